This is an optimization exercise on Yosys and OpenROAD, whose aim is small area, a short achievable clock period and few clock cycles per item, not a production implementation.
RTL that was checked went through simulation tests only; none was proved equivalent to the original.
The runs stand in the order in which they began. Some may have run side by side, so a run need not build on the results above it, and the first need not be the original design.
The series may have gaps, and a smaller design here may also do less where the tests do not look.
Function not checked in runs 2 and 3: the RTL went through the layout flow alone.
Power is estimated from default activity; no workload was simulated.

==> flow/design.v <==
module CNN(
    input                           clk,
    input                           rst_n,
    input                           in_valid,
    input      signed   [15:0]      in_data,
    input                           opt,
    output reg                      out_valid, 
    output reg signed   [15:0]      out_data	
);
reg signed [15:0] ifmap_Buffer[0:5][0:5];   
reg signed [15:0] kernel_Buffer[0:8];  
reg [5:0] count;
reg [2:0] state, next_state;
reg signed [15:0] conv_layer[0:15];
reg signed [15:0] relu_layer[0:15];
reg opt_reg;
genvar i;
parameter IDLE = 'd0;
parameter READ = 'd1;
parameter CAL  = 'd2;
parameter OUT  = 'd3;
always @(posedge clk or negedge rst_n) begin
    if(!rst_n)begin
        state <= IDLE;
    end
    else begin
        state <= next_state;
    end 
end
always @(*) begin
    case(state)
        IDLE:begin
            if(in_valid)begin
                next_state <= READ;
            end
            else begin
                next_state <= IDLE;
            end
        end
        READ:begin
            if(count == 'd44)begin
                next_state <= CAL;
            end
            else begin
                next_state <= READ;
            end
        end
        CAL:begin
            if(count == 'd16)begin
                next_state <= OUT;
            end
            else begin
                next_state <= CAL;
            end
        end
        OUT:begin
            if(count == 'd3)begin
                next_state <= IDLE;
            end
            else begin
                next_state <= OUT;
            end
        end
        default : next_state <= IDLE;
    endcase
end
always @(posedge clk) begin
    if(in_valid && count == 0)begin
        opt_reg <= opt;
    end
end
always@(posedge clk) begin
	if(in_valid && (count < 36 && count >= 0))begin
        ifmap_Buffer[count/6][count%6] <= in_data;
    end
end
always@(posedge clk) begin
    if(in_valid && (count < 45 && count >= 36))begin
        kernel_Buffer[count - 'd36] <= in_data;
    end
end
always@(posedge clk or negedge rst_n) begin
	if(!rst_n) begin
		count <= 'd0;
	end
    else if(count == 'd44 && state == READ) begin
		count <= 'd0;
	end 
	else if(in_valid) begin
		count <= count + 'd1;
	end 
	else if(count == 'd16 && state == CAL) begin
		count <= 'd0;
	end
    else if(count == 'd3 && state == OUT) begin
		count <= 'd0;
	end  
    else if(state == CAL || state == OUT) begin
		count <= count + 'd1;
	end                  
	else begin
		count <= count;
	end 
end
wire [2:0] row = count[4:2];
wire [2:0] col = count[1:0];
always@(posedge clk) begin
    if(count < 16 && state == CAL)begin
        conv_layer[count] <= ifmap_Buffer[row  ][col  ] * kernel_Buffer[0] +
                             ifmap_Buffer[row  ][col+1] * kernel_Buffer[1] +
                             ifmap_Buffer[row  ][col+2] * kernel_Buffer[2] +
                             ifmap_Buffer[row+1][col  ] * kernel_Buffer[3] +
                             ifmap_Buffer[row+1][col+1] * kernel_Buffer[4] +
                             ifmap_Buffer[row+1][col+2] * kernel_Buffer[5] +
                             ifmap_Buffer[row+2][col  ] * kernel_Buffer[6] +
                             ifmap_Buffer[row+2][col+1] * kernel_Buffer[7] +
                             ifmap_Buffer[row+2][col+2] * kernel_Buffer[8] ;
    end
end
generate
for(i = 0; i < 16; i = i + 1)begin
    always @(posedge clk) begin
        if(!opt_reg)begin
            if(conv_layer[i][15])begin
                relu_layer[i] <= 0;
            end
            else begin
                relu_layer[i] <= conv_layer[i];      
            end
        end
        else begin
            relu_layer[i] <= conv_layer[i];
        end
    end
end
endgenerate
wire signed [15:0] maxpool_l1 [0:7];
wire signed [15:0] maxpool_l2 [0:3];
assign maxpool_l1[0] = (relu_layer[0]  > relu_layer[1])  ? relu_layer[0]  : relu_layer[1];
assign maxpool_l1[1] = (relu_layer[2]  > relu_layer[3])  ? relu_layer[2]  : relu_layer[3];
assign maxpool_l1[2] = (relu_layer[4]  > relu_layer[5])  ? relu_layer[4]  : relu_layer[5];
assign maxpool_l1[3] = (relu_layer[6]  > relu_layer[7])  ? relu_layer[6]  : relu_layer[7];
assign maxpool_l1[4] = (relu_layer[8]  > relu_layer[9])  ? relu_layer[8]  : relu_layer[9];
assign maxpool_l1[5] = (relu_layer[10] > relu_layer[11]) ? relu_layer[10] : relu_layer[11];
assign maxpool_l1[6] = (relu_layer[12] > relu_layer[13]) ? relu_layer[12] : relu_layer[13];
assign maxpool_l1[7] = (relu_layer[14] > relu_layer[15]) ? relu_layer[14] : relu_layer[15];
assign maxpool_l2[0] = (maxpool_l1[0] > maxpool_l1[2]) ? maxpool_l1[0] : maxpool_l1[2];
assign maxpool_l2[1] = (maxpool_l1[1] > maxpool_l1[3]) ? maxpool_l1[1] : maxpool_l1[3];
assign maxpool_l2[2] = (maxpool_l1[4] > maxpool_l1[6]) ? maxpool_l1[4] : maxpool_l1[6];
assign maxpool_l2[3] = (maxpool_l1[5] > maxpool_l1[7]) ? maxpool_l1[5] : maxpool_l1[7];
always@(posedge clk or negedge rst_n) begin
    if(!rst_n)begin
        out_valid <= 0;
    end
    else if(state == OUT)begin
        out_valid <= 1;
    end
    else begin
        out_valid <= 0;
    end
end
always@(posedge clk or negedge rst_n) begin
    if(!rst_n)begin
        out_data <= 0;
    end
    else if(state == OUT)begin
        out_data <= maxpool_l2[count];
    end
    else begin
        out_data <= 0;
    end
end
endmodule
==> flow/run.sh <==
#!/bin/bash
# synth_recipe.tcl (not shown) runs the flow's synth.tcl, then flattens the netlist and writes it again
# the make line also repeats each setting of config.mk as NAME=value (left out here)
make -C /OpenROAD-flow-scripts/flow DESIGN_CONFIG=/design/flow/config.mk WORK_HOME=/design/flow/orfs CLKGATE_MAP_FILE= SYNTH_SCRIPT=/design/flow/synth_recipe.tcl finish
==> flow/config.mk <==
export PLATFORM = sky130hd
export DESIGN_NAME = CNN
export DESIGN_NICKNAME = CNN
export VERILOG_FILES = /design/flow/design.v
export SDC_FILE = /design/flow/constraint.sdc
export NUM_CORES = 4
export LEC_CHECK = 0
export CAP_MARGIN = 20
export CORE_MARGIN = 2
export CORE_UTILIZATION = 40
export SLEW_MARGIN = 20
==> flow/constraint.sdc <==
create_clock -name core_clock -period 18.0 [get_ports {clk}]
set_input_delay 3.6000 -clock core_clock [delete_from_list [all_inputs] [get_ports {clk}]]
set_output_delay 3.6000 -clock core_clock [all_outputs]
set_load 0.01 [all_outputs]
==> results of run 1 <==
-- logic make-up (layout without fill, tap and decap cells) --
group           Yosys count  after routing
flops                  1258           1258
buf+inv                1670           1766
mux                    1178           1178
other cells               0              8
simple gates           2097           2097
fa+ha+maj              1586           1586
compound gates          621            621
xor+xnor                352            352
-- area by class of cell --
class	instances	area, um2
Antenna cell	8	20.0
Clock buffer	189	4090
Clock inverter	79	830
Fill cell	24600	152000
Inverter	1232	4620
Multi-Input combinational cell	5834	67300
Sequential cell	1258	35100
Tap cell	3570	4470
Timing Repair Buffer	266	2140
-- critical path: cells and delay by family, from the launching register on --
kind            cells  cell delay, ns
flops               1            0.88
simple gates        2            0.33
xor+xnor            5            1.40
buf+inv             9            1.94
compound gates     11            3.53
mux                 1            0.57
fa+ha+maj          15            6.97
-- per-layer routing --
metal  track usage  vias to the layer above  part of all wire
met3        0.0683                      938              0.11
li1              -                    30400                 -
met5             0                        -           0.00013
met4         0.146                        8             0.069
met1         0.343                    37800              0.38
met2         0.415                     4143              0.45
-- per-stage QoR --
step,hold slack [ns],worst slack (ns),instances
2_1_floorplan,0.420,3.67,8762
3_3_place_gp,0.422,2.42,12200
3_5_place_dp,0.424,2.27,12200
4_1_cts,0.344,2.15,12400
5_1_grt,0.377,1.25,12400
6_report,0.357,1.99,12400
-- synth_stat cells, types with 18 or more instances --
cell      number
inv_1       1230
edfxtp_1     977
fa_1         918
nand2_1      880
mux4_2       768
and2_1       677
ha_1         668
mux2i_1      271
xnor2_1      266
dfxtp_1      256
clkbuf_1     247
nor2b_1      130
mux2_2       129
nor2_1       127
o21ai_0      123
a21oi_1      107
buf_2         77
o21a_1        73
nand2b_1      69
nand4_1       60
xor2_1        60
and3_1        47
nand3_1       47
a211oi_1      44
a31oi_1       41
buf_4         36
buf_6         35
a21o_1        34
o211ai_1      33
buf_1         30
o22ai_1       29
dfrtp_1       25
a221oi_1      20
or2_2         19
o221ai_1      18
-- worst max-delay path by stage --
stage | startpoint | to | slack (ns) | cells after the start
floorplan | count[0] | conv_layer[0][15] | 3.67 | 52
global placement | count[2] | conv_layer[4][15] | 2.42 | 43
detailed placement | count[2] | conv_layer[4][15] | 2.27 | 43
CTS | count[2] | conv_layer[14][15] | 2.15 | 43
global route | count[2] | conv_layer[14][15] | 1.25 | 43
finish | count[2] | conv_layer[14][15] | 1.99 | 43
==> impl_metrics.csv, run 1 <==
group,metric,value,unit
sta,report.final.slew_viol_count,0,
synthesis,synthArstFlopShare,0.0199,
floorplan,fp.coreArea,270000,um2
synthesis,yosysUniqueCellTypes,89,
synthesis,synthXorXnorAreaFrac,0.0312,
worst_hold_path,hp-start,"conv_layer[14][3]",
final_layout,area_delta_synth_final,9.30,%
floorplan,dieArea,275000,um2
detailed_routing,drc,0,
sta,fin_skew,0.0954,ns
synthesis,synth_mux_area_frac,0.199,
synthesis,yosysSeqAreaShare,0.324,
synthesis,avgSynthCellArea,12.4,um2
worst_hold_path,whs_endpoint,"relu_layer[14][3]",
floorplan,row_count,191,
worst_setup_path,critical_path.max_stage_delay,1.00,ns
floorplan,io_pins,37,
placement,io_buffers,36,
sta,rsz0062_at_grt,"no",
worst_setup_path,cpMostUsedCell,"fa_1",
synthesis,synth_top_cell_area_share,0.271,
final_layout,final_cell_mix,"1230 x inv_1, 977 x edfxtp_1, 913 x fa_1",
worst_setup_path,path_class,"flip-flop to flip-flop",
cts,htreeDepth,4,
worst_hold_path,hold_class,"flip-flop to flip-flop",
detailed_routing,vias_per_cell,5.89,
synthesis,synth_top_family_by_area,"adder cells",
cts,cts-buffers-inserted,155,
synthesis,synth_compound_area_frac,0.0382,
placement,gp_congestion,0.975,
grt,grt_pass1_wl,533000,um
grt,grt_antenna_before_repair,24,
worst_setup_path,r2r_cells,43,
synthesis,ys_ff_latch,1258,
final_layout,reg_top3,"ifmap_Buffer (576), conv_layer (256), relu_layer (256)",
grt,grt_max_degree,134,
cts,root_buffer,"clkbuf_16",
synthesis,syn_area,108000,um2
final_layout,final_area,119000,um2
worst_setup_path,endpoint_kind,"flip-flop",
grt,track_usage,0.268,
cts,cts_setup_buffers,0,
sta,setup_viol,0,
final_layout,post-route-util,0.438,
sta,fmax,62.5,MHz
detailed_routing,routed_wl,370000,um
cts,clock_latency,0.87,ns
floorplan,die_w,525,um
synthesis,synth_fa_ha_area_frac,0.247,
worst_setup_path,r2r_start,"count[2]",
detailed_routing,wl_per_cell,29.7,um
final_layout,mostFrequentLayoutCell,"inv_1",
detailed_routing,firstDrtPassIters,7,
cts,clk_pin_slew_worst_paths,0.07,ns
detailed_routing,ant_nets,0,
worst_setup_path,startpoint_type,"flip-flop",
floorplan,initial_core_util,0.401,
synthesis,synth-edff-count,977,
synthesis,ys_warn_count,2,
detailed_routing,num_vias,73300,
final_layout,largest_register,"ifmap_Buffer",
sta,hold_viol,0,
synthesis,synth-main-ff-cell,"edfxtp_1",
worst_setup_path,arrival,16.59,ns
sta,worstMarginPinSlew,1.24,ns
synthesis,synth_area_leader_cell,"edfxtp_1",
cts,cts_tree,"yes",
final_layout,drive_above_1_share,0.172,
placement,placed_area,114000,um2
worst_hold_path,hold_depth,1,
cts,numClockSinks,1258,
floorplan,die_y,525,um
detailed_routing,drtIter0Drc,8342,
run_status,outcome,"complete, no violations",
worst_setup_path,r2r_end,"conv_layer[14][15]",
worst_setup_path,r2r_slack,1.99,ns
synthesis,synth_fp_nets,10400,
synthesis,synthTopCellsByArea,"edfxtp_1 27%, fa_1 17%, mux4_2 16%",
grt,grt_pass1_vias,74700,
grt,overflow,0,
sta,finalSetupTns,0,ns
placement,hpwl,277000,um
worst_setup_path,cpMaxStageDelayCell,"a211oi_1",
final_layout,largest_reg_flops,576,
worst_setup_path,path_max_fanout,18,
cts,hold_buffers,0,
final_layout,layout.nets,10400,
sta,relSlewSlack,0.171,
cts,clockBufferDepth,4,
sta,finalCriticalPeriod,16.01,ns
synthesis,syn_inst,8762,
job,cap_violations,0,
synthesis,yosys.area_share.simple,0.0974,
worst_setup_path,required,18.58,ns
sta,period_share,0.889,
cts,post_cts_resized,0,
Testbench counts, summed over its fixed seeds: cycles 64,320, items 960.
Power of run 1 is left out: the tool's default activity adds up to more than one toggle a clock period on the data nets, which glitch-free logic cannot reach.
## Run 2: large edit since run 1, in outline
flow/design.v: 173 -> 4144 lines; modules unchanged: 0
  CNN: edited, 173 -> 4144 lines, shown in part
==> module CNN, changes in run 2, first 62 of 4308 lines <==
@@ -1,173 +1,4144 @@
 module CNN(
-    input                           clk,
-    input                           rst_n,
-    input                           in_valid,
-    input      signed   [15:0]      in_data,
-    input                           opt,
-    output reg                      out_valid, 
-    output reg signed   [15:0]      out_data	
+    input                       clk,
+    input                       rst_n,
+    input                       in_valid,
+    input      signed [15:0]    in_data,
+    input                       opt,
+    output reg                  out_valid,
+    output reg signed [15:0]    out_data
 );
-reg signed [15:0] ifmap_Buffer[0:5][0:5];   
-reg signed [15:0] kernel_Buffer[0:8];  
-reg [5:0] count;
-reg [2:0] state, next_state;
-reg signed [15:0] conv_layer[0:15];
-reg signed [15:0] relu_layer[0:15];
-reg opt_reg;
-genvar i;
-parameter IDLE = 'd0;
-parameter READ = 'd1;
-parameter CAL  = 'd2;
-parameter OUT  = 'd3;
+reg [15:0] ring [0:35];
+reg [15:0] kr   [0:8];
+reg [6:0]  cnt;              
+reg        opt_r;
+reg [15:0] sa0, sa1, sb0, sb1;
+reg signed [15:0] m1, m2, m3;
+integer i;
 always @(posedge clk or negedge rst_n) begin
-    if(!rst_n)begin
-        state <= IDLE;
-    end
-    else begin
-        state <= next_state;
-    end 
+    if (!rst_n)
+        cnt <= 7'd0;
+    else if (cnt == 7'd68)
+        cnt <= 7'd0;
+    else if (cnt != 7'd0 || in_valid)
+        cnt <= cnt + 7'd1;
 end
+always @(posedge clk or negedge rst_n) begin
+    if (!rst_n)
+        out_valid <= 1'b0;
+    else
+        out_valid <= (cnt >= 7'd64) && (cnt <= 7'd67);
+end
+always @(posedge clk) begin
+    if (cnt == 7'd0)
+        opt_r <= opt;
+end
+always @(posedge clk) begin
+    ring[0] <= (cnt < 7'd36) ? in_data : ring[35];
--- a/flow/config.mk
+++ b/flow/config.mk
@@ -5,6 +5,7 @@
 export SDC_FILE = /design/flow/constraint.sdc
 export NUM_CORES = 4
 export LEC_CHECK = 0
+export ABC_CLOCK_PERIOD_IN_PS = 4500
 export CAP_MARGIN = 20
 export CORE_MARGIN = 2
 export CORE_UTILIZATION = 40
==> run 2 against run 1 <==
Synthesized cell count decreased by 28%. Core utilization decreased by 0.46 points. Critical endpoint is now sa1[15]. Clock skew fell by 0.021 ns. Global-route usage fell by 1.3 points. Worst setup slack improved by 9.1 ns. First-iteration DRC count fell by 28%. Via count is 38% lower. Sequential cell count shrank 401. Highest routed layer unchanged. Critical path depth shrank 19. Sequential share of layout area grew 0.95 points. Area after synthesis fell by 46%.
==> impl_metrics.csv, run 2 <==
group,metric,value,unit
sta,finalSetupTns,0,ns
detailed_routing,vias_per_cell,5.74,
worst_setup_path,required,18.67,ns
worst_hold_path,hold_class,"flip-flop to flip-flop",
power,internal_power,0.00514,W
sta,worstMarginPinSlew,1.15,ns
floorplan,die_y,387,um
cts,hold_buffers,0,
floorplan,initial_core_util,0.403,
floorplan,fp.coreArea,146000,um2
cts,root_buffer,"clkbuf_16",
cts,cts_tree,"yes",
power,combPwrFrac,0.471,
sta,fin_ws,11.10,ns
detailed_routing,ant_nets,0,
grt,track_usage,0.254,
power,peakVddDrop,0.180,mV
placement,pre_cts_ws,10.98,ns
cts,clk_pin_slew_worst_paths,0.07,ns
worst_setup_path,endpoint_kind,"flip-flop",
worst_setup_path,path_max_fanout,26,
cts,post_cts_resized,0,
worst_setup_path,r2r_start,"kr[1][3]",
worst_setup_path,r2r_end,"sa1[15]",
cts,clockBufferDepth,3,
placement,gp_congestion,0.997,
final_layout,post-route-util,0.434,
grt,grt_max_degree,73,
synthesis,synth_common_cells,"641 x nand2_1, 640 x dfxtp_1, 547 x fa_1",
final_layout,area_delta_synth_final,7.78,%
sta,finalCriticalPeriod,6.90,ns
synthesis,ys_ff_latch,857,
floorplan,row_count,140,
power,switching_share,0.385,
final_layout,layout.nets,6603,
sta,hold_viol,0,
final_layout,largest_reg_flops,576,
detailed_routing,firstDrtPassIters,6,
grt,grt_pass1_vias,41600,
worst_setup_path,startpoint_type,"flip-flop",
cts,cts-buffers-inserted,94,
sta,holdWs,0.318,ns
detailed_routing,drtIter0Drc,6018,
final_layout,mostFrequentLayoutCell,"nand2_1",
cts,cts_setup_buffers,0,
power,p_seq_frac,0.292,
cts,numClockSinks,857,
floorplan,die_w,387,um
final_layout,final_cell_mix,"641 x nand2_1, 634 x dfxtp_1, 547 x fa_1",
sta,fin_skew,0.0742,ns
sta,fmax,145,MHz
final_layout,largest_register,"ring",
run_status,outcome,"complete, no violations",
sta,period_share,0.383,
synthesis,synth-main-ff-cell,"dfxtp_1",
worst_setup_path,crit_end,"sa1[15]",
detailed_routing,drc,0,
detailed_routing,num_vias,45700,
detailed_routing,routed_wl,194000,um
power,pwr-share-clk,0.237,
synthesis,synth_top_cell_area_share,0.219,
synthesis,avgSynthCellArea,9.26,um2
placement,hpwl,143000,um
sta,report.final.slew_viol_count,0,
synthesis,yosysUniqueCellTypes,79,
power,p_sw,0.00322,W
synthesis,syn_inst,6326,
sta,rsz0062_at_grt,"no",
cts,htreeDepth,3,
final_layout,drive_above_1_share,0.0612,
worst_setup_path,r2r_slack,11.10,ns
synthesis,synthArstFlopShare,0.00933,
synthesis,synthTopCellsByArea,"dfxtp_1 22%, fa_1 19%, edfxtp_1 11%",
power,power_density,132,nW/um2
sta,setup_viol,0,
grt,overflow,0,
worst_setup_path,path_class,"flip-flop to flip-flop",
worst_setup_path,arrival,7.58,ns
synthesis,synth_area_leader_cell,"dfxtp_1",
power,p_leak,24.7,nW
cts,clock_latency,0.73,ns
synthesis,synth_fp_nets,6965,
floorplan,dieArea,150000,um2
floorplan,io_pins,37,
job,cap_violations,0,
final_layout,reg_top3,"ring (576), kr (144)",
placement,io_buffers,36,
sta,relSlewSlack,0.232,
grt,grt_pass1_wl,284000,um
synthesis,yosysSeqAreaShare,0.329,
detailed_routing,wl_per_cell,24.4,um
synthesis,syn_area,58600,um2
worst_setup_path,crit_start,"kr[1][3]",
synthesis,synth-edff-count,209,
synthesis,yosysMostFrequentCell,"nand2_1",
worst_setup_path,r2r_cells,24,
grt,grt_antenna_before_repair,14,
synthesis,ys_warn_count,3,
[run 2: metrics by stage]
| stage | std cells | cell area [um2] | power, W |
|---|---|---|---|
| finish | 7964 | 63200 | 0.00836 |
| CTS | 7960 | 63100 | 0.00838 |
| global placement | 7784 | 59900 | 0.00633 |
| floorplan | 6326 | 58600 | 0.00505 |
| global route | 7961 | 63100 | 0.00892 |
| detailed placement | 7784 | 59900 | 0.00639 |
[run 2: worst min-delay path by stage]
stage / from / slack (ns) / endpoint / depth (start not counted)
floorplan: ring[9][0] / 0.31 / ring[10][0] / 0
global placement: ring[28][2] / 0.31 / ring[29][2] / 0
detailed placement: ring[9][14] / 0.31 / ring[10][14] / 0
CTS: ring[33][3] / 0.32 / ring[34][3] / 0
global route: ring[9][14] / 0.32 / ring[10][14] / 0
finish: ring[13][14] / 0.32 / ring[14][14] / 0
[run 2: routing by layer]
metal,global-route usage,vias up,share of wire
met5,0,-,0.00015
met3,0.0401,406,0.091
met4,0.122,4,0.055
met2,0.395,2337,0.45
met1,0.347,22200,0.41
li1,-,20700,-
[run 2: logic make-up (layout without fill, tap and decap cells)]
logic type	count (synthesis)	in the layout	synth area share
simple gates	1430	1430	0.114
compound gates	1611	1611	0.174
xor+xnor	429	429	0.0654
other cells	0	3	0
flops	857	857	0.329
fa+ha+maj	745	745	0.224
buf+inv	1149	867	0.0750
mux	105	105	0.0190
[run 2: area by class of cell]
cell class | count | area (um2)
Antenna cell | 3 | 7.51
Clock inverter | 55 | 601
Inverter | 538 | 2020
Tap cell | 1917 | 2400
Multi-Input combinational cell | 4320 | 35000
Timing Repair Buffer | 153 | 1210
Clock buffer | 121 | 2660
Fill cell | 13900 | 82400
Sequential cell | 857 | 19300
[run 2: critical path, stage by stage, from the launching register on]
cell	delay, ns
edfxtp_1	0.98
nor2b_1	0.60
nand2_1	0.10
o21ai_0	0.11
a21oi_1	0.15
fa_1	0.61
inv_1	0.07
fa_1	0.44
fa_1	0.55
inv_1	0.05
fa_1	0.52
inv_1	0.06
fa_1	0.53
inv_1	0.05
fa_1	0.41
inv_1	0.10
fa_1	0.21
xnor2_1	0.15
xnor2_1	0.16
xnor2_1	0.16
xnor2_1	0.15
xnor2_1	0.10
xnor2_1	0.27
xnor2_2	0.15
xnor2_1	0.13
[run 2: power groups by stage]
stage,clock [W],combinational [W],sequential (W)
final,0.00198,0.00393,0.00244
after global routing,0.00210,0.00436,0.00246
after CTS,0.00202,0.00391,0.00244
after detailed placement,0,0.00390,0.00249
after global placement,0,0.00385,0.00248
after floorplan,0,0.00260,0.00244
--- run 3: outline of the changes from run 2 ---
flow/design.v: 4144 -> 5282 lines; modules unchanged: 0
  CNN: edited, 4144 -> 5282 lines, shown in part
==> module CNN, changes in run 3, first 79 of 9296 lines <==
@@ -8,12 +8,19 @@
     output reg signed [15:0]    out_data
 );
 reg [15:0] ring [0:35];
-reg [15:0] kr   [0:8];
 reg [6:0]  cnt;              
 reg        opt_r;
-reg [15:0] sa0, sa1, sb0, sb1;
 reg signed [15:0] m1, m2, m3;
 integer i;
+reg [7:0]  k_one [0:8];
+reg [7:0]  k_two [0:8];
+reg [7:0]  k_neg [0:8];
+reg [15:0] cs0_0, cs0_1;
+reg [1:0] cs0_x;
+reg [15:0] cs1_0, cs1_1;
+reg [1:0] cs1_x;
+reg [15:0] cs2_0, cs2_1;
+reg [1:0] cs2_x;
 always @(posedge clk or negedge rst_n) begin
     if (!rst_n)
         cnt <= 7'd0;
@@ -37,4078 +44,5209 @@
     for (i = 1; i < 36; i = i + 1)
         ring[i] <= ring[i-1];
 end
+wire [16:0] kx = {in_data, 1'b0};
+reg  [7:0]  e_one, e_two, e_neg;
+always @(*) begin
+    for (i = 0; i < 8; i = i + 1) begin
+        e_one[i] = kx[2*i+1] ^ kx[2*i];
+        e_two[i] = (kx[2*i+2] & ~kx[2*i+1] & ~kx[2*i]) | (~kx[2*i+2] & kx[2*i+1] & kx[2*i]);
+        e_neg[i] = kx[2*i+2] & ~(kx[2*i+1] & kx[2*i]);
+    end
+end
 always @(posedge clk) begin
     for (i = 0; i < 9; i = i + 1)
-        if (cnt == 7'd36 + i)
-            kr[i] <= in_data;
+        if (cnt == 7'd36 + i) begin
+            k_one[i] <= e_one;
+            k_two[i] <= e_two;
+            k_neg[i] <= e_neg;
+        end
 end
-wire a0_one0;
-wire a0_two0;
-wire a0_pp0_0;
-wire a0_pp0_1;
-wire a0_pp0_2;
-wire a0_pp0_3;
-wire a0_pp0_4;
-wire a0_pp0_5;
-wire a0_pp0_6;
-wire a0_pp0_7;
-wire a0_pp0_8;
-wire a0_pp0_9;
-wire a0_pp0_10;
-wire a0_pp0_11;
-wire a0_pp0_12;
-wire a0_pp0_13;
-wire a0_pp0_14;
-wire a0_pp0_15;
-wire a0_one1;
-wire a0_two1;
-wire a0_pp1_0;
-wire a0_pp1_1;
-wire a0_pp1_2;
-wire a0_pp1_3;
-wire a0_pp1_4;
-wire a0_pp1_5;
-wire a0_pp1_6;
-wire a0_pp1_7;
-wire a0_pp1_8;
-wire a0_pp1_9;
-wire a0_pp1_10;
-wire a0_pp1_11;
-wire a0_pp1_12;
-wire a0_pp1_13;
==> run 3 against run 2 <==
Clock power rose by 5%. Worst setup slack improved by 1.5 ns. Sequential power rose by 19%. Still clean. Sequential share of layout area rose by 6.9 points. Hold slack got worse by 0.025 ns. Global-route usage fell by 2.9 points. Core utilization rose by 0.48 points. First-iteration DRC count fell by 30%. Non-clock buffer count fell by 56. Largest cell class unchanged. Sequential cell count rose by 110. Power rose by 11%. Final area fell by 6.1%.
==> impl_metrics.csv, run 3 <==
group,metric,value,unit
run_status,outcome,"complete, no violations",
power,p_sw,0.00364,W
grt,use_met1,0.315,
synthesis,synth_fp_nets,5445,
sta,rsz0062_at_grt,"no",
synthesis,synth-main-ff-cell,"dfxtp_1",
power,p_leak,24.7,nW
grt,grtUsageMet2,0.353,
power,pwr-share-clk,0.222,
synthesis,avgSynthCellArea,11.4,um2
power,switching_share,0.391,
synthesis,yosysMostFrequentCell,"dfxtp_1",
cts,clockBufferDepth,3,
sta,worstMarginPinSlew,1.24,ns
synthesis,synth_common_cells,"678 x dfxtp_1, 617 x inv_1, 543 x fa_1",
power,peakVddDrop,0.226,mV
grt,grt_pass1_wl,231000,um
grt,busiest_layer,"met2",
sta,fin_skew,0.0657,ns
detailed_routing,ant_nets,0,
grt,grt_pass1_vias,34900,
sta,finalSetupTns,0,ns
worst_setup_path,crit_buf_inv,4,
worst_hold_path,hold_depth,0,
synthesis,yosysUniqueCellTypes,66,
sta,report.final.slew_viol_count,0,
synthesis,yosysSeqAreaShare,0.409,
cts,clock_latency,0.72,ns
worst_setup_path,crit_family,"compound AO/OA/AOI/OAI gates",
power,p_seq_frac,0.313,
synthesis,synth-edff-count,281,
placement,gp_congestion,0.926,
grt,use_met3,0.0355,
final_layout,mostFrequentLayoutCell,"dfxtp_1",
worst_setup_path,arrival,5.88,ns
sta,relSlewSlack,0.175,
worst_setup_path,r2r_start,"cnt[2]",
worst_setup_path,startpoint_type,"flip-flop",
detailed_routing,drtIter0Drc,4225,
synthesis,syn_inst,4781,
cts,hold_buffers,0,
worst_setup_path,required,18.46,ns
floorplan,io_pins,37,
power,finalPower,0.00932,W
cts,post_cts_resized,0,
synthesis,ys_warn_count,5,
final_layout,largest_reg_flops,576,
cts,root_buffer,"clkbuf_16",
cts,cts_tree,"yes",
grt,overflow,0,
worst_setup_path,r2r_end,"m3[9]",
cts,htreeDepth,3,
worst_setup_path,r2r_slack,12.58,ns
floorplan,row_count,135,
power,power_density,157,nW/um2
sta,finalCriticalPeriod,5.42,ns
synthesis,synth_area_leader_cell,"dfxtp_1",
worst_setup_path,crit_chain,"or3_1 -> nor3_1 -> nor2_4 -> inv_1 -> buf_4 -> a22o_1 -> o21a_1 -> inv_1 -> ha_1 -> a21oi_1 -> a21boi_0 -> o21a_1 -> o21a_1 -> o31ai_1 -> buf_4 -> and3_1 -> nor2_1",
detailed_routing,drc,0,
final_layout,final_cell_mix,"677 x dfxtp_1, 617 x inv_1, 543 x fa_1",
detailed_routing,wl_per_cell,24.3,um
worst_setup_path,path_max_fanout,18,
detailed_routing,num_vias,36200,
cts,numClockSinks,967,
worst_setup_path,critical_path.max_stage_delay,0.79,ns
cts,clk_pin_slew_worst_paths,0.06,ns
placement,hpwl,119000,um
grt,track_usage,0.225,
grt,grt_antenna_before_repair,3,
synthesis,syn_area,54300,um2
sta,setup_viol,0,
floorplan,die_w,373,um
sta,fin_ws,12.58,ns
floorplan,initial_core_util,0.402,
worst_hold_path,hold_class,"flip-flop to flip-flop",
power,internal_power,0.00568,W
cts,cts_setup_buffers,0,
detailed_routing,firstDrtPassIters,8,
floorplan,fp.coreArea,135000,um2
job,cap_violations,0,
floorplan,dieArea,139000,um2
final_layout,layout.nets,5245,
synthesis,synth_top_cell_area_share,0.250,
worst_hold_path,hp-start,"ring[25][6]",
final_layout,largest_register,"ring",
synthesis,ys_ff_latch,967,
detailed_routing,vias_per_cell,5.62,
worst_hold_path,whs_endpoint,"ring[26][6]",
worst_setup_path,endpoint_kind,"flip-flop",
sta,hold_viol,0,
worst_setup_path,cpMaxStageDelayCell,"o31ai_1",
sta,period_share,0.301,
sta,fmax,184,MHz
power,combPwrFrac,0.465,
detailed_routing,routed_wl,157000,um
worst_setup_path,r2r_cells,17,
worst_setup_path,path_class,"flip-flop to flip-flop",
cts,cts-buffers-inserted,96,
sta,holdWs,0.293,ns
final_layout,drive_above_1_share,0.0738,
floorplan,die_y,373,um
placement,io_buffers,36,
placement,pre_cts_ws,12.35,ns
final_layout,area_delta_synth_final,9.08,%
synthesis,synthTopCellsByArea,"dfxtp_1 25%, fa_1 20%, edfxtp_1 16%",
worst_setup_path,cpMostUsedCell,"o21a_1",
synthesis,synthArstFlopShare,0.00827,
grt,grt_max_degree,38,
## run 3: cell families after synthesis
| kind of cell | share of synthesized area |
|---|---|
| compound gates | 0.159 |
| xor+xnor | 0.0903 |
| mux | 0.00352 |
| fa+ha+maj | 0.223 |
| simple gates | 0.0436 |
| flops | 0.409 |
| buf+inv | 0.0711 |
## run 3: cell type report
cell class,instances,area (um2)
fill,12500,75900
multi-input combinational,2794,28300
sequential,967,22200
clock buffer,127,2800
inverter,625,2350
tap,1781,2230
timing repair buffer,97,837
clock inverter,51,528
antenna,1,2.50
## run 3: through the flow
step | utilization | cells | cell area, um2
6_report | 0.439 | 6443 | 59300
2_1_floorplan | - | 4781 | 54300
3_5_place_dp | 0.414 | 6261 | 55900
5_1_grt | 0.439 | 6442 | 59300
3_3_place_gp | 0.414 | 6261 | 55900
4_1_cts | 0.438 | 6439 | 59200
## run 3: worst max path at each step
stage | startpoint | endpoint | depth (start not counted)
global placement | in_data[3] | k_neg[0][2] | 3
CTS | out_data[14] | out_data[14] | 1
detailed placement | in_data[3] | k_neg[2][2] | 3
floorplan | k_neg[4][0] | cs1_1[13] | 13
global route | cnt[0] | m2[9] | 19
finish | cnt[2] | m3[9] | 17
## run 3: power by group through the flow
stage               logic [W]  registers [W]  clock network, W
global placement      0.00424        0.00296                 0
CTS                   0.00434        0.00291           0.00212
floorplan             0.00288        0.00287                 0
global route          0.00483        0.00293           0.00220
detailed placement    0.00433        0.00296                 0
finish                0.00434        0.00291           0.00207
## run 3: metal layers
layer | share of wire | wire (um) | vias up
met4 | 0.039 | 6110 | 0
met1 | 0.42 | 66100 | 18300
met3 | 0.080 | 12600 | 278
li1 | - | - | 16000
met5 | 0 | 0 | -
met2 | 0.46 | 71900 | 1680
==> run 4, diff against run 3 <==
--- a/flow/design.v
+++ b/flow/design.v
@@ -5242,20 +5242,24 @@
     cs2_1 <= {r2_c1260, r2_s1259, r2_s1257, r2_s1255, r2_s1253, r2_s1251, r2_s1249, r2_s1247, r2_s1245, r2_s1243, r2_s1241, r2_s1239, r2_s1237, r2_s1235, r2_s1233, r2_s1143};
     cs2_x <= {r2_c1200, r2_c1230};
 end
-wire signed [15:0] conv = cs2_0 + cs2_1 + {^cs2_x, 15'd0};
+wire        px = ^cs2_x;
+wire [17:0] t1 = {2'b0, cs2_0} + {2'b0, cs2_1} + (px ? 18'h10000 : 18'h08000);
+wire signed [15:0] conv = t1[15:0] ^ 16'h8000;
 reg  [1:0] blk;
-reg        upd, first, last;
-always @(*) begin
-    blk = 2'd0; upd = 1'b0;
-    case (cnt)
-        7'd46, 7'd47, 7'd52, 7'd53: begin blk = 2'd0; upd = 1'b1; end
-        7'd48, 7'd49, 7'd54, 7'd55: begin blk = 2'd1; upd = 1'b1; end
-        7'd58, 7'd59, 7'd64, 7'd65: begin blk = 2'd2; upd = 1'b1; end
-        7'd60, 7'd61, 7'd66, 7'd67: begin blk = 2'd3; upd = 1'b1; end
+reg        upd, first, last, ld1, ld2;
+always @(posedge clk) begin
+    blk <= 2'd0; upd <= 1'b0;
+    case (cnt + 7'd1)
+        7'd46, 7'd47, 7'd52, 7'd53: begin blk <= 2'd0; upd <= 1'b1; end
+        7'd48, 7'd49, 7'd54, 7'd55: begin blk <= 2'd1; upd <= 1'b1; end
+        7'd58, 7'd59, 7'd64, 7'd65: begin blk <= 2'd2; upd <= 1'b1; end
+        7'd60, 7'd61, 7'd66, 7'd67: begin blk <= 2'd3; upd <= 1'b1; end
         default: ;
     endcase
-    first = (cnt == 7'd46) || (cnt == 7'd48) || (cnt == 7'd58) || (cnt == 7'd60);
-    last  = (cnt == 7'd67);
+    first <= (cnt == 7'd45) || (cnt == 7'd47) || (cnt == 7'd57) || (cnt == 7'd59);
+    last  <= (cnt == 7'd66);
+    ld1   <= (cnt == 7'd64);
+    ld2   <= (cnt == 7'd65);
 end
 reg signed [15:0] mb;
 always @(*) begin
@@ -5267,16 +5271,19 @@
     endcase
 end
 wire signed [15:0] acur = first ? {opt_r, 15'd0} : mb;
-wire signed [15:0] mx   = (conv > acur) ? conv : acur;
+wire [17:0] t2 = {2'b0, cs2_0} + {2'b0, cs2_1} + (px ? 18'h10000 : 18'h08000)
+               + {2'b0, ~(acur ^ 16'h8000)};
+wire               gt   = t1[16] ^ t2[16];
+wire signed [15:0] mx   = gt ? conv : acur;
 always @(posedge clk) begin
     if (upd && blk == 2'd1) m1 <= mx;
     if (upd && blk == 2'd2) m2 <= mx;
     if (upd && blk == 2'd3) m3 <= mx;
     if ((upd && blk == 2'd0) || last)
         out_data <= mx;
-    else if (cnt == 7'd65)
+    else if (ld1)
         out_data <= m1;
-    else if (cnt == 7'd66)
+    else if (ld2)
         out_data <= m2;
 end
 endmodule
==> run 4 against run 3 <==
Still clean on timing, DRC and antenna. Count of clock-buffer cells in the layout rose by 4. Final cell count down 3.0%. Routed wire length shrank 0.86%. First-iteration DRC count down 16%. Global-route usage increased by 0.095 points. Maximum frequency increased by 2.5%. Synthesized cell count shrank 4.9%. Core utilization grew 0.33 points. Register-to-register slack gained 0.23 ns. Worst setup slack gained 0.13 ns. Via count fell by 5.5%. Critical path depth shrank 16.
==> impl_metrics.csv, run 4 <==
group,metric,value,unit
grt,track_usage,0.226,
sta,setup_viol,0,
final_layout,area_delta_synth_final,9.77,%
floorplan,fp.coreArea,133000,um2
cts,cts-buffers-inserted,99,
placement,placed_area,55400,um2
sta,period_share,0.294,
detailed_routing,ant_nets,0,
final_layout,drive_above_1_share,0.0759,
final_layout,largest_register,"ring",
final_layout,final_cell_mix,"685 x dfxtp_1, 615 x inv_1, 544 x fa_1",
synthesis,synth_area_leader_cell,"dfxtp_1",
final_layout,mostFrequentLayoutCell,"dfxtp_1",
grt,use_met1,0.319,
sta,fin_skew,0.0883,ns
cts,numClockSinks,974,
detailed_routing,wl_per_cell,24.9,um
worst_setup_path,path_class,"flip-flop to primary output",
sta,report.final.slew_viol_count,0,
synthesis,synth_fp_nets,5211,
cts,cts_tree,"yes",
worst_setup_path,crit_buf_inv,1,
grt,grt_pass1_wl,227000,um
cts,htreeDepth,3,
worst_hold_path,hold_class,"flip-flop to flip-flop",
worst_setup_path,required,14.40,ns
sta,finalSetupTns,0,ns
floorplan,io_pins,37,
run_status,outcome,"complete, no violations",
worst_setup_path,r2r_cells,13,
synthesis,syn_area,53700,um2
grt,overflow,0,
synthesis,yosysUniqueCellTypes,63,
detailed_routing,num_vias,34200,
synthesis,ys_ff_latch,974,
placement,hpwl,118000,um
synthesis,synth_top_cell_area_share,0.255,
worst_setup_path,endpoint_kind,"primary output",
placement,io_buffers,36,
cts,cts_setup_buffers,0,
synthesis,synthArstFlopShare,0.00821,
final_layout,largest_reg_flops,576,
synthesis,synth-main-ff-cell,"dfxtp_1",
cts,clockBufferDepth,3,
cts,post_cts_resized,0,
floorplan,dieArea,137000,um2
sta,rsz0062_at_grt,"no",
synthesis,ys_warn_count,5,
sta,fmax,189,MHz
grt,grtUsageMet2,0.352,
synthesis,avgSynthCellArea,11.8,um2
final_layout,layout.nets,5061,
sta,relSlewSlack,0.259,
final_layout,fillCellCount,12400,
grt,busiest_layer,"met2",
cts,root_buffer,"clkbuf_16",
detailed_routing,firstDrtPassIters,6,
worst_hold_path,hold_depth,0,
worst_setup_path,cpMaxStageDelayCell,"clkdlybuf4s50_1",
detailed_routing,drc,0,
placement,gp_congestion,0.947,
synthesis,syn_inst,4545,
synthesis,synth-edff-count,281,
floorplan,die_y,370,um
detailed_routing,routed_wl,155000,um
cts,clock_latency,0.74,ns
worst_setup_path,crit_chain,"clkdlybuf4s50_1",
worst_setup_path,r2r_slack,12.81,ns
sta,finalCriticalPeriod,5.29,ns
synthesis,synth_common_cells,"685 x dfxtp_1, 615 x inv_1, 544 x fa_1",
floorplan,row_count,134,
sta,worstMarginPinSlew,1.10,ns
grt,use_met3,0.0418,
floorplan,die_w,370,um
floorplan,initial_core_util,0.403,
detailed_routing,drtIter0Drc,3541,
synthesis,yosysSeqAreaShare,0.416,
cts,hold_buffers,0,
worst_setup_path,critical_path.max_stage_delay,0.56,ns
synthesis,synthTopCellsByArea,"dfxtp_1 26%, fa_1 20%, edfxtp_1 16%",
worst_setup_path,arrival,1.69,ns
worst_setup_path,crit_family,"buffers and inverters",
worst_setup_path,r2r_end,"cs1_1[14]",
worst_setup_path,path_max_fanout,2,
detailed_routing,vias_per_cell,5.47,
job,cap_violations,0,
worst_setup_path,r2r_start,"k_neg[3][1]",
grt,grt_max_degree,34,
worst_hold_path,hp-start,"ring[3][2]",
worst_setup_path,startpoint_type,"flip-flop",
worst_hold_path,whs_endpoint,"ring[4][2]",
grt,grt_antenna_before_repair,7,
cts,clk_pin_slew_worst_paths,0.07,ns
grt,grt_pass1_vias,33500,
sta,hold_viol,0,
final_layout,final_area,59000,um2
synthesis,yosysMostFrequentCell,"dfxtp_1",
-- run 4: cell type report --
cell class	count	area, um2	share of cell area
well taps	1768	2210	0.0375
flip-flops and latches	974	22400	0.379
clock buffers	131	2760	0.0468
multi-input cells	2607	27800	0.471
repair buffers	88	771	0.0131
diodes	2	5.00	0.0000849
clock inverters	54	748	0.0127
inverters	625	2350	0.0398
-- run 4: worst max-delay path by stage --
stage	from	end	depth (start not counted)
global placement	in_data[5]	k_two[6][3]	3
CTS	out_data[15]	out_data[15]	1
finish	out_data[15]	out_data[15]	1
global route	k_neg[3][1]	cs1_1[14]	13
floorplan	k_neg[3][1]	cs1_1[14]	15
detailed placement	in_data[5]	k_two[6][3]	3
-- run 4: logic make-up (layout without fill, tap and decap cells) --
family,count (synthesis),in the layout,share of synthesized area
AND/OR/NAND/NOR,369,369,0.0315
adder cells (fa/ha/maj),646,646,0.226
flip-flops,974,974,0.416
AO/OA/AOI/OAI,916,916,0.139
buffers and inverters,964,898,0.0682
multiplexers,56,56,0.0153
XOR/XNOR,620,620,0.104
other,0,2,0
-- run 4: metal layers --
layer  vias to the layer above  part of all wire
li1                      15100                 -
met1                     17400              0.43
met2                      1508              0.45
met3                       254             0.081
met4                        10             0.034
met5                         -           0.00041
-- run 4: through the flow --
stage	hold slack, ns	std cells	setup slack [ns]	utilization
floorplan	0.310	4545	12.96	-
global placement	0.310	6060	12.35	0.415
detailed placement	0.312	6061	12.30	0.415
CTS	0.282	6246	12.65	0.442
global route	0.292	6247	12.64	0.442
finish	0.275	6249	12.71	0.442
Testbench counts for the RTL of run 4, summed over its fixed seeds: cycles 66,240, items 960.
Power of run 4 is left out: the tool's default activity adds up to more than one toggle a clock period on the data nets, which glitch-free logic cannot reach.
==> run 5, diff against run 4 <==
--- a/flow/config.mk
+++ b/flow/config.mk
@@ -8,5 +8,6 @@
 export ABC_CLOCK_PERIOD_IN_PS = 4500
 export CAP_MARGIN = 20
 export CORE_MARGIN = 2
-export CORE_UTILIZATION = 40
+export CORE_UTILIZATION = 60
+export PLACE_DENSITY = 0.7
 export SLEW_MARGIN = 20
==> run 5 against run 4 <==
Final area down 1.9%. Final cell count shrank 10%. Synthesized cell count is the same. Area after synthesis unchanged. Routed wire length down 2.9%. Critical path depth increased by 11. Sequential cell count unchanged. Critical endpoint is now cs2_1[13].
==> impl_metrics.csv, run 5 <==
group,metric,value,unit
run_status,outcome,"complete, no violations",
floorplan,initial_core_util,0.607,
cts,numClockSinks,974,
synthesis,ys_warn_count,5,
floorplan,io_pins,37,
sta,relSlewSlack,0.245,
job,cap_violations,0,
synthesis,synthTopCellsByArea,"dfxtp_1 26%, fa_1 20%, edfxtp_1 16%",
floorplan,dieArea,91900,um2
grt,track_usage,0.332,
cts,clock_latency,0.71,ns
synthesis,synth_common_cells,"685 x dfxtp_1, 615 x inv_1, 544 x fa_1",
placement,placed_area,54600,um2
floorplan,die_y,303,um
worst_hold_path,hold_class,"flip-flop to flip-flop",
grt,use_met3,0.0710,
placement,pre_cts_ws,12.32,ns
grt,use_met1,0.472,
final_layout,drive_above_1_share,0.0724,
final_layout,fillCellCount,6705,
synthesis,avgSynthCellArea,11.8,um2
cts,root_buffer,"clkbuf_16",
placement,io_buffers,36,
grt,overflow,0,
final_layout,multiInputGateArea,27800,um2
detailed_routing,firstDrtPassIters,6,
synthesis,synth_top_cell_area_share,0.255,
worst_setup_path,arrival,5.78,ns
synthesis,synthArstFlopShare,0.00821,
worst_setup_path,r2r_cells,12,
cts,htreeDepth,3,
cts,cts-buffers-inserted,93,
placement,gp_congestion,0.997,
grt,grtUsageMet2,0.502,
cts,hold_buffers,0,
sta,worstMarginPinSlew,1.12,ns
final_layout,final_cell_mix,"684 x dfxtp_1, 615 x inv_1, 544 x fa_1",
final_layout,largest_register,"ring",
grt,busiest_layer,"met2",
grt,grt_pass1_wl,220000,um
sta,setup_viol,0,
sta,fin_ws,12.74,ns
synthesis,synth-edff-count,281,
detailed_routing,ant_nets,0,
floorplan,die_w,303,um
synthesis,yosysSeqAreaShare,0.416,
sta,finalCriticalPeriod,5.26,ns
final_layout,mostFrequentLayoutCell,"dfxtp_1",
detailed_routing,num_vias,34600,
synthesis,yosysMostFrequentCell,"dfxtp_1",
sta,period_share,0.292,
sta,fin_skew,0.0787,ns
detailed_routing,drtIter0Drc,4178,
cts,cts_setup_buffers,0,
final_layout,largest_reg_flops,576,
synthesis,ys_ff_latch,974,
sta,report.final.slew_viol_count,0,
synthesis,synth_area_leader_cell,"dfxtp_1",
grt,grt_antenna_before_repair,6,
synthesis,syn_inst,4545,
cts,clk_pin_slew_worst_paths,0.06,ns
cts,cts_tree,"yes",
worst_setup_path,path_class,"flip-flop to flip-flop",
cts,clockBufferDepth,3,
final_layout,final_area,57800,um2
placement,hpwl,114000,um
detailed_routing,routed_wl,151000,um
synthesis,syn_area,53700,um2
grt,grt_max_degree,34,
detailed_routing,vias_per_cell,6.14,
synthesis,synth_fp_nets,5211,
floorplan,fp.coreArea,88500,um2
sta,fmax,190,MHz
final_layout,layout.nets,5049,
sta,hold_viol,0,
final_layout,seqCellArea,22400,um2
final_layout,stdcell_count,5625,
sta,finalSetupTns,0,ns
synthesis,yosysUniqueCellTypes,63,
worst_setup_path,required,18.52,ns
final_layout,area_delta_synth_final,7.66,%
synthesis,synth-main-ff-cell,"dfxtp_1",
worst_setup_path,startpoint_type,"flip-flop",
worst_setup_path,endpoint_kind,"flip-flop",
detailed_routing,drc,0,
worst_setup_path,path_max_fanout,18,
floorplan,row_count,109,
placement,dp.cells,5452,
grt,grt_pass1_vias,33600,
worst_hold_path,hold_depth,0,
sta,rsz0062_at_grt,"no",
cts,post_cts_resized,0,
detailed_routing,wl_per_cell,26.8,um
run 5: cell count changes in the layout (fill, tap and decap cells not counted), moves of 2 or more:
| cell | before | now |
|---|---|---|
| clkinvlp_4 | 9 | 7 |
| inv_6 | 12 | 4 |
| buf_4 | 51 | 46 |
| clkbuf_1 | 17 | 10 |
| bufinv_16 | 10 | 4 |
| clkbuf_16 | 100 | 95 |
| clkinv_2 | 9 | 14 |
| clkinv_1 | 11 | 15 |
| clkbuf_8 | 14 | 19 |
run 5: cells by family (layout without fill, tap and decap cells):
| kind of cell | count (synthesis) | after routing | synth area share |
|---|---|---|---|
| adder cells (fa/ha/maj) | 646 | 646 | 0.226 |
| buffers and inverters | 964 | 878 | 0.0682 |
| flip-flops | 974 | 974 | 0.416 |
| AND/OR/NAND/NOR | 369 | 369 | 0.0315 |
| AO/OA/AOI/OAI | 916 | 916 | 0.139 |
| multiplexers | 56 | 56 | 0.0153 |
| other | 0 | 1 | 0 |
| XOR/XNOR | 620 | 620 | 0.104 |
run 5: area by class of cell:
class	instances	share of cell area
antenna	1	0.0000433
clock buffer	124	0.0463
clock inverter	47	0.00896
inverter	625	0.0406
multi-input combinational	2607	0.480
sequential	974	0.386
tap	1165	0.0252
timing repair buffer	82	0.0122
run 5: per-layer routing:
metal  vias to the layer above  part of all wire
met3                       292              0.10
met2                      1805              0.45
met1                     17400              0.41
li1                      15000                 -
met4                         8             0.042
met5                         -           0.00030
run 5: final timing paths:
path	start	endpoint	slack [ns]
max	k_one[7][0]	cs2_1[13]	12.74
min	ring[29][12]	ring[30][12]	0.31
max reg2reg	k_one[7][0]	cs2_1[13]	12.74
min reg2reg	ring[29][12]	ring[30][12]	0.31
max in group asynchronous	rst_n	cnt[5]	14.49
min in group asynchronous	rst_n	cnt[3]	3.21
run 5: through the flow:
stage / hold slack, ns / utilization
after detailed placement: 0.312 / 0.617
after CTS: 0.303 / 0.653
after global routing: 0.299 / 0.653
after floorplan: 0.310 / -
final: 0.308 / 0.653
after global placement: 0.309 / 0.617
run 5: worst max-delay path: stages (launching register included):
cell	delay, ns
edfxtp_1	0.86
inv_1	0.49
o221a_2	0.41
nor2_1	0.16
ha_1	0.29
fa_1	0.52
fa_1	0.52
inv_1	0.06
fa_1	0.49
fa_1	0.39
fa_1	0.49
inv_1	0.05
fa_1	0.42
Power of run 5 is left out for the same reason.
==> run 6, diff against run 5 <==
==> flow/flow/run.sh (new file) <==
#!/bin/bash
set -euo pipefail
export SETUP_SLACK_MARGIN=13.5
bash standard.sh > standard.log 2>&1
==> flow/standard.sh (new file) <==
#!/bin/bash
# synth_recipe.tcl (not shown) runs the flow's synth.tcl, then flattens the netlist and writes it again
# the make line also repeats each setting of config.mk as NAME=value (left out here)
make -C /OpenROAD-flow-scripts/flow DESIGN_CONFIG=/design/flow/config.mk WORK_HOME=/design/flow/orfs CLKGATE_MAP_FILE= SYNTH_SCRIPT=/design/flow/synth_recipe.tcl "${@:-finish}"
--- a/flow/config.mk
+++ b/flow/config.mk
@@ -8,6 +8,5 @@
 export ABC_CLOCK_PERIOD_IN_PS = 4500
 export CAP_MARGIN = 20
 export CORE_MARGIN = 2
-export CORE_UTILIZATION = 60
-export PLACE_DENSITY = 0.7
+export CORE_UTILIZATION = 40
 export SLEW_MARGIN = 20
removed: flow/run.sh
==> run 6 against run 5 <==
Still clean. Register-to-register slack gained 0.69 ns. Clock skew increased by 0.0068 ns. Critical path depth is 11 lower. Via count increased by 2.2%. Maximum frequency increased by 7.5%. Global-route usage decreased by 10 points. First-iteration DRC count down 5.0%. Hold slack gained 0.010 ns. Critical endpoint is now out_data[15]. Largest cell class unchanged.
==> impl_metrics.csv, run 6 <==
group,metric,value,unit
floorplan,dieArea,137000,um2
cts,root_buffer,"clkbuf_16",
worst_setup_path,path_class,"flip-flop to primary output",
sta,fmax,204,MHz
worst_hold_path,hold_depth,0,
floorplan,fp.coreArea,133000,um2
synthesis,syn_area,53700,um2
placement,hpwl,114000,um
worst_setup_path,critical_path.max_stage_delay,0.43,ns
worst_hold_path,whs_endpoint,"ring[18][10]",
final_layout,largest_reg_flops,576,
worst_setup_path,r2r_cells,14,
cts,cts-buffers-inserted,98,
floorplan,initial_core_util,0.403,
worst_hold_path,hp-start,"ring[17][10]",
worst_setup_path,path_max_fanout,2,
floorplan,die_y,370,um
synthesis,synth-main-ff-cell,"dfxtp_1",
worst_setup_path,required,14.40,ns
worst_setup_path,r2r_end,"cs1_1[13]",
sta,hold_viol,0,
placement,io_buffers,36,
detailed_routing,num_vias,35300,
sta,period_share,0.272,
cts,numClockSinks,974,
cts,clockBufferDepth,3,
grt,grt_pass1_wl,230000,um
final_layout,largest_register,"ring",
worst_hold_path,hold_class,"flip-flop to flip-flop",
worst_setup_path,cpMaxStageDelayCell,"edfxtp_1",
placement,gp_congestion,0.991,
synthesis,synth_common_cells,"685 x dfxtp_1, 615 x inv_1, 544 x fa_1",
worst_setup_path,r2r_start,"k_neg[3][1]",
detailed_routing,vias_per_cell,5.44,
worst_setup_path,startpoint_type,"flip-flop",
worst_setup_path,crit_chain,"buf_2",
detailed_routing,ant_nets,0,
final_layout,fillCellCount,12100,
detailed_routing,drc,0,
final_layout,multiInputGateArea,28500,um2
placement,placed_area,55400,um2
grt,grt_pass1_vias,34800,
synthesis,yosysSeqAreaShare,0.416,
sta,relSlewSlack,0.282,
sta,setup_viol,0,
run_status,outcome,"complete, no violations",
grt,overflow,0,
final_layout,post-route-util,0.463,
final_layout,seqCellArea,22500,um2
floorplan,io_pins,37,
final_layout,final_area,61700,um2
sta,worstMarginPinSlew,1.08,ns
worst_setup_path,r2r_slack,13.43,ns
sta,rsz0062_at_grt,"yes",
detailed_routing,routed_wl,157000,um
detailed_routing,firstDrtPassIters,6,
synthesis,synthTopCellsByArea,"dfxtp_1 26%, fa_1 20%, edfxtp_1 16%",
grt,grt_antenna_before_repair,10,
synthesis,yosysUniqueCellTypes,63,
final_layout,area_delta_synth_final,14.9,%
sta,finalSetupTns,0,ns
synthesis,ys_ff_latch,974,
synthesis,ys_warn_count,5,
synthesis,syn_inst,4545,
job,cap_violations,0,
synthesis,synthArstFlopShare,0.00821,
sta,finalCriticalPeriod,4.89,ns
synthesis,synth_fp_nets,5211,
sta,fin_skew,0.0854,ns
worst_setup_path,arrival,1.29,ns
sta,report.final.slew_viol_count,0,
cts,clock_latency,0.74,ns
cts,htreeDepth,3,
floorplan,row_count,134,
floorplan,die_w,370,um
grt,grt_max_degree,34,
detailed_routing,wl_per_cell,24.2,um
synthesis,synth_area_leader_cell,"dfxtp_1",
worst_setup_path,crit_family,"flip-flops",
final_layout,final_cell_mix,"627 x dfxtp_1, 573 x inv_1, 494 x fa_1",
cts,cts_tree,"yes",
grt,track_usage,0.228,
final_layout,layout.nets,5302,
final_layout,drive_above_1_share,0.175,
synthesis,avgSynthCellArea,11.8,um2
cts,hold_buffers,0,
detailed_routing,drtIter0Drc,3968,
synthesis,synth_top_cell_area_share,0.255,
worst_setup_path,endpoint_kind,"primary output",
cts,clk_pin_slew_worst_paths,0.06,ns
synthesis,yosysMostFrequentCell,"dfxtp_1",
final_layout,mostFrequentLayoutCell,"dfxtp_1",
worst_setup_path,crit_buf_inv,1,
synthesis,synth-edff-count,281,
[run 6: worst max path at each step]
stage,end,cells after the start,start,slack [ns]
after global routing,out_data[15],1,out_data[15],13.05
after floorplan,cs1_1[14],15,k_neg[3][1],13.46
after detailed placement,k_two[8][2],3,in_data[4],12.39
after CTS,out_data[15],1,out_data[15],13.04
after global placement,k_two[0][2],3,in_data[4],12.37
final,out_data[15],1,out_data[15],13.11
[run 6: final cells by class]
| type | instances | area share |
|---|---|---|
| flip-flops and latches | 974 | 0.364 |
| well taps | 1768 | 0.0358 |
| repair buffers | 328 | 0.0458 |
| inverters | 625 | 0.0390 |
| multi-input cells | 2609 | 0.461 |
| diodes | 4 | 0.000162 |
| clock buffers | 130 | 0.0440 |
| clock inverters | 48 | 0.0101 |
[run 6: kinds of logic (layout without fill, tap and decap cells)]
logic type | Yosys count | in the layout | synth area share
AO/OA/AOI/OAI | 916 | 918 | 0.139
XOR/XNOR | 620 | 620 | 0.104
adder cells (fa/ha/maj) | 646 | 646 | 0.226
buffers and inverters | 964 | 1131 | 0.0682
flip-flops | 974 | 974 | 0.416
multiplexers | 56 | 56 | 0.0153
other | 0 | 4 | 0
AND/OR/NAND/NOR | 369 | 369 | 0.0315
[run 6: routing by layer]
metal | vias to the layer above | wire [um] | GRT usage
li1 | 15500 | - | -
met1 | 17700 | 65600 | 0.316
met2 | 1708 | 70200 | 0.352
met3 | 336 | 13800 | 0.0414
met4 | 10 | 7230 | 0.0917
met5 | - | 61 | 0
[run 6: through the flow]
step / hold slack [ns] / instances / setup WS [ns]
CTS: 0.316 / 6400 / 13.04
floorplan: 0.310 / 4545 / 13.46
global route: 0.325 / 6483 / 13.05
finish: 0.318 / 6486 / 13.11
detailed placement: 0.312 / 6057 / 12.39
global placement: 0.310 / 6057 / 12.37
[run 6: repair_timing]
item / 4_1_cts / 5_1_grt
setup buffers: 163 / 82
pin swaps: 44 / 114
resized for setup: 202 / 170
setup endpoints to repair: 256 / 123
gates cloned: 2 / 0
Power of run 6 is left out for the same reason.
==> run 7, diff against run 6 <==
==> flow/run.sh (new file) <==
#!/bin/bash
# synth_recipe.tcl (not shown) runs the flow's synth.tcl, then flattens the netlist and writes it again
# the make line also repeats each setting of config.mk as NAME=value (left out here)
make -C /OpenROAD-flow-scripts/flow DESIGN_CONFIG=/design/flow/config.mk WORK_HOME=/design/flow/orfs CLKGATE_MAP_FILE= SYNTH_SCRIPT=/design/flow/synth_recipe.tcl finish
--- a/flow/config.mk
+++ b/flow/config.mk
@@ -9,4 +9,6 @@
 export CAP_MARGIN = 20
 export CORE_MARGIN = 2
 export CORE_UTILIZATION = 40
+export CTS_CLUSTER_DIAMETER = 150
+export CTS_CLUSTER_SIZE = 20
 export SLEW_MARGIN = 20
removed: flow/flow/run.sh
removed: flow/standard.sh
==> run 7 against run 6 <==
Clock skew down 0.029 ns. Critical path depth unchanged. Die area unchanged. Critical path type unchanged. Register-to-register slack worse by 0.59 ns. Highest routed layer unchanged. Sequential share of layout area up 2.8 points. Count of clock-buffer cells in the layout down 51.
==> impl_metrics.csv, run 7 <==
group,metric,value,unit
run_status,outcome,"complete, no violations",
worst_setup_path,required,14.40,ns
worst_setup_path,path_class,"flip-flop to primary output",
cts,numClockSinks,974,
final_layout,post-route-util,0.427,
worst_setup_path,crit_buf_inv,1,
placement,placed_area,55400,um2
sta,fmax,191,MHz
grt,grt_pass1_vias,33000,
cts,clk_pin_slew_worst_paths,0.09,ns
floorplan,die_w,370,um
synthesis,synth-edff-count,281,
worst_hold_path,hold_class,"flip-flop to flip-flop",
synthesis,synthTopCellsByArea,"dfxtp_1 26%, fa_1 20%, edfxtp_1 16%",
synthesis,synthArstFlopShare,0.00821,
final_layout,mostFrequentLayoutCell,"dfxtp_1",
synthesis,ys_ff_latch,974,
cts,hold_buffers,0,
detailed_routing,ant_nets,0,
sta,rsz0062_at_grt,"no",
synthesis,synth_compound_area_frac,0.139,
synthesis,avgSynthCellArea,11.8,um2
final_layout,final_cell_mix,"685 x dfxtp_1, 615 x inv_1, 544 x fa_1",
synthesis,ys_warn_count,5,
grt,overflow,0,
synthesis,yosysUniqueCellTypes,63,
sta,hold_viol,0,
detailed_routing,vias_per_cell,5.50,
final_layout,layout.nets,5016,
detailed_routing,routed_wl,154000,um
detailed_routing,drc,0,
worst_setup_path,endpoint_kind,"primary output",
worst_setup_path,crit_family,"buffers and inverters",
synthesis,synthXorXnorAreaFrac,0.104,
synthesis,yosysSeqAreaShare,0.416,
cts,cts_setup_buffers,0,
sta,setup_viol,0,
floorplan,dieArea,137000,um2
sta,report.final.slew_viol_count,0,
grt,grt_max_degree,34,
worst_setup_path,crit_chain,"clkdlybuf4s50_1",
synthesis,synth_top_cell_area_share,0.255,
worst_setup_path,critical_path.max_stage_delay,0.56,ns
floorplan,fp.coreArea,133000,um2
placement,hpwl,118000,um
job,cap_violations,0,
floorplan,io_pins,37,
cts,clock_latency,0.70,ns
placement,io_buffers,36,
detailed_routing,wl_per_cell,25.0,um
cts,cts_tree,"yes",
final_layout,final_area,57000,um2
synthesis,synth_top_family_by_area,"adder cells",
synthesis,synth_fp_nets,5211,
final_layout,largest_register,"ring",
grt,grt_antenna_before_repair,9,
sta,fin_skew,0.0562,ns
cts,root_buffer,"clkbuf_16",
synthesis,syn_inst,4545,
detailed_routing,firstDrtPassIters,6,
floorplan,initial_core_util,0.403,
sta,finalCriticalPeriod,5.22,ns
worst_setup_path,cpMaxStageDelayCell,"clkdlybuf4s50_1",
cts,htreeDepth,2,
detailed_routing,drtIter0Drc,3686,
worst_setup_path,path_max_fanout,2,
synthesis,synth-main-ff-cell,"dfxtp_1",
final_layout,drive_above_1_share,0.0532,
worst_setup_path,startpoint_type,"flip-flop",
final_layout,area_delta_synth_final,6.14,%
final_layout,largest_reg_flops,576,
placement,gp_congestion,0.947,
floorplan,row_count,134,
final_layout,fillCellCount,12600,
synthesis,synth_common_cells,"685 x dfxtp_1, 615 x inv_1, 544 x fa_1",
synthesis,syn_area,53700,um2
sta,finalSetupTns,0,ns
sta,worstMarginPinSlew,1.11,ns
synthesis,synth_area_leader_cell,"dfxtp_1",
synthesis,yosys.area_share.simple,0.0315,
grt,grt_pass1_wl,224000,um
detailed_routing,num_vias,33900,
grt,track_usage,0.223,
worst_setup_path,arrival,1.62,ns
cts,post_cts_resized,0,
synthesis,yosysMostFrequentCell,"dfxtp_1",
cts,cts-buffers-inserted,54,
sta,holdWs,0.307,ns
sta,relSlewSlack,0.255,
floorplan,die_y,370,um
cts,clockBufferDepth,3,
synthesis,synth_fa_ha_area_frac,0.226,
synthesis,synth_mux_area_frac,0.0153,
sta,period_share,0.290,
-- run 7: cell families (layout without fill, tap and decap cells) --
logic type | count (synthesis) | count (layout)
AND/OR/NAND/NOR | 369 | 369
buffers and inverters | 964 | 797
multiplexers | 56 | 56
adder cells (fa/ha/maj) | 646 | 646
other | 0 | 5
flip-flops | 974 | 974
XOR/XNOR | 620 | 620
AO/OA/AOI/OAI | 916 | 916
-- run 7: per-stage QoR --
step | worst slack, ns | cells
2_1_floorplan | 12.96 | 4545
3_3_place_gp | 12.35 | 6060
3_5_place_dp | 12.30 | 6061
4_1_cts | 12.70 | 6145
5_1_grt | 12.68 | 6146
6_report | 12.78 | 6151
-- run 7: per-layer routing --
layer  up-vias  track usage  part of all wire
met1     17200        0.318              0.43
li1      14900            -                 -
met2      1542        0.349              0.45
met5         -            0           0.00049
met3       231       0.0362             0.081
met4        12       0.0698             0.034
-- run 7: worst paths after layout --
path	start	to	slack, ns	cells past startpoint
worst max-delay path	out_data[15]	out_data[15]	12.78	1
worst min-delay path	ring[19][15]	ring[20][15]	0.31	0
worst max register to register	k_neg[3][1]	cs1_1[14]	12.84	13
worst min register to register	ring[19][15]	ring[20][15]	0.31	0
max in group asynchronous	rst_n	cnt[5]	14.52	1
min in group asynchronous	rst_n	out_valid	3.22	1
-- run 7: cell type report --
| class | instances | area [um2] | area share |
|---|---|---|---|
| clock inverter | 5 | 100 | 0.00176 |
| clock buffer | 79 | 1450 | 0.0253 |
| timing repair buffer | 88 | 771 | 0.0135 |
| antenna | 5 | 12.5 | 0.000219 |
| inverter | 625 | 2350 | 0.0411 |
| multi-input combinational | 2607 | 27800 | 0.487 |
| tap | 1768 | 2210 | 0.0388 |
| sequential | 974 | 22400 | 0.392 |
Power of run 7 is left out for the same reason.
==> run 8, diff against run 7 <==
--- a/flow/config.mk
+++ b/flow/config.mk
@@ -9,6 +9,6 @@
 export CAP_MARGIN = 20
 export CORE_MARGIN = 2
 export CORE_UTILIZATION = 40
-export CTS_CLUSTER_DIAMETER = 150
-export CTS_CLUSTER_SIZE = 20
+export CTS_CLUSTER_DIAMETER = 120
+export CTS_CLUSTER_SIZE = 24
 export SLEW_MARGIN = 20
==> run 8 against run 7 <==
Clock skew increased by 0.0016 ns. Sequential cell count unchanged. Worst setup slack got worse by 0.038 ns. Highest routed layer unchanged. Via count about the same. Core utilization about the same.
==> impl_metrics.csv, run 8 <==
group,metric,value,unit
synthesis,yosysUniqueCellTypes,63,
synthesis,synth-edff-count,281,
sta,worstMarginPinSlew,1.15,ns
worst_setup_path,cpMaxStageDelayCell,"clkdlybuf4s50_1",
floorplan,row_count,134,
worst_setup_path,path_class,"flip-flop to primary output",
detailed_routing,wl_per_cell,25.0,um
synthesis,yosysSeqAreaShare,0.416,
synthesis,synthXorXnorAreaFrac,0.104,
cts,htreeDepth,2,
synthesis,synth_fp_nets,5211,
worst_setup_path,crit_family,"buffers and inverters",
final_layout,multiInputGateArea,27800,um2
synthesis,synth_mux_area_frac,0.0153,
sta,setup_viol,0,
final_layout,final_cell_mix,"685 x dfxtp_1, 616 x inv_1, 544 x fa_1",
worst_hold_path,hold_class,"flip-flop to flip-flop",
synthesis,synthTopCellsByArea,"dfxtp_1 26%, fa_1 20%, edfxtp_1 16%",
floorplan,die_w,370,um
worst_setup_path,startpoint_type,"flip-flop",
detailed_routing,drc,0,
final_layout,layout.nets,5011,
sta,finalSetupTns,0,ns
sta,fin_skew,0.0578,ns
cts,cts-buffers-inserted,49,
synthesis,synthArstFlopShare,0.00821,
grt,grt_pass1_wl,224000,um
synthesis,synth_area_leader_cell,"dfxtp_1",
synthesis,avgSynthCellArea,11.8,um2
grt,grt_pass1_vias,33000,
sta,report.final.slew_viol_count,0,
synthesis,ys_warn_count,5,
detailed_routing,routed_wl,154000,um
synthesis,synth_top_cell_area_share,0.255,
grt,track_usage,0.223,
cts,clock_latency,0.71,ns
synthesis,ys_ff_latch,974,
run_status,outcome,"complete, no violations",
detailed_routing,firstDrtPassIters,7,
synthesis,synth_common_cells,"685 x dfxtp_1, 615 x inv_1, 544 x fa_1",
detailed_routing,ant_nets,0,
floorplan,io_pins,37,
final_layout,largest_register,"ring",
cts,hold_buffers,0,
worst_setup_path,required,14.40,ns
job,cap_violations,0,
worst_setup_path,crit_buf_inv,1,
worst_setup_path,arrival,1.66,ns
floorplan,fp.coreArea,133000,um2
detailed_routing,vias_per_cell,5.51,
synthesis,synth-main-ff-cell,"dfxtp_1",
sta,fmax,190,MHz
synthesis,synth_compound_area_frac,0.139,
sta,relSlewSlack,0.229,
synthesis,syn_inst,4545,
final_layout,seqCellArea,22400,um2
detailed_routing,drtIter0Drc,3788,
synthesis,yosys.area_share.simple,0.0315,
sta,hold_viol,0,
cts,numClockSinks,974,
grt,overflow,0,
placement,gp_congestion,0.947,
floorplan,initial_core_util,0.403,
final_layout,mostFrequentLayoutCell,"dfxtp_1",
sta,finalCriticalPeriod,5.26,ns
final_layout,area_delta_synth_final,6.14,%
cts,clockBufferDepth,3,
floorplan,dieArea,137000,um2
cts,root_buffer,"clkbuf_16",
worst_setup_path,crit_chain,"clkdlybuf4s50_1",
final_layout,fillCellCount,12600,
synthesis,synth_fa_ha_area_frac,0.226,
sta,rsz0062_at_grt,"no",
synthesis,synth_top_family_by_area,"adder cells",
worst_setup_path,endpoint_kind,"primary output",
floorplan,die_y,370,um
worst_setup_path,critical_path.max_stage_delay,0.56,ns
cts,clk_pin_slew_worst_paths,0.10,ns
cts,cts_tree,"yes",
cts,post_cts_resized,0,
placement,io_buffers,36,
worst_setup_path,path_max_fanout,2,
final_layout,drive_above_1_share,0.0542,
placement,hpwl,118000,um
cts,cts_setup_buffers,0,
synthesis,yosysMostFrequentCell,"dfxtp_1",
grt,grt_antenna_before_repair,7,
detailed_routing,num_vias,33900,
sta,period_share,0.292,
final_layout,largest_reg_flops,576,
grt,grt_max_degree,34,
synthesis,syn_area,53700,um2
-- run 8: changes by cell type in the layout (fill, tap and decap cells not counted), sizes merged --
| cell | change |
|---|---|
| clkinv | -1 |
| diode | +1 |
| clkbuf | -13 |
| bufinv | +2 |
| inv | +6 |
| clkinvlp | +2 |
-- run 8: cells by family after synthesis --
kind of cell / count (synthesis)
mux: 56
simple gates: 369
buf+inv: 964
flops: 974
compound gates: 916
fa+ha+maj: 646
xor+xnor: 620
-- run 8: final timing paths --
| kind | depth (start not counted) | slack, ns | startpoint | to |
|---|---|---|---|---|
| setup / recovery | 1 | 12.74 | out_data[15] | out_data[15] |
| hold / removal | 0 | 0.29 | ring[19][11] | ring[20][11] |
| setup reg to reg | 13 | 12.81 | k_neg[3][1] | cs1_1[14] |
| hold reg to reg | 0 | 0.29 | ring[19][11] | ring[20][11] |
| max in group asynchronous | 1 | 14.54 | rst_n | cnt[5] |
| min in group asynchronous | 1 | 3.20 | rst_n | cnt[4] |
-- run 8: stage by stage --
stage | instance area, um2 | setup WS, ns | util | hold slack (ns) | std cells
2_1_floorplan | 53700 | 12.96 | - | 0.310 | 4545
3_3_place_gp | 55400 | 12.35 | 0.415 | 0.310 | 6060
3_5_place_dp | 55400 | 12.30 | 0.415 | 0.312 | 6061
4_1_cts | 57000 | 12.68 | 0.427 | 0.299 | 6141
5_1_grt | 57000 | 12.64 | 0.427 | 0.315 | 6142
6_report | 57000 | 12.74 | 0.427 | 0.289 | 6148
-- run 8: area by class of cell --
| type | count | share of cell area |
|---|---|---|
| multi-input cells | 2607 | 0.487 |
| flip-flops and latches | 974 | 0.392 |
| inverters | 625 | 0.0411 |
| well taps | 1768 | 0.0388 |
| clock buffers | 66 | 0.0230 |
| repair buffers | 88 | 0.0135 |
| clock inverters | 14 | 0.00410 |
| diodes | 6 | 0.000263 |
-- run 8: per-layer routing --
layer,track usage,vias up,routed length [um]
li1,-,14900,-
met1,0.319,17300,67000
met2,0.351,1501,69400
met3,0.0371,208,12600
met4,0.0607,10,4530
met5,0,-,64
Power of run 8 is left out for the same reason.
==> run 9, diff against run 8 <==
==> flow/flow/run.sh (new file) <==
#!/bin/bash
# The standard layout (standard.sh) with one change to synthesis: Yosys's
# synth runs with -noabc, so the generic ABC pass before full-adder
# extraction does not restructure the hand-written carry-save trees (the
# registers and all other passes are unchanged).  make's output is in
# standard.log; each tool's own log is under orfs/logs.
set -euo pipefail
export SYNTH_ARGS=-noabc
bash standard.sh > standard.log 2>&1
==> flow/standard.sh (new file) <==
#!/bin/bash
# synth_recipe.tcl (not shown) runs the flow's synth.tcl, then flattens the netlist and writes it again
# the make line also repeats each setting of config.mk as NAME=value (left out here)
make -C /OpenROAD-flow-scripts/flow DESIGN_CONFIG=/design/flow/config.mk WORK_HOME=/design/flow/orfs CLKGATE_MAP_FILE= SYNTH_SCRIPT=/design/flow/synth_recipe.tcl "${@:-finish}"
--- a/flow/config.mk
+++ b/flow/config.mk
@@ -9,6 +9,4 @@
 export CAP_MARGIN = 20
 export CORE_MARGIN = 2
 export CORE_UTILIZATION = 40
-export CTS_CLUSTER_DIAMETER = 120
-export CTS_CLUSTER_SIZE = 24
 export SLEW_MARGIN = 20
removed: flow/run.sh
==> run 9 against run 8 <==
Synthesized cell count fell by 17%. Non-clock buffer count fell by 11. Critical path depth did not move. Critical path type unchanged.
==> impl_metrics.csv, run 9 <==
group,metric,value,unit
floorplan,die_w,360,um
cts,post_cts_resized,0,
sta,hold_viol,0,
detailed_routing,routed_wl,143000,um
synthesis,ys_ff_latch,974,
final_layout,largest_reg_flops,576,
synthesis,synth_area_leader_cell,"dfxtp_1",
synthesis,ys_warn_count,5,
grt,overflow,0,
floorplan,die_y,360,um
worst_setup_path,required,14.40,ns
floorplan,dieArea,130000,um2
worst_setup_path,cpMaxStageDelayCell,"clkdlybuf4s50_1",
cts,clk_pin_slew_worst_paths,0.06,ns
synthesis,yosysMostFrequentCell,"dfxtp_1",
sta,holdWs,0.318,ns
placement,gp_congestion,0.914,
placement,hpwl,112000,um
synthesis,yosysUniqueCellTypes,58,
synthesis,synth_common_cells,"685 x dfxtp_1, 634 x xor2_1, 547 x a22o_1",
run_status,outcome,"complete, no violations",
sta,fmax,191,MHz
synthesis,synth-edff-count,281,
worst_hold_path,hold_class,"flip-flop to flip-flop",
sta,period_share,0.291,
sta,setup_viol,0,
sta,report.final.slew_viol_count,0,
synthesis,yosysSeqAreaShare,0.440,
cts,hold_buffers,0,
detailed_routing,drtIter0Drc,3237,
cts,root_buffer,"clkbuf_16",
detailed_routing,drc,0,
synthesis,syn_area,50800,um2
placement,io_buffers,36,
sta,fin_skew,0.0883,ns
worst_setup_path,path_class,"flip-flop to primary output",
final_layout,drive_above_1_share,0.0716,
floorplan,row_count,130,
grt,grt_pass1_vias,30200,
grt,track_usage,0.221,
detailed_routing,wl_per_cell,26.6,um
detailed_routing,num_vias,29700,
synthesis,synth_top_cell_area_share,0.270,
sta,finalCriticalPeriod,5.25,ns
cts,htreeDepth,3,
final_layout,largest_register,"ring",
synthesis,synth-main-ff-cell,"dfxtp_1",
final_layout,layout.nets,4314,
worst_setup_path,startpoint_type,"flip-flop",
worst_setup_path,critical_path.max_stage_delay,0.58,ns
floorplan,initial_core_util,0.404,
final_layout,final_area,55800,um2
cts,cts-buffers-inserted,99,
floorplan,fp.coreArea,126000,um2
sta,finalSetupTns,0,ns
worst_setup_path,crit_family,"buffers and inverters",
job,cap_violations,0,
placement,placed_area,52400,um2
synthesis,synthTopCellsByArea,"dfxtp_1 27%, fa_1 21%, edfxtp_1 17%",
worst_setup_path,arrival,1.65,ns
synthesis,avgSynthCellArea,13.5,um2
grt,grt_max_degree,33,
synthesis,synthArstFlopShare,0.00821,
final_layout,final_cell_mix,"685 x dfxtp_1, 634 x xor2_1, 547 x a22o_1",
sta,relSlewSlack,0.221,
detailed_routing,vias_per_cell,5.53,
floorplan,io_pins,37,
grt,grt_antenna_before_repair,5,
worst_setup_path,crit_chain,"clkdlybuf4s50_1",
worst_setup_path,path_max_fanout,2,
cts,cts_tree,"yes",
synthesis,synth_fp_nets,4438,
cts,cts_setup_buffers,0,
final_layout,area_delta_synth_final,9.86,%
worst_setup_path,crit_buf_inv,1,
cts,clockBufferDepth,3,
sta,rsz0062_at_grt,"no",
detailed_routing,firstDrtPassIters,5,
sta,worstMarginPinSlew,1.17,ns
worst_setup_path,endpoint_kind,"primary output",
detailed_routing,ant_nets,0,
cts,clock_latency,0.74,ns
final_layout,mostFrequentLayoutCell,"dfxtp_1",
cts,numClockSinks,974,
synthesis,syn_inst,3768,
grt,grt_pass1_wl,209000,um
==> run 9: worst paths after layout <==
check                      depth (start not counted)  slack [ns]            to         start
setup reg to reg                                  16       12.96   out_data[8]      cs2_0[1]
max in group asynchronous                          1       14.55        cnt[3]         rst_n
min in group asynchronous                          1        3.17        cnt[0]         rst_n
setup / recovery                                   1       12.75  out_data[13]  out_data[13]
hold / removal                                     0        0.32   ring[13][8]   ring[12][8]
hold reg to reg                                    0        0.32   ring[13][8]   ring[12][8]
==> run 9: kinds of logic (layout without fill, tap and decap cells) <==
group | count (synthesis) | in the layout | share of synthesized area
AND/OR/NAND/NOR | 202 | 202 | 0.0208
flip-flops | 974 | 974 | 0.440
multiplexers | 56 | 56 | 0.0128
XOR/XNOR | 766 | 766 | 0.133
buffers and inverters | 333 | 293 | 0.0255
other | 0 | 2 | 0
AO/OA/AOI/OAI | 787 | 787 | 0.128
adder cells (fa/ha/maj) | 650 | 650 | 0.240
==> run 9: layer usage <==
layer,part of all wire,global-route usage,up-vias
met5,0.00018,0,-
met4,0.038,0.0770,4
met3,0.066,0.0375,255
met2,0.48,0.370,1172
met1,0.42,0.289,15400
li1,-,-,12900
==> run 9: through the flow <==
| stage | setup slack (ns) | std cells | utilization |
|---|---|---|---|
| detailed placement | 12.44 | 5193 | 0.416 |
| CTS | 12.68 | 5378 | 0.444 |
| finish | 12.75 | 5380 | 0.444 |
| global placement | 12.49 | 5193 | 0.416 |
| floorplan | 13.37 | 3768 | - |
| global route | 12.65 | 5379 | 0.444 |
==> run 9: final cells by class <==
cell class              count  area (um2)
fillers                 11400       70100
multi-input cells        2461       27200
flip-flops and latches    974       22400
clock buffers             130        2730
well taps                1650        2060
clock inverters            55         714
repair buffers             77         668
inverters                  31         116
diodes                      2        5.00
Power of run 9 is left out for the same reason.
==> run 10, diff against run 9 <==
==> flow/flow/run.sh (replaced) <==
#!/bin/bash
set -euo pipefail
export SYNTH_ARGS=-noabc
export SETUP_SLACK_MARGIN=13.5
bash standard.sh > standard.log 2>&1
==> run 10 against run 9 <==
Core utilization up 0.96 points. Synthesized cell count did not move. Global-route usage up 0.067 points. Routed wire length increased by 0.60%. Area after synthesis unchanged. Count of clock-buffer cells in the layout up 6. Critical endpoint is now out_data[0]. Still clean on timing, DRC and antenna. First-iteration DRC count shrank 17%.
==> impl_metrics.csv, run 10 <==
group,metric,value,unit
worst_hold_path,hold_depth,0,
cts,clk_pin_slew_worst_paths,0.06,ns
worst_setup_path,required,14.40,ns
detailed_routing,num_vias,30200,
synthesis,yosysMostFrequentCell,"dfxtp_1",
worst_setup_path,r2r_end,"cs1_1[12]",
synthesis,syn_area,50800,um2
cts,htreeDepth,3,
final_layout,largest_register,"ring",
detailed_routing,drc,0,
final_layout,drive_above_1_share,0.120,
worst_setup_path,crit_buf_inv,1,
floorplan,fp.coreArea,126000,um2
worst_setup_path,path_class,"flip-flop to primary output",
final_layout,largest_reg_flops,576,
final_layout,area_delta_synth_final,12.2,%
synthesis,avgSynthCellArea,13.5,um2
floorplan,die_y,360,um
detailed_routing,routed_wl,144000,um
grt,grt_pass1_wl,210000,um
synthesis,synth_compound_area_frac,0.128,
grt,grt_pass1_vias,30700,
detailed_routing,wl_per_cell,26.2,um
floorplan,io_pins,37,
worst_setup_path,cpMaxStageDelayCell,"edfxtp_1",
synthesis,synth_area_leader_cell,"dfxtp_1",
sta,finalCriticalPeriod,4.88,ns
worst_setup_path,cp.depth,1,
worst_setup_path,arrival,1.28,ns
sta,setup_viol,0,
worst_setup_path,crit_chain,"buf_2",
sta,fin_skew,0.0982,ns
sta,fmax,205,MHz
detailed_routing,firstDrtPassIters,7,
final_layout,final_cell_mix,"655 x dfxtp_1, 633 x xor2_1, 547 x a22o_1",
sta,report.final.slew_viol_count,0,
grt,grt_antenna_before_repair,7,
worst_setup_path,crit_family,"flip-flops",
sta,rsz0062_at_grt,"yes",
synthesis,synth_top_family_by_area,"adder cells",
worst_setup_path,r2r_cells,9,
cts,root_buffer,"clkbuf_16",
synthesis,ys_ff_latch,974,
worst_hold_path,hold_class,"flip-flop to flip-flop",
placement,hpwl,112000,um
worst_setup_path,startpoint_type,"flip-flop",
sta,fin_ws,13.12,ns
synthesis,synth_mux_area_frac,0.0128,
placement,io_buffers,36,
final_layout,mostFrequentLayoutCell,"dfxtp_1",
sta,worstMarginPinSlew,1.01,ns
floorplan,die_w,360,um
worst_setup_path,r2r_slack,13.54,ns
final_layout,final_area,57100,um2
sta,relSlewSlack,0.323,
synthesis,synth-main-ff-cell,"dfxtp_1",
grt,overflow,0,
cts,numClockSinks,974,
synthesis,synthXorXnorAreaFrac,0.133,
sta,hold_viol,0,
sta,finalSetupTns,0,ns
detailed_routing,drtIter0Drc,2697,
synthesis,yosysUniqueCellTypes,58,
cts,cts-buffers-inserted,98,
worst_setup_path,critical_path.max_stage_delay,0.43,ns
synthesis,synth_common_cells,"685 x dfxtp_1, 634 x xor2_1, 547 x a22o_1",
placement,gp_congestion,0.948,
grt,grt_max_degree,33,
floorplan,row_count,130,
floorplan,initial_core_util,0.404,
worst_setup_path,endpoint_kind,"primary output",
synthesis,synthTopCellsByArea,"dfxtp_1 27%, fa_1 21%, edfxtp_1 17%",
synthesis,syn_inst,3768,
cts,cts_tree,"yes",
synthesis,synth_fp_nets,4438,
synthesis,yosys.area_share.simple,0.0208,
job,cap_violations,0,
synthesis,synth-edff-count,281,
worst_hold_path,hp-start,"ring[2][7]",
detailed_routing,ant_nets,0,
synthesis,synth_top_cell_area_share,0.270,
worst_setup_path,path_max_fanout,2,
worst_setup_path,r2r_start,"k_neg[4][1]",
synthesis,yosysSeqAreaShare,0.440,
sta,period_share,0.271,
run_status,outcome,"complete, no violations",
worst_setup_path,crit_start,"out_data[0]",
final_layout,layout.nets,4424,
synthesis,ys_warn_count,5,
worst_hold_path,whs_endpoint,"ring[3][7]",
synthesis,synth_fa_ha_area_frac,0.240,
floorplan,dieArea,130000,um2
placement,pre_cts_ws,12.67,ns
grt,track_usage,0.221,
detailed_routing,vias_per_cell,5.50,
final_layout,post-route-util,0.453,
cts,clock_latency,0.75,ns
cts,clockBufferDepth,3,
synthesis,synthArstFlopShare,0.00821,
placement,placed_area,52400,um2
-- run 10: cell counts after synthesis --
No cell type changed its count.
-- run 10: layer usage --
metal  wire length, um  GRT usage
met5                23          0
met4              5950     0.0861
met2             69700      0.371
met3              9400     0.0340
met1             59000      0.288
-- run 10: cell families (layout without fill, tap and decap cells) --
| family | after synthesis | in the layout |
|---|---|---|
| mux | 56 | 56 |
| fa+ha+maj | 650 | 650 |
| flops | 974 | 974 |
| simple gates | 202 | 202 |
| other cells | 0 | 5 |
| xor+xnor | 766 | 766 |
| compound gates | 787 | 787 |
| buf+inv | 333 | 403 |
-- run 10: worst max-delay path by stage --
stage,endpoint,slack (ns)
after floorplan,cs1_1[14],13.56
after global placement,k_neg[7][1],12.77
after detailed placement,k_neg[7][3],12.67
after CTS,out_data[0],13.07
after global routing,out_data[1],13.07
final,out_data[0],13.12
-- run 10: per-stage QoR --
step	std cells	hold slack, ns
global route	5488	0.298
floorplan	3768	0.310
global placement	5189	0.310
finish	5493	0.298
detailed placement	5189	0.312
CTS	5432	0.282
-- run 10: final cells by class --
cell class | count | area (um2)
antenna | 5 | 12.5
clock inverter | 48 | 587
sequential | 974 | 22400
timing repair buffer | 188 | 1690
clock buffer | 136 | 2820
tap | 1650 | 2060
inverter | 31 | 116
multi-input combinational | 2461 | 27400
fill | 11300 | 68800
-- run 10: repair_timing --
action,4_1_cts,5_1_grt
endpoints found under the setup margin,114,96
gates resized for setup,96,63
hold buffers,0,0
setup buffers,59,54
pin swaps,10,18
cloned,0,2
Power of run 10 is left out for the same reason.
==> run 11, diff against run 10 <==
--- a/flow/design.v
+++ b/flow/design.v
@@ -10,7 +10,7 @@
 reg [15:0] ring [0:35];
 reg [6:0]  cnt;              
 reg        opt_r;
-reg signed [15:0] m1, m2, m3;
+reg signed [15:0] m0, m1, m2, m3;
 integer i;
 reg [7:0]  k_one [0:8];
 reg [7:0]  k_two [0:8];
@@ -5246,7 +5246,7 @@
 wire [17:0] t1 = {2'b0, cs2_0} + {2'b0, cs2_1} + (px ? 18'h10000 : 18'h08000);
 wire signed [15:0] conv = t1[15:0] ^ 16'h8000;
 reg  [1:0] blk;
-reg        upd, first, last, ld1, ld2;
+reg        upd, first, last, ld0, ld1, ld2;
 always @(posedge clk) begin
     blk <= 2'd0; upd <= 1'b0;
     case (cnt + 7'd1)
@@ -5258,13 +5258,14 @@
     endcase
     first <= (cnt == 7'd45) || (cnt == 7'd47) || (cnt == 7'd57) || (cnt == 7'd59);
     last  <= (cnt == 7'd66);
+    ld0   <= (cnt == 7'd63);
     ld1   <= (cnt == 7'd64);
     ld2   <= (cnt == 7'd65);
 end
 reg signed [15:0] mb;
 always @(*) begin
     case (blk)
-        2'd0: mb = out_data;
+        2'd0: mb = m0;
         2'd1: mb = m1;
         2'd2: mb = m2;
         default: mb = m3;
@@ -5276,14 +5277,10 @@
 wire               gt   = t1[16] ^ t2[16];
 wire signed [15:0] mx   = gt ? conv : acur;
 always @(posedge clk) begin
+    if (upd && blk == 2'd0) m0 <= mx;
     if (upd && blk == 2'd1) m1 <= mx;
     if (upd && blk == 2'd2) m2 <= mx;
     if (upd && blk == 2'd3) m3 <= mx;
-    if ((upd && blk == 2'd0) || last)
-        out_data <= mx;
-    else if (ld1)
-        out_data <= m1;
-    else if (ld2)
-        out_data <= m2;
+    out_data <= ld0 ? m0 : ld1 ? m1 : ld2 ? m2 : mx;
 end
 endmodule
==> flow/run.sh (new file) <==
#!/bin/bash
# synth_recipe.tcl (not shown) runs the flow's synth.tcl, then flattens the netlist and writes it again
# the make line also repeats each setting of config.mk as NAME=value (left out here)
make -C /OpenROAD-flow-scripts/flow DESIGN_CONFIG=/design/flow/config.mk WORK_HOME=/design/flow/orfs CLKGATE_MAP_FILE= SYNTH_SCRIPT=/design/flow/synth_recipe.tcl finish
--- a/flow/config.mk
+++ b/flow/config.mk
@@ -9,4 +9,6 @@
 export CAP_MARGIN = 20
 export CORE_MARGIN = 2
 export CORE_UTILIZATION = 40
+export CTS_CLUSTER_DIAMETER = 150
+export CTS_CLUSTER_SIZE = 20
 export SLEW_MARGIN = 20
removed: flow/flow/run.sh
removed: flow/standard.sh
==> run 11 against run 10 <==
Hold slack gained 0.0019 ns. Die area grew 7.5%. Sequential cell count grew 16. Maximum frequency shrank 6.3%. Register-to-register slack lost 0.75 ns. Global-route usage shrank 0.27 points. Sequential share of layout area is essentially flat. Area after synthesis grew 7.6%. Routed wire length grew 7.3%. Final cell count grew 14%. Synthesized cell count grew 24%.
==> impl_metrics.csv, run 11 <==
group,metric,value,unit
cts,cts-buffers-inserted,55,
synthesis,syn_inst,4689,
grt,track_usage,0.219,
synthesis,syn_area,54700,um2
worst_setup_path,r2r_cells,17,
synthesis,synth-main-ff-cell,"dfxtp_1",
detailed_routing,num_vias,34800,
final_layout,area_delta_synth_final,5.67,%
worst_setup_path,startpoint_type,"flip-flop",
placement,io_buffers,36,
sta,setup_viol,0,
detailed_routing,vias_per_cell,5.54,
worst_setup_path,crit_end,"m1[13]",
worst_setup_path,r2r_slack,12.79,ns
sta,report.final.slew_viol_count,0,
detailed_routing,drc,0,
sta,finalSetupTns,0,ns
worst_setup_path,required,18.47,ns
sta,rsz0062_at_grt,"no",
cts,post_cts_resized,0,
final_layout,largest_reg_flops,576,
detailed_routing,ant_nets,0,
grt,grt_antenna_before_repair,8,
worst_setup_path,path_max_fanout,15,
detailed_routing,routed_wl,155000,um
synthesis,yosysSeqAreaShare,0.415,
cts,clk_pin_slew_worst_paths,0.08,ns
final_layout,mostFrequentLayoutCell,"dfxtp_1",
grt,overflow,0,
grt,grt_max_degree,34,
floorplan,die_y,374,um
floorplan,io_pins,37,
cts,root_buffer,"clkbuf_16",
cts,hold_buffers,0,
cts,htreeDepth,2,
worst_setup_path,arrival,5.68,ns
sta,fmax,192,MHz
worst_setup_path,endpoint_kind,"flip-flop",
floorplan,row_count,135,
final_layout,drive_above_1_share,0.0524,
synthesis,ys_ff_latch,990,
synthesis,yosysMostFrequentCell,"dfxtp_1",
floorplan,die_w,374,um
job,cap_violations,0,
placement,gp_congestion,0.956,
final_layout,fillCellCount,12600,
synthesis,synthTopCellsByArea,"dfxtp_1 26%, fa_1 20%, edfxtp_1 15%",
synthesis,synth_fp_nets,5355,
worst_setup_path,crit_start,"cs2_0[1]",
synthesis,synth_area_leader_cell,"dfxtp_1",
floorplan,initial_core_util,0.403,
synthesis,synth_common_cells,"701 x dfxtp_1, 618 x inv_1, 544 x fa_1",
synthesis,synth-edff-count,281,
cts,cts_setup_buffers,0,
worst_setup_path,r2r_end,"m1[13]",
sta,fin_skew,0.0607,ns
cts,clock_latency,0.73,ns
synthesis,ys_warn_count,5,
final_layout,layout.nets,5124,
detailed_routing,firstDrtPassIters,6,
cts,cts_tree,"yes",
grt,grt_pass1_wl,227000,um
cts,clockBufferDepth,3,
sta,worstMarginPinSlew,1.11,ns
worst_setup_path,path_class,"flip-flop to flip-flop",
worst_setup_path,r2r_start,"cs2_0[1]",
synthesis,synth_top_cell_area_share,0.257,
final_layout,largest_register,"ring",
placement,hpwl,118000,um
run_status,outcome,"complete, no violations",
detailed_routing,wl_per_cell,24.6,um
grt,grt_pass1_vias,33700,
cts,numClockSinks,990,
sta,finalCriticalPeriod,5.21,ns
sta,holdWs,0.300,ns
detailed_routing,drtIter0Drc,3457,
floorplan,dieArea,140000,um2
final_layout,final_cell_mix,"700 x dfxtp_1, 618 x inv_1, 544 x fa_1",
sta,relSlewSlack,0.257,
synthesis,yosysUniqueCellTypes,69,
synthesis,synthArstFlopShare,0.00808,
worst_hold_path,hold_class,"flip-flop to flip-flop",
sta,period_share,0.289,
floorplan,fp.coreArea,136000,um2
sta,hold_viol,0,
synthesis,avgSynthCellArea,11.7,um2
[run 11: cell types whose count changed after synthesis, sizes merged, moves of 50 or more]
cell	before	now
inv	31	618
a22o	547	211
a22oi	66	250
xor2	634	472
nand2	40	186
nor2	42	125
a221o	0	77
o221a	0	76
o221ai	2	76
a221oi	19	90
o21ai	35	87
clkbuf	212	262
[run 11: cell type report]
type	instances	area, um2	area share
diodes	4	10.0	0.000173
clock buffers	81	1480	0.0257
clock inverters	4	98.8	0.00171
inverters	626	2350	0.0407
multi-input cells	2704	28200	0.489
flip-flops and latches	990	22700	0.392
well taps	1781	2230	0.0386
repair buffers	81	698	0.0121
[run 11: routing by layer]
layer	share of wire	global-route usage	vias to the layer above	routed length, um
li1	-	-	15400	-
met1	0.43	0.310	17700	66600
met2	0.45	0.342	1465	69800
met3	0.088	0.0413	212	13600
met4	0.029	0.0610	6	4510
met5	0.00027	0	-	41
[run 11: logic make-up (layout without fill, tap and decap cells)]
group,after synthesis,in the layout,share of synthesized area
and+or+nand+nor,443,443,0.0363
DFF,990,990,0.415
adders and majority gates,646,646,0.223
AOI/OAI and AO/OA,977,977,0.147
xor gates and xnor gates,596,596,0.0980
buffers and inverters,995,792,0.0696
other,0,4,0
muxes,42,42,0.0117
[run 11: worst max-delay path, stage by stage, from the launching register on]
cell and delay, ns:
dfxtp_1 0.31, ha_1 0.29, ha_1 0.22, fa_1 0.48, a21o_1 0.21, a221oi_2 0.35
nor3_1 0.12, a211oi_1 0.27, xor2_1 0.32, inv_1 0.08, ha_1 0.33, a211o_1 0.27
a31oi_1 0.16, o21bai_1 0.10, a21o_1 0.27, a211oi_4 0.80, nor2_1 0.16, a21oi_1 0.28
[run 11: worst min-delay path by stage]
stage                 startpoint            to  slack (ns)  cells after the start
detailed placement  ring[10][15]  ring[11][15]        0.31                      0
CTS                 ring[18][11]  ring[19][11]        0.32                      0
finish              ring[18][11]  ring[19][11]        0.30                      0
global placement     ring[21][6]   ring[22][6]        0.31                      0
global route         ring[26][0]   ring[27][0]        0.32                      0
floorplan             ring[9][0]   ring[10][0]        0.31                      0
[run 11: metrics by stage]
stage               cells  worst slack, ns  utilization  instance area [um2]
floorplan            4689            13.11            -                54700
global placement     6182            12.44        0.414                56200
finish               6271            12.79        0.426                57800
CTS                  6267            12.73        0.426                57800
global route         6267            12.37        0.426                57800
detailed placement   6182            12.38        0.414                56200
Testbench counts for the RTL of run 11, summed over its fixed seeds: cycles 66,240, items 960.
Power of run 11 is left out for the same reason.
==> run 12, diff against run 11 <==
==> flow/flow/run.sh (new file) <==
#!/bin/bash
set -euo pipefail
export SYNTH_ARGS=-noabc
export SETUP_SLACK_MARGIN=13.5
bash standard.sh > standard.log 2>&1
==> flow/standard.sh (new file) <==
#!/bin/bash
# synth_recipe.tcl (not shown) runs the flow's synth.tcl, then flattens the netlist and writes it again
# the make line also repeats each setting of config.mk as NAME=value (left out here)
make -C /OpenROAD-flow-scripts/flow DESIGN_CONFIG=/design/flow/config.mk WORK_HOME=/design/flow/orfs CLKGATE_MAP_FILE= SYNTH_SCRIPT=/design/flow/synth_recipe.tcl "${@:-finish}"
removed: flow/run.sh
==> run 12 against run 11 <==
Worst setup slack improved by 0.40 ns. Synthesized cell count fell by 19%. Maximum frequency rose by 8.4%. Still clean on timing, DRC and antenna. Final area fell by 3.7%. Area after synthesis fell by 6.3%. Clock skew rose by 0.015 ns. Die area fell by 6.2%. Non-clock buffer count rose by 115. Via count fell by 14%. Highest routed layer unchanged.
==> impl_metrics.csv, run 12 <==
group,metric,value,unit
synthesis,syn_area,51200,um2
sta,holdWs,0.300,ns
final_layout,drive_above_1_share,0.0926,
synthesis,synth-edff-count,281,
final_layout,final_cell_mix,"667 x dfxtp_1, 642 x xor2_1, 553 x a22o_1",
worst_setup_path,path_class,"flip-flop to primary output",
grt,track_usage,0.216,
detailed_routing,drtIter0Drc,2955,
final_layout,area_delta_synth_final,8.65,%
sta,report.final.slew_viol_count,0,
final_layout,multiInputGateArea,27400,um2
worst_setup_path,arrival,1.21,ns
detailed_routing,dr_wl_met2,67800,um
synthesis,ys_ff_latch,990,
sta,finalSetupTns,0,ns
synthesis,yosysUniqueCellTypes,60,
synthesis,synth_fa_ha_area_frac,0.239,
detailed_routing,vias_per_cell,5.48,
synthesis,yosys.area_share.simple,0.0220,
run_status,outcome,"complete, no violations",
sta,rsz0062_at_grt,"yes",
worst_setup_path,endpoint_kind,"primary output",
job,cap_violations,0,
worst_setup_path,cpMaxStageDelayCell,"dfrtp_1",
detailed_routing,drc,0,
cts,cts_tree,"yes",
synthesis,synth_compound_area_frac,0.131,
floorplan,die_w,362,um
detailed_routing,wl_per_cell,26.1,um
synthesis,synth_top_family_by_area,"adder cells",
grt,overflow,0,
synthesis,synthXorXnorAreaFrac,0.133,
synthesis,ys_warn_count,5,
cts,root_buffer,"clkbuf_16",
sta,setup_viol,0,
grt,grt_antenna_before_repair,11,
synthesis,yosysSeqAreaShare,0.443,
final_layout,largest_register,"ring",
final_layout,mostFrequentLayoutCell,"dfxtp_1",
worst_setup_path,crit_buf_inv,1,
synthesis,avgSynthCellArea,13.4,um2
detailed_routing,top_layer,"met5",
detailed_routing,num_vias,29900,
floorplan,fp.coreArea,127000,um2
worst_setup_path,r2r_start,"k_neg[6][4]",
final_layout,layout.nets,4434,
detailed_routing,met3WireLength,9140,um
detailed_routing,routed_wl,142000,um
worst_setup_path,required,14.40,ns
grt,grt_pass1_vias,30300,
detailed_routing,wl_met1,58800,um
synthesis,yosysMostFrequentCell,"dfxtp_1",
placement,io_buffers,36,
cts,numClockSinks,990,
placement,gp_congestion,0.924,
sta,hold_viol,0,
grt,grt_pass1_wl,207000,um
cts,cts-buffers-inserted,56,
sta,period_share,0.267,
worst_setup_path,crit_family,"flip-flops",
synthesis,syn_inst,3815,
synthesis,synth-main-ff-cell,"dfxtp_1",
floorplan,io_pins,37,
cts,htreeDepth,2,
floorplan,row_count,131,
final_layout,seqCellArea,22700,um2
synthesis,synth_area_leader_cell,"dfxtp_1",
detailed_routing,firstDrtPassIters,5,
cts,hold_buffers,0,
synthesis,synth_common_cells,"701 x dfxtp_1, 643 x xor2_1, 553 x a22o_1",
placement,hpwl,111000,um
grt,grt_max_degree,36,
floorplan,dieArea,131000,um2
final_layout,fillCellCount,11600,
synthesis,synth_fp_nets,4485,
cts,clockBufferDepth,3,
cts,clock_latency,0.71,ns
sta,fmax,208,MHz
worst_setup_path,crit_chain,"buf_2",
sta,worstMarginPinSlew,0.974,ns
synthesis,synthArstFlopShare,0.00808,
worst_setup_path,critical_path.max_stage_delay,0.37,ns
final_layout,largest_reg_flops,576,
worst_hold_path,hp-start,"ring[20][4]",
cts,clk_pin_slew_worst_paths,0.09,ns
worst_setup_path,path_max_fanout,1,
floorplan,initial_core_util,0.402,
worst_setup_path,startpoint_type,"flip-flop",
synthesis,synth_mux_area_frac,0.00635,
synthesis,synthTopCellsByArea,"dfxtp_1 27%, fa_1 21%, edfxtp_1 16%",
worst_setup_path,crit_start,"out_valid",
worst_hold_path,hold_class,"flip-flop to flip-flop",
sta,relSlewSlack,0.350,
sta,fin_skew,0.0761,ns
sta,finalCriticalPeriod,4.81,ns
floorplan,die_y,362,um
synthesis,synth_top_cell_area_share,0.274,
detailed_routing,ant_nets,0,
run 12: changes by cell type after synthesis, sizes merged, moves of 36 or more:
cell / before / now
a22o: 211 / 553
a22oi: 250 / 67
a221o: 77 / 4
clkbuf: 262 / 182
o221ai: 76 / 1
nor2: 125 / 51
nand2: 186 / 46
inv: 618 / 26
o221a: 76 / 0
xor2: 472 / 643
o21ai: 87 / 51
a221oi: 90 / 12
run 12: worst paths after layout:
path / to / slack, ns / depth (start not counted)
worst max-delay path: out_valid / 13.19 / 1
worst min-delay path: ring[21][4] / 0.30 / 0
worst max register to register: cs2_1[14] / 13.56 / 9
worst min register to register: ring[21][4] / 0.30 / 0
max in group asynchronous: cnt[0] / 14.54 / 1
min in group asynchronous: out_valid / 3.18 / 1
run 12: area by class of cell:
class,instances,share of cell area
Antenna cell,1,0.0000450
Timing Repair Buffer,196,0.0317
Tap cell,1662,0.0374
Sequential cell,990,0.408
Clock inverter,5,0.00155
Multi-Input combinational cell,2494,0.492
Clock buffer,81,0.0272
Inverter,26,0.00175
run 12: timing repair:
action | 4_1_cts | 5_1_grt
resized for setup | 106 | 56
setup buffers | 69 | 58
setup endpoints to repair | 203 | 166
pin swaps | 3 | 15
run 12: logic make-up after synthesis:
logic type / after synthesis
AO/OA/AOI/OAI: 822
XOR/XNOR: 775
adder cells (fa/ha/maj): 650
buffers and inverters: 331
flip-flops: 990
multiplexers: 28
AND/OR/NAND/NOR: 219
run 12: per-layer routing:
| metal | up-vias | GRT usage |
|---|---|---|
| met5 | - | 0 |
| met4 | 8 | 0.0888 |
| met3 | 258 | 0.0313 |
| met2 | 1118 | 0.360 |
| met1 | 15400 | 0.283 |
| li1 | 13200 | - |
run 12: metrics by stage:
step	setup WS, ns	cells	instance area, um2	util
3_5_place_dp	12.58	5241	52700	0.414
4_1_cts	13.15	5396	55000	0.432
3_3_place_gp	12.67	5241	52700	0.414
2_1_floorplan	13.56	3815	51200	-
5_1_grt	13.15	5455	55700	0.437
6_report	13.19	5455	55700	0.437
Power of run 12 is left out for the same reason.
==> run 13, diff against run 12 <==
--- a/flow/design.v
+++ b/flow/design.v
@@ -54,11 +54,16 @@
     end
 end
 always @(posedge clk) begin
-    for (i = 0; i < 9; i = i + 1)
-        if (cnt == 7'd36 + i) begin
-            k_one[i] <= e_one;
-            k_two[i] <= e_two;
-            k_neg[i] <= e_neg;
+    if (cnt >= 7'd36 && cnt <= 7'd44) begin
+        k_one[8] <= e_one;
+        k_two[8] <= e_two;
+        k_neg[8] <= e_neg;
+    end
+    for (i = 0; i < 8; i = i + 1)
+        if (cnt == 7'd37 + i) begin
+            k_one[i] <= k_one[8];
+            k_two[i] <= k_two[8];
+            k_neg[i] <= k_neg[8];
         end
 end
 wire s0t0_xn0_0;
@@ -5245,42 +5250,34 @@
 wire        px = ^cs2_x;
 wire [17:0] t1 = {2'b0, cs2_0} + {2'b0, cs2_1} + (px ? 18'h10000 : 18'h08000);
 wire signed [15:0] conv = t1[15:0] ^ 16'h8000;
-reg  [1:0] blk;
-reg        upd, first, last, ld0, ld1, ld2;
+reg  [3:0] wr, wr_n;
+reg        first, last, ld0, ld1, ld2;
+always @(*) begin
+    wr_n[0] = (cnt == 7'd45) || (cnt == 7'd46) || (cnt == 7'd51) || (cnt == 7'd52);
+    wr_n[1] = (cnt == 7'd47) || (cnt == 7'd48) || (cnt == 7'd53) || (cnt == 7'd54);
+    wr_n[2] = (cnt == 7'd57) || (cnt == 7'd58) || (cnt == 7'd63) || (cnt == 7'd64);
+    wr_n[3] = (cnt == 7'd59) || (cnt == 7'd60) || (cnt == 7'd65) || (cnt == 7'd66);
+end
 always @(posedge clk) begin
-    blk <= 2'd0; upd <= 1'b0;
-    case (cnt + 7'd1)
-        7'd46, 7'd47, 7'd52, 7'd53: begin blk <= 2'd0; upd <= 1'b1; end
-        7'd48, 7'd49, 7'd54, 7'd55: begin blk <= 2'd1; upd <= 1'b1; end
-        7'd58, 7'd59, 7'd64, 7'd65: begin blk <= 2'd2; upd <= 1'b1; end
-        7'd60, 7'd61, 7'd66, 7'd67: begin blk <= 2'd3; upd <= 1'b1; end
-        default: ;
-    endcase
+    wr    <= wr_n;
     first <= (cnt == 7'd45) || (cnt == 7'd47) || (cnt == 7'd57) || (cnt == 7'd59);
     last  <= (cnt == 7'd66);
     ld0   <= (cnt == 7'd63);
     ld1   <= (cnt == 7'd64);
     ld2   <= (cnt == 7'd65);
 end
-reg signed [15:0] mb;
-always @(*) begin
-    case (blk)
-        2'd0: mb = m0;
-        2'd1: mb = m1;
-        2'd2: mb = m2;
-        default: mb = m3;
-    endcase
-end
+wire signed [15:0] mb = ({16{wr[0]}} & m0) | ({16{wr[1]}} & m1)
+                      | ({16{wr[2]}} & m2) | ({16{wr[3]}} & m3);
 wire signed [15:0] acur = first ? {opt_r, 15'd0} : mb;
 wire [17:0] t2 = {2'b0, cs2_0} + {2'b0, cs2_1} + (px ? 18'h10000 : 18'h08000)
                + {2'b0, ~(acur ^ 16'h8000)};
 wire               gt   = t1[16] ^ t2[16];
 wire signed [15:0] mx   = gt ? conv : acur;
 always @(posedge clk) begin
-    if (upd && blk == 2'd0) m0 <= mx;
-    if (upd && blk == 2'd1) m1 <= mx;
-    if (upd && blk == 2'd2) m2 <= mx;
-    if (upd && blk == 2'd3) m3 <= mx;
+    if (wr[0]) m0 <= mx;
+    if (wr[1]) m1 <= mx;
+    if (wr[2]) m2 <= mx;
+    if (wr[3]) m3 <= mx;
     out_data <= ld0 ? m0 : ld1 ? m1 : ld2 ? m2 : mx;
 end
 endmodule
==> run 13 against run 12 <==
Still clean on timing, DRC and antenna. Routed wire length increased by 0.43%. Die area is 0.45% lower. Clock skew is 0.016 ns higher. Global-route usage rose by 0.18 points. Area after synthesis down 0.46%. Critical path depth unchanged. Maximum frequency fell by 0.82%. Sequential cell count grew 1. Worst setup slack worse by 0.040 ns. Core utilization up 0.64 points.
==> impl_metrics.csv, run 13 <==
group,metric,value,unit
worst_setup_path,r2r_cells,16,
final_layout,mostFrequentLayoutCell,"dfxtp_1",
floorplan,dieArea,130000,um2
worst_setup_path,path_class,"flip-flop to primary output",
worst_setup_path,r2r_slack,13.57,ns
run_status,outcome,"complete, no violations",
floorplan,io_pins,37,
synthesis,yosysSeqAreaShare,0.445,
worst_setup_path,cp.depth,1,
synthesis,synthTopCellsByArea,"dfxtp_1 28%, fa_1 21%, edfxtp_1 17%",
sta,fin_skew,0.0926,ns
placement,io_buffers,36,
floorplan,die_y,361,um
grt,overflow,0,
cts,cts_tree,"yes",
final_layout,largest_reg_flops,576,
synthesis,ys_ff_latch,991,
detailed_routing,routed_wl,143000,um
sta,holdWs,0.265,ns
synthesis,avgSynthCellArea,13.6,um2
worst_setup_path,r2r_end,"out_data[15]",
worst_setup_path,crit_end,"out_valid",
final_layout,layout.nets,4417,
final_layout,final_cell_mix,"665 x dfxtp_1, 649 x xor2_1, 570 x a22o_1",
detailed_routing,firstDrtPassIters,5,
synthesis,syn_area,51000,um2
grt,grt_pass1_vias,30300,
worst_setup_path,startpoint_type,"flip-flop",
sta,report.final.slew_viol_count,0,
worst_setup_path,crit_start,"out_valid",
floorplan,initial_core_util,0.404,
worst_setup_path,crit_buf_inv,1,
detailed_routing,drtIter0Drc,2499,
synthesis,ys_warn_count,5,
worst_hold_path,hold_depth,0,
synthesis,yosysMostFrequentCell,"dfxtp_1",
grt,track_usage,0.218,
cts,root_buffer,"clkbuf_16",
worst_setup_path,critical_path.max_stage_delay,0.41,ns
synthesis,yosysUniqueCellTypes,69,
job,cap_violations,0,
final_layout,area_delta_synth_final,9.62,%
detailed_routing,ant_nets,0,
floorplan,row_count,130,
sta,fmax,206,MHz
cts,clock_latency,0.71,ns
worst_hold_path,hold_class,"flip-flop to flip-flop",
floorplan,fp.coreArea,126000,um2
synthesis,synth_common_cells,"702 x dfxtp_1, 650 x xor2_1, 570 x a22o_1",
worst_setup_path,path_max_fanout,1,
cts,cts-buffers-inserted,55,
grt,grt_antenna_before_repair,12,
detailed_routing,drc,0,
synthesis,synth_area_leader_cell,"dfxtp_1",
synthesis,synth-main-ff-cell,"dfxtp_1",
sta,rsz0062_at_grt,"yes",
placement,gp_congestion,0.936,
final_layout,drive_above_1_share,0.106,
sta,relSlewSlack,0.355,
placement,hpwl,107000,um
synthesis,syn_inst,3752,
grt,grt_pass1_wl,208000,um
detailed_routing,vias_per_cell,5.48,
sta,hold_viol,0,
worst_setup_path,cpMaxStageDelayCell,"dfrtp_1",
worst_setup_path,endpoint_kind,"primary output",
detailed_routing,wl_per_cell,26.3,um
sta,period_share,0.269,
detailed_routing,num_vias,29800,
worst_setup_path,crit_chain,"buf_2",
synthesis,synth-edff-count,281,
cts,htreeDepth,2,
cts,clk_pin_slew_worst_paths,0.09,ns
grt,grt_max_degree,33,
final_layout,largest_register,"ring",
worst_setup_path,crit_family,"flip-flops",
floorplan,die_w,361,um
worst_setup_path,required,14.40,ns
final_layout,fillCellCount,11400,
worst_setup_path,r2r_start,"cs2_0[2]",
cts,numClockSinks,991,
sta,setup_viol,0,
synthesis,synthArstFlopShare,0.00807,
cts,hold_buffers,0,
sta,finalSetupTns,0,ns
synthesis,synth_top_cell_area_share,0.276,
sta,finalCriticalPeriod,4.85,ns
sta,worstMarginPinSlew,0.967,ns
synthesis,synth_fp_nets,4418,
cts,clockBufferDepth,3,
worst_setup_path,arrival,1.25,ns
==> run 13: changes by cell type in the layout (fill, tap and decap cells not counted), moves of 9 or more <==
cell      previous run  this run
a222oi_1            16         0
a22o_1             553       570
a22oi_1             67        99
buf_4              138       182
mux2i_1              1        14
nor2_1              51        21
o21a_1              11         2
o21ai_0             42        19
==> run 13: cell type report <==
type,instances,area [um2],share of cell area
Timing Repair Buffer,239,2110,0.0377
Multi-Input combinational cell,2431,27300,0.488
Tap cell,1650,2060,0.0369
Antenna cell,3,7.51,0.000134
Clock inverter,4,61.3,0.00110
Sequential cell,991,22700,0.407
Clock buffer,86,1510,0.0271
Inverter,33,124,0.00222
==> run 13: layer usage <==
| layer | wire length (um) | GRT usage | share of wire |
|---|---|---|---|
| met4 | 5600 | 0.0753 | 0.039 |
| met2 | 69100 | 0.367 | 0.48 |
| met3 | 7500 | 0.0287 | 0.053 |
| met1 | 60500 | 0.289 | 0.42 |
| met5 | 47 | 0 | 0.00033 |
==> run 13: worst min-delay path by stage <==
stage	start	end
finish	ring[28][1]	ring[29][1]
floorplan	ring[9][0]	ring[10][0]
global route	ring[29][2]	ring[30][2]
detailed placement	ring[33][14]	ring[34][14]
CTS	ring[29][2]	ring[30][2]
global placement	ring[11][5]	ring[12][5]
==> run 13: metrics by stage <==
stage | setup slack (ns) | instances | util | cell area [um2]
final | 13.15 | 5437 | 0.443 | 55900
after global routing | 13.10 | 5434 | 0.443 | 55900
after CTS | 13.10 | 5348 | 0.436 | 54900
after detailed placement | 12.79 | 5192 | 0.418 | 52700
after global placement | 12.76 | 5192 | 0.418 | 52700
after floorplan | 13.55 | 3752 | - | 51000
==> run 13: logic make-up after synthesis <==
family          after synthesis  share of synthesized area
mux                          41                    0.00893
flops                       991                      0.445
xor+xnor                    783                      0.135
compound gates              804                      0.131
simple gates                157                     0.0161
buf+inv                     330                     0.0256
fa+ha+maj                   646                      0.239
==> run 13: repair_timing <==
item | 4_1_cts | 5_1_grt
gates resized for setup | 115 | 67
setup buffers | 66 | 85
pin swaps | 10 | 29
endpoints found under the setup margin | 126 | 113
gates cloned | 0 | 1
Testbench counts for the RTL of run 13, summed over its fixed seeds: cycles 66,240, items 960.
Power of run 13 is left out for the same reason.
==> run 14, diff against run 13 <==
--- a/flow/config.mk
+++ b/flow/config.mk
@@ -12,3 +12,4 @@
 export CTS_CLUSTER_DIAMETER = 150
 export CTS_CLUSTER_SIZE = 20
 export SLEW_MARGIN = 20
+export TNS_END_PERCENT = 20
==> run 14 against run 13 <==
Non-clock buffer count shrank 3. Final area decreased by 0.17%. Count of clock-buffer cells in the layout grew 1. Still clean on timing, DRC and antenna. Highest routed layer unchanged. Area after synthesis did not move. Largest cell class unchanged. Synthesized cell count stayed put.
==> impl_metrics.csv, run 14 <==
group,metric,value,unit
cts,clock_latency,0.73,ns
detailed_routing,drtIter0Drc,2433,
synthesis,yosysUniqueCellTypes,69,
floorplan,initial_core_util,0.404,
final_layout,mostFrequentLayoutCell,"dfxtp_1",
synthesis,syn_inst,3752,
grt,overflow,0,
grt,grt_pass1_wl,207000,um
worst_setup_path,required,14.40,ns
placement,placed_area,52600,um2
worst_setup_path,startpoint_type,"flip-flop",
detailed_routing,top_layer,"met5",
placement,hpwl,106000,um
sta,report.final.slew_viol_count,0,
sta,rsz0062_at_grt,"yes",
synthesis,synth-main-ff-cell,"dfxtp_1",
worst_setup_path,crit_buf_inv,1,
worst_setup_path,critical_path.max_stage_delay,0.42,ns
detailed_routing,ant_nets,0,
worst_setup_path,arrival,1.27,ns
grt,grt_antenna_before_repair,9,
floorplan,fp.coreArea,126000,um2
floorplan,die_y,361,um
sta,finalCriticalPeriod,4.87,ns
detailed_routing,routed_wl,141000,um
sta,fmax,205,MHz
synthesis,yosysSeqAreaShare,0.445,
synthesis,yosysMostFrequentCell,"dfxtp_1",
final_layout,final_area,55800,um2
cts,clockBufferDepth,3,
floorplan,dieArea,130000,um2
worst_setup_path,cpMaxStageDelayCell,"dfrtp_1",
worst_setup_path,crit_family,"flip-flops",
final_layout,largest_register,"ring",
synthesis,synth-edff-count,281,
synthesis,avgSynthCellArea,13.6,um2
job,cap_violations,0,
grt,grt_max_degree,33,
synthesis,syn_area,51000,um2
synthesis,synth_area_leader_cell,"dfxtp_1",
synthesis,synth_fp_nets,4418,
worst_setup_path,path_max_fanout,1,
sta,finalSetupTns,0,ns
detailed_routing,num_vias,29600,
detailed_routing,met3WireLength,8590,um
final_layout,fillCellCount,11400,
cts,cts-buffers-inserted,55,
cts,clk_pin_slew_worst_paths,0.09,ns
final_layout,area_delta_synth_final,9.43,%
sta,worstMarginPinSlew,0.959,ns
detailed_routing,wl_met1,60400,um
detailed_routing,vias_per_cell,5.45,
placement,io_buffers,36,
sta,fin_ws,13.13,ns
detailed_routing,firstDrtPassIters,6,
final_layout,layout.nets,4414,
worst_setup_path,path_class,"flip-flop to primary output",
final_layout,drive_above_1_share,0.100,
detailed_routing,dr_wl_met2,66400,um
sta,hold_viol,0,
cts,cts_tree,"yes",
sta,setup_viol,0,
final_layout,largest_reg_flops,576,
synthesis,synthArstFlopShare,0.00807,
placement,gp_congestion,0.942,
sta,fin_skew,0.0737,ns
synthesis,ys_warn_count,5,
synthesis,synth_top_cell_area_share,0.276,
worst_hold_path,hold_class,"flip-flop to flip-flop",
synthesis,ys_ff_latch,991,
cts,htreeDepth,2,
worst_setup_path,r2r_slack,13.40,ns
grt,track_usage,0.216,
synthesis,synthTopCellsByArea,"dfxtp_1 28%, fa_1 21%, edfxtp_1 17%",
worst_setup_path,crit_chain,"buf_6",
run_status,outcome,"complete, no violations",
floorplan,die_w,361,um
cts,root_buffer,"clkbuf_16",
final_layout,final_cell_mix,"670 x dfxtp_1, 648 x xor2_1, 570 x a22o_1",
floorplan,io_pins,37,
sta,period_share,0.271,
sta,relSlewSlack,0.360,
grt,grt_pass1_vias,30600,
detailed_routing,drc,0,
worst_setup_path,endpoint_kind,"primary output",
placement,pre_cts_ws,12.79,ns
detailed_routing,wl_per_cell,26.0,um
synthesis,synth_common_cells,"702 x dfxtp_1, 650 x xor2_1, 570 x a22o_1",
floorplan,row_count,130,
cts,numClockSinks,991,
[run 14: cell counts after synthesis]
No cell type changed its count.
[run 14: cell families (layout without fill, tap and decap cells)]
| logic type | after synthesis | count (layout) | share of synthesized area |
|---|---|---|---|
| AO/OA/AOI/OAI | 804 | 804 | 0.131 |
| XOR/XNOR | 783 | 783 | 0.135 |
| adder cells (fa/ha/maj) | 646 | 646 | 0.239 |
| buffers and inverters | 330 | 360 | 0.0256 |
| flip-flops | 991 | 991 | 0.445 |
| multiplexers | 41 | 41 | 0.00893 |
| other | 0 | 1 | 0 |
| AND/OR/NAND/NOR | 157 | 157 | 0.0161 |
[run 14: final cells by class]
class | instances | area [um2] | area share
Antenna cell | 1 | 2.50 | 0.0000449
Clock buffer | 87 | 1500 | 0.0268
Clock inverter | 4 | 75.1 | 0.00135
Inverter | 33 | 124 | 0.00222
Multi-Input combinational cell | 2431 | 27200 | 0.488
Sequential cell | 991 | 22700 | 0.408
Tap cell | 1650 | 2060 | 0.0370
Timing Repair Buffer | 236 | 2070 | 0.0371
[run 14: worst paths after layout]
check	from	endpoint	cells after the start
max in group asynchronous	rst_n	out_valid	1
min in group asynchronous	rst_n	cnt[5]	1
setup / recovery	out_valid	out_valid	1
hold / removal	ring[25][4]	ring[26][4]	0
setup reg to reg	ring[32][3]	cs2_1[14]	9
hold reg to reg	ring[25][4]	ring[26][4]	0
[run 14: metal layers]
metal	track usage	up-vias
met3	0.0308	225
li1	-	13000
met1	0.290	15400
met5	0	-
met4	0.0836	4
met2	0.353	992
[run 14: per-stage QoR]
step / utilization / std cells / hold slack (ns)
2_1_floorplan: - / 3752 / 0.310
4_1_cts: 0.431 / 5292 / 0.265
3_3_place_gp: 0.418 / 5191 / 0.310
6_report: 0.443 / 5433 / 0.272
5_1_grt: 0.443 / 5432 / 0.287
3_5_place_dp: 0.418 / 5191 / 0.312
[run 14: repair_timing]
action	4_1_cts	5_1_grt
resized for setup	108	59
setup buffers	10	140
pin swaps	7	26
endpoints found under the setup margin	124	133
hold buffers	0	0
Power of run 14 is left out for the same reason.
==> run 15, diff against run 14 <==
--- a/flow/design.v
+++ b/flow/design.v
@@ -29,12 +29,8 @@
     else if (cnt != 7'd0 || in_valid)
         cnt <= cnt + 7'd1;
 end
-always @(posedge clk or negedge rst_n) begin
-    if (!rst_n)
-        out_valid <= 1'b0;
-    else
-        out_valid <= (cnt >= 7'd64) && (cnt <= 7'd67);
-end
+always @(posedge clk)
+    out_valid <= (cnt >= 7'd64) && (cnt <= 7'd67);
 always @(posedge clk) begin
     if (cnt == 7'd0)
         opt_r <= opt;
--- a/flow/config.mk
+++ b/flow/config.mk
@@ -12,4 +12,3 @@
 export CTS_CLUSTER_DIAMETER = 150
 export CTS_CLUSTER_SIZE = 20
 export SLEW_MARGIN = 20
-export TNS_END_PERCENT = 20
==> run 15 against run 14 <==
Core utilization is 0.37 points lower. Sequential cell count stayed put. Routed wire length is 2.3% higher. Critical path type unchanged. Largest cell class unchanged.
==> impl_metrics.csv, run 15 <==
group,metric,value,unit
worst_setup_path,arrival,1.16,ns
final_layout,largest_reg_flops,576,
synthesis,synth-main-ff-cell,"dfxtp_1",
cts,clk_pin_slew_worst_paths,0.11,ns
placement,pre_cts_ws,12.58,ns
final_layout,final_cell_mix,"657 x dfxtp_1, 646 x xor2_1, 568 x a22o_1",
synthesis,synth_fp_nets,4424,
sta,fmax,210,MHz
grt,grt_max_degree,33,
synthesis,synth-edff-count,281,
synthesis,synth_top_cell_area_share,0.276,
worst_setup_path,path_max_fanout,1,
detailed_routing,firstDrtPassIters,5,
synthesis,ys_ff_latch,991,
sta,period_share,0.265,
sta,worstMarginPinSlew,0.929,ns
final_layout,largest_register,"ring",
cts,cts-buffers-inserted,55,
final_layout,mostFrequentLayoutCell,"dfxtp_1",
sta,fin_ws,13.24,ns
synthesis,yosysMostFrequentCell,"dfxtp_1",
placement,gp_congestion,0.952,
cts,cts_tree,"yes",
final_layout,area_delta_synth_final,9.30,%
sta,fin_skew,0.0329,ns
synthesis,yosysSeqAreaShare,0.445,
worst_setup_path,required,14.40,ns
cts,clock_latency,0.71,ns
worst_setup_path,crit_buf_inv,1,
synthesis,ys_warn_count,5,
grt,overflow,0,
sta,hold_viol,0,
floorplan,dieArea,130000,um2
worst_setup_path,critical_path.max_stage_delay,0.37,ns
grt,grt_antenna_before_repair,10,
worst_setup_path,r2r_slack,13.53,ns
worst_hold_path,hold_class,"flip-flop to flip-flop",
floorplan,fp.coreArea,127000,um2
final_layout,drive_above_1_share,0.105,
worst_setup_path,cp.depth,1,
detailed_routing,vias_per_cell,5.51,
floorplan,io_pins,37,
cts,numClockSinks,991,
grt,grt_pass1_wl,210000,um
worst_setup_path,crit_family,"flip-flops",
grt,grt_pass1_vias,30300,
synthesis,synth_area_leader_cell,"dfxtp_1",
run_status,outcome,"complete, no violations",
synthesis,syn_area,51000,um2
synthesis,synthTopCellsByArea,"dfxtp_1 28%, fa_1 21%, edfxtp_1 17%",
detailed_routing,ant_nets,0,
floorplan,die_y,361,um
worst_setup_path,cpMaxStageDelayCell,"dfxtp_2",
worst_setup_path,endpoint_kind,"primary output",
sta,setup_viol,0,
synthesis,synthArstFlopShare,0.00706,
worst_setup_path,startpoint_type,"flip-flop",
synthesis,syn_inst,3758,
floorplan,initial_core_util,0.402,
detailed_routing,drc,0,
final_layout,layout.nets,4405,
worst_setup_path,crit_chain,"buf_6",
worst_setup_path,path_class,"flip-flop to primary output",
placement,io_buffers,36,
synthesis,synth_common_cells,"703 x dfxtp_1, 651 x xor2_1, 568 x a22o_1",
sta,relSlewSlack,0.379,
cts,htreeDepth,2,
placement,hpwl,109000,um
synthesis,avgSynthCellArea,13.6,um2
detailed_routing,wl_per_cell,26.5,um
job,cap_violations,0,
sta,finalSetupTns,0,ns
cts,clockBufferDepth,3,
detailed_routing,num_vias,30000,
sta,rsz0062_at_grt,"yes",
floorplan,row_count,131,
floorplan,die_w,361,um
sta,finalCriticalPeriod,4.76,ns
detailed_routing,drtIter0Drc,2967,
worst_hold_path,hold_depth,0,
synthesis,yosysUniqueCellTypes,68,
cts,root_buffer,"clkbuf_16",
grt,track_usage,0.220,
worst_setup_path,r2r_cells,9,
sta,report.final.slew_viol_count,0,
detailed_routing,routed_wl,145000,um
run 15: cell types whose count changed after synthesis, moves of 2 or more:
cell,delta
a22o_1,-2
and3_1,+7
buf_1,+6
clkbuf_1,-6
inv_1,-2
mux2i_1,-2
nand2b_1,-3
nand3_1,+6
nand4_1,-2
nor2_1,-5
nor2b_1,+5
nor3_1,-4
o21ai_0,+8
run 15: worst paths after layout:
| check | start | to |
|---|---|---|
| max in group asynchronous | rst_n | cnt[0] |
| setup / recovery | out_data[14] | out_data[14] |
| hold / removal | ring[34][2] | ring[35][2] |
| setup reg to reg | ring[0][4] | cs1_1[14] |
| min in group asynchronous | rst_n | cnt[6] |
| hold reg to reg | ring[34][2] | ring[35][2] |
run 15: cell type report:
type                    instances  area, um2
multi-input cells            2439      27300
well taps                    1662       2080
clock buffers                  92       1520
fillers                     11400      71300
inverters                      31        116
repair buffers                221       1860
clock inverters                 4       87.6
flip-flops and latches        991      22700
diodes                          4       10.0
run 15: kinds of logic after synthesis:
family | synth area share
buffers and inverters | 0.0254
muxes | 0.00854
AOI/OAI and AO/OA | 0.131
and+or+nand+nor | 0.0170
adders and majority gates | 0.238
DFF | 0.445
xor gates and xnor gates | 0.135
run 15: routing by layer:
| layer | wire (um) | GRT usage | share of wire |
|---|---|---|---|
| met4 | 4030 | 0.0647 | 0.028 |
| met5 | 13 | 0 | 0.000090 |
| met2 | 64800 | 0.339 | 0.45 |
| met1 | 64600 | 0.316 | 0.45 |
| met3 | 11000 | 0.0411 | 0.076 |
run 15: stage by stage:
step | util | instances | cell area (um2) | hold WS [ns]
detailed placement | 0.414 | 5205 | 52600 | 0.312
finish | 0.439 | 5444 | 55800 | 0.302
floorplan | - | 3758 | 51000 | 0.310
global placement | 0.414 | 5205 | 52600 | 0.309
global route | 0.439 | 5441 | 55800 | 0.302
CTS | 0.433 | 5387 | 55000 | 0.300
run 15: repair_timing:
item / 4_1_cts / 5_1_grt
setup endpoints to repair: 135 / 94
gates cloned: 0 / 1
pin swaps: 6 / 40
gates resized for setup: 103 / 90
buffers inserted: 86 / 52
hold buffers: 0 / 0
Testbench counts for the RTL of run 15, summed over its fixed seeds: cycles 66,240, items 960.
Power of run 15 is left out for the same reason.
==> run 16, diff against run 15 <==
--- a/flow/config.mk
+++ b/flow/config.mk
@@ -8,7 +8,8 @@
 export ABC_CLOCK_PERIOD_IN_PS = 4500
 export CAP_MARGIN = 20
 export CORE_MARGIN = 2
-export CORE_UTILIZATION = 40
+export CORE_UTILIZATION = 55
 export CTS_CLUSTER_DIAMETER = 150
-export CTS_CLUSTER_SIZE = 20
+export CTS_CLUSTER_SIZE = 24
+export PLACE_DENSITY = 0.65
 export SLEW_MARGIN = 20
==> run 16 against run 15 <==
Critical path type unchanged. First-iteration DRC count grew 2.3%. Largest cell class unchanged. Die area shrank 27%. Non-clock buffer count increased by 13. Still clean on timing, DRC and antenna. Global-route usage is 8.7 points higher. Critical path depth unchanged.
==> impl_metrics.csv, run 16 <==
group,metric,value,unit
run_status,outcome,"complete, no violations",
final_layout,largest_register,"ring",
grt,use_met3,0.0587,
synthesis,syn_area,51000,um2
cts,clock_latency,0.68,ns
sta,worstMarginPinSlew,1.13,ns
grt,grt_pass1_wl,211000,um
detailed_routing,drtIter0Drc,3035,
synthesis,yosysSeqAreaShare,0.445,
worst_setup_path,r2r_cells,9,
final_layout,largest_reg_flops,576,
synthesis,syn_inst,3758,
floorplan,io_pins,37,
detailed_routing,ant_nets,0,
synthesis,synth_top_cell_area_share,0.276,
placement,gp_congestion,0.945,
worst_setup_path,cpMaxStageDelayCell,"dfxtp_2",
synthesis,ys_ff_latch,991,
synthesis,avgSynthCellArea,13.6,um2
cts,root_buffer,"clkbuf_16",
grt,grt_pass1_vias,31400,
synthesis,synth_fp_nets,4424,
sta,period_share,0.263,
worst_hold_path,hp-start,"ring[23][2]",
placement,io_buffers,36,
cts,numClockSinks,991,
worst_setup_path,endpoint_kind,"primary output",
worst_setup_path,critical_path.max_stage_delay,0.36,ns
detailed_routing,drc,0,
worst_setup_path,r2r_start,"k_neg[6][1]",
synthesis,synth-edff-count,281,
synthesis,ys_warn_count,5,
floorplan,dieArea,95200,um2
synthesis,synth_top_family_by_area,"adder cells",
grt,grt_max_degree,33,
grt,use_met1,0.416,
placement,hpwl,107000,um
synthesis,synthArstFlopShare,0.00706,
cts,clockBufferDepth,3,
job,cap_violations,0,
grt,grtUsageMet2,0.490,
worst_setup_path,arrival,1.13,ns
detailed_routing,num_vias,30600,
worst_setup_path,crit_chain,"buf_6",
sta,rsz0062_at_grt,"yes",
synthesis,yosysUniqueCellTypes,68,
final_layout,drive_above_1_share,0.111,
synthesis,yosys.area_share.simple,0.0170,
sta,relSlewSlack,0.245,
synthesis,synth-main-ff-cell,"dfxtp_1",
cts,htreeDepth,2,
synthesis,synthXorXnorAreaFrac,0.135,
detailed_routing,vias_per_cell,6.09,
cts,cts_tree,"yes",
final_layout,final_cell_mix,"648 x xor2_1, 648 x dfxtp_1, 568 x a22o_1",
synthesis,synth_common_cells,"703 x dfxtp_1, 651 x xor2_1, 568 x a22o_1",
synthesis,synth_compound_area_frac,0.131,
floorplan,initial_core_util,0.556,
floorplan,die_w,309,um
floorplan,die_y,309,um
worst_hold_path,whs_endpoint,"ring[24][2]",
final_layout,layout.nets,4410,
cts,clk_pin_slew_worst_paths,0.12,ns
worst_hold_path,hold_class,"flip-flop to flip-flop",
detailed_routing,wl_per_cell,29.0,um
sta,fin_skew,0.0521,ns
sta,finalCriticalPeriod,4.73,ns
sta,setup_viol,0,
grt,overflow,0,
detailed_routing,firstDrtPassIters,6,
synthesis,synth_mux_area_frac,0.00854,
worst_hold_path,hold_depth,0,
detailed_routing,routed_wl,146000,um
worst_setup_path,crit_family,"flip-flops",
grt,grt_antenna_before_repair,13,
synthesis,synth_area_leader_cell,"dfxtp_1",
grt,busiest_layer,"met2",
sta,fmax,212,MHz
floorplan,row_count,111,
final_layout,area_delta_synth_final,8.11,%
worst_setup_path,crit_buf_inv,1,
worst_setup_path,path_class,"flip-flop to primary output",
synthesis,synth_fa_ha_area_frac,0.238,
worst_setup_path,path_max_fanout,1,
sta,finalSetupTns,0,ns
worst_setup_path,r2r_end,"cs2_1[14]",
worst_setup_path,r2r_slack,13.54,ns
synthesis,yosysMostFrequentCell,"dfxtp_1",
cts,cts-buffers-inserted,47,
sta,report.final.slew_viol_count,0,
floorplan,fp.coreArea,91800,um2
grt,track_usage,0.307,
sta,hold_viol,0,
synthesis,synthTopCellsByArea,"dfxtp_1 28%, fa_1 21%, edfxtp_1 17%",
worst_setup_path,startpoint_type,"flip-flop",
worst_setup_path,required,14.40,ns
## run 16: cell counts after synthesis
Identical to the previous run, type by type.
## run 16: how the worst max path moves through the flow
stage | from | to | cells past startpoint
final | out_data[1] | out_data[1] | 1
after global routing | out_data[12] | out_data[12] | 1
after global placement | cs2_0[2] | m0[14] | 17
after detailed placement | cs2_0[2] | out_data[3] | 18
after floorplan | k_neg[8][1] | cs2_1[13] | 10
after CTS | out_data[12] | out_data[12] | 1
## run 16: cells by family after synthesis
group           Yosys count
flops                   991
buf+inv                 328
fa+ha+maj               646
simple gates            162
mux                      39
compound gates          808
xor+xnor                784
## run 16: what timing repair did
item | 4_1_cts | 5_1_grt
hold buffers | 0 | 0
buffers inserted | 102 | 48
gates cloned | 1 | 0
setup endpoints to repair | 123 | 87
pin swaps | 10 | 41
gates resized for setup | 129 | 92
## run 16: final cells by class
type | instances | area (um2)
Antenna cell | 8 | 20.0
Clock buffer | 76 | 1280
Clock inverter | 4 | 110
Fill cell | 7205 | 36700
Inverter | 31 | 116
Multi-Input combinational cell | 2439 | 27400
Sequential cell | 991 | 22800
Tap cell | 1243 | 1560
Timing Repair Buffer | 234 | 1950
## run 16: through the flow
stage	area (um2)	util	worst slack, ns	cells	hold WS, ns
global placement	52100	0.568	12.46	4786	0.309
global route	55100	0.601	13.23	5018	0.324
CTS	54400	0.593	13.24	4970	0.317
finish	55200	0.601	13.27	5026	0.312
floorplan	51000	-	13.55	3758	0.310
detailed placement	52100	0.568	12.77	4787	0.312
## run 16: per-layer routing
layer / wire length, um / up-vias
met5: 23 / -
met4: 6190 / 4
met3: 11100 / 311
met2: 67900 / 1370
met1: 60700 / 15900
li1: - / 13000
Power of run 16 is left out for the same reason.
==> run 17, diff against run 16 <==
==> flow/run.sh (new file) <==
#!/bin/bash
# synth_recipe.tcl (not shown) runs the flow's synth.tcl, then flattens the netlist and writes it again
# the make line also repeats each setting of config.mk as NAME=value (left out here)
make -C /OpenROAD-flow-scripts/flow DESIGN_CONFIG=/design/flow/config.mk WORK_HOME=/design/flow/orfs CLKGATE_MAP_FILE= SYNTH_SCRIPT=/design/flow/synth_recipe.tcl finish
--- a/flow/config.mk
+++ b/flow/config.mk
@@ -8,8 +8,7 @@
 export ABC_CLOCK_PERIOD_IN_PS = 4500
 export CAP_MARGIN = 20
 export CORE_MARGIN = 2
-export CORE_UTILIZATION = 55
+export CORE_UTILIZATION = 40
 export CTS_CLUSTER_DIAMETER = 150
-export CTS_CLUSTER_SIZE = 24
-export PLACE_DENSITY = 0.65
+export CTS_CLUSTER_SIZE = 20
 export SLEW_MARGIN = 20
removed: flow/flow/run.sh
removed: flow/standard.sh
==> run 17 against run 16 <==
Still clean. Final cell count grew 27%. Core utilization is 18 points lower. First-iteration DRC count rose by 32%. Hold slack got worse by 0.064 ns. Maximum frequency down 10%. Count of clock-buffer cells in the layout increased by 10. Register-to-register slack got worse by 0.65 ns. Non-clock buffer count down 141. Final area increased by 5.1%. Routed wire length up 6.8%. Area after synthesis is 7.7% higher. Via count is 17% higher.
==> impl_metrics.csv, run 17 <==
group,metric,value,unit
final_layout,drive_above_1_share,0.0574,
synthesis,yosysSeqAreaShare,0.413,
sta,relSlewSlack,0.212,
detailed_routing,routed_wl,156000,um
cts,htreeDepth,2,
worst_setup_path,cpMaxStageDelayCell,"clkdlybuf4s50_1",
cts,clockBufferDepth,3,
worst_setup_path,crit_chain,"clkdlybuf4s50_1",
synthesis,synth-main-ff-cell,"dfxtp_1",
sta,setup_viol,0,
grt,grt_pass1_vias,35200,
synthesis,synth_fp_nets,5442,
worst_hold_path,hold_class,"flip-flop to flip-flop",
final_layout,largest_register,"ring",
floorplan,initial_core_util,0.401,
run_status,outcome,"complete, no violations",
floorplan,fp.coreArea,137000,um2
detailed_routing,ant_nets,0,
sta,rsz0062_at_grt,"no",
grt,grt_pass1_wl,232000,um
final_layout,largest_reg_flops,576,
cts,numClockSinks,991,
detailed_routing,drc,0,
detailed_routing,wl_per_cell,24.5,um
job,cap_violations,0,
detailed_routing,firstDrtPassIters,7,
grt,overflow,0,
placement,hpwl,115000,um
final_layout,final_cell_mix,"702 x dfxtp_1, 638 x inv_1, 544 x fa_1",
detailed_routing,drtIter0Drc,4004,
synthesis,synth_area_leader_cell,"dfxtp_1",
synthesis,syn_area,55000,um2
synthesis,synthTopCellsByArea,"dfxtp_1 26%, fa_1 20%, edfxtp_1 15%",
cts,cts_tree,"yes",
detailed_routing,num_vias,35900,
worst_setup_path,required,14.40,ns
placement,io_buffers,36,
floorplan,dieArea,140000,um2
synthesis,synth-edff-count,281,
worst_setup_path,path_max_fanout,1,
worst_hold_path,hp-start,"ring[28][14]",
sta,fmax,190,MHz
floorplan,io_pins,37,
grt,track_usage,0.221,
sta,finalCriticalPeriod,5.26,ns
sta,period_share,0.292,
final_layout,mostFrequentLayoutCell,"dfxtp_1",
sta,finalSetupTns,0,ns
final_layout,area_delta_synth_final,5.51,%
detailed_routing,vias_per_cell,5.64,
worst_setup_path,crit_family,"buffers and inverters",
cts,hold_buffers,0,
synthesis,ys_warn_count,5,
floorplan,die_w,375,um
cts,cts_setup_buffers,0,
sta,worstMarginPinSlew,1.18,ns
final_layout,layout.nets,5197,
grt,grt_max_degree,39,
worst_setup_path,startpoint_type,"flip-flop",
sta,report.final.slew_viol_count,0,
sta,hold_viol,0,
floorplan,row_count,136,
worst_setup_path,crit_buf_inv,1,
synthesis,yosysMostFrequentCell,"dfxtp_1",
cts,post_cts_resized,0,
worst_setup_path,arrival,1.66,ns
worst_setup_path,r2r_cells,14,
synthesis,yosysUniqueCellTypes,69,
synthesis,ys_ff_latch,991,
cts,cts-buffers-inserted,55,
cts,clock_latency,0.74,ns
synthesis,synthArstFlopShare,0.00706,
cts,root_buffer,"clkbuf_16",
grt,grt_antenna_before_repair,16,
worst_hold_path,hold_depth,0,
worst_setup_path,cp.depth,1,
floorplan,die_y,375,um
worst_setup_path,endpoint_kind,"primary output",
worst_setup_path,crit_start,"out_data[0]",
worst_setup_path,critical_path.max_stage_delay,0.56,ns
worst_setup_path,r2r_start,"cs2_0[1]",
worst_setup_path,path_class,"flip-flop to primary output",
sta,fin_skew,0.0926,ns
synthesis,synth_common_cells,"703 x dfxtp_1, 638 x inv_1, 544 x fa_1",
placement,gp_congestion,0.946,
synthesis,syn_inst,4778,
cts,clk_pin_slew_worst_paths,0.10,ns
synthesis,synth_top_cell_area_share,0.256,
synthesis,avgSynthCellArea,11.5,um2
-- run 17: worst paths after layout --
kind	endpoint	slack, ns
min in group asynchronous	cnt[0]	3.14
max reg2reg	m2[13]	12.89
max	out_data[0]	12.74
max in group asynchronous	cnt[3]	14.62
min	ring[29][14]	0.25
min reg2reg	ring[29][14]	0.25
-- run 17: layout make-up --
cell class,instances,area [um2]
fill,12800,79000
sequential,991,22700
clock buffer,86,1490
clock inverter,4,98.8
antenna,3,7.51
timing repair buffer,93,788
tap,1794,2240
multi-input combinational,2744,28200
inverter,648,2430
-- run 17: metrics by stage --
step           setup slack, ns  cells  hold WS [ns]  area [um2]  utilization
2_1_floorplan            13.17   4778         0.310       55000            -
3_3_place_gp             12.94   6270         0.310       56400        0.412
3_5_place_dp             12.90   6270         0.312       56400        0.412
4_1_cts                  12.68   6360         0.238       58000        0.423
5_1_grt                  12.49   6360         0.254       58000        0.423
6_report                 12.74   6363         0.248       58000        0.423
-- run 17: cells by family after synthesis --
kind of cell,Yosys count,synth area share
multiplexers,18,0.00369
AO/OA/AOI/OAI,1091,0.165
adder cells (fa/ha/maj),644,0.221
flip-flops,991,0.413
buffers and inverters,1043,0.0740
XOR/XNOR,518,0.0863
AND/OR/NAND/NOR,473,0.0374
-- run 17: per-layer routing --
| layer | track usage | vias to the layer above | routed length, um |
|---|---|---|---|
| li1 | - | 15800 | - |
| met1 | 0.301 | 18300 | 65000 |
| met2 | 0.356 | 1546 | 72700 |
| met3 | 0.0312 | 245 | 11700 |
| met4 | 0.0876 | 2 | 6440 |
| met5 | 0 | - | 30 |
-- run 17: worst register-to-register path, delay by kind of cell, from the launching register on --
family,cells,cell delay (ns)
flip-flops,1,0.31
adder cells (fa/ha/maj),4,1.35
AO/OA/AOI/OAI,4,1.04
AND/OR/NAND/NOR,6,2.09
Power of run 17 is not shown: the default activity estimate is doubtful for this run.
==> run 18, diff against run 17 <==
==> flow/flow/run.sh (new file) <==
#!/bin/bash
set -euo pipefail
export SYNTH_ARGS=-noabc
export SETUP_SLACK_MARGIN=13.25
bash standard.sh > standard.log 2>&1
==> flow/standard.sh (new file) <==
#!/bin/bash
# synth_recipe.tcl (not shown) runs the flow's synth.tcl, then flattens the netlist and writes it again
# the make line also repeats each setting of config.mk as NAME=value (left out here)
make -C /OpenROAD-flow-scripts/flow DESIGN_CONFIG=/design/flow/config.mk WORK_HOME=/design/flow/orfs CLKGATE_MAP_FILE= SYNTH_SCRIPT=/design/flow/synth_recipe.tcl "${@:-finish}"
removed: flow/run.sh
==> run 18 against run 17 <==
Worst setup slack gained 0.49 ns. Routed wire length shrank 9.2%. Hold slack improved by 0.060 ns.
==> impl_metrics.csv, run 18 <==
group,metric,value,unit
final_layout,fillCellCount,11500,
synthesis,yosysUniqueCellTypes,68,
floorplan,die_w,361,um
final_layout,largest_register,"ring",
detailed_routing,vias_per_cell,5.48,
placement,io_buffers,36,
detailed_routing,met3WireLength,11200,um
detailed_routing,dr_wl_met2,63300,um
synthesis,yosysMostFrequentCell,"dfxtp_1",
cts,clockBufferDepth,3,
detailed_routing,firstDrtPassIters,5,
final_layout,mostFrequentLayoutCell,"dfxtp_1",
floorplan,row_count,131,
worst_setup_path,r2r_end,"cs1_1[14]",
worst_setup_path,endpoint_kind,"primary output",
worst_setup_path,r2r_start,"ring[1][3]",
detailed_routing,drtIter0Drc,2918,
floorplan,io_pins,37,
worst_hold_path,whs_endpoint,"ring[23][10]",
synthesis,synth_area_leader_cell,"dfxtp_1",
sta,finalCriticalPeriod,4.77,ns
grt,grt_max_degree,33,
final_layout,stdcell_count,5378,
sta,hold_viol,0,
cts,hold_buffers,0,
synthesis,synth_common_cells,"703 x dfxtp_1, 651 x xor2_1, 568 x a22o_1",
worst_setup_path,path_max_fanout,1,
placement,dp.cells,5210,
worst_setup_path,arrival,1.17,ns
cts,htreeDepth,2,
worst_setup_path,r2r_cells,9,
synthesis,synth-main-ff-cell,"dfxtp_1",
placement,gp_congestion,0.930,
sta,fin_skew,0.0462,ns
worst_setup_path,crit_family,"flip-flops",
synthesis,avgSynthCellArea,13.6,um2
detailed_routing,drc,0,
worst_setup_path,critical_path.max_stage_delay,0.37,ns
synthesis,synth_top_cell_area_share,0.276,
detailed_routing,routed_wl,142000,um
synthesis,synth-edff-count,281,
detailed_routing,ant_nets,0,
synthesis,synthArstFlopShare,0.00706,
sta,relSlewSlack,0.279,
synthesis,yosysSeqAreaShare,0.445,
job,cap_violations,0,
synthesis,synthTopCellsByArea,"dfxtp_1 28%, fa_1 21%, edfxtp_1 17%",
final_layout,drive_above_1_share,0.0694,
cts,numClockSinks,991,
floorplan,initial_core_util,0.402,
cts,clk_pin_slew_worst_paths,0.10,ns
detailed_routing,top_layer,"met5",
final_layout,area_delta_synth_final,7.80,%
worst_setup_path,startpoint_type,"flip-flop",
synthesis,ys_warn_count,5,
floorplan,fp.coreArea,127000,um2
cts,clock_latency,0.70,ns
sta,finalSetupTns,0,ns
worst_setup_path,required,14.40,ns
worst_setup_path,crit_chain,"buf_6",
final_layout,largest_reg_flops,576,
final_layout,final_area,55000,um2
detailed_routing,wl_per_cell,26.3,um
worst_setup_path,cpMaxStageDelayCell,"dfxtp_4",
placement,hpwl,107000,um
worst_setup_path,crit_buf_inv,1,
floorplan,dieArea,130000,um2
worst_setup_path,path_class,"flip-flop to primary output",
synthesis,ys_ff_latch,991,
detailed_routing,num_vias,29500,
cts,cts-buffers-inserted,55,
worst_setup_path,r2r_slack,13.34,ns
sta,fmax,210,MHz
synthesis,synth_fp_nets,4424,
grt,overflow,0,
cts,root_buffer,"clkbuf_16",
cts,cts_tree,"yes",
synthesis,syn_inst,3758,
sta,setup_viol,0,
placement,placed_area,52700,um2
grt,grt_antenna_before_repair,17,
worst_hold_path,hold_class,"flip-flop to flip-flop",
grt,grt_pass1_wl,207000,um
worst_hold_path,hold_depth,0,
sta,rsz0062_at_grt,"yes",
final_layout,layout.nets,4339,
synthesis,syn_area,51000,um2
worst_hold_path,hp-start,"ring[22][10]",
sta,report.final.slew_viol_count,0,
sta,period_share,0.265,
floorplan,die_y,361,um
detailed_routing,wl_met1,63200,um
grt,track_usage,0.216,
run_status,outcome,"complete, no violations",
sta,worstMarginPinSlew,1.07,ns
final_layout,final_cell_mix,"687 x dfxtp_1, 651 x xor2_1, 568 x a22o_1",
grt,grt_pass1_vias,30100,
==> run 18: timing repair <==
action,in CTS,in global routing
buffers inserted,16,51
gates resized for setup,89,23
pin swaps,3,4
hold endpoints to repair,0,0
endpoints found under the setup margin,103,85
cloned,0,1
==> run 18: per-stage QoR <==
step                      setup WS (ns)   util  hold WS, ns
after floorplan                   13.37      -        0.310
after global placement            12.67  0.415        0.310
after detailed placement          12.66  0.415        0.312
after CTS                         13.16  0.429        0.298
after global routing              13.16  0.433        0.296
final                             13.23  0.433        0.308
==> run 18: routing by layer <==
layer  vias to the layer above  GRT usage
met5                         -          0
met1                     15200      0.309
met4                         6     0.0553
met2                      1123      0.335
met3                       203     0.0428
li1                      12900          -
==> run 18: worst max path at each step <==
stage	slack [ns]	end	startpoint	depth (start not counted)
2_1_floorplan	13.37	cs2_1[14]	k_neg[6][2]	11
4_1_cts	13.16	out_data[2]	out_data[2]	1
5_1_grt	13.16	out_data[2]	out_data[2]	1
6_report	13.23	out_data[2]	out_data[2]	1
3_3_place_gp	12.67	m0[14]	cs2_0[2]	18
3_5_place_dp	12.66	out_data[3]	cs2_0[2]	18
==> run 18: cell type report <==
type | instances | area [um2] | area share
diodes | 1 | 2.50 | 0.0000455
clock buffers | 96 | 1550 | 0.0282
clock inverters | 3 | 71.3 | 0.00130
inverters | 31 | 116 | 0.00212
multi-input cells | 2439 | 27100 | 0.493
flip-flops and latches | 991 | 22700 | 0.413
well taps | 1662 | 2080 | 0.0378
repair buffers | 155 | 1380 | 0.0251
==> run 18: kinds of logic (layout without fill, tap and decap cells) <==
family / count (synthesis) / after routing / synth area share
DFF: 991 / 991 / 0.445
AOI/OAI and AO/OA: 808 / 808 / 0.131
xor gates and xnor gates: 784 / 784 / 0.135
adders and majority gates: 646 / 646 / 0.238
buffers and inverters: 328 / 285 / 0.0254
and+or+nand+nor: 162 / 162 / 0.0170
muxes: 39 / 39 / 0.00854
other: 0 / 1 / 0
Power of run 18 is not shown: default switching activity piles up to over one toggle a cycle in this logic, so the estimate is an artifact.

## re-timing with driven ports
The flow's constraints put no driver on any port. The routed layouts listed below were extracted and timed again, unchanged, in two steps.
Step 1 assumes that a clkbuf_16 drives the clock port and a buf_2 every other input.
Step 2 adds t to the input delays and takes it off the output delays; t is the mean of the earliest and latest rising clock arrival at the registers after step 1. Input paths then give back, and output paths get back, about the clock's delay inside the block.
Three values: ideal ports, drivers, drivers and shift; two values: the first two.
| run | t, ns | setup slack, ns | worst register clock-pin slew, ns | worst slew at a driven data input, ns | pins driven straight from the clock port |
|---|---|---|---|---|---|
| run 1 | 0.918 | 1.994 / 1.994 / 1.994 | 0.08 / 0.08 | 0.11 | 1 |
| run 2 | 0.781 | 11.098 / 11.098 / 11.098 | 0.07 / 0.07 | 0.06 | 1 |
| run 3 | 0.761 | 12.579 / 12.578 / 12.239 | 0.07 / 0.07 | 0.08 | 1 |
| run 4 | 0.781 | 12.712 / 12.629 / 12.280 | 0.07 / 0.07 | 0.15 | 1 |
| run 5 | 0.740 | 12.738 / 12.738 / 12.325 | 0.08 / 0.08 | 0.12 | 1 |
| run 6 | 0.775 | 13.105 / 13.026 / 12.666 | 0.08 / 0.08 | 0.17 | 1 |
| run 7 | 0.750 | 12.776 / 12.701 / 12.273 | 0.10 / 0.10 | 0.15 | 1 |
| run 8 | 0.762 | 12.737 / 12.658 / 12.244 | 0.11 / 0.11 | 0.15 | 1 |
| run 9 | 0.765 | 12.755 / 12.679 / 12.426 | 0.07 / 0.07 | 0.15 | 1 |
| run 10 | 0.777 | 13.118 / 13.040 / 12.787 | 0.07 / 0.07 | 0.13 | 1 |
| run 11 | 0.770 | 12.791 / 12.720 / 12.339 | 0.11 / 0.11 | 0.15 | 1 |
| run 12 | 0.763 | 13.195 / 13.105 / 12.818 | 0.10 / 0.10 | 0.13 | 1 |
| run 13 | 0.749 | 13.155 / 13.077 / 13.036 | 0.10 / 0.10 | 0.09 | 1 |
| run 14 | 0.769 | 13.128 / 13.049 / 13.002 | 0.10 / 0.10 | 0.07 | 1 |
| run 15 | 0.771 | 13.236 / 13.159 / 13.000 | 0.11 / 0.11 | 0.12 | 1 |
| run 16 | 0.720 | 13.272 / 13.209 / 12.974 | 0.12 / 0.12 | 0.16 | 1 |
| run 17 | 0.757 | 12.739 / 12.662 / 12.891 | 0.11 / 0.11 | 0.05 | 1 |
| run 18 | 0.747 | 13.231 / 13.161 / 13.020 | 0.11 / 0.11 | 0.13 | 1 |
After both steps setup and hold are still met in every run listed. For run 7, which loses most, drivers alone change the setup slack by -0.075 ns; drivers and shift together by -0.503 ns.
